What follows belongs to an exercise in optimizing a design on an open flow for small area; a production flow would make more cautious choices.
At most, simulation tests tie the RTL to the original design; equivalence was not proved.
The runs stand in the order in which they began. Some may have run side by side, so a run need not build on the results above it, and the first need not be the original design.
The series may have gaps, and a smaller design here may also do less where the tests do not look.
No functional check of the RTL was part of runs 1 to 4, 8, 10 and 11.

## run.sh

```bash
#!/bin/bash
# synth_recipe.tcl (not shown) runs the flow's synth.tcl, then flattens the netlist and writes it again
# the make line also repeats each setting of config.mk as NAME=value (left out here)
make -C /OpenROAD-flow-scripts/flow DESIGN_CONFIG=/design/flow/config.mk WORK_HOME=/design/flow/orfs CLKGATE_MAP_FILE= SYNTH_SCRIPT=/design/flow/synth_recipe.tcl finish
```

## config.mk

```make
export PLATFORM = sky130hd
export DESIGN_NAME = PIPE_Top
export DESIGN_NICKNAME = PIPE_Top
export VERILOG_FILES = /design/flow/design.v
export SDC_FILE = /design/flow/constraint.sdc
export NUM_CORES = 4
export LEC_CHECK = 0
export CAP_MARGIN = 20
export CORE_MARGIN = 2
export CORE_UTILIZATION = 30
export PLACE_DENSITY = 0.5
export SLEW_MARGIN = 20
```

## constraint.sdc

```tcl
create_clock -name core_clock -period 8.5 [get_ports {clk}]
set_input_delay 1.7000 -clock core_clock [delete_from_list [all_inputs] [get_ports {clk}]]
set_output_delay 1.7000 -clock core_clock [all_outputs]
set_load 0.01 [all_outputs]
```

## design.v

```verilog
`timescale 1ns/1ns
module Register #(parameter size) (clk,rst,ld,Input,Output); 
	input clk,rst,ld;
	input [size-1:0]Input;
	output reg [size-1:0]Output;
	always @(posedge clk or posedge rst)begin
		if (rst) 
			Output<=0;
		else if(ld)
			Output<=Input;
	end
endmodule
`timescale 1ns/1ns
module Adder(A,B,cin,cout,S);
	input [31:0]A,B;
	input cin;
	output [31:0]S;
	output cout;
	assign {cout,S}=A+B+cin;
endmodule
`timescale 1ns/1ns
module ALU(Operation,A,B,Result,zero);
	input [31:0]A,B;
	input [2:0]Operation;
	output reg [31:0]Result;
	output zero;
	always@(Operation,A,B)begin	
		Result=32'b0;
		if(Operation==3'b000)
			Result=A&B;
		else if(Operation==3'b001)
			Result=A|B;
		else if(Operation==3'b010)
			Result=A+B;
		else if(Operation==3'b110)
			Result=A-B;
		else if(Operation==3'b111)begin
			if(A[31]==B[31])
				Result=(A<B)?32'b1:32'b0;
			if(A[31]==1'b1&B[31]==1'b0)
				Result=32'b1;
			if(A[31]==1'b0&B[31]==1'b1)
				Result=32'b0;
		end
	end
	assign zero = (Result==32'd0) ? 1'b1 : 1'b0;
endmodule
`timescale 1ns/1ns
module mux2to1_32bit(i0, i1, select ,Ioutput);
	input [31:0] i0,i1;
	input select;
	output [31:0] Ioutput;
	assign Ioutput = select ? i1 :i0;
endmodule
`timescale 1ns/1ns
module mux2to1_5bit(i0, i1, select ,Ioutput);
	input [4:0] i0,i1;
	input select;
	output [4:0] Ioutput;
	assign Ioutput = select ? i1 :i0;
endmodule
`timescale 1ns/1ns
module mux4to1_32b (i0,i1,i2,i3,sel,Ioutput);
	input [31:0] i0,i1,i2,i3;
	input [1:0] sel;
	output [31:0] Ioutput;
	assign Ioutput =(sel==2'b00) ? i0:
		 	(sel==2'b01) ? i1:
			(sel==2'b10) ? i2:
		 	(sel==2'b11) ? i3: 1'bx;
endmodule
`timescale 1ns/1ns
module RegisterFile(clk,rst,RegWrite,ReadReg1,ReadReg2,WriteReg,WriteData,ReadData1,ReadData2);
	input clk,rst,RegWrite;
	input[4:0]ReadReg1,ReadReg2,WriteReg;
	input [31:0]WriteData;
	output[31:0]ReadData1,ReadData2;
	reg [31:0] Registers [0:31];
	assign ReadData1 = Registers[ReadReg1];
	assign ReadData2 = Registers[ReadReg2];
	integer k;
	always @(negedge clk or posedge rst)begin
		if(rst)
   			for (k = 0; k < 32; k = k + 1) begin
   				Registers[k] <= 32'b0; 
   			end 	
		else if (RegWrite) 
			Registers[WriteReg] <= WriteData;
	end
endmodule
`timescale 1ns/1ns
module HazardUnit(clk,Rt,Rs,ID_EX_Rt,ID_EX_MemRead,Bubble,PCWrite,IF_ID_Write);
	input clk,ID_EX_MemRead;
	input [4:0]Rt,Rs,ID_EX_Rt;
	output reg Bubble,PCWrite,IF_ID_Write;
	always @(*)begin
		{PCWrite,IF_ID_Write,Bubble}=3'b111;
		if(ID_EX_MemRead)begin
			if(Rt==ID_EX_Rt | Rs==ID_EX_Rt)begin	
				{PCWrite,IF_ID_Write,Bubble}=3'b000;
			end
		end
	end
endmodule	
`timescale 1ns/1ns
module ForwardingUnit(EX_MEM_RegWrite,MEM_WB_RegWrite,EX_MEM_Rd,MEM_WB_Rd,ID_EX_Rs,ID_EX_Rt,selA,selB);
	input EX_MEM_RegWrite,MEM_WB_RegWrite;
	input [4:0] EX_MEM_Rd,MEM_WB_Rd,ID_EX_Rs,ID_EX_Rt;
	output reg [1:0] selA,selB;
	always @(EX_MEM_RegWrite,MEM_WB_RegWrite,EX_MEM_Rd,MEM_WB_Rd,ID_EX_Rs,ID_EX_Rt)begin
		{selA,selB}=4'b0;
		if((EX_MEM_RegWrite==1'b1)&(EX_MEM_Rd==ID_EX_Rs)&(EX_MEM_Rd!=5'b0))
			selA=2'b10;
		if((EX_MEM_RegWrite==1'b1)&(EX_MEM_Rd==ID_EX_Rt)&(EX_MEM_Rd!=5'b0))
			selB=2'b10;
		if((MEM_WB_RegWrite==1'b1)&(MEM_WB_Rd==ID_EX_Rs)&(MEM_WB_Rd!=5'b0)& !((EX_MEM_RegWrite==1'b1)&(EX_MEM_Rd==ID_EX_Rs)&(EX_MEM_Rd!=5'b0)))
			selA=2'b01;
		if((MEM_WB_RegWrite==1'b1)&(MEM_WB_Rd==ID_EX_Rt)&(MEM_WB_Rd!=5'b0)& !((EX_MEM_RegWrite==1'b1)&(EX_MEM_Rd==ID_EX_Rt)&(EX_MEM_Rd!=5'b0)))
			selB=2'b01;
	end
endmodule
`timescale 1ns/1ns
module PIPE_Control(clk,rst,Bubble,Opc,Func,zero,ID_EX_Out,EX_MEM_Out,MEM_WB_Out,PCSrc);
	input clk,rst,Bubble;
	input [5:0]Opc,Func;
	input zero;
	output PCSrc;
	output [13:0] ID_EX_Out;
	output [5:0] EX_MEM_Out;
	output [2:0] MEM_WB_Out;
	wire[13:0]ID_EX_In;
	reg[1:0]ALUop;
	reg RegDst,RegWrite,ALUSrc,MemRead,MemWrite,MemToReg,WriteSrc,SelWrite,JorJr,Jmp;
	reg [2:0]ALUOperation;
	reg branch; 
	assign ID_EX_In=Bubble?{ALUSrc,RegDst,SelWrite,ALUOperation,JorJr,Jmp,branch,MemRead,MemWrite,MemToReg,WriteSrc,RegWrite}:14'b0;
	Register #(14) IDEX(clk,rst,1'b1,ID_EX_In,ID_EX_Out); 
	Register #(6) EXMEM(clk,rst,1'b1,ID_EX_Out[5:0],EX_MEM_Out);
	Register #(3) MEMWB(clk,rst,1'b1,EX_MEM_Out[2:0],MEM_WB_Out);
	parameter[5:0] RT=0,addi=1,slti=2,lw=3,sw=4,beq=5,j=6,jr=7,jal=8;
	always@(Opc)begin
		{RegDst,RegWrite,ALUSrc,MemRead,MemWrite,MemToReg,branch,WriteSrc,SelWrite,JorJr,Jmp}=11'b0;
		ALUop=2'b00;
		case(Opc)
			slti:begin ALUSrc=1'b1;ALUop=2'b11;MemToReg=1'b0; WriteSrc=1'b0;RegDst=1'b0;SelWrite=1'b0;RegWrite=1'b1;end
			addi:begin ALUSrc=1'b1;ALUop=2'b01;MemToReg=1'b0; WriteSrc=1'b0;RegDst=1'b0;SelWrite=1'b0;RegWrite=1'b1;end
			jr:begin JorJr=1'b1;Jmp=1'b1;end
			jal:begin WriteSrc=1'b1;SelWrite=1'b1;JorJr=1'b0;Jmp=1'b1;RegWrite=1'b1;end
			j:begin JorJr=1'b0;Jmp=1'b1;end
			beq:begin ALUSrc=1'b0;ALUop=2'b10;Jmp=1'b0;branch=1'b1;end
			lw:begin ALUSrc=1'b1;ALUop=2'b01;MemRead=1'b1;MemToReg=1'b1; WriteSrc=1'b0;RegDst=1'b0;SelWrite=1'b0;RegWrite=1'b1;end
			sw:begin ALUSrc=1'b1;ALUop=2'b01;MemWrite=1'b1;end	
			RT:begin ALUSrc=1'b0;ALUop=2'b00;MemToReg=1'b0; WriteSrc=1'b0;RegDst=1'b1;SelWrite=1'b0;RegWrite=1'b1;end
		endcase
	end
	assign PCSrc=EX_MEM_Out[5]&zero;
	always@(Func,ALUop)begin 
		ALUOperation=3'b0;
		case(ALUop)
			2'b00:case(Func)
					6'b000001:ALUOperation=3'b010;
					6'b000010:ALUOperation=3'b110;
					6'b000100:ALUOperation=3'b000;
					6'b001000:ALUOperation=3'b001;
					6'b010000:ALUOperation=3'b111;
				endcase
			2'b01:ALUOperation=3'b010;
			2'b10:ALUOperation=3'b110;
			2'b11:ALUOperation=3'b111;	
		endcase
	end
endmodule
`timescale 1ns/1ns
module PIPE_DP(clk,rst,RegDst,RegWrite,ALUSrc,ALUOp,MemToReg,PCSrc,WriteSrc,SelWrite,InstOut,DMReadData,zero,JorJr,selA,selB,
	PCWrite,IF_ID_Write,Bubble,Jmp,Func,Opc,PCOut,DMAddress,DMWriteData, EX_MEM_Rd , MEM_WB_Rd , ID_EX_Rt , ID_EX_Rs , IF_ID_Rs , IF_ID_Rt);
	input [31:0]InstOut,DMReadData;
	input clk,rst,RegDst,RegWrite,ALUSrc,MemToReg,PCSrc,WriteSrc,SelWrite,JorJr,Jmp,PCWrite,IF_ID_Write,Bubble;
	input [1:0]selA,selB;
	input [2:0]ALUOp;
	output [4:0]EX_MEM_Rd,MEM_WB_Rd,ID_EX_Rt,ID_EX_Rs,IF_ID_Rs,IF_ID_Rt;
	output [5:0]Opc,Func;
	output [31:0]PCOut,DMAddress,DMWriteData;
	output zero;
	wire [31:0]mux1out,mux2out,mux3out,mux4out,mux7out,mux8out,mux9out,mux10out;
	wire [4:0]mux5out,mux6out;
	wire [63:0]IF_ID_Out;
	wire [153:0]ID_EX_Out;
	wire [133:0]EX_MEM_Out;
	wire [100:0]MEM_WB_Out;
	wire[31:0]adder1out,adder2out;
	wire ALUzero;
	wire [31:0]ALUResult;	
	wire [31:0]ReadData1,ReadData2;
	wire [31:0]PCOut;	
	assign zero=EX_MEM_Out[69];
	assign Opc=IF_ID_Out[31:26];
	assign Func=IF_ID_Out[5:0];
	assign EX_MEM_Rd=EX_MEM_Out[4:0];
	assign MEM_WB_Rd=MEM_WB_Out[4:0];
	assign ID_EX_Rt=ID_EX_Out[116:112];
	assign ID_EX_Rs=ID_EX_Out[121:117];
	assign IF_ID_Rs=IF_ID_Out[25:21];
	assign IF_ID_Rt=IF_ID_Out[20:16];
	assign DMAddress=EX_MEM_Out[68:37];
	assign DMWriteData=EX_MEM_Out[36:5];
	Register #(64) IF_ID(clk,rst,IF_ID_Write,{adder1out,InstOut},IF_ID_Out);
	Register #(154) ID_EX(clk,rst,1'b1,{IF_ID_Out[63:32],IF_ID_Out[25:0],ReadData1,ReadData2,{{16{IF_ID_Out[15]}},IF_ID_Out[15:0]}},ID_EX_Out);	
	Register #(134) EX_MEM(clk,rst,1'b1,{ID_EX_Out[153:122],adder2out,ALUzero,ALUResult,mux10out,mux6out},EX_MEM_Out);
	Register #(101) MEM_WB(clk,rst,1'b1,{EX_MEM_Out[133:102],DMReadData,EX_MEM_Out[68:37],EX_MEM_Out[4:0]},MEM_WB_Out);
	Register #(32) PC(clk,rst,PCWrite,mux1out,PCOut); 	
	mux2to1_32bit m1(mux3out,mux2out,Jmp,mux1out);
	mux2to1_32bit m2({ID_EX_Out[153:150],ID_EX_Out[121:96],2'b0},mux9out,JorJr,mux2out);
	mux2to1_32bit m3(adder1out,EX_MEM_Out[101:70],PCSrc,mux3out);
	mux2to1_32bit m4(mux10out,ID_EX_Out[31:0],ALUSrc,mux4out);
	mux2to1_5bit m5(ID_EX_Out[116:112],ID_EX_Out[111:107],RegDst,mux5out);
	mux2to1_5bit m6(mux5out,5'd31,SelWrite,mux6out);
	mux2to1_32bit m7(MEM_WB_Out[36:5],MEM_WB_Out[68:37],MemToReg,mux7out);
	mux2to1_32bit m8(mux7out,MEM_WB_Out[100:69],WriteSrc,mux8out);		
	mux4to1_32b m9(ID_EX_Out[95:64],mux8out,EX_MEM_Out[68:37],32'b0,selA,mux9out);
	mux4to1_32b m10(ID_EX_Out[63:32],mux8out,EX_MEM_Out[68:37],32'b0,selB,mux10out);
	RegisterFile RegFile(clk,rst,RegWrite,IF_ID_Out[25:21],IF_ID_Out[20:16],MEM_WB_Out[4:0],mux8out,ReadData1,ReadData2);
	Adder add1(32'd4,PCOut,1'b0,,adder1out);
	Adder add2(ID_EX_Out[153:122],{ID_EX_Out[31:0]<<2},1'b0,,adder2out);
	ALU alu(ALUOp,mux9out,mux4out,ALUResult,ALUzero);
endmodule
`timescale 1ns/1ns
module PIPE_Top(clk,rst,InstOut,DMReadData,PCOut,DMAddress,DMWriteData,MemRead,MemWrite);
	input clk,rst;
	input [31:0]InstOut,DMReadData;
	output MemRead,MemWrite;
	output [31:0]DMWriteData,DMAddress,PCOut;
	wire [4:0]ID_EX_Rt,ID_EX_Rs,IF_ID_Rs,IF_ID_Rt,EX_MEM_Rd,MEM_WB_Rd;
	wire IF_ID_Write,PCWrite,Bubble;
	wire [1:0]selA,selB;
	wire RegDst,RegWrite,ALUSrc,MemToReg,PCSrc,WriteSrc,SelWrite,JorJr,Jmp;
	wire [2:0]ALUOperation;
	wire [4:0]Rt,Rs;
	wire [13:0] ID_EX_Out;
	wire [5:0] EX_MEM_Out;
	wire [2:0] MEM_WB_Out;
	wire [5:0]Opc,Func;
	wire zero;
	wire ID_EX_MemRead;
	wire EX_MEM_RegWrite,MEM_WB_RegWrite;
	assign EX_MEM_RegWrite=EX_MEM_Out[0];
	assign MEM_WB_RegWrite=MEM_WB_Out[0];
	assign RegWrite=MEM_WB_Out[0];
	assign WriteSrc=MEM_WB_Out[1];
	assign MemToReg=MEM_WB_Out[2];
	assign MemWrite=EX_MEM_Out[3];
	assign MemRead=EX_MEM_Out[4];
	assign Jmp=ID_EX_Out[6];
	assign JorJr=ID_EX_Out[7];
	assign ALUOperation=ID_EX_Out[10:8];
	assign SelWrite=ID_EX_Out[11];
	assign RegDst=ID_EX_Out[12];
	assign ALUSrc=ID_EX_Out[13];
	assign Rt=IF_ID_Rt;
	assign Rs=IF_ID_Rs;
	assign ID_EX_MemRead=ID_EX_Out[4];
	PIPE_DP dp(clk,rst,RegDst,RegWrite,ALUSrc,ALUOperation,MemToReg,PCSrc,WriteSrc,SelWrite,InstOut,DMReadData,zero,JorJr,selA,selB,
		PCWrite,IF_ID_Write,Bubble,Jmp,Func,Opc,PCOut,DMAddress,DMWriteData,EX_MEM_Rd,MEM_WB_Rd,ID_EX_Rt,ID_EX_Rs,IF_ID_Rs,IF_ID_Rt);
	PIPE_Control con(clk,rst,Bubble,Opc,Func,zero,ID_EX_Out,EX_MEM_Out,MEM_WB_Out,PCSrc);
	HazardUnit hazard(clk,Rt,Rs,ID_EX_Rt,ID_EX_MemRead,Bubble,PCWrite,IF_ID_Write);
	ForwardingUnit forward(EX_MEM_RegWrite,MEM_WB_RegWrite,EX_MEM_Rd,MEM_WB_Rd,ID_EX_Rs,ID_EX_Rt,selA,selB);
endmodule
```

==> results.sh, run 1 <==
export IMPL_place_gp_congestion=0.933
export IMPL_reg2reg_depth=7
export IMPL_grt_usage=0.299
export IMPL_antenna_left=0
export IMPL_setup_viol=0
export IMPL_die_h_um=493
export IMPL_hold_buffers=0
export IMPL_synth_top_cell_area_share=0.357
export IMPL_start_util=0.302
export IMPL_yosysWarningCount=14
export IMPL_max_cap_violations=0
export IMPL_synthSimpleGateAreaFrac=0.126
export IMPL_hold_path_class="reg -> reg"
export IMPL_synth_ff_type="dfrtn_1"
export IMPL_synth_area_leaders="dfrtn_1, dfrtp_1, o21ai_0, nand2_1, a22o_1"
export IMPL_crit_fanout=54
export IMPL_num_vias=67200
export IMPL_tns_ps=0
export IMPL_slew_viol_final=0
export IMPL_criticalPathCategory="reg -> reg"
export IMPL_rows=179
export IMPL_synth_seq_cells=1495
export IMPL_synth_seq_area_share=0.522
export IMPL_areaGrowthSynthToFinish_pct=16.3
export IMPL_coreArea_um2=238000
export IMPL_wire_per_inst_um=34.7
export IMPL_synth_compound_area_frac=0.253
export IMPL_syn_avg_cell_area_um2=9.46
export IMPL_synth_top_cell_by_area="dfrtn_1"
export IMPL_cts_sinks=1495
export IMPL_post_cts_setup_buffers=0
export IMPL_rsz0062_at_grt="no"
export IMPL_dr_pass1_iters=19
export IMPL_fin_hold_ws_ps=349
export IMPL_clk_latency_ps=840
export IMPL_path_clk_slew_ps=60
export IMPL_min_path_cells=0
export IMPL_cts_tree="built"
export IMPL_syn_num_nets=7776
export IMPL_cp_required_ps=4800
export IMPL_finalHoldViolCount=0
export IMPL_grt_max_degree=128
export IMPL_crit_chain="buf_4 > nor2b_1 > buf_4 > nand2_4 > buf_4 > nand2_1 > o21ai_0"
export IMPL_slew_headroom=0.129
export IMPL_drc=0
export IMPL_start_kind="flip-flop"
export IMPL_ios=164
export IMPL_cpMaxStageDelayCell="nand2_4"
export IMPL_chipWidth_um=493
export IMPL_cts_root_buf="clkbuf_16"
export IMPL_synthMuxAreaShare=0.0148
export IMPL_routed_wirelength_um=374000
export IMPL_cts_buffers=164
export IMPL_worstMarginPinSlew_ps=1310
export IMPL_mostFrequentLayoutCells="nand2_1, o21ai_0, dfrtn_1"
export IMPL_port_buffers=163
export IMPL_fin_nets=7661
export IMPL_synth_top_family_by_area="compound AO/OA/AOI/OAI gates"
export IMPL_syn_inst=7580
export IMPL_async_flop_share=1.00
export IMPL_critPathMostFrequentCell="buf_4"
export IMPL_drive_gt1_frac=0.0985
export IMPL_overflow=0
export IMPL_synthXorXnorAreaFrac=0.0128
export IMPL_cts_buffer_depth=3
export IMPL_via_per_inst=6.23
export IMPL_synth_edf_count=0
export IMPL_grt_pass1_vias=63200
export IMPL_hpwl_um=223000
export IMPL_antenna_found_initial=19
export IMPL_synthAdderAreaFrac=0.0230
export IMPL_critPathMaxStageDelay_ps=580
export IMPL_die_area_um2=243000
export IMPL_drt_iter0_drc=10100
export IMPL_cts_resized_gates=0
export IMPL_htreeDepth=4
export IMPL_critPathCaptureType="flip-flop"
export IMPL_layout_commonest_cell="nand2_1"
export IMPL_finalClockSkew_ps=121
export IMPL_crit_arrival_ps=3470
export IMPL_nFillCells=24100
export IMPL_run_status="complete, no violations"
export IMPL_synth_distinct_cells=88
export IMPL_grt_pass1_wl_um=515000
export IMPL_mappedNetlistArea_um2=71700
## cells by family after synthesis
family                     after synthesis
AOI/OAI and AO/OA                     2752
muxes                                  101
DFF                                   1495
adders and majority gates              130
and+or+nand+nor                       2123
xor gates and xnor gates               105
buffers and inverters                  874
## through the flow
| stage | worst slack (ps) | area (um2) | std cells | util |
|---|---|---|---|---|
| final | 1330 | 83400 | 10800 | 0.351 |
| after global routing | 1200 | 83400 | 10800 | 0.350 |
| after CTS | 1330 | 83300 | 10800 | 0.350 |
| after detailed placement | 930 | 77700 | 10500 | 0.327 |
| after global placement | 930 | 77700 | 10500 | 0.327 |
| after floorplan | -17630 | 71700 | 7580 | - |
## worst max-delay path: cells and delay by family, from the launching register on
kind | cells | cell delay [ps]
AOI/OAI and AO/OA | 1 | 80
buffers and inverters | 3 | 1010
DFF | 1 | 500
and+or+nand+nor | 3 | 1050
## synth_stat cells (all sizes together), types with 10 or more instances
| cell | count |
|---|---|
| a22o | 333 |
| dfrtp | 471 |
| ha | 127 |
| nand3 | 116 |
| o211ai | 22 |
| o21ai | 1157 |
| a21oi | 317 |
| and3 | 17 |
| nand2 | 1319 |
| nor2b | 25 |
| a21o | 21 |
| or3 | 12 |
| a211oi | 15 |
| mux2i | 63 |
| xnor2 | 72 |
| o21bai | 14 |
| o21a | 42 |
| or2 | 15 |
| a222oi | 10 |
| nor2 | 341 |
| nand4 | 149 |
| inv | 161 |
| a22oi | 324 |
| nor3b | 10 |
| nor3 | 45 |
| a31oi | 13 |
| o32a | 64 |
| clkbuf | 614 |
| a221oi | 329 |
| dfrtn | 1024 |
| nand2b | 21 |
| xor2 | 33 |
| o22ai | 13 |
| nor4 | 19 |
| mux2 | 38 |
| buf | 98 |
## registers in the layout, indices dropped and copies added, names as in the netlist
signal,flops
con.IDEX.Output,12
dp.PC.Output,32
dp.RegFile.Registers,1024
con.EXMEM.Output,5
dp.ID_EX.Output,122
dp.IF_ID.Output,64
dp.MEM_WB.Output,101
con.MEMWB.Output,3
dp.EX_MEM.Output,132
## layer usage
metal | vias up | routed length (um) | track usage
li1 | 27200 | - | -
met5 | - | 134 | 0.00411
met4 | 16 | 23800 | 0.155
met1 | 33300 | 150000 | 0.406
met2 | 5249 | 149000 | 0.407
met3 | 1417 | 51600 | 0.116
## layout make-up
class                   count  area (um2)  area share
well taps                3167        3960      0.0475
diodes                     20        50.0    0.000600
clock inverters            59         707     0.00848
flip-flops and latches   1495       37400       0.449
repair buffers            431        4090      0.0490
multi-input cells        5211       31700       0.380
inverters                 162         612     0.00734
clock buffers             236        4830      0.0579
## path summary, 6_finish.rpt
path	from	to	slack (ps)
max in group asynchronous	rst	dp.RegFile.Registers[27][16]	1690
hold reg to reg	dp.ID_EX.Output[123]	dp.EX_MEM.Output[103]	350
min in group asynchronous	rst	dp.ID_EX.Output[62]	1910
setup reg to reg	dp.MEM_WB.Output[1]	dp.RegFile.Registers[9][31]	1330
setup / recovery	dp.MEM_WB.Output[1]	dp.RegFile.Registers[9][31]	1330
hold / removal	dp.ID_EX.Output[123]	dp.EX_MEM.Output[103]	350
Power of run 1 is not shown: the default activity estimate is doubtful for this run.
==> inputs of run 2 (changes only) <==
==> design.v (replaced) <==
`timescale 1ns/1ns
module ALU(sel,sub,A,B,Result,Sum);
	input [1:0] sel;
	input sub;
	input [31:0] A,B;
	output reg [31:0] Result;
	output [31:0] Sum;
	assign Sum = A + (B ^ {32{sub}}) + {31'd0,sub};
	wire lt = (A[31] ^ B[31]) ? A[31] : Sum[31];
	always @(*) begin
		case (sel)
			2'd0: Result = A & B;
			2'd1: Result = A | B;
			2'd2: Result = Sum;
			default: Result = {31'd0, lt};
		endcase
	end
endmodule
`timescale 1ns/1ns
module RegisterFile(clk,rst,we,waddr,wdata,raddr,rdata);
	input clk,rst,we;
	input [4:0] waddr,raddr;
	input [31:0] wdata;
	output reg [31:0] rdata;
	reg [1023:0] mem;
	reg [31:0] valid;
	wire [31:0] wsel = we ? (32'd1 << waddr) : 32'd0;
	wire [31:0] rsel = valid & (32'd1 << raddr);
	integer i;
	always @(posedge clk) begin
		for (i = 0; i < 32; i = i + 1)
			if (wsel[i]) mem[i*32 +: 32] <= wdata;
	end
	always @(posedge clk or posedge rst) begin
		if (rst) valid <= 32'd0;
		else valid <= valid | wsel;
	end
	always @(*) begin
		rdata = 32'd0;
		for (i = 0; i < 32; i = i + 1)
			rdata = rdata | (mem[i*32 +: 32] & {32{rsel[i]}});
	end
endmodule
`timescale 1ns/1ns
module PIPE_Top(clk,rst,InstOut,DMReadData,PCOut,DMAddress,DMWriteData,MemRead,MemWrite);
	input clk,rst;
	input [31:0]InstOut,DMReadData;
	output MemRead,MemWrite;
	output [31:0]DMWriteData,DMAddress,PCOut;
	reg [31:0] pc;
	wire [31:0] pc4 = pc + 32'd4;
	reg [31:0] id_pc4;
	reg [30:0] id_inst_lo;
	reg id_inst_hi;            
	wire [31:0] id_inst = {id_inst_hi, id_inst_lo};
	wire [5:0] op = id_inst[31:26];
	wire [5:0] fn = id_inst[5:0];
	wire [4:0] id_rs = id_inst[25:21];
	wire [4:0] id_rt = id_inst[20:16];
	wire op_r = op == 6'd0, op_addi = op == 6'd1, op_slti = op == 6'd2, op_lw = op == 6'd3, op_sw = op == 6'd4,
	     op_beq = op == 6'd5, op_j = op == 6'd6, op_jr = op == 6'd7, op_jal = op == 6'd8;
	wire d_regwrite = op_r | op_addi | op_slti | op_lw | op_jal;
	wire d_jmp = op_j | op_jr | op_jal;
	wire d_alusrc = op_addi | op_slti | op_lw | op_sw;
	reg [1:0] d_sel; reg d_sub;
	always @(*) begin
		if (op_addi | op_lw | op_sw) begin d_sel = 2'd2; d_sub = 1'b0; end
		else if (op_beq) begin d_sel = 2'd2; d_sub = 1'b1; end
		else if (op_slti) begin d_sel = 2'd3; d_sub = 1'b1; end
		else case (fn)
			6'd1: begin d_sel = 2'd2; d_sub = 1'b0; end
			6'd2: begin d_sel = 2'd2; d_sub = 1'b1; end
			6'd8: begin d_sel = 2'd1; d_sub = 1'b0; end
			6'd16: begin d_sel = 2'd3; d_sub = 1'b1; end
			default: begin d_sel = 2'd0; d_sub = 1'b0; end
		endcase
	end
	reg ex_regwrite, ex_memread, ex_memwrite, ex_branch, ex_jmp;    
	reg ex_jr, ex_jal, ex_alusrc, ex_regdst, ex_sub;
	reg [1:0] ex_sel;
	reg [31:0] ex_pc4, ex_a, ex_b;
	reg [25:0] ex_inst;
	wire [4:0] ex_rs = ex_inst[25:21];
	wire [4:0] ex_rt = ex_inst[20:16];
	wire [4:0] ex_rd = ex_inst[15:11];
	wire stall = ex_memread & ((ex_rt == id_rs) | (ex_rt == id_rt));
	reg ph_p, ph_n;
	wire first_half = ph_p ^ ph_n;
	wire [4:0] raddr = first_half ? id_rt : id_rs;
	wire [31:0] rdata;
	reg [31:0] rt_n;
	reg mem_regwrite; reg [4:0] mem_rd; wire [31:0] wbval;
	RegisterFile rf(clk, rst, mem_regwrite, mem_rd, wbval, raddr, rdata);
	always @(posedge clk or posedge rst)
		if (rst) ph_p <= 1'b0; else ph_p <= ~ph_p;
	always @(negedge clk) begin
		ph_n <= ph_p;
		rt_n <= rdata;
	end
	reg mem_memread, mem_memwrite, mem_taken;     
	reg mem_jal;
	reg [31:0] mem_result, mem_sd;
	reg wb_regwrite;                               
	reg [4:0] wb_rd;
	reg [31:0] wb_val;
	wire fa_mem = mem_regwrite & (mem_rd == ex_rs) & (mem_rd != 5'd0);
	wire fa_wb  = wb_regwrite & (wb_rd == ex_rs) & (wb_rd != 5'd0);
	wire fb_mem = mem_regwrite & (mem_rd == ex_rt) & (mem_rd != 5'd0);
	wire fb_wb  = wb_regwrite & (wb_rd == ex_rt) & (wb_rd != 5'd0);
	wire [31:0] opa = fa_mem ? mem_result : fa_wb ? wb_val : ex_a;
	wire [31:0] rtv = fb_mem ? mem_result : fb_wb ? wb_val : ex_b;
	wire [31:0] imm = {{16{ex_inst[15]}}, ex_inst[15:0]};
	wire [31:0] opb = ex_alusrc ? imm : rtv;
	wire [31:0] alu_res, alu_sum;
	ALU alu(ex_sel, ex_sub, opa, opb, alu_res, alu_sum);
	wire [31:0] target = ex_pc4 + {imm[29:0], 2'b00};
	wire [4:0] ex_dest = ex_jal ? 5'd31 : ex_regdst ? ex_rd : ex_rt;
	assign DMAddress = mem_result;
	assign DMWriteData = mem_sd;
	assign MemRead = mem_memread;
	assign MemWrite = mem_memwrite;
	assign wbval = mem_jal ? mem_sd : mem_memread ? DMReadData : mem_result;
	wire [31:0] jtarget = ex_jr ? opa : {ex_pc4[31:28], ex_inst, 2'b00};
	wire [31:0] npc = ex_jmp ? jtarget : mem_taken ? mem_result : pc4;
	assign PCOut = pc;
	always @(posedge clk or posedge rst) begin
		if (rst) begin
			pc <= 32'd0;
			id_inst_hi <= 1'b1;
			ex_regwrite <= 1'b0; ex_memread <= 1'b0; ex_memwrite <= 1'b0; ex_branch <= 1'b0; ex_jmp <= 1'b0;
			mem_regwrite <= 1'b0; mem_memread <= 1'b0; mem_memwrite <= 1'b0; mem_taken <= 1'b0;
			wb_regwrite <= 1'b0;
		end else begin
			if (!stall) begin
				pc <= npc;
				id_inst_hi <= InstOut[31];
			end
			ex_regwrite <= d_regwrite & ~stall;
			ex_memread <= op_lw & ~stall;
			ex_memwrite <= op_sw & ~stall;
			ex_branch <= op_beq & ~stall;
			ex_jmp <= d_jmp & ~stall;
			mem_regwrite <= ex_regwrite;
			mem_memread <= ex_memread;
			mem_memwrite <= ex_memwrite;
			mem_taken <= ex_branch & (alu_sum == 32'd0);
			wb_regwrite <= mem_regwrite;
		end
	end
	always @(posedge clk) begin
		if (!stall) begin
			id_pc4 <= pc4;
			id_inst_lo <= InstOut[30:0];
		end
		ex_jr <= op_jr; ex_jal <= op_jal; ex_alusrc <= d_alusrc; ex_regdst <= op_r;
		ex_sel <= d_sel; ex_sub <= d_sub;
		ex_pc4 <= id_pc4; ex_inst <= id_inst[25:0];
		ex_a <= rdata; ex_b <= rt_n;
		mem_jal <= ex_jal;
		mem_rd <= ex_dest;
		mem_result <= ex_branch ? target : alu_res;
		mem_sd <= ex_jal ? ex_pc4 : rtv;
		wb_rd <= mem_rd;
		wb_val <= wbval;
	end
endmodule
==> run 2 against run 1 <==
Die area is 22% lower; worst setup slack worse by 790 ps; cell area is 20% lower; still clean on timing, DRC and antenna; clock skew is 72 ps lower.
==> results.sh, run 2 <==
export IMPL_run_status="complete, no violations"
export IMPL_cts_buffers=149
export IMPL_num_vias=36400
export IMPL_layout_commonest_cell="edfxtp_1"
export IMPL_place_gp_congestion=0.911
export IMPL_synth_common_cells="edfxtp_1, a22oi_1, dfxtp_1"
export IMPL_hold_buffers=0
export IMPL_syn_inst=3806
export IMPL_clk_latency_ps=790
export IMPL_syn_avg_cell_area_um2=14.6
export IMPL_cpMaxStageDelayCell="or4_1"
export IMPL_synthAdderAreaFrac=0.0199
export IMPL_cts_tree="built"
export IMPL_via_per_inst=5.44
export IMPL_mappedNetlistArea_um2=55700
export IMPL_synth_ff_type="edfxtp_1"
export IMPL_synthMostInstantiatedCell="edfxtp_1"
export IMPL_synth_seq_area_share=0.717
export IMPL_criticalPathCategory="reg -> reg"
export IMPL_min_path_cells=0
export IMPL_post_cts_setup_buffers=0
export IMPL_regToRegEndpoint="rt_n[20]"
export IMPL_tns_ps=0
export IMPL_rr_startpoint="ph_p"
export IMPL_rrSetupSlack_ps=540
export IMPL_overflow=0
export IMPL_crit_buf_inv=1
export IMPL_grt_pass1_vias=35600
export IMPL_max_cap_violations=0
export IMPL_holdPathEnd="ex_inst[11]"
export IMPL_synth_top_cell_area_share=0.586
export IMPL_worstMarginPinSlew_ps=1220
export IMPL_coreArea_um2=185000
export IMPL_synthSimpleGateAreaFrac=0.0645
export IMPL_routed_wirelength_um=211000
export IMPL_top_register="rf.mem"
export IMPL_synth_edf_count=1087
export IMPL_grt_max_degree=69
export IMPL_drt_iter0_drc=4950
export IMPL_synth_compound_area_frac=0.120
export IMPL_slew_viol_final=0
export IMPL_start_util=0.301
export IMPL_areaGrowthSynthToFinish_pct=19.6
export IMPL_reg2reg_depth=9
export IMPL_fin_nets=4205
export IMPL_slew_headroom=0.181
export IMPL_critPathMaxStageDelay_ps=710
export IMPL_port_buffers=163
export IMPL_rows=158
export IMPL_grt_pass1_wl_um=291000
export IMPL_antenna_found_initial=9
export IMPL_min_from="id_inst_lo[11]"
export IMPL_grt_usage=0.217
export IMPL_cts_sinks=1432
export IMPL_synth_distinct_cells=76
export IMPL_crit_chain="xnor2_1 > buf_4 > mux2i_1 > nor2_1 > and3_2 > a22o_1 > a221oi_1 > nand3_1 > or4_1"
export IMPL_ios=164
export IMPL_htreeDepth=4
export IMPL_synth_top_cell_by_area="edfxtp_1"
export IMPL_cts_resized_gates=0
export IMPL_path_clk_slew_ps=60
export IMPL_async_flop_share=0.0531
export IMPL_die_area_um2=189000
export IMPL_synth_top_family_by_area="compound AO/OA/AOI/OAI gates"
export IMPL_synth_area_leaders="edfxtp_1, dfxtp_1, a22oi_1, dfrtp_1, mux2i_1"
export IMPL_cts_buffer_depth=3
export IMPL_finalClockSkew_ps=48.9
export IMPL_die_h_um=435
export IMPL_path_delay_family="simple AND/OR/NAND/NOR gates"
export IMPL_synthMuxAreaShare=0.0369
export IMPL_drive_gt1_frac=0.146
export IMPL_cp_required_ps=4810
export IMPL_crit_arrival_ps=4270
export IMPL_syn_num_nets=3936
export IMPL_start_kind="flip-flop"
export IMPL_cts_root_buf="clkbuf_16"
export IMPL_wire_per_inst_um=31.5
export IMPL_crit_fanout=19
export IMPL_hold_path_class="reg -> reg"
export IMPL_synth_seq_cells=1432
export IMPL_rsz0062_at_grt="no"
export IMPL_yosysWarningCount=3
export IMPL_critPathCaptureType="flip-flop"
export IMPL_antenna_left=0
export IMPL_dr_pass1_iters=6
export IMPL_chipWidth_um=435
export IMPL_drc=0
export IMPL_largest_reg_flops=1024
export IMPL_nFillCells=17700
export IMPL_hpwl_um=129000
export IMPL_setup_viol=0
export IMPL_mostFrequentLayoutCells="edfxtp_1, a22oi_1, dfxtp_1"
export IMPL_finalHoldViolCount=0
export IMPL_synthXorXnorAreaFrac=0.0230
## run 2: layer usage
metal	global-route usage	wire length (um)	vias to the layer above
li1	-	-	15500
met1	0.297	87800	18800
met2	0.352	98700	1864
met3	0.0350	17600	300
met4	0.0704	6610	0
met5	0	0	-
## run 2: how the worst max path moves through the flow
stage | from | to | cells past startpoint
floorplan | ph_p | rt_n[11] | 12
global placement | ph_p | rt_n[1] | 9
detailed placement | ph_p | rt_n[20] | 9
CTS | ph_p | rt_n[20] | 9
global route | ph_p | rt_n[20] | 9
finish | ph_p | rt_n[20] | 9
## run 2: area by class of cell
cell class	instances	area [um2]	share of cell area
Antenna cell	14	35.0	0.000526
Clock buffer	201	4240	0.0636
Clock inverter	110	997	0.0150
Inverter	44	168	0.00252
Multi-Input combinational cell	2100	15200	0.228
Sequential cell	1432	39900	0.599
Tap cell	2480	3100	0.0466
Timing Repair Buffer	315	2940	0.0442
## run 2: kinds of logic after synthesis
logic type / after synthesis
and+or+nand+nor: 709
xor gates and xnor gates: 146
adders and majority gates: 93
muxes: 197
DFF: 1432
AOI/OAI and AO/OA: 955
buffers and inverters: 274
## run 2: metrics by stage
stage                     cell area [um2]   util  std cells  hold slack, ps  worst slack (ps)
final                               66600  0.360       6696             334               539
after global routing                66600  0.360       6692             343               465
after CTS                           66600  0.360       6681             339               615
after detailed placement            61400  0.332       6371             327               665
after global placement              61300  0.331       6370             325               546
after floorplan                     55700      -       3806             323              1170
Power of run 2 is not shown: the default activity estimate is doubtful for this run.
==> inputs of run 3 (changes only) <==
--- a/config.mk
+++ b/config.mk
@@ -8,5 +8,7 @@
 export CAP_MARGIN = 20
 export CORE_MARGIN = 2
 export CORE_UTILIZATION = 30
+export CTS_BUF_LIST = sky130_fd_sc_hd__clkbuf_4
+export CTS_CLUSTER_SIZE = 20
 export PLACE_DENSITY = 0.5
 export SLEW_MARGIN = 20
==> run 3 against run 2 <==
Cell area shrank 0.10%; worst setup slack worse by 50 ps; wire length grew 1.3%; register-to-register slack lost 50 ps; largest cell class unchanged.
==> results.sh, run 3 <==
export IMPL_ios=164
export IMPL_die_h_um=435
export IMPL_cpMaxStageDelayCell="and3_2"
export IMPL_place_gp_congestion=0.911
export IMPL_critPathMaxStageDelay_ps=1060
export IMPL_hold_path_class="reg -> reg"
export IMPL_chipWidth_um=435
export IMPL_max_cap_violations=0
export IMPL_start_kind="flip-flop"
export IMPL_grt_pass1_vias=37500
export IMPL_top_register="rf.mem"
export IMPL_post_cts_setup_buffers=0
export IMPL_rows=158
export IMPL_cts_buffer_depth=4
export IMPL_routed_wirelength_um=213000
export IMPL_drc=0
export IMPL_crit_arrival_ps=4790
export IMPL_synth_top_cell_area_share=0.586
export IMPL_synth_ff_type="edfxtp_1"
export IMPL_grt_usage=0.220
export IMPL_slew_viol_final=0
export IMPL_coreArea_um2=185000
export IMPL_async_flop_share=0.0531
export IMPL_syn_avg_cell_area_um2=14.6
export IMPL_layout_commonest_cell="edfxtp_1"
export IMPL_path_clk_slew_ps=60
export IMPL_mostFrequentLayoutCells="edfxtp_1, clkbuf_4, a22oi_1"
export IMPL_worstMarginPinSlew_ps=1180
export IMPL_die_area_um2=189000
export IMPL_drive_gt1_frac=0.218
export IMPL_synthMostInstantiatedCell="edfxtp_1"
export IMPL_synth_seq_cells=1432
export IMPL_cts_sinks=1432
export IMPL_synth_seq_area_share=0.717
export IMPL_tns_ps=0
export IMPL_start_util=0.301
export IMPL_dr_pass1_iters=8
export IMPL_slew_headroom=0.217
export IMPL_cts_root_buf="clkbuf_4"
export IMPL_cts_buffers=379
export IMPL_criticalPathCategory="reg -> reg"
export IMPL_overflow=0
export IMPL_finalClockSkew_ps=263
export IMPL_yosysWarningCount=3
export IMPL_synth_common_cells="edfxtp_1, a22oi_1, dfxtp_1"
export IMPL_mappedNetlistArea_um2=55700
export IMPL_cts_resized_gates=0
export IMPL_hpwl_um=129000
export IMPL_path_delay_family="simple AND/OR/NAND/NOR gates"
export IMPL_crit_buf_inv=2
export IMPL_via_per_inst=5.38
export IMPL_clk_latency_ps=1360
export IMPL_finalHoldViolCount=0
export IMPL_num_vias=38100
export IMPL_largest_reg_flops=1024
export IMPL_grt_pass1_wl_um=294000
export IMPL_crit_chain="xnor2_1 > buf_4 > o31ai_1 > and3_2 > buf_4 > a22oi_1 > nand4_1 > or4_1"
export IMPL_setup_viol=0
export IMPL_critPathMostFrequentCell="buf_4"
export IMPL_wire_per_inst_um=30.1
export IMPL_synth_edf_count=1087
export IMPL_drt_iter0_drc=5110
export IMPL_grt_max_degree=69
export IMPL_htreeDepth=5
export IMPL_syn_num_nets=3936
export IMPL_run_status="complete, no violations"
export IMPL_fin_nets=4436
export IMPL_synth_area_leaders="edfxtp_1, dfxtp_1, a22oi_1, dfrtp_1, mux2i_1"
export IMPL_rsz0062_at_grt="no"
export IMPL_antenna_left=0
export IMPL_antenna_found_initial=12
export IMPL_port_buffers=163
export IMPL_synth_distinct_cells=76
export IMPL_cts_tree="built"
export IMPL_syn_inst=3806
export IMPL_cp_required_ps=5280
export IMPL_final_util=0.360
export IMPL_crit_fanout=23
export IMPL_hold_buffers=0
export IMPL_areaGrowthSynthToFinish_pct=19.5
export IMPL_synth_top_cell_by_area="edfxtp_1"
export IMPL_critPathCaptureType="flip-flop"
[run 3: cells by family after synthesis]
group                    count (synthesis)  share of synthesized area
multiplexers                           197                     0.0369
adder cells (fa/ha/maj)                 93                     0.0199
AND/OR/NAND/NOR                        709                     0.0645
buffers and inverters                  274                     0.0188
XOR/XNOR                               146                     0.0230
flip-flops                            1432                      0.717
AO/OA/AOI/OAI                          955                      0.120
[run 3: metrics by stage]
step | setup WS, ps | cells | instance area [um2] | hold slack, ps
detailed placement | 665 | 6371 | 61400 | 327
global route | 373 | 7083 | 66600 | 298
global placement | 546 | 6370 | 61300 | 325
floorplan | 1170 | 3806 | 55700 | 323
CTS | 515 | 7069 | 66500 | 270
finish | 490 | 7087 | 66600 | 289
[run 3: metal layers]
layer	track usage	part of all wire	vias up
met5	0	0.00060	-
met4	0.0715	0.028	2
met2	0.356	0.47	2203
met1	0.295	0.41	19400
met3	0.0418	0.092	309
li1	-	-	16200
[run 3: path summary, 6_finish.rpt]
| check | from | to | slack, ps | cells past startpoint |
|---|---|---|---|---|
| max in group asynchronous | rst | mem_taken | 6500 | 3 |
| worst max register to register | ph_p | rt_n[28] | 490 | 8 |
| worst min-delay path | id_pc4[1] | ex_pc4[1] | 290 | 0 |
| worst min register to register | id_pc4[1] | ex_pc4[1] | 290 | 0 |
| min in group asynchronous | rst | rf.valid[25] | 720 | 2 |
| worst max-delay path | ph_p | rt_n[28] | 490 | 8 |
[run 3: final cells by class]
class | instances | area, um2
Antenna cell | 16 | 40.0
Clock buffer | 555 | 4170
Clock inverter | 144 | 975
Fill cell | 17900 | 118000
Inverter | 44 | 168
Multi-Input combinational cell | 2100 | 15200
Sequential cell | 1432 | 39900
Tap cell | 2480 | 3100
Timing Repair Buffer | 316 | 2960
Power of run 3 is not shown: the default activity estimate is doubtful for this run.
==> inputs of run 4 (changes only) <==
--- a/config.mk
+++ b/config.mk
@@ -7,8 +7,8 @@
 export LEC_CHECK = 0
 export CAP_MARGIN = 20
 export CORE_MARGIN = 2
-export CORE_UTILIZATION = 30
-export CTS_BUF_LIST = sky130_fd_sc_hd__clkbuf_4
-export CTS_CLUSTER_SIZE = 20
-export PLACE_DENSITY = 0.5
+export CORE_UTILIZATION = 50
+export CTS_BUF_LIST = sky130_fd_sc_hd__clkbuf_8
+export CTS_CLUSTER_SIZE = 30
+export PLACE_DENSITY = 0.65
 export SLEW_MARGIN = 20
==> run 4 against run 3 <==
Cell count decreased by 18%; synthesized cell count did not move; first-iteration DRC count rose by 9.7%; critical endpoint is now rt_n[26]; highest routed layer unchanged.
==> results.sh, run 4 <==
export IMPL_mappedNetlistArea_um2=55700
export IMPL_top_usage_layer="met2"
export IMPL_routed_wirelength_um=190000
export IMPL_tns_ps=0
export IMPL_port_buffers=163
export IMPL_fin_nets=4274
export IMPL_post_cts_setup_buffers=0
export IMPL_syn_avg_cell_area_um2=14.6
export IMPL_htreeDepth=4
export IMPL_synth_edf_count=1087
export IMPL_cts_tree="built"
export IMPL_layout_commonest_cell="edfxtp_1"
export IMPL_grt_usage=0.331
export IMPL_place_gp_congestion=0.975
export IMPL_cts_sinks=1432
export IMPL_crit_fanout=19
export IMPL_rsz0062_at_grt="no"
export IMPL_chipWidth_um=338
export IMPL_cpMaxStageDelayCell="and3_2"
export IMPL_regToRegEndpoint="rt_n[26]"
export IMPL_min_from="id_inst_lo[13]"
export IMPL_mostFrequentLayoutCells="edfxtp_1, a22oi_1, dfxtp_1"
export IMPL_grt_pass1_wl_um=264000
export IMPL_overflow=0
export IMPL_cp_required_ps=4930
export IMPL_start_kind="flip-flop"
export IMPL_top_register="rf.mem"
export IMPL_critPathMostFrequentCell="buf_4"
export IMPL_synth_seq_area_share=0.717
export IMPL_drc=0
export IMPL_antenna_left=0
export IMPL_critPathCaptureType="flip-flop"
export IMPL_dr_pass1_iters=6
export IMPL_critPathMaxStageDelay_ps=530
export IMPL_min_path_cells=0
export IMPL_slew_headroom=0.219
export IMPL_ios=164
export IMPL_holdPathEnd="ex_inst[13]"
export IMPL_synth_common_cells="edfxtp_1, a22oi_1, dfxtp_1"
export IMPL_crit_buf_inv=2
export IMPL_worstMarginPinSlew_ps=1170
export IMPL_grtUsageMet3=0.0750
export IMPL_num_vias=37200
export IMPL_synth_top_cell_by_area="edfxtp_1"
export IMPL_synth_area_leaders="edfxtp_1, dfxtp_1, a22oi_1, dfrtp_1, mux2i_1"
export IMPL_synth_top_cell_area_share=0.586
export IMPL_synthMostInstantiatedCell="edfxtp_1"
export IMPL_fin_hold_ws_ps=337
export IMPL_wire_per_inst_um=32.6
export IMPL_run_status="complete, no violations"
export IMPL_yosysWarningCount=3
export IMPL_grt_pass1_vias=35500
export IMPL_rows=122
export IMPL_hpwl_um=115000
export IMPL_finalClockSkew_ps=115
export IMPL_rr_startpoint="ph_p"
export IMPL_cts_buffers=215
export IMPL_cts_buffer_depth=3
export IMPL_use_met1=0.444
export IMPL_slew_viol_final=0
export IMPL_die_area_um2=114000
export IMPL_use_met2=0.516
export IMPL_start_util=0.503
export IMPL_drt_iter0_drc=5604
export IMPL_grt_max_degree=84
export IMPL_synth_distinct_cells=76
export IMPL_worst_path_stages=10
export IMPL_drive_gt1_frac=0.162
export IMPL_cts_resized_gates=0
export IMPL_path_delay_family="simple AND/OR/NAND/NOR gates"
export IMPL_path_clk_slew_ps=60
export IMPL_clk_latency_ps=910
export IMPL_cts_root_buf="clkbuf_8"
export IMPL_crit_arrival_ps=4410
export IMPL_largest_reg_flops=1024
export IMPL_via_per_inst=6.39
export IMPL_finalHoldViolCount=0
export IMPL_hold_buffers=0
export IMPL_crit_chain="xnor2_1 > buf_4 > mux2i_1 > nor2_1 > and3_2 > buf_4 > a22o_1 > a221oi_1 > nand4_1 > or3_1"
export IMPL_syn_inst=3806
export IMPL_die_h_um=338
export IMPL_reg2reg_depth=10
export IMPL_async_flop_share=0.0531
export IMPL_max_cap_violations=0
export IMPL_synth_seq_cells=1432
export IMPL_criticalPathCategory="reg -> reg"
export IMPL_rrSetupSlack_ps=510
export IMPL_hold_path_class="reg -> reg"
export IMPL_coreArea_um2=111000
export IMPL_setup_viol=0
export IMPL_areaGrowthSynthToFinish_pct=16.3
export IMPL_antenna_found_initial=15
export IMPL_syn_num_nets=3936
export IMPL_synth_ff_type="edfxtp_1"
[run 4: worst max path at each step]
| stage | start | to | slack, ps |
|---|---|---|---|
| after floorplan | ph_p | rt_n[11] | 1170 |
| after global placement | ph_p | rt_n[26] | 740 |
| after detailed placement | ph_p | rt_n[26] | 690 |
| after CTS | ph_p | rt_n[26] | 550 |
| after global routing | ph_p | rt_n[26] | 350 |
| final | ph_p | rt_n[26] | 510 |
[run 4: metal layers]
metal,wire length (um),vias up
met2,86900,2649
met4,9210,4
met1,71100,18500
met3,23100,462
met5,15,-
li1,-,15600
[run 4: worst register-to-register path, delay by kind of cell (launching register included)]
family | cells | cell delay (ps)
DFF | 1 | 400
muxes | 1 | 340
xor gates and xnor gates | 1 | 140
buffers and inverters | 2 | 540
and+or+nand+nor | 4 | 1520
AOI/OAI and AO/OA | 2 | 560
[run 4: layout make-up]
type / instances / area, um2
fill: 8561 / 45900
sequential: 1432 / 39900
multi-input combinational: 2100 / 15200
clock buffer: 250 / 3440
timing repair buffer: 318 / 3010
tap: 1488 / 1860
clock inverter: 190 / 1130
inverter: 44 / 166
antenna: 7 / 17.5
[run 4: logic make-up (layout without fill, tap and decap cells)]
kind of cell	Yosys count	count (layout)	synth area share
simple gates	709	709	0.0645
compound gates	955	955	0.120
xor+xnor	146	146	0.0230
other cells	0	7	0
mux	197	197	0.0369
flops	1432	1432	0.717
fa+ha+maj	93	93	0.0199
buf+inv	274	802	0.0188
[run 4: metrics by stage]
| step | util | instances | instance area [um2] | worst slack [ps] |
|---|---|---|---|---|
| after floorplan | - | 3806 | 55700 | 1170 |
| after global placement | 0.544 | 5383 | 60200 | 741 |
| after detailed placement | 0.544 | 5383 | 60200 | 694 |
| after CTS | 0.585 | 5822 | 64800 | 555 |
| after global routing | 0.585 | 5828 | 64800 | 351 |
| final | 0.585 | 5829 | 64800 | 513 |
Power of run 4 is not shown: the default activity estimate is doubtful for this run.
==> inputs of run 5 (changes only) <==
--- a/design.v
+++ b/design.v
@@ -97,18 +97,15 @@
 		ph_n <= ph_p;
 		rt_n <= rdata;
 	end
+	wire id_byp_rs = mem_regwrite & (mem_rd == id_rs) & (mem_rd != 5'd0);
+	wire id_byp_rt = mem_regwrite & (mem_rd == id_rt) & (mem_rd != 5'd0);
 	reg mem_memread, mem_memwrite, mem_taken;     
 	reg mem_jal;
 	reg [31:0] mem_result, mem_sd;
-	reg wb_regwrite;                               
-	reg [4:0] wb_rd;
-	reg [31:0] wb_val;
 	wire fa_mem = mem_regwrite & (mem_rd == ex_rs) & (mem_rd != 5'd0);
-	wire fa_wb  = wb_regwrite & (wb_rd == ex_rs) & (wb_rd != 5'd0);
 	wire fb_mem = mem_regwrite & (mem_rd == ex_rt) & (mem_rd != 5'd0);
-	wire fb_wb  = wb_regwrite & (wb_rd == ex_rt) & (wb_rd != 5'd0);
-	wire [31:0] opa = fa_mem ? mem_result : fa_wb ? wb_val : ex_a;
-	wire [31:0] rtv = fb_mem ? mem_result : fb_wb ? wb_val : ex_b;
+	wire [31:0] opa = fa_mem ? mem_result : ex_a;
+	wire [31:0] rtv = fb_mem ? mem_result : ex_b;
 	wire [31:0] imm = {{16{ex_inst[15]}}, ex_inst[15:0]};
 	wire [31:0] opb = ex_alusrc ? imm : rtv;
 	wire [31:0] alu_res, alu_sum;
@@ -129,7 +126,6 @@
 			id_inst_hi <= 1'b1;
 			ex_regwrite <= 1'b0; ex_memread <= 1'b0; ex_memwrite <= 1'b0; ex_branch <= 1'b0; ex_jmp <= 1'b0;
 			mem_regwrite <= 1'b0; mem_memread <= 1'b0; mem_memwrite <= 1'b0; mem_taken <= 1'b0;
-			wb_regwrite <= 1'b0;
 		end else begin
 			if (!stall) begin
 				pc <= npc;
@@ -144,7 +140,6 @@
 			mem_memread <= ex_memread;
 			mem_memwrite <= ex_memwrite;
 			mem_taken <= ex_branch & (alu_sum == 32'd0);
-			wb_regwrite <= mem_regwrite;
 		end
 	end
 	always @(posedge clk) begin
@@ -155,12 +150,11 @@
 		ex_jr <= op_jr; ex_jal <= op_jal; ex_alusrc <= d_alusrc; ex_regdst <= op_r;
 		ex_sel <= d_sel; ex_sub <= d_sub;
 		ex_pc4 <= id_pc4; ex_inst <= id_inst[25:0];
-		ex_a <= rdata; ex_b <= rt_n;
+		ex_a <= id_byp_rs ? wbval : rdata;
+		ex_b <= id_byp_rt ? wbval : rt_n;
 		mem_jal <= ex_jal;
 		mem_rd <= ex_dest;
 		mem_result <= ex_branch ? target : alu_res;
 		mem_sd <= ex_jal ? ex_pc4 : rtv;
-		wb_rd <= mem_rd;
-		wb_val <= wbval;
 	end
 endmodule
==> run 5 against run 4 <==
Synthesized cell count fell by 3.2%; sequential share of layout area down 0.60 points; highest routed layer unchanged; worst hold slack lost 2.0 ps; non-clock buffer count shrank 1; core utilization grew 0.24 points; wire length decreased by 1.8%; global-route usage decreased by 0.33 points; cell count down 2.2%; largest cell class unchanged; register-to-register slack got worse by 180 ps; critical path depth did not move; clock-buffer cell count increased by 11; still clean on timing, DRC and antenna.
==> results.sh, run 5 <==
export IMPL_run_status="complete, no violations"
export IMPL_wire_per_inst_um=32.8
export IMPL_synth_edf_count=1087
export IMPL_port_buffers=163
export IMPL_coreArea_um2=109000
export IMPL_synth_top_cell_area_share=0.592
export IMPL_crit_buf_inv=1
export IMPL_synth_area_leaders="edfxtp_1, dfxtp_1, a22oi_1, dfrtp_1, mux2i_1"
export IMPL_dr_pass1_iters=5
export IMPL_critPathCaptureType="flip-flop"
export IMPL_highest_layer="met5"
export IMPL_antenna_found_initial=8
export IMPL_syn_num_nets=3815
export IMPL_fin_nets=4163
export IMPL_place_gp_congestion=0.945
export IMPL_antenna_left=0
export IMPL_nFillCells=8434
export IMPL_overflow=0
export IMPL_tns_ps=0
export IMPL_finalHoldViolCount=0
export IMPL_yosysWarningCount=3
export IMPL_synth_seq_area_share=0.710
export IMPL_wl_met3_um=23500
export IMPL_mostFrequentLayoutCells="edfxtp_1, a22oi_1, clkbuf_8"
export IMPL_synth_seq_cells=1394
export IMPL_top_register="rf.mem"
export IMPL_grt_max_degree=71
export IMPL_worstMarginPinSlew_ps=1180
export IMPL_hpwl_um=112000
export IMPL_grt_pass1_wl_um=259000
export IMPL_hold_path_class="reg -> reg"
export IMPL_htreeDepth=4
export IMPL_cp_required_ps=9280
export IMPL_via_per_inst=6.43
export IMPL_die_area_um2=113000
export IMPL_cts_resized_gates=0
export IMPL_die_h_um=336
export IMPL_max_cap_violations=0
export IMPL_syn_avg_cell_area_um2=15.0
export IMPL_crit_arrival_ps=8950
export IMPL_hold_buffers=0
export IMPL_async_flop_share=0.0538
export IMPL_synth_ff_type="edfxtp_1"
export IMPL_setup_viol=0
export IMPL_grt_pass1_vias=34800
export IMPL_regArea_um2=39200
export IMPL_start_kind="flip-flop"
export IMPL_crit_fanout=14
export IMPL_num_vias=36600
export IMPL_synth_distinct_cells=79
export IMPL_cts_buffer_depth=3
export IMPL_finalClockSkew_ps=118
export IMPL_grt_usage=0.328
export IMPL_start_util=0.505
export IMPL_synth_common_cells="edfxtp_1, a22oi_1, dfxtp_1"
export IMPL_criticalPathCategory="reg -> reg"
export IMPL_drt_iter0_drc=5254
export IMPL_syn_inst=3685
export IMPL_rows=121
export IMPL_cts_root_buf="clkbuf_8"
export IMPL_cts_tree="built"
export IMPL_ios=164
export IMPL_routed_wirelength_um=187000
export IMPL_chipWidth_um=336
export IMPL_mappedNetlistArea_um2=55100
export IMPL_path_clk_slew_ps=60
export IMPL_post_cts_setup_buffers=0
export IMPL_slew_viol_final=0
export IMPL_wl_met2_um=84700
export IMPL_drive_gt1_frac=0.176
export IMPL_cts_sinks=1394
export IMPL_slew_headroom=0.215
export IMPL_clk_latency_ps=920
export IMPL_synthMostInstantiatedCell="edfxtp_1"
export IMPL_critPathMaxStageDelay_ps=680
export IMPL_path_delay_family="simple AND/OR/NAND/NOR gates"
export IMPL_synth_top_cell_by_area="edfxtp_1"
export IMPL_cts_buffers=215
export IMPL_rsz0062_at_grt="no"
export IMPL_largest_reg_flops=1024
export IMPL_crit_chain="xor2_2 > mux2i_1 > nor2b_1 > and3_2 > buf_4 > a22o_1 > a221oi_1 > nand4_1 > or3_1 > mux2_2"
export IMPL_cpMaxStageDelayCell="mux2i_1"
export IMPL_layout_commonest_cell="edfxtp_1"
export IMPL_met1_length_um=70400
export IMPL_areaGrowthSynthToFinish_pct=16.4
export IMPL_drc=0
export IMPL_multi_input_area_um2=15200
[run 5: through the flow]
stage / instance area [um2] / worst slack, ps / utilization / cells / hold slack [ps]
after detailed placement: 59500 / 286 / 0.545 / 5258 / 327
final: 64200 / 329 / 0.588 / 5701 / 335
after floorplan: 55100 / 1370 / - / 3685 / 323
after CTS: 64100 / 359 / 0.587 / 5698 / 339
after global placement: 59500 / 444 / 0.545 / 5257 / 325
after global routing: 64200 / 65.8 / 0.588 / 5701 / 345
[run 5: worst paths after layout]
| kind | slack [ps] | depth (start not counted) | endpoint | from |
|---|---|---|---|---|
| min in group asynchronous | 1220 | 2 | pc[29] | rst |
| min reg2reg | 330 | 0 | ex_pc4[21] | id_pc4[21] |
| max reg2reg | 330 | 10 | ex_a[20] | ph_n |
| max in group asynchronous | 6120 | 3 | ex_jmp | rst |
| max | 330 | 10 | ex_a[20] | ph_n |
| min | 330 | 0 | ex_pc4[21] | id_pc4[21] |
[run 5: logic make-up after synthesis]
| group | share of synthesized area |
|---|---|
| mux | 0.0475 |
| flops | 0.710 |
| compound gates | 0.122 |
| fa+ha+maj | 0.0199 |
| simple gates | 0.0558 |
| buf+inv | 0.0215 |
| xor+xnor | 0.0233 |
[run 5: cell type report]
class,instances,share of cell area
Multi-Input combinational cell,1987,0.237
Clock inverter,180,0.0163
Clock buffer,261,0.0560
Timing Repair Buffer,317,0.0464
Tap cell,1476,0.0288
Inverter,85,0.00503
Antenna cell,1,0.0000390
Sequential cell,1394,0.611
[run 5: metal layers]
metal | track usage | vias to the layer above
li1 | - | 15300
met1 | 0.440 | 18400
met2 | 0.507 | 2515
met3 | 0.0864 | 467
met4 | 0.134 | 6
met5 | 0.0111 | -
Power of run 5 is not shown: the default activity estimate is doubtful for this run.
==> inputs of run 6 (changes only) <==
--- a/design.v
+++ b/design.v
@@ -17,15 +17,15 @@
 	end
 endmodule
 `timescale 1ns/1ns
-module RegisterFile(clk,rst,we,waddr,wdata,raddr,rdata);
-	input clk,rst,we;
+module RegisterFile(clk,rst,we,waddr,wdata,raddr,rbyp,rdata);
+	input clk,rst,we,rbyp;
 	input [4:0] waddr,raddr;
 	input [31:0] wdata;
 	output reg [31:0] rdata;
 	reg [1023:0] mem;
 	reg [31:0] valid;
 	wire [31:0] wsel = we ? (32'd1 << waddr) : 32'd0;
-	wire [31:0] rsel = valid & (32'd1 << raddr);
+	wire [31:0] rsel = rbyp ? 32'd0 : valid & (32'd1 << raddr);
 	integer i;
 	always @(posedge clk) begin
 		for (i = 0; i < 32; i = i + 1)
@@ -36,7 +36,7 @@
 		else valid <= valid | wsel;
 	end
 	always @(*) begin
-		rdata = 32'd0;
+		rdata = wdata & {32{rbyp}};
 		for (i = 0; i < 32; i = i + 1)
 			rdata = rdata | (mem[i*32 +: 32] & {32{rsel[i]}});
 	end
@@ -90,15 +90,16 @@
 	wire [31:0] rdata;
 	reg [31:0] rt_n;
 	reg mem_regwrite; reg [4:0] mem_rd; wire [31:0] wbval;
-	RegisterFile rf(clk, rst, mem_regwrite, mem_rd, wbval, raddr, rdata);
+	wire id_byp_rs = mem_regwrite & (mem_rd == id_rs) & (mem_rd != 5'd0);
+	wire id_byp_rt = mem_regwrite & (mem_rd == id_rt) & (mem_rd != 5'd0);
+	wire rbyp = first_half ? id_byp_rt : id_byp_rs;
+	RegisterFile rf(clk, rst, mem_regwrite, mem_rd, wbval, raddr, rbyp, rdata);
 	always @(posedge clk or posedge rst)
 		if (rst) ph_p <= 1'b0; else ph_p <= ~ph_p;
 	always @(negedge clk) begin
 		ph_n <= ph_p;
 		rt_n <= rdata;
 	end
-	wire id_byp_rs = mem_regwrite & (mem_rd == id_rs) & (mem_rd != 5'd0);
-	wire id_byp_rt = mem_regwrite & (mem_rd == id_rt) & (mem_rd != 5'd0);
 	reg mem_memread, mem_memwrite, mem_taken;     
 	reg mem_jal;
 	reg [31:0] mem_result, mem_sd;
@@ -150,8 +151,7 @@
 		ex_jr <= op_jr; ex_jal <= op_jal; ex_alusrc <= d_alusrc; ex_regdst <= op_r;
 		ex_sel <= d_sel; ex_sub <= d_sub;
 		ex_pc4 <= id_pc4; ex_inst <= id_inst[25:0];
-		ex_a <= id_byp_rs ? wbval : rdata;
-		ex_b <= id_byp_rt ? wbval : rt_n;
+		ex_a <= rdata; ex_b <= rt_n;
 		mem_jal <= ex_jal;
 		mem_rd <= ex_dest;
 		mem_result <= ex_branch ? target : alu_res;
==> flow/run.sh (new file) <==
#!/bin/bash
# Standard layout, with two changes: clock tree synthesis inserts no dummy
# loads and uses larger sink clusters, and the port buffers are the smallest buffer cell.
set -e
export CTS_ARGS="-sink_clustering_enable -repair_clock_nets -dont_use_dummy_load -buf_list sky130_fd_sc_hd__clkbuf_8 -sink_clustering_size 16 -sink_clustering_max_diameter 60"
export BUFFER_PORTS_ARGS="-buffer_cell sky130_fd_sc_hd__buf_1"
bash standard.sh > standard.log 2>&1
==> standard.sh (new file) <==
#!/bin/bash
# synth_recipe.tcl (not shown) runs the flow's synth.tcl, then flattens the netlist and writes it again
# the make line also repeats each setting of config.mk as NAME=value (left out here)
make -C /OpenROAD-flow-scripts/flow DESIGN_CONFIG=/design/flow/config.mk WORK_HOME=/design/flow/orfs CLKGATE_MAP_FILE= SYNTH_SCRIPT=/design/flow/synth_recipe.tcl "${@:-finish}"
removed: run.sh
==> run 6 against run 5 <==
The layout now fails its checks (setup timing); non-clock buffer count rose by 42; global-route usage rose by 1.1 points; clock-buffer cell count fell by 155; cell area fell by 6.2%; critical path type unchanged; critical endpoint is now rt_n[8]; highest routed layer unchanged.
==> results.sh, run 6 <==
export IMPL_async_flop_share=0.0538
export IMPL_mappedNetlistArea_um2=54700
export IMPL_syn_inst=3663
export IMPL_slew_viol_final=0
export IMPL_slew_headroom=0.209
export IMPL_criticalPathCategory="reg -> reg"
export IMPL_ios=164
export IMPL_cts_sinks=1394
export IMPL_wl_met2_um=90100
export IMPL_cts_buffer_depth=3
export IMPL_fin_hold_ws_ps=325
export IMPL_place_area_um2=58500
export IMPL_antenna_found_initial=8
export IMPL_place_gp_congestion=0.958
export IMPL_stdcell_area_um2=60200
export IMPL_top_register="rf.mem"
export IMPL_finalClockSkew_ps=133
export IMPL_rows=121
export IMPL_chipWidth_um=335
export IMPL_setup_viol=1
export IMPL_fin_nets=4097
export IMPL_worstMarginPinSlew_ps=1180
export IMPL_synth_distinct_cells=83
export IMPL_wl_met3_um=22400
export IMPL_wire_per_inst_um=35.8
export IMPL_path_clk_slew_ps=90
export IMPL_run_status="complete, but fails checks"
export IMPL_grt_max_degree=66
export IMPL_so_faults="setup timing"
export IMPL_highest_layer="met5"
export IMPL_mostFrequentLayoutCells="edfxtp_1, a22oi_1, dfxtp_1"
export IMPL_coreArea_um2=109000
export IMPL_drive_gt1_frac=0.132
export IMPL_final_cells=5384
export IMPL_cts_root_buf="clkbuf_8"
export IMPL_synth_common_cells="edfxtp_1, a22oi_1, dfxtp_1"
export IMPL_syn_avg_cell_area_um2=14.9
export IMPL_num_vias=36400
export IMPL_synth_area_leaders="edfxtp_1, dfxtp_1, a22oi_1, dfrtp_1, mux2i_1"
export IMPL_hold_buffers=0
export IMPL_grt_usage=0.339
export IMPL_synth_ff_type="edfxtp_1"
export IMPL_layout_commonest_cell="edfxtp_1"
export IMPL_dr_pass1_iters=6
export IMPL_hpwl_um=120000
export IMPL_yosysWarningCount=3
export IMPL_dp_cells=5238
export IMPL_start_util=0.504
export IMPL_critPathCaptureType="flip-flop"
export IMPL_syn_num_nets=3793
export IMPL_finalHoldViolCount=0
export IMPL_synth_seq_cells=1394
export IMPL_crit_fanout=20
export IMPL_crit_arrival_ps=4800
export IMPL_die_h_um=335
export IMPL_die_area_um2=112000
export IMPL_routed_wirelength_um=193000
export IMPL_synthMostInstantiatedCell="edfxtp_1"
export IMPL_synth_edf_count=1087
export IMPL_drc=0
export IMPL_areaGrowthSynthToFinish_pct=9.91
export IMPL_met1_length_um=71100
export IMPL_overflow=0
export IMPL_tns_ps=-15.4
export IMPL_antenna_left=0
export IMPL_grt_pass1_vias=34900
export IMPL_start_kind="flip-flop"
export IMPL_synth_top_cell_area_share=0.596
export IMPL_fin_ws_ps=-15.4
export IMPL_port_buffers=163
export IMPL_largest_reg_flops=1024
export IMPL_htreeDepth=3
export IMPL_hold_path_class="reg -> reg"
export IMPL_cts_buffers=106
export IMPL_synth_seq_area_share=0.715
export IMPL_drt_iter0_drc=5626
export IMPL_max_cap_violations=0
export IMPL_cts_tree="built"
export IMPL_clk_latency_ps=840
export IMPL_cp_required_ps=4790
export IMPL_synth_top_cell_by_area="edfxtp_1"
export IMPL_grt_pass1_wl_um=267000
export IMPL_via_per_inst=6.75
[run 6: cell count changes after synthesis, moves of 17 or more]
| cell | before | now |
|---|---|---|
| and3_1 | 44 | 14 |
| nand4_1 | 94 | 67 |
| nor4_1 | 4 | 49 |
| a222oi_1 | 0 | 32 |
| nand2_1 | 108 | 160 |
| mux2_2 | 116 | 60 |
| a221oi_1 | 119 | 136 |
| a22oi_1 | 306 | 249 |
| nand3_1 | 58 | 83 |
[run 6: cell families after synthesis]
kind of cell    synth area share
compound gates             0.126
xor+xnor                  0.0222
fa+ha+maj                 0.0200
buf+inv                   0.0191
flops                      0.715
mux                       0.0368
simple gates              0.0601
[run 6: final timing paths]
check                           cells after the start  slack [ps]            to       start
worst max-delay path                               14         -20       rt_n[8]        ph_p
worst min-delay path                                0         330    ex_pc4[15]  id_pc4[15]
worst max register to register                     14         -20       rt_n[8]        ph_p
worst min register to register                      0         330    ex_pc4[15]  id_pc4[15]
max in group asynchronous                           3        6290   mem_memread         rst
min in group asynchronous                           2         960  rf.valid[14]         rst
[run 6: repair_timing]
action	CTS	global route
pin swaps	0	1
buffers inserted	0	2
gates cloned	0	1
endpoints found under the setup margin	1	3
gates resized for setup	1	2
[run 6: layout make-up]
type | instances | area (um2)
fill | 8725 | 48500
tap | 1414 | 1770
antenna | 5 | 12.5
multi-input combinational | 1994 | 15100
clock buffer | 106 | 1460
clock inverter | 33 | 124
sequential | 1394 | 39200
timing repair buffer | 359 | 2220
inverter | 79 | 300
[run 6: through the flow]
| stage | setup slack, ps | utilization |
|---|---|---|
| global placement | 77.0 | 0.538 |
| global route | -4.91 | 0.554 |
| finish | -15.4 | 0.554 |
| floorplan | 553 | - |
| detailed placement | 66.1 | 0.538 |
| CTS | 104 | 0.553 |
[run 6: critical path, cell delays in order, from the launching register on]
cell      delay, ps
dfrtp_1         450
xnor2_4         250
mux2_2          400
or3_1           360
a211oi_4        330
buf_4           200
buf_12          110
buf_6           270
nor4_2          100
buf_4           280
a22o_1          290
a221oi_1        300
nand4_1         120
nor3_1          260
nand2_1         280
[run 6: per-layer routing]
metal  vias up  track usage
met2      2580        0.545
li1      15000            -
met4         4        0.146
met3       470       0.0648
met1     18300        0.453
met5         -            0
Power of run 6 is not shown: the default activity estimate is doubtful for this run.
==> inputs of run 7 (changes only) <==
==> flow/run.sh (replaced) <==
#!/bin/bash
# Standard layout, with two changes: clock tree synthesis inserts no dummy
# loads and uses larger sink clusters, and the port buffers are the smallest buffer cell.
set -e
export CTS_ARGS="-sink_clustering_enable -repair_clock_nets -dont_use_dummy_load -buf_list sky130_fd_sc_hd__clkbuf_16 -sink_clustering_size 32 -sink_clustering_max_diameter 80"
export BUFFER_PORTS_ARGS="-buffer_cell sky130_fd_sc_hd__buf_1"
bash standard.sh > standard.log 2>&1
==> run 7 against run 6 <==
Now clean on timing, DRC and antenna; clock-buffer cell count down 49; wire length down 0.19%; core utilization about the same; sequential share of layout area up 0.051 points; die area unchanged; non-clock buffer count down 1; area after synthesis unchanged; synthesized cell count unchanged; via count about the same; critical path type unchanged; highest routed layer unchanged.
==> results.sh, run 7 <==
export IMPL_drc=0
export IMPL_via_per_inst=6.81
export IMPL_rows=121
export IMPL_chipWidth_um=335
export IMPL_synth_distinct_cells=83
export IMPL_antenna_left=0
export IMPL_path_clk_slew_ps=120
export IMPL_mostFrequentLayoutCells="edfxtp_1, a22oi_1, dfxtp_1"
export IMPL_synth_edf_count=1087
export IMPL_htreeDepth=2
export IMPL_synth_seq_area_share=0.715
export IMPL_synth_area_leaders="edfxtp_1, dfxtp_1, a22oi_1, dfrtp_1, mux2i_1"
export IMPL_syn_avg_cell_area_um2=14.9
export IMPL_nFillCells=8705
export IMPL_cts_buffer_depth=3
export IMPL_place_area_um2=58500
export IMPL_criticalPathCategory="reg -> reg"
export IMPL_mappedNetlistArea_um2=54700
export IMPL_cts_buffers=57
export IMPL_clk_latency_ps=760
export IMPL_overflow=0
export IMPL_num_vias=36300
export IMPL_top_register="rf.mem"
export IMPL_die_area_um2=112000
export IMPL_crit_fanout=21
export IMPL_antenna_found_initial=9
export IMPL_routed_wirelength_um=192000
export IMPL_critPathMaxStageDelay_ps=540
export IMPL_die_h_um=335
export IMPL_setup_viol=0
export IMPL_start_kind="flip-flop"
export IMPL_cp_required_ps=4790
export IMPL_slew_viol_final=0
export IMPL_areaGrowthSynthToFinish_pct=9.83
export IMPL_cts_root_buf="clkbuf_16"
export IMPL_hpwl_um=120000
export IMPL_syn_inst=3663
export IMPL_ios=164
export IMPL_rrSetupSlack_ps=120
export IMPL_yosysWarningCount=3
export IMPL_synth_common_cells="edfxtp_1, a22oi_1, dfxtp_1"
export IMPL_finalHoldViolCount=0
export IMPL_start_util=0.504
export IMPL_synth_ff_type="edfxtp_1"
export IMPL_drt_iter0_drc=5479
export IMPL_stdcell_area_um2=60100
export IMPL_crit_arrival_ps=4670
export IMPL_port_buffers=163
export IMPL_hold_path_class="reg -> reg"
export IMPL_run_status="complete, no violations"
export IMPL_grt_max_degree=66
export IMPL_async_flop_share=0.0538
export IMPL_coreArea_um2=109000
export IMPL_cpMaxStageDelayCell="nor4_1"
export IMPL_grt_pass1_vias=34500
export IMPL_grt_pass1_wl_um=265000
export IMPL_dp_cells=5238
export IMPL_critPathCaptureType="flip-flop"
export IMPL_max_cap_violations=0
export IMPL_finalClockSkew_ps=98.2
export IMPL_cts_sinks=1394
export IMPL_drive_gt1_frac=0.121
export IMPL_grt_usage=0.337
export IMPL_layout_commonest_cell="edfxtp_1"
export IMPL_rsz0062_at_grt="no"
export IMPL_final_cells=5336
export IMPL_tns_ps=0
export IMPL_cts_tree="built"
export IMPL_place_gp_congestion=0.958
export IMPL_fin_nets=4047
export IMPL_synth_top_cell_by_area="edfxtp_1"
export IMPL_synth_seq_cells=1394
export IMPL_largest_reg_flops=1024
export IMPL_worstMarginPinSlew_ps=1190
export IMPL_dr_pass1_iters=6
export IMPL_critPathMostFrequentCell="buf_4"
export IMPL_crit_chain="xnor2_4 > mux2_2 > or3_1 > a211oi_4 > clkbuf_16 > nor4_2 > buf_4 > a221oi_1 > nand3_1 > nor4_1 > buf_4 > nand2_1"
export IMPL_synth_top_cell_area_share=0.596
export IMPL_slew_headroom=0.199
export IMPL_wire_per_inst_um=36.0
export IMPL_syn_num_nets=3793
export IMPL_synthMostInstantiatedCell="edfxtp_1"
## run 7: path summary, 6_finish.rpt
path                       cells after the start        from            to
max reg2reg                                   12        ph_p       rt_n[6]
max in group asynchronous                      3         rst     ex_branch
min in group asynchronous                      2         rst  rf.valid[19]
max                                           12        ph_p       rt_n[6]
min                                            0  id_pc4[22]    ex_pc4[22]
min reg2reg                                    0  id_pc4[22]    ex_pc4[22]
## run 7: final cells by class
cell class | instances | area, um2 | area share
timing repair buffer | 358 | 2200 | 0.0365
antenna | 7 | 17.5 | 0.000291
inverter | 79 | 300 | 0.00499
tap | 1414 | 1770 | 0.0294
clock buffer | 57 | 1430 | 0.0237
multi-input combinational | 1994 | 15100 | 0.251
clock inverter | 33 | 124 | 0.00206
sequential | 1394 | 39200 | 0.652
## run 7: what timing repair did
action                                  4_1_cts  5_1_grt
buffers inserted                              0        1
hold buffers                                  0        0
endpoints found under the setup margin        0        5
endpoints found under the hold margin         0        0
gates resized for setup                       0        3
## run 7: logic make-up after synthesis
logic type,Yosys count,share of synthesized area
mux,194,0.0368
buf+inv,275,0.0191
flops,1394,0.715
simple gates,640,0.0601
fa+ha+maj,92,0.0200
xor+xnor,139,0.0222
compound gates,929,0.126
## run 7: per-layer routing
metal	up-vias	track usage	routed length, um
met5	-	0	27
met4	4	0.141	8980
met3	464	0.0620	21300
met2	2465	0.545	90000
met1	18400	0.450	71900
li1	14900	-	-
## run 7: critical path: cells and delay by family, from the launching register on
kind | cells | cell delay [ps]
xor+xnor | 1 | 250
compound gates | 2 | 810
simple gates | 5 | 1270
buf+inv | 3 | 800
flops | 1 | 440
mux | 1 | 400
## run 7: through the flow
stage          hold slack, ps   util  worst slack (ps)
6_report                  326  0.553               118
5_1_grt                   326  0.553              8.84
4_1_cts                   321  0.553               109
3_5_place_dp              327  0.538              66.1
3_3_place_gp              325  0.538              77.0
2_1_floorplan             323      -               553
Power of run 7 is not shown: the default activity estimate is doubtful for this run.
==> inputs of run 8 (changes only) <==
--- a/design.v
+++ b/design.v
@@ -86,7 +86,9 @@
 	wire stall = ex_memread & ((ex_rt == id_rs) | (ex_rt == id_rt));
 	reg ph_p, ph_n;
 	wire first_half = ph_p ^ ph_n;
-	wire [4:0] raddr = first_half ? id_rt : id_rs;
+	reg [4:0] ra_p, ra_n;
+	wire [4:0] raddr = ra_p ^ ra_n;
+	wire [4:0] rt_next = stall ? id_rt : InstOut[20:16];
 	wire [31:0] rdata;
 	reg [31:0] rt_n;
 	reg mem_regwrite; reg [4:0] mem_rd; wire [31:0] wbval;
@@ -95,9 +97,11 @@
 	wire rbyp = first_half ? id_byp_rt : id_byp_rs;
 	RegisterFile rf(clk, rst, mem_regwrite, mem_rd, wbval, raddr, rbyp, rdata);
 	always @(posedge clk or posedge rst)
-		if (rst) ph_p <= 1'b0; else ph_p <= ~ph_p;
+		if (rst) begin ph_p <= 1'b0; ra_p <= 5'd0; end
+		else begin ph_p <= ~ph_p; ra_p <= rt_next ^ ra_n; end
 	always @(negedge clk) begin
 		ph_n <= ph_p;
+		ra_n <= id_rs ^ ra_p;
 		rt_n <= rdata;
 	end
 	reg mem_memread, mem_memwrite, mem_taken;     
==> flow/run.sh (replaced) <==
#!/bin/bash
# Standard layout, with two changes: clock tree synthesis inserts no dummy
# loads and uses larger sink clusters, and the port buffers are the smallest buffer cell.
set -e
export CTS_ARGS="-sink_clustering_enable -repair_clock_nets -dont_use_dummy_load -buf_list sky130_fd_sc_hd__clkbuf_16 -sink_clustering_size 28 -sink_clustering_max_diameter 70"
export BUFFER_PORTS_ARGS="-buffer_cell sky130_fd_sc_hd__buf_1"
bash standard.sh > standard.log 2>&1
--- a/config.mk
+++ b/config.mk
@@ -8,7 +8,5 @@
 export CAP_MARGIN = 20
 export CORE_MARGIN = 2
 export CORE_UTILIZATION = 50
-export CTS_BUF_LIST = sky130_fd_sc_hd__clkbuf_8
-export CTS_CLUSTER_SIZE = 30
 export PLACE_DENSITY = 0.65
 export SLEW_MARGIN = 20
==> run 8 against run 7 <==
Worst setup slack improved by 160 ps; global-route usage decreased by 0.44 points; cell area is 0.65% higher; wire length fell by 1.1%; via count fell by 0.64%; highest routed layer unchanged; first-iteration DRC count rose by 7.9%.
==> results.sh, run 8 <==
export IMPL_crit_arrival_ps=4590
export IMPL_overflow=0
export IMPL_syn_avg_cell_area_um2=15.1
export IMPL_run_status="complete, no violations"
export IMPL_max_cap_violations=0
export IMPL_antenna_left=0
export IMPL_regToRegEndpoint="rt_n[14]"
export IMPL_worstMarginPinSlew_ps=1180
export IMPL_tns_ps=0
export IMPL_syn_num_nets=3781
export IMPL_start_kind="flip-flop"
export IMPL_die_area_um2=113000
export IMPL_grt_pass1_vias=33700
export IMPL_cp_required_ps=4870
export IMPL_slew_headroom=0.207
export IMPL_via_per_inst=6.80
export IMPL_antenna_found_initial=8
export IMPL_rsz0062_at_grt="no"
export IMPL_cpMaxStageDelayCell="nor4_2"
export IMPL_synth_area_leaders="edfxtp_1, dfxtp_1, dfrtp_1, a22oi_1, a221oi_1"
export IMPL_chipWidth_um=336
export IMPL_top_register="rf.mem"
export IMPL_reg2reg_depth=12
export IMPL_start_util=0.505
export IMPL_synth_top_cell_by_area="edfxtp_1"
export IMPL_stdcell_area_um2=60500
export IMPL_synth_top_cell_area_share=0.593
export IMPL_synth_edf_count=1087
export IMPL_place_area_um2=58600
export IMPL_post_cts_setup_buffers=0
export IMPL_synth_seq_cells=1404
export IMPL_layout_commonest_cell="edfxtp_1"
export IMPL_hold_path_class="reg -> reg"
export IMPL_drc=0
export IMPL_criticalPathCategory="reg -> reg"
export IMPL_die_h_um=336
export IMPL_areaGrowthSynthToFinish_pct=9.86
export IMPL_mostFrequentLayoutCells="edfxtp_1, dfxtp_1, a22oi_1"
export IMPL_path_clk_slew_ps=110
export IMPL_dr_pass1_iters=8
export IMPL_crit_fanout=12
export IMPL_num_vias=36100
export IMPL_critPathMaxStageDelay_ps=960
export IMPL_fin_nets=4018
export IMPL_port_buffers=163
export IMPL_slew_viol_final=0
export IMPL_cts_sinks=1404
export IMPL_place_gp_congestion=0.965
export IMPL_worst_path_stages=12
export IMPL_setup_viol=0
export IMPL_cts_root_buf="clkbuf_16"
export IMPL_grt_max_degree=63
export IMPL_rrSetupSlack_ps=280
export IMPL_drive_gt1_frac=0.119
export IMPL_synth_common_cells="edfxtp_1, dfxtp_1, a22oi_1"
export IMPL_critPathMostFrequentCell="buf_4"
export IMPL_hold_buffers=0
export IMPL_async_flop_share=0.0570
export IMPL_syn_inst=3651
export IMPL_clk_latency_ps=710
export IMPL_finalHoldViolCount=0
export IMPL_synth_distinct_cells=76
export IMPL_rr_startpoint="ph_p"
export IMPL_critPathCaptureType="flip-flop"
export IMPL_cts_resized_gates=0
export IMPL_path_delay_family="simple AND/OR/NAND/NOR gates"
export IMPL_largest_reg_flops=1024
export IMPL_htreeDepth=3
export IMPL_coreArea_um2=109000
export IMPL_cts_tree="built"
export IMPL_mappedNetlistArea_um2=55100
export IMPL_yosysWarningCount=3
export IMPL_grt_usage=0.333
export IMPL_drt_iter0_drc=5912
export IMPL_crit_chain="xnor2_2 > mux2i_1 > mux2_2 > and3_1 > and2_2 > buf_4 > nor4_2 > buf_4 > a22o_1 > a221oi_1 > nand4_1 > or3_1"
export IMPL_synth_seq_area_share=0.715
export IMPL_min_from="id_pc4[8]"
export IMPL_wire_per_inst_um=35.8
export IMPL_min_path_cells=0
export IMPL_cts_buffer_depth=3
export IMPL_grt_pass1_wl_um=262000
export IMPL_ios=164
export IMPL_crit_buf_inv=2
export IMPL_routed_wirelength_um=190000
export IMPL_cts_buffers=70
export IMPL_rows=121
export IMPL_holdPathEnd="ex_pc4[8]"
export IMPL_synthMostInstantiatedCell="edfxtp_1"
export IMPL_synth_ff_type="edfxtp_1"
export IMPL_hpwl_um=113000
export IMPL_finalClockSkew_ps=91.2
-- run 8: changes by cell type in the layout (fill, tap and decap cells not counted), moves of 7 or more --
cell       previous run  this run
a22oi_1             249       191
buf_4               185       156
a22o_1              118       146
xor2_1               48        72
a221oi_1            136       159
nand3_1              83        64
nor4_2               31        12
and4_2                0        16
clkbuf_16            58        70
nand2b_1             18         9
or3_1                27        36
buf_12                8        16
nand4_1              67        75
nor4_1               18        11
-- run 8: cell type report --
class / instances / area [um2]
inverter: 65 / 249
timing repair buffer: 336 / 2130
fill: 8633 / 48500
antenna: 5 / 12.5
clock buffer: 70 / 1750
clock inverter: 38 / 143
sequential: 1404 / 39400
multi-input combinational: 1973 / 15100
tap: 1414 / 1770
-- run 8: how the worst max path moves through the flow --
stage                   start        to  slack, ps
3_3_place_gp             ph_p   rt_n[4]        290
6_report                 ph_p  rt_n[14]        280
3_5_place_dp             ph_p   rt_n[4]        270
2_1_floorplan  DMReadData[29]  rt_n[29]        550
5_1_grt                  ph_p  rt_n[14]        150
4_1_cts                  ph_p  rt_n[31]        200
-- run 8: routing by layer --
| layer | wire, um | track usage | vias to the layer above |
|---|---|---|---|
| li1 | - | - | 14900 |
| met1 | 70200 | 0.445 | 18200 |
| met2 | 88100 | 0.530 | 2517 |
| met3 | 23300 | 0.0733 | 442 |
| met4 | 8350 | 0.134 | 10 |
| met5 | 65 | 0 | - |
-- run 8: through the flow --
step | hold slack (ps) | worst slack [ps] | util | std cells
after floorplan | 323 | 553 | - | 3651
after global placement | 325 | 285 | 0.537 | 5192
after detailed placement | 328 | 269 | 0.537 | 5192
after CTS | 317 | 204 | 0.555 | 5299
after global routing | 323 | 150 | 0.555 | 5300
final | 311 | 280 | 0.555 | 5305
-- run 8: logic make-up (layout without fill, tap and decap cells) --
family	after synthesis	in the layout	share of synthesized area
buf+inv	274	509	0.0204
fa+ha+maj	90	90	0.0195
flops	1404	1404	0.715
other cells	0	5	0
mux	195	195	0.0369
xor+xnor	159	159	0.0254
compound gates	923	923	0.126
simple gates	606	606	0.0570
Power of run 8 is not shown: the default activity estimate is doubtful for this run.
==> inputs of run 9 (changes only) <==
--- a/design.v
+++ b/design.v
@@ -86,9 +86,7 @@
 	wire stall = ex_memread & ((ex_rt == id_rs) | (ex_rt == id_rt));
 	reg ph_p, ph_n;
 	wire first_half = ph_p ^ ph_n;
-	reg [4:0] ra_p, ra_n;
-	wire [4:0] raddr = ra_p ^ ra_n;
-	wire [4:0] rt_next = stall ? id_rt : InstOut[20:16];
+	wire [4:0] raddr = first_half ? id_rt : id_rs;
 	wire [31:0] rdata;
 	reg [31:0] rt_n;
 	reg mem_regwrite; reg [4:0] mem_rd; wire [31:0] wbval;
@@ -97,11 +95,9 @@
 	wire rbyp = first_half ? id_byp_rt : id_byp_rs;
 	RegisterFile rf(clk, rst, mem_regwrite, mem_rd, wbval, raddr, rbyp, rdata);
 	always @(posedge clk or posedge rst)
-		if (rst) begin ph_p <= 1'b0; ra_p <= 5'd0; end
-		else begin ph_p <= ~ph_p; ra_p <= rt_next ^ ra_n; end
+		if (rst) ph_p <= 1'b0; else ph_p <= ~ph_p;
 	always @(negedge clk) begin
 		ph_n <= ph_p;
-		ra_n <= id_rs ^ ra_p;
 		rt_n <= rdata;
 	end
 	reg mem_memread, mem_memwrite, mem_taken;     
--- a/config.mk
+++ b/config.mk
@@ -9,4 +9,5 @@
 export CORE_MARGIN = 2
 export CORE_UTILIZATION = 50
 export PLACE_DENSITY = 0.65
+export SETUP_SLACK_MARGIN = 0.15
 export SLEW_MARGIN = 20
==> run 9 against run 8 <==
Non-clock buffer count grew 23; sequential share of layout area shrank 0.44 points; critical path depth shrank 1; clock skew shrank 15 ps; area after synthesis shrank 0.62%; first-iteration DRC count shrank 2.1%; clock-buffer cell count grew 3.
==> results.sh, run 9 <==
export IMPL_path_delay_family="simple AND/OR/NAND/NOR gates"
export IMPL_critPathCaptureType="flip-flop"
export IMPL_min_from="id_pc4[18]"
export IMPL_grt_pass1_vias=34700
export IMPL_coreArea_um2=109000
export IMPL_tns_ps=0
export IMPL_drc=0
export IMPL_rsz0062_at_grt="yes"
export IMPL_routed_wirelength_um=192000
export IMPL_crit_arrival_ps=4600
export IMPL_areaGrowthSynthToFinish_pct=10.7
export IMPL_crit_chain="xnor2_4 > mux2_2 > or3_1 > a211oi_4 > buf_4 > nor3b_1 > and3b_2 > buf_4 > a221oi_1 > nand4_1 > or3_1"
export IMPL_stdcell_area_um2=60600
export IMPL_hold_path_class="reg -> reg"
export IMPL_regArea_um2=39200
export IMPL_via_per_inst=6.78
export IMPL_cts_sinks=1394
export IMPL_fin_hold_ws_ps=337
export IMPL_syn_num_nets=3793
export IMPL_synth_area_leaders="edfxtp_1, dfxtp_1, a22oi_1, dfrtp_1, mux2i_1"
export IMPL_place_gp_congestion=0.958
export IMPL_nFillCells=8642
export IMPL_cpMaxStageDelayCell="or3_1"
export IMPL_rows=121
export IMPL_wire_per_inst_um=36.0
export IMPL_cts_tree="built"
export IMPL_synth_edf_count=1087
export IMPL_die_area_um2=112000
export IMPL_path_clk_slew_ps=70
export IMPL_antenna_found_initial=7
export IMPL_max_cap_violations=0
export IMPL_drt_iter0_drc=5789
export IMPL_cts_buffer_depth=3
export IMPL_synthMostInstantiatedCell="edfxtp_1"
export IMPL_rrSetupSlack_ps=190
export IMPL_synth_seq_cells=1394
export IMPL_async_flop_share=0.0538
export IMPL_synth_top_cell_area_share=0.596
export IMPL_overflow=0
export IMPL_cts_buffers=73
export IMPL_num_vias=36300
export IMPL_slew_viol_final=0
export IMPL_port_buffers=163
export IMPL_syn_inst=3663
export IMPL_synth_ff_type="edfxtp_1"
export IMPL_slew_headroom=0.174
export IMPL_fin_nets=4064
export IMPL_multi_input_area_um2=15200
export IMPL_grt_max_degree=66
export IMPL_criticalPathCategory="reg -> reg"
export IMPL_mappedNetlistArea_um2=54700
export IMPL_synth_distinct_cells=83
export IMPL_cp_required_ps=4800
export IMPL_clk_latency_ps=700
export IMPL_hpwl_um=120000
export IMPL_holdPathEnd="ex_pc4[18]"
export IMPL_top_register="rf.mem"
export IMPL_reg2reg_depth=11
export IMPL_dr_pass1_iters=8
export IMPL_layout_commonest_cell="edfxtp_1"
export IMPL_min_path_cells=0
export IMPL_crit_buf_inv=2
export IMPL_rr_startpoint="ph_p"
export IMPL_worstMarginPinSlew_ps=1230
export IMPL_cts_root_buf="clkbuf_16"
export IMPL_grt_usage=0.338
export IMPL_setup_viol=0
export IMPL_yosysWarningCount=3
export IMPL_synth_seq_area_share=0.715
export IMPL_drive_gt1_frac=0.126
export IMPL_syn_avg_cell_area_um2=14.9
export IMPL_crit_fanout=10
export IMPL_start_kind="flip-flop"
export IMPL_start_util=0.504
export IMPL_grt_pass1_wl_um=266000
export IMPL_synth_top_cell_by_area="edfxtp_1"
export IMPL_largest_reg_flops=1024
export IMPL_regToRegEndpoint="rt_n[22]"
export IMPL_antenna_left=0
export IMPL_hold_buffers=0
export IMPL_htreeDepth=3
export IMPL_finalHoldViolCount=0
export IMPL_ios=164
export IMPL_synth_common_cells="edfxtp_1, a22oi_1, dfxtp_1"
export IMPL_mostFrequentLayoutCells="edfxtp_1, a22oi_1, dfxtp_1"
export IMPL_dp_cells=5238
export IMPL_critPathMaxStageDelay_ps=490
export IMPL_final_cells=5348
export IMPL_die_h_um=335
export IMPL_run_status="complete, no violations"
export IMPL_place_area_um2=58500
export IMPL_finalClockSkew_ps=76.6
export IMPL_chipWidth_um=335
==> run 9: changes by cell type after synthesis, moves of 9 or more <==
cell / previous run / this run
nand3_1: 64 / 83
a22o_1: 146 / 118
nor4_1: 23 / 49
or3_1: 36 / 27
clkbuf_1: 137 / 162
a22oi_1: 191 / 249
buf_1: 15 / 26
xor2_1: 72 / 48
and4_1: 19 / 4
buf_2: 48 / 5
inv_1: 64 / 76
nand2b_1: 9 / 18
a221oi_1: 159 / 136
==> run 9: layer usage <==
| layer | global-route usage | share of wire | up-vias |
|---|---|---|---|
| li1 | - | - | 15000 |
| met1 | 0.450 | 0.37 | 18200 |
| met2 | 0.546 | 0.47 | 2617 |
| met3 | 0.0663 | 0.12 | 492 |
| met4 | 0.139 | 0.047 | 4 |
| met5 | 0 | 0.00014 | - |
==> run 9: what timing repair did <==
| action | CTS | global route |
|---|---|---|
| endpoints found under the setup margin | 2 | 17 |
| cloned | 0 | 1 |
| buffers inserted | 0 | 2 |
| pin swaps | 0 | 1 |
| resized for setup | 1 | 11 |
==> run 9: logic make-up (layout without fill, tap and decap cells) <==
logic type	after synthesis	count (layout)	synth area share
simple gates	640	640	0.0601
other cells	0	2	0
flops	1394	1394	0.715
compound gates	929	929	0.126
fa+ha+maj	92	92	0.0200
buf+inv	275	544	0.0191
xor+xnor	139	139	0.0222
mux	194	194	0.0368
==> run 9: how the worst max path moves through the flow <==
| stage | startpoint | endpoint | slack (ps) | cells after the start |
|---|---|---|---|---|
| 3_5_place_dp | ph_p | rt_n[6] | 70 | 13 |
| 5_1_grt | ph_p | rt_n[10] | 130 | 13 |
| 2_1_floorplan | DMReadData[20] | rt_n[20] | 550 | 6 |
| 3_3_place_gp | ph_p | rt_n[6] | 80 | 13 |
| 6_report | ph_p | rt_n[22] | 190 | 11 |
| 4_1_cts | ph_p | rt_n[28] | 170 | 12 |
==> run 9: metrics by stage <==
step                 util  setup WS, ps
detailed placement  0.538          66.1
floorplan               -           553
finish              0.557           194
global placement    0.538          77.0
global route        0.557           127
CTS                 0.556           169
==> run 9: area by class of cell <==
cell class | instances | share of cell area
sequential | 1394 | 0.647
timing repair buffer | 359 | 0.0367
multi-input combinational | 1994 | 0.250
antenna | 2 | 0.0000826
clock inverter | 33 | 0.00204
inverter | 79 | 0.00496
clock buffer | 73 | 0.0302
tap | 1414 | 0.0292
Power of run 9 is not shown: the default activity estimate is doubtful for this run.
==> inputs of run 10 (changes only) <==
--- a/design.v
+++ b/design.v
@@ -86,7 +86,9 @@
 	wire stall = ex_memread & ((ex_rt == id_rs) | (ex_rt == id_rt));
 	reg ph_p, ph_n;
 	wire first_half = ph_p ^ ph_n;
-	wire [4:0] raddr = first_half ? id_rt : id_rs;
+	reg [4:0] ra_p, ra_n;
+	wire [4:0] raddr = ra_p ^ ra_n;
+	wire [4:0] rt_next = stall ? id_rt : InstOut[20:16];
 	wire [31:0] rdata;
 	reg [31:0] rt_n;
 	reg mem_regwrite; reg [4:0] mem_rd; wire [31:0] wbval;
@@ -95,9 +97,11 @@
 	wire rbyp = first_half ? id_byp_rt : id_byp_rs;
 	RegisterFile rf(clk, rst, mem_regwrite, mem_rd, wbval, raddr, rbyp, rdata);
 	always @(posedge clk or posedge rst)
-		if (rst) ph_p <= 1'b0; else ph_p <= ~ph_p;
+		if (rst) begin ph_p <= 1'b0; ra_p <= 5'd0; end
+		else begin ph_p <= ~ph_p; ra_p <= rt_next ^ ra_n; end
 	always @(negedge clk) begin
 		ph_n <= ph_p;
+		ra_n <= id_rs ^ ra_p;
 		rt_n <= rdata;
 	end
 	reg mem_memread, mem_memwrite, mem_taken;     
--- a/flow/run.sh
+++ b/flow/run.sh
@@ -4,4 +4,5 @@
 set -e
 export CTS_ARGS="-sink_clustering_enable -repair_clock_nets -dont_use_dummy_load -buf_list sky130_fd_sc_hd__clkbuf_16 -sink_clustering_size 28 -sink_clustering_max_diameter 70"
 export BUFFER_PORTS_ARGS="-buffer_cell sky130_fd_sc_hd__buf_1"
+export RECOVER_POWER=100
 bash standard.sh > standard.log 2>&1
--- a/config.mk
+++ b/config.mk
@@ -9,5 +9,4 @@
 export CORE_MARGIN = 2
 export CORE_UTILIZATION = 50
 export PLACE_DENSITY = 0.65
-export SETUP_SLACK_MARGIN = 0.15
 export SLEW_MARGIN = 20
==> run 10 against run 9 <==
The layout now fails its checks (capacitance limit, slew limit); worst setup slack worse by 58 ps; non-clock buffer count shrank 23; sequential share of layout area grew 1.0 points; first-iteration DRC count rose by 1.8%; via count fell by 0.47%; synthesized cell count down 0.33%; clock-buffer cell count is 3 lower; worst hold slack got worse by 22 ps; cell area down 1.0%; critical path depth increased by 2; core utilization is 0.71 points lower; highest routed layer unchanged.
==> results.sh, run 10 <==
export IMPL_start_kind="flip-flop"
export IMPL_synthSimpleGateAreaFrac=0.0570
export IMPL_synth_common_cells="edfxtp_1, dfxtp_1, a22oi_1"
export IMPL_synth_edf_count=1087
export IMPL_chipWidth_um=336
export IMPL_crit_end="rt_n[5]"
export IMPL_synth_area_leaders="edfxtp_1, dfxtp_1, dfrtp_1, a22oi_1, a221oi_1"
export IMPL_cts_buffers=70
export IMPL_antenna_left=0
export IMPL_drc=0
export IMPL_hpwl_um=113000
export IMPL_hold_path_class="reg -> reg"
export IMPL_fin_nets=4018
export IMPL_clk_latency_ps=710
export IMPL_synth_compound_area_frac=0.126
export IMPL_dr_pass1_iters=6
export IMPL_criticalPathCategory="reg -> reg"
export IMPL_synthMostInstantiatedCell="edfxtp_1"
export IMPL_syn_avg_cell_area_um2=15.1
export IMPL_run_status="complete, but fails checks"
export IMPL_dp_cells=5192
export IMPL_finalHoldViolCount=0
export IMPL_finalClockSkew_ps=90.1
export IMPL_mappedNetlistArea_um2=55100
export IMPL_yosysWarningCount=3
export IMPL_crit_fanout=12
export IMPL_cts_root_buf="clkbuf_16"
export IMPL_grt_pass1_vias=33700
export IMPL_synth_top_cell_by_area="edfxtp_1"
export IMPL_worstMarginPinSlew_ps=4370
export IMPL_rsz0062_at_grt="no"
export IMPL_synth_top_family_by_area="compound AO/OA/AOI/OAI gates"
export IMPL_startpoint="ph_p"
export IMPL_so_faults="capacitance limit, slew limit"
export IMPL_path_clk_slew_ps=110
export IMPL_grt_pass1_wl_um=262000
export IMPL_largest_reg_flops=1024
export IMPL_port_buffers=163
export IMPL_crit_buf_inv=2
export IMPL_regToRegEndpoint="rt_n[5]"
export IMPL_num_vias=36100
export IMPL_nFillCells=8771
export IMPL_synthAdderAreaFrac=0.0195
export IMPL_critPathMaxStageDelay_ps=960
export IMPL_coreArea_um2=109000
export IMPL_mostFrequentLayoutCells="edfxtp_1, dfxtp_1, a22oi_1"
export IMPL_rrSetupSlack_ps=140
export IMPL_synth_distinct_cells=76
export IMPL_synthMuxAreaShare=0.0369
export IMPL_synth_seq_cells=1404
export IMPL_reg2reg_depth=13
export IMPL_drt_iter0_drc=5892
export IMPL_ios=164
export IMPL_critPathCaptureType="flip-flop"
export IMPL_worst_path_stages=13
export IMPL_grt_usage=0.333
export IMPL_cts_tree="built"
export IMPL_wire_per_inst_um=35.9
export IMPL_hold_buffers=0
export IMPL_die_area_um2=113000
export IMPL_async_flop_share=0.0570
export IMPL_cp_required_ps=4860
export IMPL_crit_chain="xnor2_1 > mux2i_1 > mux2_2 > and3_1 > and2_2 > buf_4 > nor4_4 > clkbuf_2 > a22o_1 > a221oi_1 > nand3_1 > nor4_1 > nand2_1"
export IMPL_overflow=0
export IMPL_synth_seq_area_share=0.715
export IMPL_antenna_found_initial=8
export IMPL_layout_commonest_cell="edfxtp_1"
export IMPL_grt_max_degree=63
export IMPL_start_util=0.505
export IMPL_rows=121
export IMPL_syn_inst=3651
export IMPL_crit_arrival_ps=4730
export IMPL_via_per_inst=6.81
export IMPL_cpMaxStageDelayCell="nor4_4"
export IMPL_synth_top_cell_area_share=0.593
export IMPL_tns_ps=0
export IMPL_drive_gt1_frac=0.0826
export IMPL_slew_headroom=-1.92
export IMPL_multi_input_area_um2=14800
export IMPL_routed_wirelength_um=190000
export IMPL_top_register="rf.mem"
export IMPL_syn_num_nets=3781
export IMPL_slew_viol_final=1443
export IMPL_synthXorXnorAreaFrac=0.0254
export IMPL_cts_buffer_depth=3
export IMPL_die_h_um=336
export IMPL_htreeDepth=3
export IMPL_synth_ff_type="edfxtp_1"
export IMPL_final_cells=5304
export IMPL_place_gp_congestion=0.965
export IMPL_regArea_um2=39400
export IMPL_cts_sinks=1404
export IMPL_areaGrowthSynthToFinish_pct=8.87
export IMPL_rr_startpoint="ph_p"
export IMPL_setup_viol=0
export IMPL_path_delay_family="simple AND/OR/NAND/NOR gates"
export IMPL_max_cap_violations=48
-- run 10: routing by layer --
| metal | track usage | part of all wire | vias to the layer above |
|---|---|---|---|
| met5 | 0 | 0.00023 | - |
| met4 | 0.134 | 0.044 | 6 |
| met3 | 0.0733 | 0.12 | 432 |
| met2 | 0.530 | 0.46 | 2497 |
| met1 | 0.445 | 0.37 | 18300 |
| li1 | - | - | 14900 |
-- run 10: final cells by class --
class | count | area share
Sequential cell | 1404 | 0.657
Multi-Input combinational cell | 1973 | 0.247
Timing Repair Buffer | 336 | 0.0302
Tap cell | 1414 | 0.0295
Clock buffer | 70 | 0.0292
Inverter | 65 | 0.00411
Clock inverter | 38 | 0.00238
Antenna cell | 4 | 0.000167
-- run 10: timing repair --
item | CTS | global route
setup buffers | 0 | 0
resized for setup | 0 | 1
hold endpoints to repair | 0 | 0
endpoints found under the setup margin | 0 | 3
-- run 10: metrics by stage --
step | utilization | hold WS, ps | instance area, um2 | worst slack (ps)
floorplan | - | 323 | 55100 | 553
global placement | 0.537 | 325 | 58600 | 285
detailed placement | 0.537 | 328 | 58600 | 269
CTS | 0.555 | 317 | 60500 | 204
global route | 0.550 | 323 | 60000 | 79.4
finish | 0.550 | 314 | 60000 | 135
-- run 10: worst min path at each step --
stage | from | to | slack [ps] | cells past startpoint
2_1_floorplan | id_inst_lo[10] | ex_inst[10] | 320 | 0
3_3_place_gp | id_pc4[23] | ex_pc4[23] | 320 | 0
3_5_place_dp | id_inst_lo[15] | ex_inst[15] | 330 | 0
4_1_cts | id_pc4[8] | ex_pc4[8] | 320 | 0
5_1_grt | id_pc4[7] | ex_pc4[7] | 320 | 0
6_report | id_pc4[8] | ex_pc4[8] | 310 | 0
-- run 10: logic make-up after synthesis --
| kind of cell | count (synthesis) |
|---|---|
| muxes | 195 |
| xor gates and xnor gates | 159 |
| AOI/OAI and AO/OA | 923 |
| and+or+nand+nor | 606 |
| DFF | 1404 |
| adders and majority gates | 90 |
| buffers and inverters | 274 |
Power of run 10 is not shown: the default activity estimate is doubtful for this run.
==> inputs of run 11 (changes only) <==
--- a/flow/run.sh
+++ b/flow/run.sh
@@ -4,5 +4,4 @@
 set -e
 export CTS_ARGS="-sink_clustering_enable -repair_clock_nets -dont_use_dummy_load -buf_list sky130_fd_sc_hd__clkbuf_16 -sink_clustering_size 28 -sink_clustering_max_diameter 70"
 export BUFFER_PORTS_ARGS="-buffer_cell sky130_fd_sc_hd__buf_1"
-export RECOVER_POWER=100
 bash standard.sh > standard.log 2>&1
--- a/config.mk
+++ b/config.mk
@@ -7,6 +7,6 @@
 export LEC_CHECK = 0
 export CAP_MARGIN = 20
 export CORE_MARGIN = 2
-export CORE_UTILIZATION = 50
-export PLACE_DENSITY = 0.65
+export CORE_UTILIZATION = 65
+export PLACE_DENSITY = 0.8
 export SLEW_MARGIN = 20
==> run 11 against run 10 <==
Now clean on timing, DRC and antenna; sequential cell count is the same; via count grew 2.4%; clock-buffer cell count shrank 4; sequential share of layout area shrank 0.27 points; non-clock buffer count shrank 5; first-iteration DRC count grew 13%; worst hold slack gained 25 ps; wire length shrank 5.1%; core utilization grew 17 points; worst setup slack gained 140 ps; area after synthesis is the same; highest routed layer unchanged.
==> results.sh, run 11 <==
export IMPL_drc=0
export IMPL_use_met1=0.532
export IMPL_crit_arrival_ps=4490
export IMPL_post_cts_setup_buffers=0
export IMPL_finalHoldViolCount=0
export IMPL_die_area_um2=87100
export IMPL_wire_per_inst_um=36.0
export IMPL_criticalPathCategory="reg -> reg"
export IMPL_place_gp_congestion=0.969
export IMPL_coreArea_um2=83800
export IMPL_path_clk_slew_ps=100
export IMPL_rows=106
export IMPL_hpwl_um=108000
export IMPL_crit_fanout=22
export IMPL_top_usage_layer="met2"
export IMPL_synth_common_cells="edfxtp_1, dfxtp_1, a22oi_1"
export IMPL_cts_buffer_depth=3
export IMPL_max_cap_violations=0
export IMPL_place_area_um2=58400
export IMPL_synth_ff_type="edfxtp_1"
export IMPL_die_h_um=295
export IMPL_stdcell_area_um2=60200
export IMPL_cts_buffers=66
export IMPL_cts_resized_gates=0
export IMPL_synth_compound_area_frac=0.126
export IMPL_synthSimpleGateAreaFrac=0.0570
export IMPL_drive_gt1_frac=0.117
export IMPL_mappedNetlistArea_um2=55100
export IMPL_num_vias=37000
export IMPL_overflow=0
export IMPL_synth_seq_area_share=0.715
export IMPL_layout_commonest_cell="edfxtp_1"
export IMPL_synthMuxAreaShare=0.0369
export IMPL_synthXorXnorAreaFrac=0.0254
export IMPL_finalClockSkew_ps=113
export IMPL_synth_distinct_cells=76
export IMPL_worstMarginPinSlew_ps=1170
export IMPL_mostFrequentLayoutCells="edfxtp_1, dfxtp_1, a22oi_1"
export IMPL_ios=164
export IMPL_crit_chain="xnor2_2 > mux2i_1 > xnor2_1 > nor3_1 > and2_2 > buf_12 > nor4_2 > buf_4 > buf_4 > a221oi_1 > nand3_1 > nor4_1 > nand2_1"
export IMPL_cpMaxStageDelayCell="dfrtp_1"
export IMPL_rsz0062_at_grt="no"
export IMPL_synth_top_cell_by_area="edfxtp_1"
export IMPL_run_status="complete, no violations"
export IMPL_antenna_left=0
export IMPL_use_met2=0.618
export IMPL_cts_sinks=1404
export IMPL_tns_ps=0
export IMPL_synth_area_leaders="edfxtp_1, dfxtp_1, dfrtp_1, a22oi_1, a221oi_1"
export IMPL_slew_viol_final=0
export IMPL_critPathMaxStageDelay_ps=440
export IMPL_synthAdderAreaFrac=0.0195
export IMPL_chipWidth_um=295
export IMPL_start_kind="flip-flop"
export IMPL_final_util=0.718
export IMPL_critPathCaptureType="flip-flop"
export IMPL_htreeDepth=3
export IMPL_slew_headroom=0.215
export IMPL_port_buffers=163
export IMPL_regArea_um2=39400
export IMPL_hold_path_class="reg -> reg"
export IMPL_synth_top_cell_area_share=0.593
export IMPL_crit_buf_inv=3
export IMPL_areaGrowthSynthToFinish_pct=9.33
export IMPL_synth_seq_cells=1404
export IMPL_grt_max_degree=73
export IMPL_fin_nets=4009
export IMPL_antenna_found_initial=10
export IMPL_largest_reg_flops=1024
export IMPL_synth_top_family_by_area="compound AO/OA/AOI/OAI gates"
export IMPL_grtUsageMet3=0.142
export IMPL_cts_root_buf="clkbuf_16"
export IMPL_synth_edf_count=1087
export IMPL_nFillCells=5239
export IMPL_async_flop_share=0.0570
export IMPL_cp_required_ps=4760
export IMPL_setup_viol=0
export IMPL_path_delay_family="simple AND/OR/NAND/NOR gates"
export IMPL_syn_inst=3651
export IMPL_routed_wirelength_um=181000
export IMPL_via_per_inst=7.38
export IMPL_syn_num_nets=3781
export IMPL_top_register="rf.mem"
export IMPL_synthMostInstantiatedCell="edfxtp_1"
export IMPL_cts_tree="built"
export IMPL_grt_pass1_wl_um=250000
export IMPL_grt_usage=0.411
export IMPL_multi_input_area_um2=15100
export IMPL_grt_pass1_vias=34700
export IMPL_drt_iter0_drc=6662
export IMPL_syn_avg_cell_area_um2=15.1
export IMPL_hold_buffers=0
export IMPL_yosysWarningCount=3
export IMPL_dr_pass1_iters=8
export IMPL_clk_latency_ps=710
export IMPL_start_util=0.657
export IMPL_critPathMostFrequentCell="buf_4"
==> run 11: metal layers <==
metal / up-vias / wire length (um)
met5: - / 50
met2: 3321 / 79400
li1: 14800 / -
met3: 702 / 28900
met4: 8 / 11600
met1: 18100 / 60600
==> run 11: worst reg2reg max path, delay by kind of cell (launching register included) <==
kind | cells | cell delay (ps)
AOI/OAI and AO/OA | 1 | 400
xor gates and xnor gates | 2 | 440
buffers and inverters | 3 | 850
DFF | 1 | 440
muxes | 1 | 270
and+or+nand+nor | 6 | 1460
==> run 11: final cells by class <==
cell class                 instances  share of cell area
multi-input combinational       1973               0.250
timing repair buffer             331              0.0380
inverter                          65             0.00413
clock buffer                      66              0.0274
tap                             1134              0.0236
antenna                            2           0.0000831
sequential                      1404               0.654
clock inverter                    38             0.00237
==> run 11: kinds of logic (layout without fill, tap and decap cells) <==
family	Yosys count	count (layout)
AO/OA/AOI/OAI	923	923
XOR/XNOR	159	159
adder cells (fa/ha/maj)	90	90
buffers and inverters	274	500
flip-flops	1404	1404
multiplexers	195	195
other	0	2
AND/OR/NAND/NOR	606	606
==> run 11: path summary, 6_finish.rpt <==
kind	from	endpoint	slack, ps	cells after the start
setup / recovery	ph_p	rt_n[27]	270	13
hold / removal	id_pc4[17]	ex_pc4[17]	340	0
setup reg to reg	ph_p	rt_n[27]	270	13
hold reg to reg	id_pc4[17]	ex_pc4[17]	340	0
max in group asynchronous	rst	ex_branch	6150	3
min in group asynchronous	rst	pc[20]	1080	2
==> run 11: through the flow <==
stage | worst slack [ps] | hold slack (ps) | instances
after CTS | 362 | 341 | 5011
after floorplan | 553 | 323 | 3651
final | 271 | 340 | 5013
after global placement | 547 | 325 | 4908
after detailed placement | 379 | 327 | 4908
after global routing | 211 | 344 | 5012
Power of run 11 is not shown: the default activity estimate is doubtful for this run.
==> inputs of run 12 (changes only) <==
--- a/design.v
+++ b/design.v
@@ -23,17 +23,14 @@
 	input [31:0] wdata;
 	output reg [31:0] rdata;
 	reg [1023:0] mem;
-	reg [31:0] valid;
 	wire [31:0] wsel = we ? (32'd1 << waddr) : 32'd0;
-	wire [31:0] rsel = rbyp ? 32'd0 : valid & (32'd1 << raddr);
+	wire [31:0] wen = wsel | {32{rst}};
+	wire [31:0] wd = rst ? 32'd0 : wdata;
+	wire [31:0] rsel = rbyp ? 32'd0 : (32'd1 << raddr);
 	integer i;
 	always @(posedge clk) begin
 		for (i = 0; i < 32; i = i + 1)
-			if (wsel[i]) mem[i*32 +: 32] <= wdata;
-	end
-	always @(posedge clk or posedge rst) begin
-		if (rst) valid <= 32'd0;
-		else valid <= valid | wsel;
+			if (wen[i]) mem[i*32 +: 32] <= wd;
 	end
 	always @(*) begin
 		rdata = wdata & {32{rbyp}};
--- a/config.mk
+++ b/config.mk
@@ -7,6 +7,7 @@
 export LEC_CHECK = 0
 export CAP_MARGIN = 20
 export CORE_MARGIN = 2
-export CORE_UTILIZATION = 65
-export PLACE_DENSITY = 0.8
+export CORE_UTILIZATION = 50
+export PLACE_DENSITY = 0.65
+export SETUP_SLACK_MARGIN = 0.1
 export SLEW_MARGIN = 20
==> run 12 against run 11 <==
Global-route usage down 7.9 points; area after synthesis decreased by 1.8%; worst hold slack lost 41 ps; worst setup slack worse by 32 ps; synthesized cell count increased by 1.4%; critical endpoint is now rt_n[5]; still clean; register-to-register slack worse by 30 ps; via count down 1.9%; sequential cell count down 32; non-clock buffer count rose by 7; core utilization decreased by 16 points; clock skew fell by 17 ps.
==> results.sh, run 12 <==
export IMPL_run_status="complete, no violations"
export IMPL_critPathCaptureType="flip-flop"
export IMPL_rsz0062_at_grt="no"
export IMPL_post_cts_setup_buffers=0
export IMPL_yosysWarningCount=3
export IMPL_cp_required_ps=4740
export IMPL_slew_headroom=0.221
export IMPL_synth_ff_type="edfxtp_1"
export IMPL_cts_buffers=69
export IMPL_dp_cells=5238
export IMPL_hold_path_class="reg -> reg"
export IMPL_fin_hold_ws_ps=298
export IMPL_start_util=0.504
export IMPL_worstMarginPinSlew_ps=1160
export IMPL_place_gp_congestion=0.984
export IMPL_num_vias=36300
export IMPL_synth_area_leaders="edfxtp_1, dfxtp_1, a22oi_1, mux2i_1, a221oi_1"
export IMPL_chipWidth_um=333
export IMPL_syn_avg_cell_area_um2=14.6
export IMPL_cpMaxStageDelayCell="dfrtp_1"
export IMPL_multi_input_area_um2=15100
export IMPL_via_per_inst=6.79
export IMPL_stdcell_area_um2=59500
export IMPL_synth_distinct_cells=81
export IMPL_syn_inst=3702
export IMPL_cts_sinks=1372
export IMPL_coreArea_um2=107000
export IMPL_grt_pass1_vias=34200
export IMPL_min_path_cells=0
export IMPL_crit_buf_inv=4
export IMPL_start_kind="flip-flop"
export IMPL_largest_reg_flops=1024
export IMPL_clk_latency_ps=690
export IMPL_hpwl_um=115000
export IMPL_tns_ps=0
export IMPL_antenna_found_initial=8
export IMPL_worst_path_stages=15
export IMPL_synth_common_cells="edfxtp_1, nor2_1, a21oi_1"
export IMPL_layout_commonest_cell="edfxtp_1"
export IMPL_synth_seq_area_share=0.714
export IMPL_drc=0
export IMPL_synth_seq_cells=1372
export IMPL_path_delay_family="simple AND/OR/NAND/NOR gates"
export IMPL_nFillCells=8582
export IMPL_crit_chain="xnor2_1 > buf_4 > mux2i_1 > xnor2_1 > nor4_2 > and3_1 > buf_12 > buf_4 > nor4_2 > buf_4 > a22o_1 > a221oi_1 > nand4_1 > nor3_2 > nand2_1"
export IMPL_async_flop_share=0.0350
export IMPL_cts_tree="built"
export IMPL_reg2reg_depth=15
export IMPL_crit_fanout=24
export IMPL_crit_arrival_ps=4500
export IMPL_antenna_left=0
export IMPL_top_register="rf.mem"
export IMPL_grt_usage=0.332
export IMPL_routed_wirelength_um=188000
export IMPL_critPathMaxStageDelay_ps=420
export IMPL_synth_top_cell_area_share=0.604
export IMPL_setup_viol=0
export IMPL_critPathMostFrequentCell="buf_4"
export IMPL_port_buffers=163
export IMPL_grt_max_degree=72
export IMPL_mostFrequentLayoutCells="edfxtp_1, nor2_1, a21oi_1"
export IMPL_rows=120
export IMPL_finalHoldViolCount=0
export IMPL_drive_gt1_frac=0.101
export IMPL_ios=164
export IMPL_dr_pass1_iters=7
export IMPL_cts_buffer_depth=3
export IMPL_overflow=0
export IMPL_die_area_um2=111000
export IMPL_areaGrowthSynthToFinish_pct=10.0
export IMPL_mappedNetlistArea_um2=54100
export IMPL_finalClockSkew_ps=95.7
export IMPL_criticalPathCategory="reg -> reg"
export IMPL_cts_root_buf="clkbuf_16"
export IMPL_die_h_um=333
export IMPL_synthMostInstantiatedCell="edfxtp_1"
export IMPL_slew_viol_final=0
export IMPL_fin_nets=4073
export IMPL_grt_pass1_wl_um=260000
export IMPL_regArea_um2=38600
export IMPL_final_cells=5345
export IMPL_drt_iter0_drc=5624
export IMPL_wire_per_inst_um=35.2
export IMPL_max_cap_violations=0
export IMPL_path_clk_slew_ps=100
export IMPL_htreeDepth=3
export IMPL_syn_num_nets=3832
export IMPL_synth_edf_count=1087
export IMPL_synth_top_cell_by_area="edfxtp_1"
export IMPL_place_area_um2=57600
[run 12: logic make-up (layout without fill, tap and decap cells)]
family,Yosys count,count (layout),share of synthesized area
buffers and inverters,253,492,0.0180
XOR/XNOR,158,158,0.0258
adder cells (fa/ha/maj),89,89,0.0197
flip-flops,1372,1372,0.714
other,0,1,0
AO/OA/AOI/OAI,958,958,0.126
multiplexers,181,181,0.0348
AND/OR/NAND/NOR,691,691,0.0616
[run 12: worst paths after layout]
path	from	to	slack, ps
setup / recovery	ph_p	rt_n[5]	240
min in group asynchronous	rst	pc[22]	1240
max in group asynchronous	rst	ra_p[4]	6200
setup reg to reg	ph_p	rt_n[5]	240
hold reg to reg	id_pc4[5]	ex_pc4[5]	300
hold / removal	id_pc4[5]	ex_pc4[5]	300
[run 12: per-layer routing]
layer / vias to the layer above / part of all wire / track usage
met5: - / 0.00014 / 0
li1: 15000 / - / -
met1: 18200 / 0.37 / 0.454
met2: 2629 / 0.46 / 0.530
met3: 413 / 0.13 / 0.0698
met4: 4 / 0.039 / 0.118
[run 12: cell type report]
class / count / share of cell area
Clock inverter: 38 / 0.00240
Sequential cell: 1372 / 0.649
Tap cell: 1403 / 0.0295
Inverter: 47 / 0.00301
Antenna cell: 1 / 0.0000421
Multi-Input combinational cell: 2077 / 0.253
Timing Repair Buffer: 338 / 0.0338
Clock buffer: 69 / 0.0290
[run 12: worst reg2reg max path, stage by stage, from the launching register on]
cell      delay [ps]
dfrtp_1          420
xnor2_1          140
buf_4            170
mux2i_1          220
xnor2_1          110
nor4_2           390
and3_1           320
buf_12           240
buf_4            250
nor4_2            80
buf_4            210
a22o_1           240
a221oi_1         320
nand4_1          200
nor3_2           340
nand2_1          200
[run 12: per-stage QoR]
stage                      util  worst slack [ps]
after floorplan               -               892
after global placement    0.537               238
after detailed placement  0.537               236
after CTS                 0.555               167
after global routing      0.555               105
final                     0.555               239
[run 12: timing repair]
action                                  in CTS  in global routing
resized for setup                            0                  2
hold buffers                                 0                  0
endpoints found under the setup margin       0                 13
Power of run 12 is not shown: the default activity estimate is doubtful for this run.
==> inputs of run 13 (changes only) <==
--- a/config.mk
+++ b/config.mk
@@ -9,5 +9,4 @@
 export CORE_MARGIN = 2
 export CORE_UTILIZATION = 50
 export PLACE_DENSITY = 0.65
-export SETUP_SLACK_MARGIN = 0.1
 export SLEW_MARGIN = 20
==> run 13 against run 12 <==
Critical path type unchanged; largest cell class unchanged; non-clock buffer count is the same; register-to-register slack is essentially flat; first-iteration DRC count is the same.
==> results.sh, run 13 <==
export IMPL_htreeDepth=3
export IMPL_cts_buffer_depth=3
export IMPL_place_gp_congestion=0.984
export IMPL_layout_commonest_cell="edfxtp_1"
export IMPL_start_util=0.504
export IMPL_grt_pass1_vias=34200
export IMPL_syn_avg_cell_area_um2=14.6
export IMPL_synth_common_cells="edfxtp_1, nor2_1, a21oi_1"
export IMPL_tns_ps=0
export IMPL_slew_viol_final=0
export IMPL_final_cells=5345
export IMPL_largest_reg_flops=1024
export IMPL_drc=0
export IMPL_hpwl_um=115000
export IMPL_cts_root_buf="clkbuf_16"
export IMPL_mostFrequentLayoutCells="edfxtp_1, nor2_1, a21oi_1"
export IMPL_yosysWarningCount=3
export IMPL_synth_top_cell_area_share=0.604
export IMPL_rr_startpoint="ph_p"
export IMPL_syn_inst=3702
export IMPL_run_status="complete, no violations"
export IMPL_synth_distinct_cells=81
export IMPL_path_clk_slew_ps=100
export IMPL_die_h_um=333
export IMPL_top_register="rf.mem"
export IMPL_crit_end="rt_n[5]"
export IMPL_areaGrowthSynthToFinish_pct=10.0
export IMPL_max_cap_violations=0
export IMPL_overflow=0
export IMPL_cts_sinks=1372
export IMPL_rows=120
export IMPL_num_vias=36300
export IMPL_cp_required_ps=4740
export IMPL_synth_edf_count=1087
export IMPL_dr_pass1_iters=7
export IMPL_slew_headroom=0.221
export IMPL_synth_ff_type="edfxtp_1"
export IMPL_start_kind="flip-flop"
export IMPL_drt_iter0_drc=5624
export IMPL_setup_viol=0
export IMPL_hold_path_class="reg -> reg"
export IMPL_worstMarginPinSlew_ps=1160
export IMPL_die_area_um2=111000
export IMPL_grt_max_degree=72
export IMPL_rrSetupSlack_ps=240
export IMPL_synth_seq_cells=1372
export IMPL_ios=164
export IMPL_criticalPathCategory="reg -> reg"
export IMPL_grt_usage=0.332
export IMPL_finalHoldViolCount=0
export IMPL_fin_nets=4073
export IMPL_crit_arrival_ps=4500
export IMPL_grt_pass1_wl_um=260000
export IMPL_synth_seq_area_share=0.714
export IMPL_hold_buffers=0
export IMPL_antenna_found_initial=8
export IMPL_dp_cells=5238
export IMPL_crit_fanout=24
export IMPL_async_flop_share=0.0350
export IMPL_chipWidth_um=333
export IMPL_clk_latency_ps=690
export IMPL_synth_top_cell_by_area="edfxtp_1"
export IMPL_via_per_inst=6.79
export IMPL_cts_buffers=69
export IMPL_rsz0062_at_grt="no"
export IMPL_coreArea_um2=107000
export IMPL_wire_per_inst_um=35.2
export IMPL_synthMostInstantiatedCell="edfxtp_1"
export IMPL_regToRegEndpoint="rt_n[5]"
export IMPL_synth_area_leaders="edfxtp_1, dfxtp_1, a22oi_1, mux2i_1, a221oi_1"
export IMPL_mappedNetlistArea_um2=54100
export IMPL_syn_num_nets=3832
export IMPL_reg2reg_depth=15
export IMPL_finalClockSkew_ps=95.7
export IMPL_port_buffers=163
export IMPL_startpoint="ph_p"
export IMPL_antenna_left=0
export IMPL_critPathCaptureType="flip-flop"
export IMPL_cts_tree="built"
export IMPL_routed_wirelength_um=188000
export IMPL_drive_gt1_frac=0.101
## run 13: cell counts in the layout (fill, tap and decap cells not counted)
No cell type changed its count.
## run 13: cell type report
type                            instances  area [um2]
Fill cell                            8582       47700
Sequential cell                      1372       38600
Multi-Input combinational cell       2077       15100
Timing Repair Buffer                  338        2010
Tap cell                             1403        1760
Clock buffer                           69        1730
Inverter                               47         179
Clock inverter                         38         143
Antenna cell                            1        2.50
## run 13: cell families (layout without fill, tap and decap cells)
| kind of cell | Yosys count | count (layout) | share of synthesized area |
|---|---|---|---|
| AO/OA/AOI/OAI | 958 | 958 | 0.126 |
| XOR/XNOR | 158 | 158 | 0.0258 |
| AND/OR/NAND/NOR | 691 | 691 | 0.0616 |
| multiplexers | 181 | 181 | 0.0348 |
| flip-flops | 1372 | 1372 | 0.714 |
| other | 0 | 1 | 0 |
| buffers and inverters | 253 | 492 | 0.0180 |
| adder cells (fa/ha/maj) | 89 | 89 | 0.0197 |
## run 13: worst min path at each step
stage | startpoint | to | slack [ps] | depth (start not counted)
3_3_place_gp | id_pc4[23] | ex_pc4[23] | 320 | 0
3_5_place_dp | id_inst_lo[14] | ex_inst[14] | 330 | 0
4_1_cts | id_pc4[5] | ex_pc4[5] | 300 | 0
2_1_floorplan | id_inst_lo[10] | ex_inst[10] | 320 | 0
5_1_grt | id_pc4[5] | ex_pc4[5] | 300 | 0
6_report | id_pc4[5] | ex_pc4[5] | 300 | 0
## run 13: critical path, stage by stage (launching register included)
cell      delay [ps]
dfrtp_1          420
xnor2_1          140
buf_4            170
mux2i_1          220
xnor2_1          110
nor4_2           390
and3_1           320
buf_12           240
buf_4            220
nor4_2            80
buf_4            210
a22o_1           240
a221oi_1         320
nand4_1          200
nor3_2           340
nand2_1          200
## run 13: routing by layer
layer | wire length, um | track usage | vias to the layer above
met2 | 86800 | 0.530 | 2629
met1 | 70300 | 0.454 | 18200
met3 | 23500 | 0.0698 | 413
met5 | 26 | 0 | -
li1 | - | - | 15000
met4 | 7300 | 0.118 | 4
## run 13: timing repair
action | CTS | global route
setup buffers | 0 | 0
setup endpoints to repair | 0 | 3
resized for setup | 0 | 2
## run 13: stage by stage
step	hold WS (ps)	utilization	setup WS [ps]	cell area, um2
after floorplan	323	-	892	54100
after CTS	296	0.555	167	59500
after detailed placement	327	0.537	236	57600
after global placement	325	0.537	238	57500
after global routing	303	0.555	105	59500
final	298	0.555	239	59500
Power of run 13 is not shown: the default activity estimate is doubtful for this run.
==> inputs of run 14 (changes only) <==
--- a/config.mk
+++ b/config.mk
@@ -8,5 +8,6 @@
 export CAP_MARGIN = 20
 export CORE_MARGIN = 2
 export CORE_UTILIZATION = 50
+export GPL_TIMING_DRIVEN = 0
 export PLACE_DENSITY = 0.65
 export SLEW_MARGIN = 20
==> run 14 against run 13 <==
The layout now fails its checks (setup timing); global-route usage grew 4.5 points; area after synthesis stayed put; first-iteration DRC count rose by 15%; critical path depth decreased by 6.
==> results.sh, run 14 <==
export IMPL_run_status="complete, but fails checks"
export IMPL_so_faults="setup timing"
export IMPL_hold_buffers=0
export IMPL_min_path_cells=0
export IMPL_syn_num_nets=3832
export IMPL_syn_avg_cell_area_um2=14.6
export IMPL_finalHoldViolCount=0
export IMPL_rsz0062_at_grt="yes"
export IMPL_fin_nets=4206
export IMPL_drc=0
export IMPL_crit_chain="xor2_2 > clkbuf_2 > nand3_1 > nor2_2 > buf_2 > a221oi_1 > nand4_1 > nor3_2 > nand2_2"
export IMPL_die_area_um2=111000
export IMPL_critPathMaxStageDelay_ps=750
export IMPL_synth_common_cells="edfxtp_1, nor2_1, a21oi_1"
export IMPL_slew_viol_final=0
export IMPL_mappedNetlistArea_um2=54100
export IMPL_max_cap_violations=0
export IMPL_overflow=0
export IMPL_rrSetupSlack_ps=-50
export IMPL_num_vias=37600
export IMPL_nFillCells=8484
export IMPL_syn_inst=3702
export IMPL_rows=120
export IMPL_reg2reg_depth=9
export IMPL_async_flop_share=0.0350
export IMPL_setup_viol=2
export IMPL_die_h_um=333
export IMPL_layout_commonest_cell="edfxtp_1"
export IMPL_fin_ws_ps=-50.2
export IMPL_regToRegEndpoint="ex_a[5]"
export IMPL_synth_top_cell_area_share=0.604
export IMPL_holdPathEnd="ex_pc4[16]"
export IMPL_min_from="id_pc4[16]"
export IMPL_cts_buffers=77
export IMPL_start_util=0.504
export IMPL_antenna_found_initial=6
export IMPL_grt_usage=0.378
export IMPL_synth_area_leaders="edfxtp_1, dfxtp_1, a22oi_1, mux2i_1, a221oi_1"
export IMPL_cp_required_ps=9090
export IMPL_criticalPathCategory="reg -> reg"
export IMPL_clk_latency_ps=710
export IMPL_areaGrowthSynthToFinish_pct=14.0
export IMPL_finalClockSkew_ps=117
export IMPL_yosysWarningCount=3
export IMPL_synth_ff_type="edfxtp_1"
export IMPL_start_kind="flip-flop"
export IMPL_crit_arrival_ps=9140
export IMPL_cpMaxStageDelayCell="buf_2"
export IMPL_drt_iter0_drc=6493
export IMPL_slew_headroom=0.180
export IMPL_crit_fanout=11
export IMPL_ios=164
export IMPL_worstMarginPinSlew_ps=1230
export IMPL_synth_seq_area_share=0.714
export IMPL_cts_tree="built"
export IMPL_largest_reg_flops=1024
export IMPL_hpwl_um=150000
export IMPL_final_util=0.575
export IMPL_synth_edf_count=1087
export IMPL_cts_sinks=1372
export IMPL_grt_max_degree=45
export IMPL_cts_buffer_depth=3
export IMPL_chipWidth_um=333
export IMPL_synth_top_cell_by_area="edfxtp_1"
export IMPL_dr_pass1_iters=6
export IMPL_synthMostInstantiatedCell="edfxtp_1"
export IMPL_routed_wirelength_um=214000
export IMPL_rr_startpoint="ra_n[4]"
export IMPL_port_buffers=162
export IMPL_via_per_inst=6.87
export IMPL_antenna_left=0
export IMPL_post_cts_setup_buffers=0
export IMPL_final_cells=5478
export IMPL_drive_gt1_frac=0.125
export IMPL_fin_hold_ws_ps=323
export IMPL_htreeDepth=3
export IMPL_hold_path_class="reg -> reg"
export IMPL_mostFrequentLayoutCells="edfxtp_1, dfxtp_1, a21oi_1"
export IMPL_dp_cells=5366
export IMPL_grt_pass1_wl_um=287000
export IMPL_place_gp_congestion=1.03
export IMPL_coreArea_um2=107000
export IMPL_path_clk_slew_ps=100
export IMPL_cts_root_buf="clkbuf_16"
export IMPL_synth_distinct_cells=81
export IMPL_top_register="rf.mem"
export IMPL_synth_seq_cells=1372
export IMPL_critPathCaptureType="flip-flop"
export IMPL_grt_pass1_vias=35300
export IMPL_tns_ps=-68.4
export IMPL_wire_per_inst_um=39.0
==> run 14: changes by cell type in the layout (fill, tap and decap cells not counted), moves of 9 or more <==
cell,previous run,this run
buf_16,1,40
nor2_1,249,218
nor2_2,0,29
buf_1,162,172
buf_8,0,16
clkbuf_4,0,36
buf_4,169,15
clkbuf_1,0,73
buf_2,0,29
nor4_4,3,12
clkbuf_2,1,42
buf_6,0,22
==> run 14: metal layers <==
layer,vias to the layer above,global-route usage,share of wire
li1,15300,-,-
met1,18900,0.485,0.36
met2,2863,0.592,0.45
met3,633,0.0950,0.12
met4,10,0.204,0.068
met5,-,0,0.00033
==> run 14: worst max-delay path: cells and delay by family, from the launching register on <==
| family | cells | cell delay, ps |
|---|---|---|
| compound gates | 1 | 210 |
| flops | 1 | 520 |
| xor+xnor | 1 | 700 |
| simple gates | 5 | 1460 |
| buf+inv | 2 | 1260 |
==> run 14: area by class of cell <==
type                            count  area, um2  share of cell area
Antenna cell                        1       2.50           0.0000406
Buffer                            202       1090              0.0176
Clock buffer                       77       1930              0.0313
Clock inverter                     38        143             0.00231
Inverter                           47        176             0.00286
Multi-Input combinational cell   2077      15500               0.251
Sequential cell                  1372      38600               0.626
Tap cell                         1403       1760              0.0285
Timing Repair Buffer              261       2480              0.0403
==> run 14: how the worst max path moves through the flow <==
| stage | startpoint | endpoint | slack (ps) | depth (start not counted) |
|---|---|---|---|---|
| 2_1_floorplan | ph_p | rt_n[24] | 890 | 12 |
| 3_3_place_gp | ph_p | rt_n[3] | -2440 | 13 |
| 3_5_place_dp | ph_p | rt_n[2] | -1530 | 13 |
| 4_1_cts | mem_rd[0] | rt_n[6] | -4 | 13 |
| 5_1_grt | ph_p | rt_n[2] | -20 | 13 |
| 6_report | ra_n[4] | ex_a[5] | -50 | 9 |
==> run 14: cells by family after synthesis <==
group | synth area share
simple gates | 0.0616
mux | 0.0348
buf+inv | 0.0180
compound gates | 0.126
fa+ha+maj | 0.0197
flops | 0.714
xor+xnor | 0.0258
==> run 14: metrics by stage <==
step	setup slack [ps]	cell area, um2
2_1_floorplan	892	54100
3_3_place_gp	-2440	56400
3_5_place_dp	-1530	58900
4_1_cts	-4.25	61400
5_1_grt	-23.2	61600
6_report	-50.2	61600
==> run 14: what timing repair did <==
item | 4_1_cts | 5_1_grt
gates resized for setup | 179 | 87
pin swaps | 10 | 13
setup endpoints to repair | 65 | 51
endpoints found under the hold margin | 0 | 0
Power of run 14 is not shown: the default activity estimate is doubtful for this run.
==> inputs of run 15 (changes only) <==
--- a/design.v
+++ b/design.v
@@ -112,7 +112,7 @@
 	wire [31:0] opb = ex_alusrc ? imm : rtv;
 	wire [31:0] alu_res, alu_sum;
 	ALU alu(ex_sel, ex_sub, opa, opb, alu_res, alu_sum);
-	wire [31:0] target = ex_pc4 + {imm[29:0], 2'b00};
+	wire [31:0] pcv = ex_pc4 + {imm[29:0] & {30{ex_branch}}, 2'b00};
 	wire [4:0] ex_dest = ex_jal ? 5'd31 : ex_regdst ? ex_rd : ex_rt;
 	assign DMAddress = mem_result;
 	assign DMWriteData = mem_sd;
@@ -120,7 +120,7 @@
 	assign MemWrite = mem_memwrite;
 	assign wbval = mem_jal ? mem_sd : mem_memread ? DMReadData : mem_result;
 	wire [31:0] jtarget = ex_jr ? opa : {ex_pc4[31:28], ex_inst, 2'b00};
-	wire [31:0] npc = ex_jmp ? jtarget : mem_taken ? mem_result : pc4;
+	wire [31:0] npc = ex_jmp ? jtarget : mem_taken ? mem_sd : pc4;
 	assign PCOut = pc;
 	always @(posedge clk or posedge rst) begin
 		if (rst) begin
@@ -155,7 +155,7 @@
 		ex_a <= rdata; ex_b <= rt_n;
 		mem_jal <= ex_jal;
 		mem_rd <= ex_dest;
-		mem_result <= ex_branch ? target : alu_res;
-		mem_sd <= ex_jal ? ex_pc4 : rtv;
+		mem_result <= alu_res;
+		mem_sd <= (ex_jal | ex_branch) ? pcv : rtv;
 	end
 endmodule
--- a/config.mk
+++ b/config.mk
@@ -8,6 +8,5 @@
 export CAP_MARGIN = 20
 export CORE_MARGIN = 2
 export CORE_UTILIZATION = 50
-export GPL_TIMING_DRIVEN = 0
 export PLACE_DENSITY = 0.65
 export SLEW_MARGIN = 20
==> run 15 against run 14 <==
The run now finishes clean; non-clock buffer count decreased by 119; cell count is 2.9% lower; worst setup slack improved by 380 ps; wire length shrank 11%; cell area decreased by 3.4%; worst hold slack better by 18 ps; register-to-register slack improved by 380 ps; clock-buffer cell count is 3 lower; via count is 5.0% lower; critical path type unchanged.
==> results.sh, run 15 <==
export IMPL_run_status="complete, no violations"
export IMPL_synth_seq_cells=1372
export IMPL_synth_top_cell_by_area="edfxtp_1"
export IMPL_nFillCells=8523
export IMPL_critPathCaptureType="flip-flop"
export IMPL_grt_pass1_wl_um=261000
export IMPL_ios=164
export IMPL_antenna_found_initial=3
export IMPL_tns_ps=0
export IMPL_areaGrowthSynthToFinish_pct=10.6
export IMPL_cts_buffer_depth=3
export IMPL_antenna_left=0
export IMPL_synth_seq_area_share=0.717
export IMPL_synth_common_cells="edfxtp_1, dfxtp_1, nor2_1"
export IMPL_post_cts_setup_buffers=0
export IMPL_finalHoldViolCount=0
export IMPL_num_vias=35800
export IMPL_crit_arrival_ps=4470
export IMPL_rows=120
export IMPL_synth_area_leaders="edfxtp_1, dfxtp_1, a22oi_1, dfrtp_1, a221oi_1"
export IMPL_hold_buffers=0
export IMPL_largest_reg_flops=1024
export IMPL_rsz0062_at_grt="no"
export IMPL_layout_commonest_cell="edfxtp_1"
export IMPL_grt_usage=0.337
export IMPL_drt_iter0_drc=5415
export IMPL_dr_pass1_iters=8
export IMPL_die_area_um2=110000
export IMPL_die_h_um=332
export IMPL_top_register="rf.mem"
export IMPL_coreArea_um2=107000
export IMPL_clk_latency_ps=720
export IMPL_cts_resized_gates=0
export IMPL_yosysWarningCount=3
export IMPL_htreeDepth=3
export IMPL_start_kind="flip-flop"
export IMPL_grt_pass1_vias=34000
export IMPL_slew_viol_final=0
export IMPL_criticalPathCategory="reg -> reg"
export IMPL_routed_wirelength_um=189000
export IMPL_crit_fanout=9
export IMPL_wire_per_inst_um=35.6
export IMPL_max_cap_violations=0
export IMPL_port_buffers=163
export IMPL_synthMostInstantiatedCell="edfxtp_1"
export IMPL_cts_buffers=74
export IMPL_overflow=0
export IMPL_worstMarginPinSlew_ps=1190
export IMPL_syn_num_nets=3788
export IMPL_mappedNetlistArea_um2=53800
export IMPL_chipWidth_um=332
export IMPL_path_clk_slew_ps=70
export IMPL_syn_avg_cell_area_um2=14.7
export IMPL_start_util=0.503
export IMPL_grt_max_degree=70
export IMPL_cts_tree="built"
export IMPL_via_per_inst=6.72
export IMPL_setup_viol=0
export IMPL_finalClockSkew_ps=110
export IMPL_synth_edf_count=1087
export IMPL_place_gp_congestion=0.975
export IMPL_drive_gt1_frac=0.103
export IMPL_synth_ff_type="edfxtp_1"
export IMPL_cts_root_buf="clkbuf_16"
export IMPL_synth_distinct_cells=82
export IMPL_hpwl_um=116000
export IMPL_async_flop_share=0.0350
export IMPL_cts_sinks=1372
export IMPL_cp_required_ps=4800
export IMPL_slew_headroom=0.200
export IMPL_syn_inst=3658
export IMPL_hold_path_class="reg -> reg"
export IMPL_drc=0
export IMPL_mostFrequentLayoutCells="edfxtp_1, dfxtp_1, nor2_1"
export IMPL_fin_nets=4048
export IMPL_synth_top_cell_area_share=0.607
run 15: area by class of cell:
class	count	area, um2	share of cell area
inverter	56	215	0.00362
multi-input combinational	2032	14700	0.248
clock inverter	38	143	0.00240
sequential	1372	38600	0.649
antenna	1	2.50	0.0000421
clock buffer	74	1850	0.0311
timing repair buffer	344	2190	0.0368
tap	1403	1760	0.0295
run 15: final timing paths:
check,startpoint,end,slack (ps),cells after the start
worst min register to register,id_pc4[17],ex_pc4[17],340,0
max in group asynchronous,rst,pc[2],5640,4
worst max register to register,ph_p,rt_n[2],330,14
worst min-delay path,id_pc4[17],ex_pc4[17],340,0
min in group asynchronous,rst,ra_p[4],1590,3
worst max-delay path,ph_p,rt_n[2],330,14
run 15: kinds of logic after synthesis:
logic type / count (synthesis) / synth area share
AO/OA/AOI/OAI: 920 / 0.124
XOR/XNOR: 156 / 0.0255
adder cells (fa/ha/maj): 93 / 0.0206
buffers and inverters: 254 / 0.0181
flip-flops: 1372 / 0.717
multiplexers: 165 / 0.0320
AND/OR/NAND/NOR: 698 / 0.0627
run 15: per-stage QoR:
stage / instance area [um2] / setup WS (ps) / util / hold WS (ps) / cells
finish: 59500 / 327 / 0.557 / 341 / 5320
global route: 59500 / 188 / 0.557 / 346 / 5319
CTS: 59500 / 406 / 0.556 / 340 / 5319
detailed placement: 57500 / 419 / 0.538 / 327 / 5208
global placement: 57500 / 380 / 0.537 / 324 / 5206
floorplan: 53800 / 888 / - / 323 / 3658
run 15: routing by layer:
layer	routed length [um]	vias up	track usage
met5	36	-	0
met4	12200	6	0.184
met3	22600	533	0.0680
met2	86300	2618	0.533
met1	68200	17800	0.441
li1	-	14800	-
run 15: worst max-delay path, cell delays in order (launching register included):
cell      delay (ps)
dfrtp_1          420
xnor2_2          340
mux2i_1          260
xor2_1           160
nand2_1          120
or4_1            610
nand3_1          160
buf_12           170
nor2_4           130
buf_4            250
a22o_1           250
a221oi_1         240
nand4_1          220
nor3_1           350
nand2_1          130
Power of run 15 is not shown: the default activity estimate is doubtful for this run.
==> inputs of run 16 (changes only) <==
==> flow/run.sh (replaced) <==
#!/bin/bash
# Standard layout, with two changes: clock tree synthesis inserts no dummy
# loads and uses larger sink clusters, and the port buffers are the smallest buffer cell.
set -e
export CTS_ARGS="-sink_clustering_enable -repair_clock_nets -dont_use_dummy_load -buf_list sky130_fd_sc_hd__clkbuf_8 -sink_clustering_size 16 -sink_clustering_max_diameter 60"
export BUFFER_PORTS_ARGS="-buffer_cell sky130_fd_sc_hd__buf_1"
bash standard.sh > standard.log 2>&1
--- a/config.mk
+++ b/config.mk
@@ -9,4 +9,5 @@
 export CORE_MARGIN = 2
 export CORE_UTILIZATION = 50
 export PLACE_DENSITY = 0.65
+export SETUP_SLACK_MARGIN = 0.1
 export SLEW_MARGIN = 20
==> run 16 against run 15 <==
Critical path type unchanged; via count increased by 0.79%; global-route usage up 0.060 points; sequential share of layout area is 0.35 points higher; highest routed layer unchanged; first-iteration DRC count increased by 0.15%; still clean.
==> results.sh, run 16 <==
export IMPL_reg2reg_depth=14
export IMPL_slew_viol_final=0
export IMPL_largest_reg_flops=1024
export IMPL_min_from="id_pc4[16]"
export IMPL_cts_buffers=111
export IMPL_crit_fanout=20
export IMPL_criticalPathCategory="reg -> reg"
export IMPL_antenna_left=0
export IMPL_synth_ff_type="edfxtp_1"
export IMPL_cts_tree="built"
export IMPL_grt_pass1_vias=34300
export IMPL_worstMarginPinSlew_ps=1210
export IMPL_slew_headroom=0.186
export IMPL_use_met2=0.539
export IMPL_routed_wirelength_um=190000
export IMPL_synth_top_cell_by_area="edfxtp_1"
export IMPL_wire_per_inst_um=35.4
export IMPL_cp_required_ps=4840
export IMPL_finalHoldViolCount=0
export IMPL_syn_num_nets=3788
export IMPL_crit_arrival_ps=4620
export IMPL_die_area_um2=110000
export IMPL_fin_nets=4085
export IMPL_holdPathEnd="ex_pc4[16]"
export IMPL_grt_pass1_wl_um=262000
export IMPL_finalClockSkew_ps=146
export IMPL_drt_iter0_drc=5423
export IMPL_start_util=0.503
export IMPL_drc=0
export IMPL_clk_latency_ps=840
export IMPL_max_cap_violations=0
export IMPL_top_usage_layer="met2"
export IMPL_setup_viol=0
export IMPL_overflow=0
export IMPL_top_register="rf.mem"
export IMPL_synth_area_leaders="edfxtp_1, dfxtp_1, a22oi_1, dfrtp_1, a221oi_1"
export IMPL_mostFrequentLayoutCells="edfxtp_1, dfxtp_1, nor2_1"
export IMPL_synth_seq_area_share=0.717
export IMPL_synth_distinct_cells=82
export IMPL_htreeDepth=3
export IMPL_min_path_cells=0
export IMPL_rows=120
export IMPL_start_kind="flip-flop"
export IMPL_path_clk_slew_ps=100
export IMPL_place_gp_congestion=0.975
export IMPL_grtUsageMet3=0.0748
export IMPL_die_h_um=332
export IMPL_coreArea_um2=107000
export IMPL_synth_edf_count=1087
export IMPL_chipWidth_um=332
export IMPL_cts_sinks=1372
export IMPL_tns_ps=0
export IMPL_grt_max_degree=70
export IMPL_nFillCells=8559
export IMPL_critPathCaptureType="flip-flop"
export IMPL_antenna_found_initial=3
export IMPL_rr_startpoint="ph_p"
export IMPL_yosysWarningCount=3
export IMPL_syn_avg_cell_area_um2=14.7
export IMPL_rrSetupSlack_ps=220
export IMPL_synth_common_cells="edfxtp_1, dfxtp_1, nor2_1"
export IMPL_synthMostInstantiatedCell="edfxtp_1"
export IMPL_run_status="complete, no violations"
export IMPL_hold_path_class="reg -> reg"
export IMPL_post_cts_setup_buffers=0
export IMPL_rsz0062_at_grt="no"
export IMPL_synth_seq_cells=1372
export IMPL_num_vias=36000
export IMPL_cts_root_buf="clkbuf_8"
export IMPL_via_per_inst=6.73
export IMPL_ios=164
export IMPL_drive_gt1_frac=0.112
export IMPL_regToRegEndpoint="rt_n[4]"
export IMPL_syn_inst=3658
export IMPL_hpwl_um=116000
export IMPL_layout_commonest_cell="edfxtp_1"
export IMPL_cts_buffer_depth=3
export IMPL_synth_top_cell_area_share=0.607
export IMPL_async_flop_share=0.0350
export IMPL_use_met1=0.436
export IMPL_grt_usage=0.338
export IMPL_dr_pass1_iters=8
export IMPL_port_buffers=163
export IMPL_mappedNetlistArea_um2=53800
export IMPL_areaGrowthSynthToFinish_pct=10.0
[run 16: layer usage]
metal,wire length (um),vias up
li1,-,14800
met1,67200,18000
met2,87500,2659
met3,23900,515
met4,11300,4
met5,27,-
[run 16: how the worst max path moves through the flow]
stage / depth (start not counted) / to / slack, ps / start
global route: 14 / rt_n[2] / 120 / ph_p
global placement: 14 / rt_n[2] / 380 / ph_p
CTS: 14 / rt_n[2] / 330 / ph_p
detailed placement: 14 / rt_n[2] / 420 / ph_p
floorplan: 14 / rt_n[27] / 890 / ph_p
finish: 14 / rt_n[4] / 220 / ph_p
[run 16: repair_timing]
action                                 CTS  global route
setup endpoints to repair                0             1
gates resized for setup                  0             1
endpoints found under the hold margin    0             0
hold buffers                             0             0
[run 16: cell type report]
class                      instances  area (um2)  share of cell area
timing repair buffer             344        2190              0.0370
tap                             1403        1760              0.0297
sequential                      1372       38600               0.652
antenna                            2        5.00           0.0000846
inverter                          56         215             0.00364
multi-input combinational       2032       14800               0.249
clock inverter                    38         143             0.00241
clock buffer                     111        1530              0.0258
[run 16: logic make-up after synthesis]
| family | after synthesis | share of synthesized area |
|---|---|---|
| flip-flops | 1372 | 0.717 |
| AO/OA/AOI/OAI | 920 | 0.124 |
| AND/OR/NAND/NOR | 698 | 0.0627 |
| buffers and inverters | 254 | 0.0181 |
| multiplexers | 165 | 0.0320 |
| XOR/XNOR | 156 | 0.0255 |
| adder cells (fa/ha/maj) | 93 | 0.0206 |
[run 16: metrics by stage]
stage / hold WS (ps) / util / cells / instance area, um2 / setup slack [ps]
finish: 332 / 0.554 / 5358 / 59200 / 217
global route: 332 / 0.554 / 5357 / 59200 / 120
CTS: 333 / 0.553 / 5356 / 59200 / 327
detailed placement: 327 / 0.538 / 5208 / 57500 / 419
global placement: 324 / 0.537 / 5206 / 57500 / 380
floorplan: 323 / - / 3658 / 53800 / 888
[run 16: critical path, cell delays in order (launching register included)]
cell and delay [ps]:
dfrtp_1 410, xnor2_2 340, mux2i_1 320, nand2_1 80, mux2_2 300, or4_1 480, nand3_1 160, buf_12 180
nor2_4 210, buf_4 290, a22o_1 190, a221oi_1 400, nand3_1 140, nor4_1 200, nand2_1 130
Power of run 16 is not shown: the default activity estimate is doubtful for this run.
==> inputs of run 17 (changes only) <==
==> flow/run.sh (replaced) <==
#!/bin/bash
# The standard layout (standard.sh), with these changes:
#  - after the floorplan, OpenROAD's restructure maps the combinational logic
#    again for area (ABC, with the platform library less its don't-use cells),
#    and repair_timing fixes setup; registers are not touched
#  - clock tree synthesis inserts no dummy loads and uses larger sink clusters
#  - the port buffers are the smallest buffer cell
# Each tool's output goes to a log file of its own in this folder.
set -euo pipefail
export CTS_ARGS="-sink_clustering_enable -repair_clock_nets -dont_use_dummy_load -buf_list sky130_fd_sc_hd__clkbuf_16 -sink_clustering_size 28 -sink_clustering_max_diameter 70"
export BUFFER_PORTS_ARGS="-buffer_cell sky130_fd_sc_hd__buf_1"
bash standard.sh floorplan > standard_floorplan.log 2>&1
RMP_DONT_USE=$(sed -n '/DONT_USE_CELLS/,/^$/p' "$FLOW_HOME/platforms/$FLOW_PLATFORM/config.mk" | grep -o 'sky130_fd_sc_hd__[a-z0-9_]*' | tr '\n' ' ')
export RMP_DONT_USE
python3 flow/filter_lib.py "$FLOW_HOME/platforms/$FLOW_PLATFORM/lib/sky130_fd_sc_hd__tt_025C_1v80.lib" abc_cells.lib $RMP_DONT_USE > filter_lib.log 2>&1
mkdir -p rmp_work
openroad -no_init -exit flow/restructure.tcl > restructure.log 2>&1
bash standard.sh > standard.log 2>&1
==> flow/filter_lib.py (new file) <==
#!/usr/bin/env python3
# Writes a copy of a liberty file without the cells whose names match the
# given patterns (fnmatch), so that ABC in restructure cannot pick them.
import sys, fnmatch, re
src, dst = sys.argv[1], sys.argv[2]
pats = sys.argv[3:]
txt = open(src).read()
out = []
i = 0
n = len(txt)
cell_re = re.compile(r'\n(\s*)cell\s*\(\s*"?([\w]+)"?\s*\)\s*\{')
removed = 0
while True:
    m = cell_re.search(txt, i)
    if not m:
        out.append(txt[i:])
        break
    name = m.group(2)
    # find the end of this cell group by brace matching
    j = m.end()
    depth = 1
    while depth:
        c = txt[j]
        if c == '{': depth += 1
        elif c == '}': depth -= 1
        elif c == '"':
            j = txt.index('"', j + 1)
        j += 1
    if any(fnmatch.fnmatchcase(name, p) for p in pats):
        out.append(txt[i:m.start()])
        removed += 1
    else:
        out.append(txt[i:j])
    i = j
open(dst, 'w').write(''.join(out))
print("removed %d cells" % removed)
==> flow/restructure.tcl (new file) <==
# Re-map the combinational logic of the floorplanned design for area.
set R orfs/results/sky130hd/PIPE_Top/base
read_liberty $::env(FLOW_HOME)/platforms/sky130hd/lib/sky130_fd_sc_hd__tt_025C_1v80.lib
read_db $R/2_floorplan.odb
read_sdc $R/2_floorplan.sdc
source $::env(FLOW_HOME)/platforms/sky130hd/setRC.tcl
set_dont_use $::env(RMP_DONT_USE)
report_design_area
report_worst_slack
restructure -target area -liberty_file abc_cells.lib \
  -tielo_port sky130_fd_sc_hd__conb_1/LO -tiehi_port sky130_fd_sc_hd__conb_1/HI \
  -work_dir rmp_work -abc_logfile rmp_abc.log
report_design_area
report_worst_slack
repair_timing -setup -verbose
report_design_area
report_worst_slack
write_db $R/2_floorplan.odb
--- a/config.mk
+++ b/config.mk
@@ -9,5 +9,5 @@
 export CORE_MARGIN = 2
 export CORE_UTILIZATION = 50
 export PLACE_DENSITY = 0.65
-export SETUP_SLACK_MARGIN = 0.1
+export SETUP_SLACK_MARGIN = 0.2
 export SLEW_MARGIN = 20
==> run 17 against run 16 <==
Non-clock buffer count is 50 higher; first-iteration DRC count is 23% higher; critical endpoint is now rt_n[19]; area after synthesis stayed put; still clean on timing, DRC and antenna; worst setup slack better by 84 ps; die area unchanged; global-route usage is 1.3 points lower; register-to-register slack gained 80 ps; worst hold slack lost 8.8 ps.
==> results.sh, run 17 <==
export IMPL_synth_top_cell_by_area="edfxtp_1"
export IMPL_syn_avg_cell_area_um2=14.7
export IMPL_antenna_left=0
export IMPL_cp_required_ps=4800
export IMPL_tns_ps=0
export IMPL_cts_buffer_depth=3
export IMPL_grt_pass1_wl_um=255000
export IMPL_synth_distinct_cells=82
export IMPL_synth_top_cell_area_share=0.607
export IMPL_async_flop_share=0.0350
export IMPL_start_util=0.503
export IMPL_rows=120
export IMPL_max_cap_violations=0
export IMPL_rsz0062_at_grt="no"
export IMPL_layout_commonest_cell="edfxtp_1"
export IMPL_mostFrequentLayoutCells="edfxtp_1, a22oi_1, dfxtp_1"
export IMPL_clk_latency_ps=700
export IMPL_cts_buffers=67
export IMPL_mappedNetlistArea_um2=53800
export IMPL_crit_arrival_ps=4500
export IMPL_place_gp_congestion=0.936
export IMPL_top_register="rf.mem"
export IMPL_critPathCaptureType="flip-flop"
export IMPL_setup_viol=0
export IMPL_die_area_um2=110000
export IMPL_finalHoldViolCount=0
export IMPL_synth_common_cells="edfxtp_1, dfxtp_1, nor2_1"
export IMPL_grt_pass1_vias=33700
export IMPL_hold_path_class="reg -> reg"
export IMPL_cts_root_buf="clkbuf_16"
export IMPL_hpwl_um=115000
export IMPL_chipWidth_um=332
export IMPL_drive_gt1_frac=0.0964
export IMPL_yosysWarningCount=3
export IMPL_cts_sinks=1372
export IMPL_crit_fanout=11
export IMPL_min_path_cells=0
export IMPL_coreArea_um2=107000
export IMPL_drt_iter0_drc=6661
export IMPL_reg2reg_depth=17
export IMPL_synth_area_leaders="edfxtp_1, dfxtp_1, a22oi_1, dfrtp_1, a221oi_1"
export IMPL_synth_seq_area_share=0.717
export IMPL_dr_pass1_iters=6
export IMPL_cts_tree="built"
export IMPL_htreeDepth=3
export IMPL_hold_buffers=0
export IMPL_nFillCells=8622
export IMPL_slew_viol_final=0
export IMPL_finalClockSkew_ps=89.2
export IMPL_fin_nets=3937
export IMPL_run_status="complete, no violations"
export IMPL_worstMarginPinSlew_ps=1260
export IMPL_port_buffers=163
export IMPL_antenna_found_initial=5
export IMPL_criticalPathCategory="reg -> reg"
export IMPL_start_kind="flip-flop"
export IMPL_ios=164
export IMPL_synth_seq_cells=1372
export IMPL_num_vias=36400
export IMPL_syn_inst=3658
export IMPL_grt_max_degree=73
export IMPL_areaGrowthSynthToFinish_pct=7.82
export IMPL_via_per_inst=6.91
export IMPL_synth_ff_type="edfxtp_1"
export IMPL_slew_headroom=0.160
export IMPL_overflow=0
export IMPL_path_clk_slew_ps=80
export IMPL_die_h_um=332
export IMPL_drc=0
export IMPL_synth_edf_count=1087
export IMPL_syn_num_nets=3788
export IMPL_largest_reg_flops=1024
export IMPL_wire_per_inst_um=35.0
export IMPL_grt_usage=0.325
export IMPL_synthMostInstantiatedCell="edfxtp_1"
export IMPL_routed_wirelength_um=184000
## run 17: cell counts after synthesis
No cell type changed its count.
## run 17: layout make-up
type	count	area, um2	area share
antenna	1	2.50	0.0000431
clock buffer	67	1680	0.0289
clock inverter	38	143	0.00246
inverter	148	558	0.00962
multi-input combinational	1850	12700	0.218
sequential	1372	38600	0.665
tap	1403	1760	0.0303
timing repair buffer	394	2610	0.0450
## run 17: critical path: stages, from the launching register on
cell	delay [ps]
dfrtp_1	390
clkinv_1	80
a2bb2oi_1	230
clkinv_1	180
o22a_1	210
a2bb2oi_1	140
o221ai_1	120
nor4b_1	270
buf_4	200
clkinv_1	120
nand3_1	140
buf_12	180
nor2_4	130
buf_4	280
a22oi_1	230
nand4_1	260
a2111oi_1	520
nand4b_1	170
## run 17: final timing paths
path,start,endpoint,slack (ps)
setup / recovery,ph_p,rt_n[19],300
hold / removal,id_pc4[11],ex_pc4[11],320
setup reg to reg,ph_p,rt_n[19],300
hold reg to reg,id_pc4[11],ex_pc4[11],320
max in group asynchronous,rst,pc[29],5650
min in group asynchronous,rst,ra_p[0],1360
## run 17: what timing repair did
item,CTS,global route
resized for setup,0,11
setup buffers,0,0
setup endpoints to repair,0,13
## run 17: per-layer routing
metal	routed length, um	GRT usage	vias up	share of wire
met3	22900	0.0628	401	0.12
met5	13	0	-	0.000071
met2	86200	0.523	2713	0.47
met1	68400	0.444	18400	0.37
met4	6810	0.114	2	0.037
li1	-	-	14900	-
## run 17: cell families after synthesis
logic type,after synthesis,synth area share
DFF,1372,0.717
buffers and inverters,254,0.0181
AOI/OAI and AO/OA,920,0.124
adders and majority gates,93,0.0206
muxes,165,0.0320
and+or+nand+nor,698,0.0627
xor gates and xnor gates,156,0.0255
## run 17: per-stage QoR
step / hold slack (ps) / cell area [um2] / setup WS [ps] / utilization / cells
final: 323 / 58000 / 301 / 0.543 / 5273
after global routing: 321 / 58000 / 203 / 0.543 / 5272
after CTS: 320 / 58000 / 316 / 0.542 / 5272
after detailed placement: 328 / 56200 / 313 / 0.525 / 5168
after global placement: 324 / 56200 / 243 / 0.525 / 5168
after floorplan: 323 / 53800 / 888 / - / 3658
Power of run 17 is not shown: the default activity estimate is doubtful for this run.
==> inputs of run 18 (changes only) <==
--- a/flow/run.sh
+++ b/flow/run.sh
@@ -7,7 +7,7 @@
 #  - the port buffers are the smallest buffer cell
 # Each tool's output goes to a log file of its own in this folder.
 set -euo pipefail
-export CTS_ARGS="-sink_clustering_enable -repair_clock_nets -dont_use_dummy_load -buf_list sky130_fd_sc_hd__clkbuf_16 -sink_clustering_size 28 -sink_clustering_max_diameter 70"
+export CTS_ARGS="-sink_clustering_enable -repair_clock_nets -dont_use_dummy_load -buf_list sky130_fd_sc_hd__clkbuf_8 -sink_clustering_size 16 -sink_clustering_max_diameter 60"
 export BUFFER_PORTS_ARGS="-buffer_cell sky130_fd_sc_hd__buf_1"
 bash standard.sh floorplan > standard_floorplan.log 2>&1
 RMP_DONT_USE=$(sed -n '/DONT_USE_CELLS/,/^$/p' "$FLOW_HOME/platforms/$FLOW_PLATFORM/config.mk" | grep -o 'sky130_fd_sc_hd__[a-z0-9_]*' | tr '\n' ' ')
==> run 18 against run 17 <==
Sequential cell count unchanged; area after synthesis unchanged; clock skew up 26 ps; via count up 0.45%; critical path depth down 2.
==> results.sh, run 18 <==
export IMPL_cts_sinks=1372
export IMPL_cpMaxStageDelayCell="nor2_4"
export IMPL_antenna_found_initial=5
export IMPL_drt_iter0_drc=6641
export IMPL_crit_chain="clkinv_1 > a2bb2oi_2 > buf_4 > o22a_1 > a2bb2oi_1 > o221ai_1 > nor4b_1 > buf_4 > or3_1 > buf_12 > nor2_4 > a22oi_1 > nand4_1 > a2111oi_0 > nand4b_1"
export IMPL_path_clk_slew_ps=100
export IMPL_largest_reg_flops=1024
export IMPL_top_register="rf.mem"
export IMPL_cts_root_buf="clkbuf_8"
export IMPL_critPathMostFrequentCell="buf_4"
export IMPL_cts_tree="built"
export IMPL_syn_num_nets=3788
export IMPL_fin_ws_ps=239
export IMPL_setup_viol=0
export IMPL_routed_wirelength_um=185000
export IMPL_drive_gt1_frac=0.107
export IMPL_cts_buffer_depth=3
export IMPL_cp_required_ps=4900
export IMPL_die_area_um2=110000
export IMPL_clk_latency_ps=840
export IMPL_drc=0
export IMPL_max_cap_violations=0
export IMPL_mostFrequentLayoutCells="edfxtp_1, a22oi_1, dfxtp_1"
export IMPL_grt_max_degree=73
export IMPL_start_kind="flip-flop"
export IMPL_coreArea_um2=107000
export IMPL_start_util=0.503
export IMPL_overflow=0
export IMPL_grt_usage=0.326
export IMPL_syn_avg_cell_area_um2=14.7
export IMPL_hpwl_um=115000
export IMPL_num_vias=36600
export IMPL_nFillCells=8674
export IMPL_synth_top_cell_area_share=0.607
export IMPL_tns_ps=0
export IMPL_yosysWarningCount=3
export IMPL_worstMarginPinSlew_ps=1290
export IMPL_pre_cts_ws_ps=313
export IMPL_crit_fanout=20
export IMPL_post_cts_setup_buffers=0
export IMPL_fin_nets=3976
export IMPL_critPathCaptureType="flip-flop"
export IMPL_antenna_left=0
export IMPL_dr_pass1_iters=10
export IMPL_die_h_um=332
export IMPL_criticalPathCategory="reg -> reg"
export IMPL_hold_path_class="reg -> reg"
export IMPL_final_cells=5313
export IMPL_cts_buffers=106
export IMPL_grt_pass1_wl_um=256000
export IMPL_slew_viol_final=0
export IMPL_slew_headroom=0.136
export IMPL_synth_common_cells="edfxtp_1, dfxtp_1, nor2_1"
export IMPL_grt_pass1_vias=34000
export IMPL_synthMostInstantiatedCell="edfxtp_1"
export IMPL_areaGrowthSynthToFinish_pct=7.50
export IMPL_synth_edf_count=1087
export IMPL_port_buffers=163
export IMPL_finalClockSkew_ps=115
export IMPL_synth_top_cell_by_area="edfxtp_1"
export IMPL_async_flop_share=0.0350
export IMPL_run_status="complete, no violations"
export IMPL_wire_per_inst_um=34.8
export IMPL_synth_ff_type="edfxtp_1"
export IMPL_syn_inst=3658
export IMPL_synth_seq_area_share=0.717
export IMPL_via_per_inst=6.89
export IMPL_synth_seq_cells=1372
export IMPL_synth_distinct_cells=82
export IMPL_rsz0062_at_grt="no"
export IMPL_chipWidth_um=332
export IMPL_place_gp_congestion=0.936
export IMPL_htreeDepth=3
export IMPL_crit_arrival_ps=4660
export IMPL_finalHoldViolCount=0
export IMPL_dp_cells=5168
export IMPL_ios=164
export IMPL_mappedNetlistArea_um2=53800
export IMPL_layout_commonest_cell="edfxtp_1"
export IMPL_synth_area_leaders="edfxtp_1, dfxtp_1, a22oi_1, dfrtp_1, a221oi_1"
export IMPL_rows=120
export IMPL_critPathMaxStageDelay_ps=960
[run 18: cell types whose count changed in the layout (fill, tap and decap cells not counted)]
cell and change:
a2111oi_0 -6, a2111oi_1 +2, a2111oi_2 +3, a2111oi_4 +1
a2bb2oi_1 -1, a2bb2oi_2 +1, clkbuf_16 -67, clkbuf_8 +106
clkinv_1 -1, diode_2 +1, inv_2 +1
[run 18: per-stage QoR]
stage               hold slack [ps]  cell area (um2)   util
finish                          308            57800  0.541
global route                    324            57800  0.541
CTS                             311            57800  0.540
detailed placement              328            56200  0.525
global placement                324            56200  0.525
floorplan                       323            53800      -
[run 18: per-layer routing]
layer	GRT usage	vias to the layer above	part of all wire
li1	-	15000	-
met1	0.443	18400	0.37
met2	0.523	2853	0.47
met3	0.0647	417	0.13
met4	0.118	0	0.039
met5	0	-	0
[run 18: final cells by class]
type | count | area, um2 | area share
clock inverters | 38 | 143 | 0.00247
multi-input cells | 1850 | 12700 | 0.220
diodes | 2 | 5.00 | 0.0000865
flip-flops and latches | 1372 | 38600 | 0.667
inverters | 148 | 558 | 0.00965
repair buffers | 394 | 2610 | 0.0451
well taps | 1403 | 1760 | 0.0304
clock buffers | 106 | 1460 | 0.0252
[run 18: worst paths after layout]
check / cells past startpoint / slack, ps / from / end
worst min register to register: 0 / 310 / id_pc4[2] / ex_pc4[2]
worst max-delay path: 15 / 240 / ph_p / rt_n[10]
worst min-delay path: 0 / 310 / id_pc4[2] / ex_pc4[2]
worst max register to register: 15 / 240 / ph_p / rt_n[10]
min in group asynchronous: 2 / 1230 / rst / ph_p
max in group asynchronous: 3 / 5780 / rst / mem_taken
[run 18: logic make-up (layout without fill, tap and decap cells)]
family | count (synthesis) | in the layout | share of synthesized area
buffers and inverters | 254 | 686 | 0.0181
other | 0 | 2 | 0
and+or+nand+nor | 698 | 569 | 0.0627
adders and majority gates | 93 | 0 | 0.0206
AOI/OAI and AO/OA | 920 | 1236 | 0.124
DFF | 1372 | 1372 | 0.717
muxes | 165 | 0 | 0.0320
xor gates and xnor gates | 156 | 45 | 0.0255
[run 18: repair_timing]
action | 4_1_cts | 5_1_grt
gates resized for setup | 2 | 22
setup endpoints to repair | 2 | 30
hold buffers | 0 | 0
[run 18: worst max-delay path, delay by kind of cell, from the launching register on]
kind | cells | cell delay, ps
AO/OA/AOI/OAI | 6 | 1010
buffers and inverters | 4 | 610
flip-flops | 1 | 360
AND/OR/NAND/NOR | 5 | 1880
Power of run 18 is not shown: the default activity estimate is doubtful for this run.
==> inputs of run 19 (changes only) <==
--- a/design.v
+++ b/design.v
@@ -81,8 +81,6 @@
 	wire [4:0] ex_rt = ex_inst[20:16];
 	wire [4:0] ex_rd = ex_inst[15:11];
 	wire stall = ex_memread & ((ex_rt == id_rs) | (ex_rt == id_rt));
-	reg ph_p, ph_n;
-	wire first_half = ph_p ^ ph_n;
 	reg [4:0] ra_p, ra_n;
 	wire [4:0] raddr = ra_p ^ ra_n;
 	wire [4:0] rt_next = stall ? id_rt : InstOut[20:16];
@@ -90,14 +88,14 @@
 	reg [31:0] rt_n;
 	reg mem_regwrite; reg [4:0] mem_rd; wire [31:0] wbval;
 	wire id_byp_rs = mem_regwrite & (mem_rd == id_rs) & (mem_rd != 5'd0);
-	wire id_byp_rt = mem_regwrite & (mem_rd == id_rt) & (mem_rd != 5'd0);
-	wire rbyp = first_half ? id_byp_rt : id_byp_rs;
+	reg bp_p, bp_n;
+	wire rbyp = bp_p ^ bp_n;
 	RegisterFile rf(clk, rst, mem_regwrite, mem_rd, wbval, raddr, rbyp, rdata);
 	always @(posedge clk or posedge rst)
-		if (rst) begin ph_p <= 1'b0; ra_p <= 5'd0; end
-		else begin ph_p <= ~ph_p; ra_p <= rt_next ^ ra_n; end
+		if (rst) begin ra_p <= 5'd0; bp_p <= 1'b0; end
+		else begin ra_p <= rt_next ^ ra_n; bp_p <= byp_rt_next ^ bp_n; end
 	always @(negedge clk) begin
-		ph_n <= ph_p;
+		bp_n <= id_byp_rs ^ bp_p;
 		ra_n <= id_rs ^ ra_p;
 		rt_n <= rdata;
 	end
@@ -111,6 +109,7 @@
 	wire [31:0] imm = {{16{ex_inst[15]}}, ex_inst[15:0]};
 	wire [31:0] opb = ex_alusrc ? imm : rtv;
 	wire [31:0] alu_res, alu_sum;
+	wire byp_rt_next = ex_regwrite & (ex_dest == rt_next) & (ex_dest != 5'd0);
 	ALU alu(ex_sel, ex_sub, opa, opb, alu_res, alu_sum);
 	wire [31:0] pcv = ex_pc4 + {imm[29:0] & {30{ex_branch}}, 2'b00};
 	wire [4:0] ex_dest = ex_jal ? 5'd31 : ex_regdst ? ex_rd : ex_rt;
--- a/config.mk
+++ b/config.mk
@@ -9,5 +9,5 @@
 export CORE_MARGIN = 2
 export CORE_UTILIZATION = 50
 export PLACE_DENSITY = 0.65
-export SETUP_SLACK_MARGIN = 0.2
+export SETUP_SLACK_MARGIN = 0.05
 export SLEW_MARGIN = 20
==> run 19 against run 18 <==
Critical endpoint is now rt_n[0]; non-clock buffer count down 58; synthesized cell count up 0.22%; cell area down 1.3%; register-to-register slack better by 190 ps; die area up 0.15%; worst hold slack better by 21 ps; wire length down 5.6%; area after synthesis up 0.15%; clock-buffer cell count unchanged; worst setup slack better by 190 ps.
==> results.sh, run 19 <==
export IMPL_final_cells=5196
export IMPL_slew_viol_final=0
export IMPL_setup_viol=0
export IMPL_wire_per_inst_um=33.6
export IMPL_reg2reg_depth=10
export IMPL_cpMaxStageDelayCell="or4_1"
export IMPL_yosysWarningCount=3
export IMPL_cp_required_ps=4820
export IMPL_antenna_left=0
export IMPL_run_status="complete, no violations"
export IMPL_regToRegEndpoint="rt_n[0]"
export IMPL_slew_headroom=0.254
export IMPL_syn_num_nets=3796
export IMPL_hpwl_um=105000
export IMPL_top_register="rf.mem"
export IMPL_crit_chain="clkinv_1 > o2bb2ai_1 > clkinv_1 > nand2_1 > nor2_4 > buf_4 > a22o_1 > a221oi_1 > nand4_1 > or4_1"
export IMPL_rrSetupSlack_ps=430
export IMPL_htreeDepth=3
export IMPL_mostFrequentLayoutCells="edfxtp_1, a22oi_1, o22ai_1"
export IMPL_synth_top_cell_by_area="edfxtp_1"
export IMPL_finalHoldViolCount=0
export IMPL_multi_input_area_um2=12300
export IMPL_die_h_um=332
export IMPL_nFillCells=8698
export IMPL_coreArea_um2=107000
export IMPL_cts_sinks=1372
export IMPL_crit_end="rt_n[0]"
export IMPL_drive_gt1_frac=0.0934
export IMPL_areaGrowthSynthToFinish_pct=6.00
export IMPL_critPathCaptureType="flip-flop"
export IMPL_finalClockSkew_ps=88.5
export IMPL_port_buffers=163
export IMPL_place_area_um2=55500
export IMPL_crit_fanout=8
export IMPL_dr_pass1_iters=9
export IMPL_drt_iter0_drc=6147
export IMPL_hold_path_class="reg -> reg"
export IMPL_clk_latency_ps=770
export IMPL_cts_buffers=106
export IMPL_synth_top_cell_area_share=0.606
export IMPL_grt_pass1_wl_um=244000
export IMPL_crit_arrival_ps=4380
export IMPL_synth_distinct_cells=79
export IMPL_cts_root_buf="clkbuf_8"
export IMPL_syn_avg_cell_area_um2=14.7
export IMPL_grt_pass1_vias=33400
export IMPL_mappedNetlistArea_um2=53900
export IMPL_rows=120
export IMPL_start_kind="flip-flop"
export IMPL_chipWidth_um=332
export IMPL_routed_wirelength_um=175000
export IMPL_largest_reg_flops=1024
export IMPL_path_clk_slew_ps=110
export IMPL_synth_ff_type="edfxtp_1"
export IMPL_syn_inst=3666
export IMPL_layout_commonest_cell="edfxtp_1"
export IMPL_grt_max_degree=61
export IMPL_max_cap_violations=0
export IMPL_antenna_found_initial=9
export IMPL_startpoint="ra_p[1]"
export IMPL_fin_nets=3859
export IMPL_stdcell_area_um2=57100
export IMPL_num_vias=36000
export IMPL_dp_cells=5050
export IMPL_grt_usage=0.307
export IMPL_overflow=0
export IMPL_cts_tree="built"
export IMPL_start_util=0.504
export IMPL_synth_area_leaders="edfxtp_1, dfxtp_1, a22oi_1, a22o_1, a221oi_1"
export IMPL_ios=164
export IMPL_regArea_um2=38600
export IMPL_critPathMaxStageDelay_ps=610
export IMPL_drc=0
export IMPL_synth_seq_area_share=0.716
export IMPL_criticalPathCategory="reg -> reg"
export IMPL_synth_seq_cells=1372
export IMPL_place_gp_congestion=0.975
export IMPL_hold_buffers=0
export IMPL_synth_common_cells="edfxtp_1, nor2_1, dfxtp_1"
export IMPL_critPathMostFrequentCell="clkinv_1"
export IMPL_rr_startpoint="ra_p[1]"
export IMPL_synthMostInstantiatedCell="edfxtp_1"
export IMPL_synth_edf_count=1087
export IMPL_async_flop_share=0.0350
export IMPL_via_per_inst=6.93
export IMPL_die_area_um2=110000
export IMPL_cts_buffer_depth=3
export IMPL_rsz0062_at_grt="no"
export IMPL_worstMarginPinSlew_ps=1110
export IMPL_tns_ps=0
-- run 19: critical path, delay by kind of cell, from the launching register on --
family,cells,cell delay (ps)
and+or+nand+nor,4,1870
AOI/OAI and AO/OA,3,860
buffers and inverters,3,500
DFF,1,370
-- run 19: cell families (layout without fill, tap and decap cells) --
| logic type | count (synthesis) | in the layout | share of synthesized area |
|---|---|---|---|
| other cells | 0 | 2 | 0 |
| compound gates | 927 | 1179 | 0.127 |
| fa+ha+maj | 94 | 0 | 0.0207 |
| mux | 162 | 0 | 0.0315 |
| flops | 1372 | 1372 | 0.716 |
| simple gates | 713 | 548 | 0.0623 |
| xor+xnor | 159 | 29 | 0.0258 |
| buf+inv | 239 | 663 | 0.0170 |
-- run 19: how the worst min path moves through the flow --
stage / from / end / cells after the start
6_report: id_pc4[15] / ex_pc4[15] / 0
3_5_place_dp: id_pc4[31] / ex_pc4[31] / 0
3_3_place_gp: id_pc4[21] / ex_pc4[21] / 0
5_1_grt: id_pc4[15] / ex_pc4[15] / 0
2_1_floorplan: id_inst_lo[10] / ex_inst[10] / 0
4_1_cts: id_pc4[15] / ex_pc4[15] / 0
-- run 19: what timing repair did --
| action | in CTS | in global routing |
|---|---|---|
| setup endpoints to repair | 0 | 3 |
| buffers inserted | 0 | 1 |
| resized for setup | 0 | 3 |
-- run 19: metal layers --
metal | part of all wire | track usage | vias up
met3 | 0.13 | 0.0633 | 460
li1 | - | - | 14700
met2 | 0.46 | 0.495 | 2767
met4 | 0.045 | 0.124 | 2
met5 | 0.00022 | 0 | -
met1 | 0.37 | 0.409 | 18000
-- run 19: final cells by class --
class	count	share of cell area
clock buffer	106	0.0255
tap	1403	0.0307
sequential	1372	0.676
timing repair buffer	336	0.0376
multi-input combinational	1756	0.216
antenna	2	0.0000876
clock inverter	38	0.00250
inverter	183	0.0122
-- run 19: through the flow --
step / util / setup slack [ps] / hold WS (ps)
floorplan: - / 1490 / 323
global placement: 0.519 / 430 / 324
detailed placement: 0.519 / 397 / 327
CTS: 0.534 / 390 / 336
global route: 0.534 / 53.1 / 340
finish: 0.534 / 433 / 329
Power of run 19 is not shown: the default activity estimate is doubtful for this run.
==> inputs of run 20 (changes only) <==
--- a/config.mk
+++ b/config.mk
@@ -9,5 +9,4 @@
 export CORE_MARGIN = 2
 export CORE_UTILIZATION = 50
 export PLACE_DENSITY = 0.65
-export SETUP_SLACK_MARGIN = 0.05
 export SLEW_MARGIN = 20
==> run 20 against run 19 <==
Register-to-register slack about the same; clock-buffer cell count unchanged; highest routed layer unchanged; still clean; global-route usage unchanged; area after synthesis unchanged; synthesized cell count unchanged.
==> results.sh, run 20 <==
export IMPL_drc=0
export IMPL_path_delay_family="simple AND/OR/NAND/NOR gates"
export IMPL_ios=164
export IMPL_synth_ff_type="edfxtp_1"
export IMPL_grt_max_degree=61
export IMPL_largest_reg_flops=1024
export IMPL_coreArea_um2=107000
export IMPL_wire_per_inst_um=33.6
export IMPL_stdcell_area_um2=57100
export IMPL_crit_fanout=8
export IMPL_rr_startpoint="ra_p[1]"
export IMPL_fin_nets=3859
export IMPL_crit_buf_inv=3
export IMPL_die_h_um=332
export IMPL_wl_met2_um=80700
export IMPL_highest_layer="met5"
export IMPL_run_status="complete, no violations"
export IMPL_critPathMostFrequentCell="clkinv_1"
export IMPL_cts_buffers=106
export IMPL_synthMostInstantiatedCell="edfxtp_1"
export IMPL_critPathMaxStageDelay_ps=610
export IMPL_num_vias=36000
export IMPL_syn_inst=3666
export IMPL_synth_seq_area_share=0.716
export IMPL_htreeDepth=3
export IMPL_criticalPathCategory="reg -> reg"
export IMPL_synth_top_cell_by_area="edfxtp_1"
export IMPL_regToRegEndpoint="rt_n[0]"
export IMPL_async_flop_share=0.0350
export IMPL_cpMaxStageDelayCell="or4_1"
export IMPL_place_area_um2=55500
export IMPL_top_register="rf.mem"
export IMPL_finalClockSkew_ps=88.5
export IMPL_met1_length_um=63900
export IMPL_cts_tree="built"
export IMPL_path_clk_slew_ps=110
export IMPL_finalHoldViolCount=0
export IMPL_overflow=0
export IMPL_synth_area_leaders="edfxtp_1, dfxtp_1, a22oi_1, a22o_1, a221oi_1"
export IMPL_chipWidth_um=332
export IMPL_via_per_inst=6.93
export IMPL_grt_usage=0.307
export IMPL_hold_path_class="reg -> reg"
export IMPL_rsz0062_at_grt="no"
export IMPL_start_kind="flip-flop"
export IMPL_crit_chain="clkinv_1 > o2bb2ai_1 > clkinv_1 > nand2_1 > nor2_4 > buf_4 > a22o_1 > a221oi_1 > nand4_1 > or4_1"
export IMPL_clk_latency_ps=770
export IMPL_drive_gt1_frac=0.0934
export IMPL_drt_iter0_drc=6147
export IMPL_cts_sinks=1372
export IMPL_start_util=0.504
export IMPL_mostFrequentLayoutCells="edfxtp_1, a22oi_1, o22ai_1"
export IMPL_holdPathEnd="ex_pc4[15]"
export IMPL_min_from="id_pc4[15]"
export IMPL_port_buffers=163
export IMPL_grt_pass1_vias=33400
export IMPL_synth_common_cells="edfxtp_1, nor2_1, dfxtp_1"
export IMPL_slew_viol_final=0
export IMPL_max_cap_violations=0
export IMPL_syn_num_nets=3796
export IMPL_setup_viol=0
export IMPL_cts_root_buf="clkbuf_8"
export IMPL_areaGrowthSynthToFinish_pct=6.00
export IMPL_layout_commonest_cell="edfxtp_1"
export IMPL_fin_hold_ws_ps=329
export IMPL_cp_required_ps=4820
export IMPL_antenna_found_initial=9
export IMPL_worstMarginPinSlew_ps=1110
export IMPL_hpwl_um=105000
export IMPL_slew_headroom=0.254
export IMPL_dr_pass1_iters=9
export IMPL_mappedNetlistArea_um2=53900
export IMPL_critPathCaptureType="flip-flop"
export IMPL_rrSetupSlack_ps=430
export IMPL_tns_ps=0
export IMPL_synth_top_cell_area_share=0.606
export IMPL_synth_seq_cells=1372
export IMPL_syn_avg_cell_area_um2=14.7
export IMPL_crit_arrival_ps=4380
export IMPL_min_path_cells=0
export IMPL_reg2reg_depth=10
export IMPL_routed_wirelength_um=175000
export IMPL_die_area_um2=110000
export IMPL_synth_edf_count=1087
export IMPL_wl_met3_um=22000
export IMPL_antenna_left=0
export IMPL_place_gp_congestion=0.975
export IMPL_cts_buffer_depth=3
export IMPL_grt_pass1_wl_um=244000
export IMPL_rows=120
export IMPL_yosysWarningCount=3
export IMPL_synth_distinct_cells=79
-- run 20: cell counts in the layout (fill, tap and decap cells not counted) --
No cell type changed its count.
-- run 20: cells by family (layout without fill, tap and decap cells) --
family / after synthesis / after routing / synth area share
DFF: 1372 / 1372 / 0.716
and+or+nand+nor: 713 / 548 / 0.0623
other: 0 / 2 / 0
xor gates and xnor gates: 159 / 29 / 0.0258
buffers and inverters: 239 / 663 / 0.0170
AOI/OAI and AO/OA: 927 / 1179 / 0.127
adders and majority gates: 94 / 0 / 0.0207
muxes: 162 / 0 / 0.0315
-- run 20: area by class of cell --
type	count	area, um2
Clock buffer	106	1460
Antenna cell	2	5.00
Tap cell	1403	1760
Multi-Input combinational cell	1756	12300
Inverter	183	696
Clock inverter	38	143
Fill cell	8698	49800
Sequential cell	1372	38600
Timing Repair Buffer	336	2150
-- run 20: layer usage --
metal,GRT usage,vias to the layer above
met5,0,-
met3,0.0633,460
met2,0.495,2767
met1,0.409,18000
li1,-,14700
met4,0.124,2
-- run 20: repair_timing --
item                                    CTS  global route
resized for setup                         0             3
hold buffers                              0             0
setup buffers                             0             1
endpoints found under the setup margin    0             3
-- run 20: worst max path at each step --
stage	startpoint	to	slack (ps)	cells past startpoint
final	ra_p[1]	rt_n[0]	430	10
after global routing	mem_rd[2]	mem_result[0]	50	36
after CTS	mem_rd[3]	mem_result[0]	390	33
after detailed placement	mem_rd[3]	mem_result[0]	400	33
after global placement	DMReadData[31]	rt_n[31]	430	7
after floorplan	DMReadData[0]	rt_n[0]	1490	7
-- run 20: worst register-to-register path, stage by stage (launching register included) --
cell and delay, ps:
dfrtp_1 370, clkinv_1 100, o2bb2ai_1 350, clkinv_1 160, nand2_1 600, nor2_4 200
buf_4 250, a22o_1 240, a221oi_1 270, nand4_1 470, or4_1 610
-- run 20: through the flow --
| stage | setup WS [ps] | utilization | instances |
|---|---|---|---|
| 5_1_grt | 53.1 | 0.534 | 5195 |
| 3_3_place_gp | 430 | 0.519 | 5050 |
| 6_report | 433 | 0.534 | 5196 |
| 3_5_place_dp | 397 | 0.519 | 5050 |
| 2_1_floorplan | 1490 | - | 3666 |
| 4_1_cts | 390 | 0.534 | 5193 |
Power of run 20 is not shown: the default activity estimate is doubtful for this run.
==> inputs of run 21 (changes only) <==
--- a/config.mk
+++ b/config.mk
@@ -9,4 +9,5 @@
 export CORE_MARGIN = 2
 export CORE_UTILIZATION = 50
 export PLACE_DENSITY = 0.65
+export SETUP_SLACK_MARGIN = 0.2
 export SLEW_MARGIN = 20
==> run 21 against run 20 <==
Worst hold slack improved by 4.9 ps; area after synthesis is the same; critical path type unchanged; first-iteration DRC count increased by 2.8%; global-route usage is the same; critical endpoint unchanged; synthesized cell count unchanged; cell area hardly changed; sequential share of layout area hardly changed; cell count is the same; worst setup slack better by 38 ps; register-to-register slack better by 40 ps.
==> results.sh, run 21 <==
export IMPL_cts_buffer_depth=3
export IMPL_clk_latency_ps=770
export IMPL_routed_wirelength_um=174000
export IMPL_port_buffers=163
export IMPL_grt_max_degree=61
export IMPL_stdcell_area_um2=57100
export IMPL_place_gp_congestion=0.975
export IMPL_yosysWarningCount=3
export IMPL_hpwl_um=105000
export IMPL_slew_headroom=0.278
export IMPL_die_area_um2=110000
export IMPL_synthMostInstantiatedCell="edfxtp_1"
export IMPL_slew_viol_final=0
export IMPL_cts_buffers=106
export IMPL_syn_num_nets=3796
export IMPL_tns_ps=0
export IMPL_max_cap_violations=0
export IMPL_antenna_left=0
export IMPL_cts_sinks=1372
export IMPL_synth_top_cell_area_share=0.606
export IMPL_nFillCells=8698
export IMPL_overflow=0
export IMPL_fin_nets=3859
export IMPL_chipWidth_um=332
export IMPL_critPathCaptureType="flip-flop"
export IMPL_syn_avg_cell_area_um2=14.7
export IMPL_place_area_um2=55500
export IMPL_mappedNetlistArea_um2=53900
export IMPL_synth_area_leaders="edfxtp_1, dfxtp_1, a22oi_1, a22o_1, a221oi_1"
export IMPL_worstMarginPinSlew_ps=1070
export IMPL_setup_viol=0
export IMPL_htreeDepth=3
export IMPL_start_util=0.504
export IMPL_coreArea_um2=107000
export IMPL_synth_common_cells="edfxtp_1, nor2_1, dfxtp_1"
export IMPL_top_register="rf.mem"
export IMPL_antenna_found_initial=9
export IMPL_grt_pass1_vias=33400
export IMPL_areaGrowthSynthToFinish_pct=6.01
export IMPL_rsz0062_at_grt="no"
export IMPL_hold_path_class="reg -> reg"
export IMPL_hold_buffers=0
export IMPL_regArea_um2=38600
export IMPL_synth_edf_count=1087
export IMPL_rows=120
export IMPL_crit_fanout=8
export IMPL_grt_pass1_wl_um=244000
export IMPL_multi_input_area_um2=12300
export IMPL_die_h_um=332
export IMPL_fin_hold_ws_ps=334
export IMPL_wire_per_inst_um=33.6
export IMPL_syn_inst=3666
export IMPL_drive_gt1_frac=0.0936
export IMPL_dr_pass1_iters=9
export IMPL_via_per_inst=6.90
export IMPL_finalHoldViolCount=0
export IMPL_finalClockSkew_ps=91.4
export IMPL_cts_tree="built"
export IMPL_mostFrequentLayoutCells="edfxtp_1, a22oi_1, o22ai_1"
export IMPL_synth_seq_cells=1372
export IMPL_synth_ff_type="edfxtp_1"
export IMPL_drt_iter0_drc=6317
export IMPL_run_status="complete, no violations"
export IMPL_path_clk_slew_ps=110
export IMPL_synth_seq_area_share=0.716
export IMPL_async_flop_share=0.0350
export IMPL_synth_top_cell_by_area="edfxtp_1"
export IMPL_criticalPathCategory="reg -> reg"
export IMPL_cp_required_ps=4820
export IMPL_layout_commonest_cell="edfxtp_1"
export IMPL_synth_distinct_cells=79
export IMPL_ios=164
export IMPL_crit_arrival_ps=4350
export IMPL_grt_usage=0.307
export IMPL_drc=0
export IMPL_start_kind="flip-flop"
export IMPL_largest_reg_flops=1024
export IMPL_num_vias=35800
export IMPL_cts_root_buf="clkbuf_8"
run 21: cell counts after synthesis:
Identical to the previous run, type by type.
run 21: path summary, 6_finish.rpt:
kind                            startpoint         end  slack (ps)  cells past startpoint
worst max-delay path               ra_p[1]     rt_n[0]         470                     10
worst min-delay path            id_pc4[15]  ex_pc4[15]         330                      0
worst max register to register     ra_p[1]     rt_n[0]         470                     10
worst min register to register  id_pc4[15]  ex_pc4[15]         330                      0
max in group asynchronous              rst       pc[4]        5940                      4
min in group asynchronous              rst     ra_p[3]        1300                      3
run 21: per-layer routing:
metal / track usage / vias to the layer above / share of wire
li1: - / 14700 / -
met1: 0.409 / 17900 / 0.37
met2: 0.495 / 2757 / 0.46
met3: 0.0633 / 440 / 0.13
met4: 0.124 / 2 / 0.045
met5: 0 / - / 0.000080
run 21: what timing repair did:
action / CTS / global route
gates resized for setup: 0 / 5
hold endpoints to repair: 0 / 0
endpoints found under the setup margin: 0 / 4
buffers inserted: 0 / 1
run 21: critical path: stages (launching register included):
cell and delay, ps:
dfrtp_1 360, clkinv_1 90, o2bb2ai_1 350, clkinv_1 170, nand2_1 590, nor2_4 200, buf_4 250, a22o_1 240
a221oi_1 250, nand4_1 450, or4_1 600
run 21: cell type report:
class                           instances  share of cell area
Antenna cell                            2           0.0000876
Clock buffer                          106              0.0255
Clock inverter                         38             0.00250
Inverter                              183              0.0122
Multi-Input combinational cell       1756               0.216
Sequential cell                      1372               0.676
Tap cell                             1403              0.0307
Timing Repair Buffer                  336              0.0376
run 21: cells by family after synthesis:
logic type / Yosys count / synth area share
xor+xnor: 159 / 0.0258
buf+inv: 239 / 0.0170
compound gates: 927 / 0.127
mux: 162 / 0.0315
fa+ha+maj: 94 / 0.0207
flops: 1372 / 0.716
simple gates: 713 / 0.0623
run 21: per-stage QoR:
step,utilization,worst slack [ps],instances
5_1_grt,0.534,252,5195
2_1_floorplan,-,1490,3666
6_report,0.534,471,5196
3_3_place_gp,0.519,430,5050
3_5_place_dp,0.519,397,5050
4_1_cts,0.534,390,5193
Power of run 21 is not shown: the default activity estimate is doubtful for this run.
==> inputs of run 22 (changes only) <==
--- a/flow/run.sh
+++ b/flow/run.sh
@@ -7,7 +7,7 @@
 #  - the port buffers are the smallest buffer cell
 # Each tool's output goes to a log file of its own in this folder.
 set -euo pipefail
-export CTS_ARGS="-sink_clustering_enable -repair_clock_nets -dont_use_dummy_load -buf_list sky130_fd_sc_hd__clkbuf_8 -sink_clustering_size 16 -sink_clustering_max_diameter 60"
+export CTS_ARGS="-sink_clustering_enable -repair_clock_nets -dont_use_dummy_load -buf_list sky130_fd_sc_hd__clkbuf_4 -sink_clustering_size 10 -sink_clustering_max_diameter 50"
 export BUFFER_PORTS_ARGS="-buffer_cell sky130_fd_sc_hd__buf_1"
 bash standard.sh floorplan > standard_floorplan.log 2>&1
 RMP_DONT_USE=$(sed -n '/DONT_USE_CELLS/,/^$/p' "$FLOW_HOME/platforms/$FLOW_PLATFORM/config.mk" | grep -o 'sky130_fd_sc_hd__[a-z0-9_]*' | tr '\n' ' ')
--- a/config.mk
+++ b/config.mk
@@ -9,5 +9,4 @@
 export CORE_MARGIN = 2
 export CORE_UTILIZATION = 50
 export PLACE_DENSITY = 0.65
-export SETUP_SLACK_MARGIN = 0.2
 export SLEW_MARGIN = 20
==> run 22 against run 21 <==
Still clean on timing, DRC and antenna; worst hold slack worse by 8.9 ps; synthesized cell count stayed put; core utilization is 0.22 points lower; cell count is 1.1% higher; non-clock buffer count stayed put; global-route usage is 0.30 points higher; via count is 1.6% higher; die area stayed put; first-iteration DRC count is 5.5% lower; critical path type unchanged; highest routed layer unchanged.
==> results.sh, run 22 <==
export IMPL_port_buffers=163
export IMPL_cts_sinks=1372
export IMPL_top_register="rf.mem"
export IMPL_antenna_found_initial=13
export IMPL_crit_fanout=8
export IMPL_cts_root_buf="clkbuf_4"
export IMPL_largest_reg_flops=1024
export IMPL_fin_nets=3914
export IMPL_synth_distinct_cells=79
export IMPL_grt_pass1_vias=33800
export IMPL_critPathCaptureType="flip-flop"
export IMPL_drt_iter0_drc=5972
export IMPL_drc=0
export IMPL_cts_buffers=161
export IMPL_synth_ff_type="edfxtp_1"
export IMPL_drive_gt1_frac=0.107
export IMPL_path_clk_slew_ps=100
export IMPL_use_met2=0.500
export IMPL_hpwl_um=105000
export IMPL_rsz0062_at_grt="no"
export IMPL_synth_top_cell_by_area="edfxtp_1"
export IMPL_chipWidth_um=332
export IMPL_synth_edf_count=1087
export IMPL_grt_max_degree=61
export IMPL_worstMarginPinSlew_ps=1110
export IMPL_yosysWarningCount=3
export IMPL_grt_usage=0.310
export IMPL_slew_viol_final=0
export IMPL_max_cap_violations=0
export IMPL_cts_tree="built"
export IMPL_die_h_um=332
export IMPL_routed_wirelength_um=175000
export IMPL_dr_pass1_iters=10
export IMPL_top_usage_layer="met2"
export IMPL_htreeDepth=4
export IMPL_synth_area_leaders="edfxtp_1, dfxtp_1, a22oi_1, a22o_1, a221oi_1"
export IMPL_hold_path_class="reg -> reg"
export IMPL_finalHoldViolCount=0
export IMPL_criticalPathCategory="reg -> reg"
export IMPL_mappedNetlistArea_um2=53900
export IMPL_via_per_inst=6.93
export IMPL_wire_per_inst_um=33.4
export IMPL_num_vias=36400
export IMPL_overflow=0
export IMPL_synth_common_cells="edfxtp_1, nor2_1, dfxtp_1"
export IMPL_use_met1=0.408
export IMPL_synth_seq_area_share=0.716
export IMPL_grt_pass1_wl_um=246000
export IMPL_async_flop_share=0.0350
export IMPL_nFillCells=8746
export IMPL_cts_buffer_depth=3
export IMPL_place_gp_congestion=0.975
export IMPL_setup_viol=0
export IMPL_hold_buffers=0
export IMPL_regArea_um2=38600
export IMPL_start_util=0.504
export IMPL_rows=120
export IMPL_cp_required_ps=5090
export IMPL_slew_headroom=0.260
export IMPL_multi_input_area_um2=12300
export IMPL_start_kind="flip-flop"
export IMPL_coreArea_um2=107000
export IMPL_grtUsageMet3=0.0706
export IMPL_synth_top_cell_area_share=0.606
export IMPL_die_area_um2=110000
export IMPL_syn_avg_cell_area_um2=14.7
export IMPL_ios=164
export IMPL_syn_num_nets=3796
export IMPL_syn_inst=3666
export IMPL_run_status="complete, no violations"
export IMPL_synth_seq_cells=1372
export IMPL_clk_latency_ps=1150
export IMPL_crit_arrival_ps=4680
export IMPL_antenna_left=0
export IMPL_mostFrequentLayoutCells="edfxtp_1, a22oi_1, o22ai_1"
export IMPL_finalClockSkew_ps=178
export IMPL_synthMostInstantiatedCell="edfxtp_1"
export IMPL_tns_ps=0
export IMPL_layout_commonest_cell="edfxtp_1"
export IMPL_areaGrowthSynthToFinish_pct=5.56
run 22: path summary, 6_finish.rpt:
path	startpoint	end	slack (ps)	cells past startpoint
setup reg to reg	ra_p[1]	rt_n[16]	410	10
max in group asynchronous	rst	pc[13]	6270	4
setup / recovery	ra_p[1]	rt_n[16]	410	10
min in group asynchronous	rst	ra_p[3]	940	3
hold / removal	id_pc4[31]	ex_pc4[31]	320	0
hold reg to reg	id_pc4[31]	ex_pc4[31]	320	0
run 22: kinds of logic after synthesis:
logic type	count (synthesis)	share of synthesized area
xor gates and xnor gates	159	0.0258
DFF	1372	0.716
AOI/OAI and AO/OA	927	0.127
buffers and inverters	239	0.0170
muxes	162	0.0315
and+or+nand+nor	713	0.0623
adders and majority gates	94	0.0207
run 22: final cells by class:
cell class,count,area share
sequential,1372,0.678
timing repair buffer,336,0.0378
multi-input combinational,1756,0.217
inverter,183,0.0122
clock buffer,161,0.0212
tap,1403,0.0309
antenna,6,0.000264
clock inverter,38,0.00251
run 22: repair_timing:
item,4_1_cts,5_1_grt
gates resized for setup,0,4
endpoints found under the setup margin,0,3
buffers inserted,0,1
run 22: per-stage QoR:
stage | cell area (um2) | hold WS, ps | cells | utilization | setup WS (ps)
2_1_floorplan | 53900 | 323 | 3666 | - | 1490
3_3_place_gp | 55500 | 324 | 5050 | 0.519 | 430
3_5_place_dp | 55500 | 327 | 5050 | 0.519 | 397
4_1_cts | 56800 | 323 | 5248 | 0.532 | 310
5_1_grt | 56900 | 332 | 5252 | 0.532 | 56.3
6_report | 56900 | 325 | 5255 | 0.532 | 408
run 22: layer usage:
| metal | wire length, um | share of wire | vias to the layer above |
|---|---|---|---|
| li1 | - | - | 14900 |
| met1 | 63700 | 0.36 | 18200 |
| met2 | 81700 | 0.47 | 2825 |
| met3 | 22400 | 0.13 | 422 |
| met4 | 7530 | 0.043 | 6 |
| met5 | 35 | 0.00020 | - |
run 22: worst max-delay path, stage by stage (launching register included):
cell	delay, ps
dfrtp_1	360
clkinv_1	90
o2bb2ai_1	350
clkinv_1	160
nand2_1	590
nor2_4	190
buf_4	250
a22o_1	240
a221oi_1	280
nand4_1	470
or4_1	600
Power of run 22 is not shown: the default activity estimate is doubtful for this run.
==> inputs of run 23 (changes only) <==
--- a/design.v
+++ b/design.v
@@ -118,20 +118,18 @@
 	assign MemRead = mem_memread;
 	assign MemWrite = mem_memwrite;
 	assign wbval = mem_jal ? mem_sd : mem_memread ? DMReadData : mem_result;
-	wire [31:0] jtarget = ex_jr ? opa : {ex_pc4[31:28], ex_inst, 2'b00};
-	wire [31:0] npc = ex_jmp ? jtarget : mem_taken ? mem_sd : pc4;
+	wire s_j = ~rst & ex_jmp & ~ex_jr, s_jr = ~rst & ex_jmp & ex_jr;
+	wire s_br = ~rst & ~ex_jmp & mem_taken, s_inc = ~rst & ~ex_jmp & ~mem_taken;
+	wire [31:0] npc = ({32{s_j}} & {ex_pc4[31:28], ex_inst, 2'b00}) | ({32{s_jr}} & opa) |
+	                  ({32{s_br}} & mem_sd) | ({32{s_inc}} & pc4);
 	assign PCOut = pc;
 	always @(posedge clk or posedge rst) begin
 		if (rst) begin
-			pc <= 32'd0;
 			id_inst_hi <= 1'b1;
 			ex_regwrite <= 1'b0; ex_memread <= 1'b0; ex_memwrite <= 1'b0; ex_branch <= 1'b0; ex_jmp <= 1'b0;
 			mem_regwrite <= 1'b0; mem_memread <= 1'b0; mem_memwrite <= 1'b0; mem_taken <= 1'b0;
 		end else begin
-			if (!stall) begin
-				pc <= npc;
-				id_inst_hi <= InstOut[31];
-			end
+			if (!stall) id_inst_hi <= InstOut[31];
 			ex_regwrite <= d_regwrite & ~stall;
 			ex_memread <= op_lw & ~stall;
 			ex_memwrite <= op_sw & ~stall;
@@ -144,6 +142,7 @@
 		end
 	end
 	always @(posedge clk) begin
+		if (!stall | rst) pc <= npc;
 		if (!stall) begin
 			id_pc4 <= pc4;
 			id_inst_lo <= InstOut[30:0];
--- a/flow/run.sh
+++ b/flow/run.sh
@@ -7,7 +7,7 @@
 #  - the port buffers are the smallest buffer cell
 # Each tool's output goes to a log file of its own in this folder.
 set -euo pipefail
-export CTS_ARGS="-sink_clustering_enable -repair_clock_nets -dont_use_dummy_load -buf_list sky130_fd_sc_hd__clkbuf_4 -sink_clustering_size 10 -sink_clustering_max_diameter 50"
+export CTS_ARGS="-sink_clustering_enable -repair_clock_nets -dont_use_dummy_load -buf_list sky130_fd_sc_hd__clkbuf_4 -sink_clustering_size 8 -sink_clustering_max_diameter 45"
 export BUFFER_PORTS_ARGS="-buffer_cell sky130_fd_sc_hd__buf_1"
 bash standard.sh floorplan > standard_floorplan.log 2>&1
 RMP_DONT_USE=$(sed -n '/DONT_USE_CELLS/,/^$/p' "$FLOW_HOME/platforms/$FLOW_PLATFORM/config.mk" | grep -o 'sky130_fd_sc_hd__[a-z0-9_]*' | tr '\n' ' ')
==> run 23 against run 22 <==
Die area down 1.1%; synthesized cell count fell by 3.3%; worst setup slack got worse by 94 ps; non-clock buffer count grew 23; clock-buffer cell count grew 34; cell count grew 0.42%; critical path type unchanged; largest cell class unchanged.
==> results.sh, run 23 <==
export IMPL_die_area_um2=109000
export IMPL_routed_wirelength_um=170000
export IMPL_worstMarginPinSlew_ps=1240
export IMPL_synth_top_cell_area_share=0.631
export IMPL_largest_reg_flops=1024
export IMPL_slew_viol_final=0
export IMPL_post_cts_setup_buffers=0
export IMPL_coreArea_um2=106000
export IMPL_slew_headroom=0.170
export IMPL_grt_pass1_wl_um=237000
export IMPL_fin_hold_ws_ps=328
export IMPL_hold_buffers=0
export IMPL_top_register="rf.mem"
export IMPL_finalClockSkew_ps=184
export IMPL_syn_inst=3546
export IMPL_fin_nets=3948
export IMPL_final_cells=5277
export IMPL_final_util=0.540
export IMPL_grt_usage=0.306
export IMPL_max_cap_violations=0
export IMPL_start_kind="flip-flop"
export IMPL_syn_avg_cell_area_um2=15.0
export IMPL_synth_area_leaders="edfxtp_1, dfxtp_1, a22oi_1, a22o_1, a221oi_1"
export IMPL_num_vias=35700
export IMPL_async_flop_share=0.0117
export IMPL_grt_pass1_vias=32800
export IMPL_clk_latency_ps=1130
export IMPL_wire_per_inst_um=32.2
export IMPL_grt_max_degree=50
export IMPL_nFillCells=8635
export IMPL_synth_seq_area_share=0.727
export IMPL_synth_distinct_cells=83
export IMPL_synth_ff_type="edfxtp_1"
export IMPL_drt_iter0_drc=6016
export IMPL_mappedNetlistArea_um2=53300
export IMPL_cts_resized_gates=0
export IMPL_crit_fanout=17
export IMPL_crit_arrival_ps=4800
export IMPL_cp_required_ps=5120
export IMPL_synth_edf_count=1119
export IMPL_run_status="complete, no violations"
export IMPL_syn_num_nets=3676
export IMPL_finalHoldViolCount=0
export IMPL_start_util=0.505
export IMPL_path_clk_slew_ps=90
export IMPL_synthMostInstantiatedCell="edfxtp_1"
export IMPL_cts_buffers=195
export IMPL_via_per_inst=6.77
export IMPL_rows=119
export IMPL_criticalPathCategory="reg -> reg"
export IMPL_synth_top_cell_by_area="edfxtp_1"
export IMPL_antenna_found_initial=14
export IMPL_setup_viol=0
export IMPL_drc=0
export IMPL_yosysWarningCount=3
export IMPL_cts_buffer_depth=3
export IMPL_cts_sinks=1372
export IMPL_rsz0062_at_grt="no"
export IMPL_synth_seq_cells=1372
export IMPL_synth_common_cells="edfxtp_1, dfxtp_1, nor2_1"
export IMPL_layout_commonest_cell="edfxtp_1"
export IMPL_tns_ps=0
export IMPL_critPathCaptureType="flip-flop"
export IMPL_mostFrequentLayoutCells="edfxtp_1, a22oi_1, dfxtp_1"
export IMPL_hpwl_um=106000
export IMPL_die_h_um=330
export IMPL_htreeDepth=4
export IMPL_areaGrowthSynthToFinish_pct=6.95
export IMPL_hold_path_class="reg -> reg"
export IMPL_cts_tree="built"
export IMPL_multi_input_area_um2=12000
export IMPL_place_gp_congestion=0.995
export IMPL_antenna_left=0
export IMPL_overflow=0
export IMPL_dp_cells=5039
export IMPL_dr_pass1_iters=9
export IMPL_chipWidth_um=330
export IMPL_drive_gt1_frac=0.120
export IMPL_ios=164
export IMPL_port_buffers=163
export IMPL_regArea_um2=38700
export IMPL_cts_root_buf="clkbuf_4"
## run 23: cell types whose count changed in the layout (fill, tap and decap cells not counted), sizes merged, moves of 25 or more
cell | before | now
dfrtp | 47 | 15
nand2 | 86 | 114
o22ai | 256 | 174
clkbuf | 162 | 196
o22a | 83 | 51
nor2 | 194 | 155
a22o | 76 | 24
nand3 | 33 | 58
edfxtp | 1087 | 1119
o21ai | 135 | 188
a22oi | 269 | 366
a221oi | 83 | 22
a222oi | 95 | 127
## run 23: cell type report
type / count / share of cell area
flip-flops and latches: 1372 / 0.680
multi-input cells: 1721 / 0.210
repair buffers: 359 / 0.0382
well taps: 1391 / 0.0305
clock buffers: 195 / 0.0257
inverters: 195 / 0.0129
clock inverters: 38 / 0.00250
diodes: 6 / 0.000263
## run 23: logic make-up (layout without fill, tap and decap cells)
logic type | after synthesis | after routing | share of synthesized area
DFF | 1372 | 1372 | 0.727
adders and majority gates | 93 | 0 | 0.0208
xor gates and xnor gates | 162 | 34 | 0.0268
AOI/OAI and AO/OA | 890 | 1143 | 0.125
buffers and inverters | 235 | 787 | 0.0169
other | 0 | 6 | 0
muxes | 117 | 0 | 0.0227
and+or+nand+nor | 677 | 544 | 0.0606
## run 23: path summary, 6_finish.rpt
path	from	to	slack (ps)	cells after the start
setup / recovery	ra_p[1]	rt_n[16]	310	8
hold / removal	id_pc4[13]	ex_pc4[13]	330	0
setup reg to reg	ra_p[1]	rt_n[16]	310	8
hold reg to reg	id_pc4[13]	ex_pc4[13]	330	0
max in group asynchronous	rst	id_inst_hi	7180	3
min in group asynchronous	rst	bp_p	1030	3
## run 23: critical path: stages (launching register included)
cell	delay, ps
dfrtp_1	410
o2bb2ai_1	450
clkinv_1	210
or3_1	540
nor2_2	850
buf_4	430
a22oi_1	120
nand4_1	310
or4_1	370
## run 23: per-stage QoR
stage          instance area, um2  worst slack, ps
6_report                    57000              313
5_1_grt                     57000              217
4_1_cts                     57000              388
3_5_place_dp                55400              318
3_3_place_gp                55300              313
2_1_floorplan               53300             1500
## run 23: routing by layer
layer,part of all wire,vias up,track usage
met3,0.13,391,0.0747
met5,0,-,0
met4,0.045,0,0.134
li1,-,14900,-
met1,0.38,17800,0.419
met2,0.45,2626,0.466
Power of run 23 is not shown: the default activity estimate is doubtful for this run.
==> inputs of run 24 (changes only) <==
--- a/flow/run.sh
+++ b/flow/run.sh
@@ -7,7 +7,7 @@
 #  - the port buffers are the smallest buffer cell
 # Each tool's output goes to a log file of its own in this folder.
 set -euo pipefail
-export CTS_ARGS="-sink_clustering_enable -repair_clock_nets -dont_use_dummy_load -buf_list sky130_fd_sc_hd__clkbuf_4 -sink_clustering_size 8 -sink_clustering_max_diameter 45"
+export CTS_ARGS="-sink_clustering_enable -repair_clock_nets -dont_use_dummy_load -buf_list sky130_fd_sc_hd__clkbuf_8 -sink_clustering_size 16 -sink_clustering_max_diameter 60"
 export BUFFER_PORTS_ARGS="-buffer_cell sky130_fd_sc_hd__buf_1"
 bash standard.sh floorplan > standard_floorplan.log 2>&1
 RMP_DONT_USE=$(sed -n '/DONT_USE_CELLS/,/^$/p' "$FLOW_HOME/platforms/$FLOW_PLATFORM/config.mk" | grep -o 'sky130_fd_sc_hd__[a-z0-9_]*' | tr '\n' ' ')
==> run 24 against run 23 <==
Via count decreased by 1.8%; sequential cell count unchanged; cell area about the same; critical endpoint unchanged; non-clock buffer count unchanged; register-to-register slack improved by 50 ps; worst setup slack improved by 53 ps; sequential share of layout area about the same; synthesized cell count unchanged; global-route usage decreased by 0.38 points; still clean; highest routed layer is now met5; first-iteration DRC count decreased by 4.3%; critical path type unchanged.
==> results.sh, run 24 <==
export IMPL_die_h_um=330
export IMPL_wire_per_inst_um=32.6
export IMPL_largest_reg_flops=1024
export IMPL_criticalPathCategory="reg -> reg"
export IMPL_regToRegEndpoint="rt_n[16]"
export IMPL_run_status="complete, no violations"
export IMPL_synth_ff_type="edfxtp_1"
export IMPL_worstMarginPinSlew_ps=1260
export IMPL_reg2reg_depth=8
export IMPL_min_from="id_pc4[11]"
export IMPL_finalHoldViolCount=0
export IMPL_cts_tree="built"
export IMPL_finalClockSkew_ps=125
export IMPL_drt_iter0_drc=5760
export IMPL_synthMostInstantiatedCell="edfxtp_1"
export IMPL_via_per_inst=6.77
export IMPL_grt_pass1_vias=32100
export IMPL_die_area_um2=109000
export IMPL_startpoint="ra_p[1]"
export IMPL_drc=0
export IMPL_cts_sinks=1372
export IMPL_synth_distinct_cells=83
export IMPL_synth_seq_area_share=0.727
export IMPL_grt_max_degree=50
export IMPL_ios=164
export IMPL_cts_root_buf="clkbuf_8"
export IMPL_hold_path_class="reg -> reg"
export IMPL_synth_edf_count=1119
export IMPL_critPathMaxStageDelay_ps=840
export IMPL_dp_cells=5039
export IMPL_cts_resized_gates=0
export IMPL_stdcell_area_um2=57000
export IMPL_routed_wirelength_um=169000
export IMPL_overflow=0
export IMPL_drive_gt1_frac=0.0990
export IMPL_syn_inst=3546
export IMPL_critPathCaptureType="flip-flop"
export IMPL_async_flop_share=0.0117
export IMPL_grt_usage=0.302
export IMPL_holdPathEnd="ex_pc4[11]"
export IMPL_synth_common_cells="edfxtp_1, dfxtp_1, nor2_1"
export IMPL_path_clk_slew_ps=80
export IMPL_synth_area_leaders="edfxtp_1, dfxtp_1, a22oi_1, a22o_1, a221oi_1"
export IMPL_rrSetupSlack_ps=370
export IMPL_cts_buffers=104
export IMPL_syn_avg_cell_area_um2=15.0
export IMPL_cp_required_ps=4820
export IMPL_grt_pass1_wl_um=234000
export IMPL_synth_top_cell_by_area="edfxtp_1"
export IMPL_cpMaxStageDelayCell="nor2_2"
export IMPL_slew_headroom=0.161
export IMPL_syn_num_nets=3676
export IMPL_tns_ps=0
export IMPL_fin_nets=3857
export IMPL_rsz0062_at_grt="no"
export IMPL_chipWidth_um=330
export IMPL_rr_startpoint="ra_p[1]"
export IMPL_final_util=0.540
export IMPL_place_gp_congestion=0.995
export IMPL_start_util=0.505
export IMPL_layout_commonest_cell="edfxtp_1"
export IMPL_slew_viol_final=0
export IMPL_num_vias=35100
export IMPL_cts_buffer_depth=3
export IMPL_mostFrequentLayoutCells="edfxtp_1, a22oi_1, dfxtp_1"
export IMPL_clk_latency_ps=810
export IMPL_antenna_left=0
export IMPL_hold_buffers=0
export IMPL_dr_pass1_iters=12
export IMPL_areaGrowthSynthToFinish_pct=6.87
export IMPL_yosysWarningCount=3
export IMPL_port_buffers=163
export IMPL_top_register="rf.mem"
export IMPL_place_area_um2=55400
export IMPL_final_cells=5183
export IMPL_rows=119
export IMPL_crit_chain="o2bb2ai_1 > clkinv_1 > or3_1 > nor2_2 > buf_4 > a22oi_1 > nand4_1 > or4_1"
export IMPL_mappedNetlistArea_um2=53300
export IMPL_post_cts_setup_buffers=0
export IMPL_synth_seq_cells=1372
export IMPL_start_kind="flip-flop"
export IMPL_setup_viol=0
export IMPL_htreeDepth=3
export IMPL_coreArea_um2=106000
export IMPL_min_path_cells=0
export IMPL_crit_arrival_ps=4450
export IMPL_crit_fanout=17
export IMPL_synth_top_cell_area_share=0.631
export IMPL_max_cap_violations=0
export IMPL_antenna_found_initial=12
export IMPL_hpwl_um=106000
-- run 24: cell counts after synthesis --
Identical to the previous run, type by type.
-- run 24: metal layers --
layer | vias to the layer above | track usage | share of wire
met5 | - | 0 | 0.000065
met4 | 2 | 0.130 | 0.046
met3 | 348 | 0.0650 | 0.13
met2 | 2500 | 0.460 | 0.44
met1 | 17600 | 0.421 | 0.38
li1 | 14600 | - | -
-- run 24: worst max path at each step --
stage	to
final	rt_n[16]
after global routing	rt_n[16]
after CTS	rt_n[16]
after detailed placement	rt_n[16]
after global placement	rt_n[16]
after floorplan	rt_n[0]
-- run 24: per-stage QoR --
stage	hold WS [ps]	worst slack, ps
global route	307	299
global placement	323	313
detailed placement	328	318
CTS	306	423
floorplan	323	1500
finish	306	367
-- run 24: kinds of logic (layout without fill, tap and decap cells) --
logic type,after synthesis,after routing,synth area share
flip-flops,1372,1372,0.727
AO/OA/AOI/OAI,890,1143,0.125
AND/OR/NAND/NOR,677,544,0.0606
buffers and inverters,235,696,0.0169
XOR/XNOR,162,34,0.0268
multiplexers,117,0,0.0227
adder cells (fa/ha/maj),93,0,0.0208
other,0,3,0
-- run 24: critical path, delay by kind of cell, from the launching register on --
family	cells	cell delay, ps
simple gates	4	2080
buf+inv	2	630
compound gates	2	560
flops	1	410
-- run 24: cell type report --
cell class                 instances  area, um2
tap                             1391       1740
clock inverter                    38        143
antenna                            3       7.51
inverter                         195        734
timing repair buffer             359       2180
multi-input combinational       1721      12000
fill                            8561      48600
clock buffer                     104       1430
sequential                      1372      38700
Power of run 24 is not shown: the default activity estimate is doubtful for this run.
